Source: an optimization exercise on an open RTL-to-GDS flow (aim: small area, a short achievable clock period and few clock cycles per item). Production flows keep margins and buffers that such runs may drop. At most, simulation tests tie the RTL to the original design; equivalence was not proved. Order is by start time. A run may have started before the one above it ended, and the first run may already hold edits. The series may have gaps, and a smaller design here may also do less where the tests do not look. No functional check of the RTL was part of runs 6 and 11. Power is estimated from default activity; no workload was simulated.

**design.v**
```verilog
`timescale 1ns / 1ps
module dijkstra_mod(
    input clk,
    input rst,
    input start,
    input [7:0] src,
    input [7:0] dest,
    output reg path_ready,
    output reg [95:0] path  
    );
    reg [5:0] dist_v [0:67] ;
    reg [67:0] visited ;
    reg [6:0] parent [0:67] ;
    reg [6:0] key ;
    reg [6:0] u ;
    reg [6:0] v ;
    reg [5:0] min ;
    reg [6:0] i ;
    reg [6:0] g ;
    reg [3:0] j ;
    reg [6:0] index_src ;
    reg [6:0] index_dest ;
    reg [7:0] dest_q ;
    reg busy ;
    reg done ;
    reg [6:0] temp_index ;
    reg [7:0] temp_node;  
    reg [5:0] w ;
    integer k ;
  always@ (posedge clk)
  begin
   if (rst)
   begin
      busy = 0 ;
      done = 0 ;
      path_ready = 0 ;
      i = 0 ; g = 0 ; v = 0 ; j = 1 ;
      key = 0 ;
      min = 60 ;
   end
   else
   begin
    if (start && !busy && !done)
    begin
      for (k = 0 ; k < 68 ; k = k + 1)
      begin
        dist_v[k] = 6'd60 ;
        parent[k] = 7'd60 ;
      end
      visited = 0 ;
      path_ready = 0 ;
      path = 0 ;
      FindIndex(src,index_src);
      FindIndex(dest,index_dest);
      dest_q = dest ;
      dist_v[index_src] = 0 ;
      parent[index_src]= 60 ;   
      i = 0 ; g = 0 ; v = 0 ; j = 1 ;
      key = 0 ;
      min = 60 ;
      busy = 1 ;
    end
    else if (busy)
    begin
   if (i <= 67 )
   begin
   if(!visited[i] && dist_v[i]<min)
           begin
            min = dist_v[i] ;
            key = i ;
           end
   i = i + 1 ;
   end
   if (i > 67)
    begin
      u = key ;
      visited[u] = 1 ;
      w = edge_w(u,v) ;
      if(!visited[v] && (dist_v[u]+w) <  dist_v[v] && w!=60)   
           begin
              parent[v] = u ;
              dist_v[v] = dist_v[u] + w ;
           end
       v = v + 1 ;
       if (v == 68)
         begin
          g = g + 1 ;
          v = 0 ;
           i = 0 ;
         key = 0 ;
         min = 60 ;
         end  
       if (g == 67)
         begin
          g = 0 ;
          busy = 0 ;
          done = 1 ;
          j = 1 ;
          temp_index = index_dest ;
          path[7:0] = dest_q ;
         end
    end
    end
    else if (done == 1)
    begin
       if (temp_index != index_src)
       begin
         temp_index = parent[temp_index] ;
         getNode(temp_index,temp_node);
         if (j < 12)
           path[8*j +: 8] = temp_node ;  
         j = j + 1 ;
       end
       else
         begin
         done = 0 ;
         path_ready = 1 ;
         end    
    end
   end
  end
    function [5:0] edge_w ;
     input [6:0] eu ;
     input [6:0] ev ;
     begin
      case ({eu,ev})
        {7'd0,7'd0} : edge_w = 6'd0 ;
        {7'd0,7'd4} : edge_w = 6'd1 ;
        {7'd1,7'd1} : edge_w = 6'd0 ;
        {7'd1,7'd5} : edge_w = 6'd1 ;
        {7'd2,7'd2} : edge_w = 6'd0 ;
        {7'd2,7'd6} : edge_w = 6'd1 ;
        {7'd3,7'd3} : edge_w = 6'd0 ;
        {7'd3,7'd4} : edge_w = 6'd5 ;
        {7'd3,7'd15} : edge_w = 6'd2 ;
        {7'd4,7'd0} : edge_w = 6'd1 ;
        {7'd4,7'd3} : edge_w = 6'd5 ;
        {7'd4,7'd4} : edge_w = 6'd0 ;
        {7'd4,7'd5} : edge_w = 6'd1 ;
        {7'd4,7'd11} : edge_w = 6'd1 ;
        {7'd5,7'd1} : edge_w = 6'd1 ;
        {7'd5,7'd4} : edge_w = 6'd1 ;
        {7'd5,7'd5} : edge_w = 6'd0 ;
        {7'd5,7'd6} : edge_w = 6'd1 ;
        {7'd5,7'd12} : edge_w = 6'd1 ;
        {7'd6,7'd2} : edge_w = 6'd1 ;
        {7'd6,7'd5} : edge_w = 6'd1 ;
        {7'd6,7'd6} : edge_w = 6'd0 ;
        {7'd6,7'd7} : edge_w = 6'd1 ;
        {7'd6,7'd13} : edge_w = 6'd1 ;
        {7'd7,7'd6} : edge_w = 6'd1 ;
        {7'd7,7'd7} : edge_w = 6'd0 ;
        {7'd7,7'd38} : edge_w = 6'd5 ;
        {7'd8,7'd8} : edge_w = 6'd0 ;
        {7'd8,7'd16} : edge_w = 6'd1 ;
        {7'd9,7'd9} : edge_w = 6'd0 ;
        {7'd9,7'd17} : edge_w = 6'd1 ;
        {7'd10,7'd10} : edge_w = 6'd0 ;
        {7'd10,7'd18} : edge_w = 6'd1 ;
        {7'd11,7'd4} : edge_w = 6'd1 ;
        {7'd11,7'd11} : edge_w = 6'd0 ;
        {7'd12,7'd5} : edge_w = 6'd1 ;
        {7'd12,7'd12} : edge_w = 6'd0 ;
        {7'd13,7'd6} : edge_w = 6'd1 ;
        {7'd13,7'd13} : edge_w = 6'd0 ;
        {7'd14,7'd14} : edge_w = 6'd0 ;
        {7'd14,7'd15} : edge_w = 6'd1 ;
        {7'd15,7'd3} : edge_w = 6'd2 ;
        {7'd15,7'd15} : edge_w = 6'd0 ;
        {7'd15,7'd16} : edge_w = 6'd1 ;
        {7'd15,7'd30} : edge_w = 6'd3 ;
        {7'd16,7'd8} : edge_w = 6'd1 ;
        {7'd16,7'd15} : edge_w = 6'd1 ;
        {7'd16,7'd16} : edge_w = 6'd0 ;
        {7'd16,7'd17} : edge_w = 6'd1 ;
        {7'd16,7'd20} : edge_w = 6'd1 ;
        {7'd17,7'd9} : edge_w = 6'd1 ;
        {7'd17,7'd16} : edge_w = 6'd1 ;
        {7'd17,7'd17} : edge_w = 6'd0 ;
        {7'd17,7'd18} : edge_w = 6'd1 ;
        {7'd17,7'd21} : edge_w = 6'd1 ;
        {7'd18,7'd10} : edge_w = 6'd1 ;
        {7'd18,7'd17} : edge_w = 6'd1 ;
        {7'd18,7'd18} : edge_w = 6'd0 ;
        {7'd18,7'd19} : edge_w = 6'd1 ;
        {7'd18,7'd22} : edge_w = 6'd1 ;
        {7'd19,7'd18} : edge_w = 6'd1 ;
        {7'd19,7'd19} : edge_w = 6'd0 ;
        {7'd19,7'd34} : edge_w = 6'd3 ;
        {7'd20,7'd16} : edge_w = 6'd1 ;
        {7'd20,7'd20} : edge_w = 6'd0 ;
        {7'd21,7'd17} : edge_w = 6'd1 ;
        {7'd21,7'd21} : edge_w = 6'd0 ;
        {7'd22,7'd18} : edge_w = 6'd1 ;
        {7'd22,7'd22} : edge_w = 6'd0 ;
        {7'd23,7'd23} : edge_w = 6'd0 ;
        {7'd23,7'd31} : edge_w = 6'd1 ;
        {7'd24,7'd24} : edge_w = 6'd0 ;
        {7'd24,7'd32} : edge_w = 6'd1 ;
        {7'd25,7'd25} : edge_w = 6'd0 ;
        {7'd25,7'd33} : edge_w = 6'd1 ;
        {7'd26,7'd26} : edge_w = 6'd0 ;
        {7'd26,7'd35} : edge_w = 6'd1 ;
        {7'd27,7'd27} : edge_w = 6'd0 ;
        {7'd27,7'd36} : edge_w = 6'd1 ;
        {7'd28,7'd28} : edge_w = 6'd0 ;
        {7'd28,7'd37} : edge_w = 6'd1 ;
        {7'd29,7'd29} : edge_w = 6'd0 ;
        {7'd29,7'd30} : edge_w = 6'd1 ;
        {7'd30,7'd15} : edge_w = 6'd3 ;
        {7'd30,7'd29} : edge_w = 6'd1 ;
        {7'd30,7'd30} : edge_w = 6'd0 ;
        {7'd30,7'd31} : edge_w = 6'd1 ;
        {7'd30,7'd49} : edge_w = 6'd3 ;
        {7'd31,7'd23} : edge_w = 6'd1 ;
        {7'd31,7'd30} : edge_w = 6'd1 ;
        {7'd31,7'd31} : edge_w = 6'd0 ;
        {7'd31,7'd32} : edge_w = 6'd1 ;
        {7'd31,7'd39} : edge_w = 6'd1 ;
        {7'd32,7'd24} : edge_w = 6'd1 ;
        {7'd32,7'd31} : edge_w = 6'd1 ;
        {7'd32,7'd32} : edge_w = 6'd0 ;
        {7'd32,7'd33} : edge_w = 6'd1 ;
        {7'd32,7'd40} : edge_w = 6'd1 ;
        {7'd33,7'd25} : edge_w = 6'd1 ;
        {7'd33,7'd32} : edge_w = 6'd1 ;
        {7'd33,7'd33} : edge_w = 6'd0 ;
        {7'd33,7'd34} : edge_w = 6'd1 ;
        {7'd33,7'd41} : edge_w = 6'd1 ;
        {7'd34,7'd19} : edge_w = 6'd3 ;
        {7'd34,7'd33} : edge_w = 6'd1 ;
        {7'd34,7'd34} : edge_w = 6'd0 ;
        {7'd34,7'd35} : edge_w = 6'd1 ;
        {7'd34,7'd53} : edge_w = 6'd3 ;
        {7'd35,7'd26} : edge_w = 6'd1 ;
        {7'd35,7'd34} : edge_w = 6'd1 ;
        {7'd35,7'd35} : edge_w = 6'd0 ;
        {7'd35,7'd36} : edge_w = 6'd1 ;
        {7'd35,7'd42} : edge_w = 6'd1 ;
        {7'd36,7'd27} : edge_w = 6'd1 ;
        {7'd36,7'd35} : edge_w = 6'd1 ;
        {7'd36,7'd36} : edge_w = 6'd0 ;
        {7'd36,7'd37} : edge_w = 6'd1 ;
        {7'd36,7'd43} : edge_w = 6'd1 ;
        {7'd37,7'd28} : edge_w = 6'd1 ;
        {7'd37,7'd36} : edge_w = 6'd1 ;
        {7'd37,7'd37} : edge_w = 6'd0 ;
        {7'd37,7'd38} : edge_w = 6'd1 ;
        {7'd37,7'd44} : edge_w = 6'd1 ;
        {7'd38,7'd7} : edge_w = 6'd5 ;
        {7'd38,7'd37} : edge_w = 6'd1 ;
        {7'd38,7'd38} : edge_w = 6'd0 ;
        {7'd38,7'd64} : edge_w = 6'd5 ;
        {7'd39,7'd31} : edge_w = 6'd1 ;
        {7'd39,7'd39} : edge_w = 6'd0 ;
        {7'd40,7'd32} : edge_w = 6'd1 ;
        {7'd40,7'd40} : edge_w = 6'd0 ;
        {7'd41,7'd33} : edge_w = 6'd1 ;
        {7'd41,7'd41} : edge_w = 6'd0 ;
        {7'd42,7'd35} : edge_w = 6'd1 ;
        {7'd42,7'd42} : edge_w = 6'd0 ;
        {7'd43,7'd36} : edge_w = 6'd1 ;
        {7'd43,7'd43} : edge_w = 6'd0 ;
        {7'd44,7'd37} : edge_w = 6'd1 ;
        {7'd44,7'd44} : edge_w = 6'd0 ;
        {7'd45,7'd45} : edge_w = 6'd0 ;
        {7'd45,7'd50} : edge_w = 6'd1 ;
        {7'd46,7'd46} : edge_w = 6'd0 ;
        {7'd46,7'd51} : edge_w = 6'd1 ;
        {7'd47,7'd47} : edge_w = 6'd0 ;
        {7'd47,7'd52} : edge_w = 6'd1 ;
        {7'd48,7'd48} : edge_w = 6'd0 ;
        {7'd48,7'd49} : edge_w = 6'd1 ;
        {7'd49,7'd31} : edge_w = 6'd3 ;
        {7'd49,7'd48} : edge_w = 6'd1 ;
        {7'd49,7'd49} : edge_w = 6'd0 ;
        {7'd49,7'd50} : edge_w = 6'd1 ;
        {7'd49,7'd60} : edge_w = 6'd2 ;
        {7'd50,7'd45} : edge_w = 6'd1 ;
        {7'd50,7'd49} : edge_w = 6'd1 ;
        {7'd50,7'd50} : edge_w = 6'd0 ;
        {7'd50,7'd51} : edge_w = 6'd1 ;
        {7'd50,7'd54} : edge_w = 6'd1 ;
        {7'd51,7'd46} : edge_w = 6'd1 ;
        {7'd51,7'd50} : edge_w = 6'd1 ;
        {7'd51,7'd51} : edge_w = 6'd0 ;
        {7'd51,7'd52} : edge_w = 6'd1 ;
        {7'd51,7'd55} : edge_w = 6'd1 ;
        {7'd52,7'd47} : edge_w = 6'd1 ;
        {7'd52,7'd51} : edge_w = 6'd1 ;
        {7'd52,7'd52} : edge_w = 6'd0 ;
        {7'd52,7'd53} : edge_w = 6'd1 ;
        {7'd52,7'd56} : edge_w = 6'd1 ;
        {7'd53,7'd35} : edge_w = 6'd3 ;
        {7'd53,7'd52} : edge_w = 6'd1 ;
        {7'd53,7'd53} : edge_w = 6'd0 ;
        {7'd54,7'd50} : edge_w = 6'd1 ;
        {7'd54,7'd54} : edge_w = 6'd0 ;
        {7'd55,7'd51} : edge_w = 6'd1 ;
        {7'd55,7'd55} : edge_w = 6'd0 ;
        {7'd56,7'd52} : edge_w = 6'd1 ;
        {7'd56,7'd56} : edge_w = 6'd0 ;
        {7'd57,7'd57} : edge_w = 6'd0 ;
        {7'd57,7'd61} : edge_w = 6'd1 ;
        {7'd58,7'd58} : edge_w = 6'd0 ;
        {7'd58,7'd62} : edge_w = 6'd1 ;
        {7'd59,7'd59} : edge_w = 6'd0 ;
        {7'd59,7'd63} : edge_w = 6'd1 ;
        {7'd60,7'd49} : edge_w = 6'd2 ;
        {7'd60,7'd60} : edge_w = 6'd0 ;
        {7'd60,7'd61} : edge_w = 6'd5 ;
        {7'd61,7'd57} : edge_w = 6'd1 ;
        {7'd61,7'd60} : edge_w = 6'd5 ;
        {7'd61,7'd61} : edge_w = 6'd0 ;
        {7'd61,7'd62} : edge_w = 6'd1 ;
        {7'd61,7'd65} : edge_w = 6'd1 ;
        {7'd62,7'd58} : edge_w = 6'd1 ;
        {7'd62,7'd61} : edge_w = 6'd1 ;
        {7'd62,7'd62} : edge_w = 6'd0 ;
        {7'd62,7'd63} : edge_w = 6'd1 ;
        {7'd62,7'd66} : edge_w = 6'd1 ;
        {7'd63,7'd59} : edge_w = 6'd1 ;
        {7'd63,7'd62} : edge_w = 6'd1 ;
        {7'd63,7'd63} : edge_w = 6'd0 ;
        {7'd63,7'd64} : edge_w = 6'd1 ;
        {7'd63,7'd67} : edge_w = 6'd1 ;
        {7'd64,7'd38} : edge_w = 6'd5 ;
        {7'd64,7'd63} : edge_w = 6'd1 ;
        {7'd64,7'd64} : edge_w = 6'd0 ;
        {7'd65,7'd61} : edge_w = 6'd1 ;
        {7'd65,7'd65} : edge_w = 6'd0 ;
        {7'd66,7'd62} : edge_w = 6'd1 ;
        {7'd66,7'd66} : edge_w = 6'd0 ;
        {7'd67,7'd63} : edge_w = 6'd1 ;
        {7'd67,7'd67} : edge_w = 6'd0 ;
        default : edge_w = 6'd60 ;
      endcase
     end
    endfunction
    task FindIndex ;
    input [7:0] value ;
    output [6:0] index ;
    begin
        index = 0 ;
        case(value[7:4])
                    4'd0 : begin
                              case(value[3:0])
                                 4'd6 : index = 0 ;  
                                 4'd7 : index = 1 ;  
                                 4'd8 : index = 2 ;  
                              endcase
                            end
                     4'd1 : begin
                              case(value[3:0])
                                 4'd1 : index = 3 ;  
                                 4'd6 : index = 4 ;  
                                 4'd7 : index = 5 ;  
                                 4'd8 : index = 6 ;  
                                 4'd9 : index = 7 ;  
                              endcase
                            end
                     4'd2 : begin
                              case(value[3:0])
                                 4'd2 : index = 8 ;  
                                 4'd3 : index = 9 ;  
                                 4'd4 : index = 10 ;  
                                 4'd6 : index = 11 ;  
                                 4'd7 : index = 12 ;  
                                 4'd8 : index = 13 ;  
                              endcase
                            end                
                     4'd3 : begin
                              case(value[3:0])
                                 4'd0 : index = 14 ;  
                                 4'd1 : index = 15 ;  
                                 4'd2 : index = 16 ;  
                                 4'd3 : index = 17 ;  
                                 4'd4 : index = 18 ;  
                                 4'd5 : index = 19 ;  
                              endcase
                            end
                     4'd4 : begin
                              case(value[3:0])
                                 4'd2 : index = 20 ;  
                                 4'd3 : index = 21 ;  
                                 4'd4 : index = 22 ;  
                              endcase
                            end    
                     4'd5 : begin
                              case(value[3:0])
                                 4'd2 : index = 23 ;  
                                 4'd3 : index = 24 ;  
                                 4'd4 : index = 25 ;  
                                 4'd6 : index = 26 ;  
                                 4'd7 : index = 27 ;  
                                 4'd8 : index = 28 ;  
                              endcase
                            end            
                     4'd6 : begin
                              case(value[3:0])
                                 4'd0 : index = 29 ;  
                                 4'd1 : index = 30 ;  
                                 4'd2 : index = 31 ;  
                                 4'd3 : index = 32 ;  
                                 4'd4 : index = 33 ;  
                                 4'd5 : index = 34 ;  
                                 4'd6 : index = 35 ;  
                                 4'd7 : index = 36 ;  
                                 4'd8 : index = 37 ;  
                                 4'd9 : index = 38 ;  
                              endcase
                            end
                      4'd7 : begin
                              case(value[3:0])
                                 4'd2 : index = 39 ;  
                                 4'd3 : index = 40 ;  
                                 4'd4 : index = 41 ;  
                                 4'd6 : index = 42 ;  
                                 4'd7 : index = 43 ;  
                                 4'd8 : index = 44 ;  
                              endcase
                            end
                      4'd8 : begin
                              case(value[3:0])
                                 4'd2 : index = 45 ;  
                                 4'd3 : index = 46 ;  
                                 4'd4 : index = 47 ;  
                              endcase
                            end
                      4'd9 : begin
                              case(value[3:0])
                                 4'd0 : index = 48 ;  
                                 4'd1 : index = 49 ;  
                                 4'd2 : index = 50 ;  
                                 4'd3 : index = 51 ;  
                                 4'd4 : index = 52 ;  
                                 4'd5 : index = 53 ;  
                              endcase
                            end
                      4'd10 : begin
                              case(value[3:0])
                                 4'd2 : index = 54 ;  
                                 4'd3 : index = 55 ;  
                                 4'd4 : index = 56 ;  
                                 4'd6 : index = 57 ;  
                                 4'd7 : index = 58 ;  
                                 4'd8 : index = 59 ;  
                              endcase
end
                      4'd11 : begin
                              case(value[3:0])
                                 4'd1 : index = 60 ;  
                                 4'd6 : index = 61 ;  
                                 4'd7 : index = 62 ;  
                                 4'd8 : index = 63 ;  
                                 4'd9 : index = 64 ;  
                              endcase
                            end
                      4'd12 : begin
                              case(value[3:0])
                                 4'd6 : index = 65 ;  
                                 4'd7 : index = 66 ;  
                                 4'd8 : index = 67 ;  
                              endcase
                            end  
endcase
    end
    endtask
    task getNode;
     input [6:0] n_index ;
     output [7:0] node ;
     begin
      node = 0 ;
      case(n_index)
        7'd0 : node = {4'd0,4'd6} ;  
        7'd1 : node = {4'd0,4'd7} ;  
        7'd2 : node = {4'd0,4'd8} ;  
        7'd3 : node = {4'd1,4'd1} ;  
        7'd4 : node = {4'd1,4'd6} ;  
        7'd5 : node = {4'd1,4'd7} ;  
        7'd6 : node = {4'd1,4'd8} ;  
        7'd7 : node = {4'd1,4'd9} ;  
        7'd8 : node = {4'd2,4'd2} ;  
        7'd9 : node = {4'd2,4'd3} ;  
        7'd10 : node = {4'd2,4'd4} ;  
        7'd11 : node = {4'd2,4'd6} ;  
        7'd12 : node = {4'd2,4'd7} ;  
        7'd13 : node = {4'd2,4'd8} ;  
        7'd14 : node = {4'd3,4'd0} ;  
        7'd15 : node = {4'd3,4'd1} ;  
        7'd16 : node = {4'd3,4'd2} ;  
        7'd17 : node = {4'd3,4'd3} ;  
        7'd18 : node = {4'd3,4'd4} ;  
        7'd19 : node = {4'd3,4'd5} ;  
        7'd20 : node = {4'd4,4'd2} ;  
        7'd21 : node = {4'd4,4'd3} ;  
        7'd22 : node = {4'd4,4'd4} ;  
        7'd23 : node = {4'd5,4'd2} ;  
        7'd24 : node = {4'd5,4'd3} ;  
        7'd25 : node = {4'd5,4'd4} ;  
        7'd26 : node = {4'd5,4'd6} ;  
        7'd27 : node = {4'd5,4'd7} ;  
        7'd28 : node = {4'd5,4'd8} ;  
        7'd29 : node = {4'd6,4'd0} ;  
        7'd30 : node = {4'd6,4'd1} ;  
        7'd31 : node = {4'd6,4'd2} ;  
        7'd32 : node = {4'd6,4'd3} ;  
        7'd33 : node = {4'd6,4'd4} ;  
        7'd34 : node = {4'd6,4'd5} ;  
        7'd35 : node = {4'd6,4'd6} ;  
        7'd36 : node = {4'd6,4'd7} ;  
        7'd37 : node = {4'd6,4'd8} ;  
        7'd38 : node = {4'd6,4'd9} ;  
        7'd39 : node = {4'd7,4'd2} ;  
        7'd40 : node = {4'd7,4'd3} ;  
        7'd41 : node = {4'd7,4'd4} ;  
        7'd42 : node = {4'd7,4'd6} ;  
        7'd43 : node = {4'd7,4'd7} ;  
        7'd44 : node = {4'd7,4'd8} ;  
        7'd45 : node = {4'd8,4'd2} ;  
        7'd46 : node = {4'd8,4'd3} ;  
        7'd47 : node = {4'd8,4'd4} ;  
        7'd48 : node = {4'd9,4'd0} ;  
        7'd49 : node = {4'd9,4'd1} ;  
        7'd50 : node = {4'd9,4'd2} ;  
        7'd51 : node = {4'd9,4'd3} ;  
        7'd52 : node = {4'd9,4'd4} ;  
        7'd53 : node = {4'd9,4'd5} ;  
        7'd54 : node = {4'd10,4'd2} ;  
        7'd55 : node = {4'd10,4'd3} ;  
        7'd56 : node = {4'd10,4'd4} ;  
        7'd57 : node = {4'd10,4'd6} ;  
        7'd58 : node = {4'd10,4'd7} ;  
        7'd59 : node = {4'd10,4'd8} ;  
        7'd60 : node = {4'd11,4'd1} ;  
        7'd61 : node = {4'd11,4'd6} ;  
        7'd62 : node = {4'd11,4'd7} ;  
        7'd63 : node = {4'd11,4'd8} ;  
        7'd64 : node = {4'd11,4'd9} ;  
        7'd65 : node = {4'd12,4'd6} ;  
        7'd66 : node = {4'd12,4'd7} ;  
        7'd67 : node = {4'd12,4'd8} ;  
      endcase
     end
    endtask
endmodule
```
**run.sh**
```bash
#!/bin/bash
# synth_recipe.tcl (not shown) runs the flow's synth.tcl, then flattens the netlist and writes it again
# the make line also repeats each setting of config.mk as NAME=value (left out here)
make -C /OpenROAD-flow-scripts/flow DESIGN_CONFIG=/design/flow/config.mk WORK_HOME=/design/flow/orfs CLKGATE_MAP_FILE= SYNTH_SCRIPT=/design/flow/synth_recipe.tcl finish
```
**config.mk**
```make
export PLATFORM = sky130hd
export DESIGN_NAME = dijkstra_mod
export DESIGN_NICKNAME = dijkstra_mod
export VERILOG_FILES = /design/flow/design.v
export SDC_FILE = /design/flow/constraint.sdc
export NUM_CORES = 4
export LEC_CHECK = 0
export CAP_MARGIN = 20
export CORE_MARGIN = 2
export CORE_UTILIZATION = 30
export SLEW_MARGIN = 20
export SYNTH_MEMORY_MAX_BITS = 65536
```
**constraint.sdc**
```tcl
create_clock -name core_clock -period 20.0 [get_ports {clk}]
set_input_delay 4.0000 -clock core_clock [delete_from_list [all_inputs] [get_ports {clk}]]
set_output_delay 4.0000 -clock core_clock [all_outputs]
set_load 0.01 [all_outputs]
```
==> results of run 1 <==
==> placed cells by master, fill, tap and decap left out, types with 22 or more instances in the layout <==
master and n:
o41ai_2 58, nand2b_1 40, nor2_1 415, clkbuf_16 133, a22o_1 147, nor4_1 66
a32o_1 30, ha_1 48, o22ai_1 24, nor2_4 58, nor2_2 66, and3_1 76
a211oi_1 83, edfxtp_1 1077, inv_1 98, nand2_1 584, diode_2 123, o21ai_0 183
and2_1 63, nor3_1 94, o21ai_1 30, nand4_1 133, a21oi_1 186, a221oi_1 157
nand3_1 194, a222oi_1 31, a31oi_1 51, a22oi_1 350, clkdlybuf4s50_1 115, a211o_1 25
mux2i_1 74, a32oi_1 102, buf_4 432, mux2_2 22, a2111oi_0 27, nor2b_1 52
clkbuf_1 31, clkinv_1 32, dfxtp_1 36
==> layout make-up <==
type                       count  area [um^2]
tap                         2656         3320
fill                       19800       127000
sequential                  1118        33200
clock buffer                 165         3460
timing repair buffer         555         4530
antenna                      123          308
multi-input combinational   3961        26800
inverter                     105          394
clock inverter                75          872
==> critical path: cells and delay by family, from the launching register on <==
family | cells | cell delay [ps]
multiplexers | 2 | 330
adder cells (fa/ha/maj) | 5 | 2690
XOR/XNOR | 1 | 360
buffers and inverters | 8 | 2810
AND/OR/NAND/NOR | 15 | 5440
flip-flops | 1 | 340
AO/OA/AOI/OAI | 12 | 3970
==> cell usage after synthesis (41+ instances only) <==
| cell | number |
|---|---|
| nor3_1 | 112 |
| and2_1 | 64 |
| edfxtp_1 | 1077 |
| nor2b_1 | 59 |
| a21oi_1 | 189 |
| nor2_1 | 538 |
| nand4_1 | 133 |
| buf_2 | 49 |
| o41ai_1 | 70 |
| nand3_1 | 194 |
| clkbuf_1 | 361 |
| mux2i_1 | 78 |
| a22oi_1 | 350 |
| nor4_1 | 70 |
| ha_1 | 48 |
| o21ai_0 | 188 |
| a22o_1 | 147 |
| nand2_1 | 588 |
| and3_1 | 79 |
| a221oi_1 | 160 |
| a31oi_1 | 52 |
| inv_1 | 98 |
| a211oi_1 | 85 |
| dfxtp_1 | 41 |
| nand2b_1 | 42 |
| a32oi_1 | 102 |
==> flip-flops by register name, summed over array words and instances (netlist names), 7 cells and up <==
signal	flops
dest_q	8
i	7
index_src	7
index_dest	7
v	7
temp_index	7
path	96
dist_v	408
key	7
parent	476
visited	68
g	7
==> cells by family after synthesis <==
kind of cell	after synthesis
adders and majority gates	49
AOI/OAI and AO/OA	1730
xor gates and xnor gates	30
and+or+nand+nor	2036
buffers and inverters	557
muxes	116
DFF	1118
==> through the flow <==
stage | instance area, um^2 | instances | power [mW] | hold WS (ps)
final | 72900 | 8758 | 6.69 | 501
after global routing | 72600 | 8655 | 6.73 | 520
after CTS | 72400 | 8630 | 6.57 | 501
after detailed placement | 68100 | 8390 | 4.14 | 467
after global placement | 68000 | 8387 | 4.15 | 468
after floorplan | 60500 | 5636 | 3.39 | 454
==> power by group through the flow <==
| stage | registers, mW | logic, mW | clock network [mW] |
|---|---|---|---|
| final | 3.25 | 0.971 | 2.47 |
| after global placement | 3.25 | 0.904 | 0 |
| after global routing | 3.20 | 0.969 | 2.56 |
| after detailed placement | 3.23 | 0.909 | 0 |
| after CTS | 3.19 | 0.912 | 2.47 |
| after floorplan | 2.96 | 0.433 | 0 |
==> per-layer routing <==
layer / wire length [um] / share of wire
met5: 1530 / 0.0028
met4: 67700 / 0.12
met3: 70400 / 0.13
met2: 219000 / 0.39
met1: 197000 / 0.35
==> worst max-delay path by stage <==
stage	startpoint	cells after the start	slack, ps	end
finish	i[0]	43	3400	parent[59][3]
global route	i[0]	44	3510	dist_v[48][0]
CTS	i[4]	44	4460	parent[59][4]
detailed placement	i[0]	45	4560	parent[59][3]
global placement	i[0]	42	3670	parent[59][0]
floorplan	i[1]	54	7710	dist_v[41][0]
==> summary.txt, run 1 <==
H-tree depth -> 4
Die area -> 205000 um^2
Setup Fix Bufs, Post-CTS -> 0
Post-synthesis xor/xnor area fraction -> 0.00457
Syn Nets -> 5704
Cell leakage power -> 24.5 nW
Vias in the first global route -> 57600
Worst VDD drop -> 0.0000910 V
Clock Skew -> 111 ps
HP Start -> path_ready
Drt first pass iters -> 8
Post-synthesis mux area share -> 0.0227
Worst hold path endpoint -> path_ready
1st-iter DRT viols -> 13100
Final setup vio count -> 0
WS Path Type -> flip-flop to flip-flop
Register area share after synthesis -> 0.548
Post-synth EDFFs -> 1077
Clk sinks -> 1118
Share of cells above drive strength 1 -> 0.167
Slew HR -> 0.0665
Worst reg2reg setup slack -> 3400 ps
Crit path DAT -> 17060 ps
Post-Syn Area -> 60500 um^2
DP Worst Slack -> 4560 ps
CTS buffer count -> 131
Total number of vias -> 65500
Number of I/O pins -> 116
Clock buffer depth -> 3
Min Tclk post-route -> 16600 ps
Synth top area cells -> edfxtp_1 (53%), a22oi_1 (4.3%), nand2_1 (3.6%), nor2_1 (3.3%), a221oi_1 (2.3%)
DP Wirelength -> 421000 um
Status -> complete, no violations
Hold/Removal Path Class -> flip-flop to flip-flop
P_sw -> 2.30 mW
Worst skew pair latency -> 890 ps
Total negative setup slack -> 0 ps
Max Cap Viol -> 0
Final hold viol count -> 0
Setup slack after layout -> 3400 ps
Largest family of logic cells by synthesized area -> compound AO/OA/AOI/OAI gates
Root Buffer -> clkbuf_16
Post-Synth Simple-Gate Area -> 0.162
First-pass GRT wire length -> 686000 um
Reg2Reg Depth -> 43
Initial antenna violation count -> 123
Routed len/inst -> 63.4 um
Final Max Slew Viols -> 0
CTS tree -> built
Startpoint types -> flip-flop
Top cell type's share of synthesized area -> 0.534
Power density cells -> 91.8 nW/um^2
Residual overflow from global routing -> 0
Slowest stage delay, CP -> 1070 ps
Mean post-synth cell area -> 10.7 um^2
Antenna Nets Post-Route -> 0
Switching part of the total power -> 0.343
CORE AREA -> 200000 um^2
Routing usage on met1 -> 0.599
Die H -> 453 um
RR Startpoint -> i[0]
F_max -> 60.3 MHz
Leading area contributor after synthesis -> edfxtp_1
Asr flop ratio synth -> 0
Fin crit share -> 0.830
Top_reg_cell synth -> edfxtp_1
Utilization after layout -> 0.364
Reg power frac -> 0.486
Routability cong. -> 1.21
Worst-Margin Slew -> 1400 ps
CP max stage cell -> ha_1
Clock network power share -> 0.369
Cell variety after synth -> 110
Final #Nets -> 5940
Met2 Resource Use GR -> 0.714
Logic pwr share -> 0.145
Crit path max fanout -> 46
Resize count post-CTS -> 0
DR DRC count -> 0
Worst path required time -> 20460 ps
Internal -> 4.39 mW
Initial Util -> 0.302
Gr usage total -> 0.528
Layout area overhead -> 20.4%
WHS Path Cells -> 2
Die W -> 453 um
Synth Instances -> 5636
Row count -> 164
Post-Synth Adder-Cell Area -> 0.0103
Via density -> 7.48
Largest net degree at the start of global routing -> 69
M3 GR Usage -> 0.243
Gr busiest metal -> met2
I/O Buffers -> 115
Register bit total from synthesis -> 1118
RSZ-0062 raised after global routing -> false
YS warnings -> 3
Hold_buf cts -> 0
Critical R2R Capture -> parent[59][3]
Worst setup EP type -> flip-flop
Synth Area in Compound Gates -> 0.215
Final wirelength -> 555000 um
Reg clk slew, reported paths -> 60 ps
Testbench counts, summed over its fixed seeds: cycles 579,402, queries 64.
==> inputs of run 2 (changes only) <==
==> design.v (replaced) <==
`timescale 1ns / 1ps
module dijkstra_mod(
    input clk,
    input rst,
    input start,
    input [7:0] src,
    input [7:0] dest,
    output reg path_ready,
    output reg [95:0] path
    );
  function [7:0] attach(input [7:0] c);
    begin
      attach = c;
      if (c[3:0] == 4'd0) attach[3:0] = 4'd1;
      else case (c[7:4])
        4'h0: attach[7:4] = 4'h1;
        4'h2: attach[7:4] = (c[3] | (c[2] & c[1])) ? 4'h1 : 4'h3;
        4'h4: attach[7:4] = 4'h3;
        4'h5: attach[7:4] = 4'h6;
        4'h7: attach[7:4] = 4'h6;
        4'h8: attach[7:4] = 4'h9;
        4'hA: attach[7:4] = (c[3] | (c[2] & c[1])) ? 4'hB : 4'h9;
        4'hC: attach[7:4] = 4'hB;
        default: ;
      endcase
    end
  endfunction
  function is_stub(input [7:0] c);
    is_stub = (c[3:0] == 4'd0) || !(c[7:4] == 4'h1 || c[7:4] == 4'h3 || c[7:4] == 4'h6 || c[7:4] == 4'h9 || c[7:4] == 4'hB);
  endfunction
  function [13:0] prm1(input [7:0] h);
    case (h)
      8'h11: prm1 = {4'd1, 4'd1, 4'd0, 1'b0, 1'b1};
      8'h16: prm1 = {4'd6, 4'd6, 4'd0, 1'b0, 1'b1};
      8'h17: prm1 = {4'd7, 4'd7, 4'd0, 1'b0, 1'b1};
      8'h18: prm1 = {4'd8, 4'd8, 4'd0, 1'b0, 1'b1};
      8'h19: prm1 = {4'd9, 4'd9, 4'd0, 1'b0, 1'b1};
      8'h31: prm1 = {4'd1, 4'd1, 4'd0, 1'b0, 1'b0};
      8'h32: prm1 = {4'd1, 4'd1, 4'd0, 1'b0, 1'b0};
      8'h33: prm1 = {4'd1, 4'd1, 4'd0, 1'b0, 1'b0};
      8'h34: prm1 = {4'd1, 4'd1, 4'd0, 1'b0, 1'b0};
      8'h35: prm1 = {4'd1, 4'd9, 4'd7, 1'b0, 1'b0};
      8'h61: prm1 = {4'd1, 4'd1, 4'd0, 1'b0, 1'b0};
      8'h62: prm1 = {4'd1, 4'd9, 4'd7, 1'b0, 1'b0};
      8'h63: prm1 = {4'd1, 4'd9, 4'd6, 1'b0, 1'b0};
      8'h64: prm1 = {4'd1, 4'd9, 4'd0, 1'b0, 1'b0};
      8'h65: prm1 = {4'd1, 4'd9, 4'd0, 1'b0, 1'b0};
      8'h66: prm1 = {4'd1, 4'd9, 4'd0, 1'b0, 1'b0};
      8'h67: prm1 = {4'd1, 4'd9, 4'd0, 1'b0, 1'b0};
      8'h68: prm1 = {4'd1, 4'd9, 4'd0, 1'b0, 1'b0};
      8'h69: prm1 = {4'd1, 4'd9, 4'd0, 1'b0, 1'b0};
      8'h91: prm1 = {4'd1, 4'd9, 4'd7, 1'b0, 1'b0};
      8'h92: prm1 = {4'd1, 4'd9, 4'd6, 1'b0, 1'b0};
      8'h93: prm1 = {4'd1, 4'd9, 4'd0, 1'b0, 1'b0};
      8'h94: prm1 = {4'd1, 4'd9, 4'd0, 1'b0, 1'b0};
      8'h95: prm1 = {4'd1, 4'd9, 4'd0, 1'b0, 1'b0};
      8'hB1: prm1 = {4'd1, 4'd9, 4'd7, 1'b0, 1'b0};
      8'hB6: prm1 = {4'd1, 4'd9, 4'd0, 1'b0, 1'b0};
      8'hB7: prm1 = {4'd1, 4'd9, 4'd0, 1'b0, 1'b0};
      8'hB8: prm1 = {4'd1, 4'd9, 4'd0, 1'b0, 1'b0};
      8'hB9: prm1 = {4'd1, 4'd9, 4'd0, 1'b0, 1'b0};
      default: prm1 = 14'bx;
    endcase
  endfunction
  function [13:0] prm3(input [7:0] h);
    case (h)
      8'h11: prm3 = {4'd1, 4'd1, 4'd0, 1'b0, 1'b0};
      8'h16: prm3 = {4'd1, 4'd1, 4'd0, 1'b0, 1'b0};
      8'h17: prm3 = {4'd1, 4'd1, 4'd0, 1'b0, 1'b0};
      8'h18: prm3 = {4'd1, 4'd1, 4'd0, 1'b0, 1'b0};
      8'h19: prm3 = {4'd1, 4'd5, 4'd3, 1'b0, 1'b0};
      8'h31: prm3 = {4'd1, 4'd1, 4'd0, 1'b0, 1'b1};
      8'h32: prm3 = {4'd2, 4'd2, 4'd0, 1'b0, 1'b1};
      8'h33: prm3 = {4'd3, 4'd3, 4'd0, 1'b0, 1'b1};
      8'h34: prm3 = {4'd4, 4'd4, 4'd0, 1'b0, 1'b1};
      8'h35: prm3 = {4'd5, 4'd5, 4'd0, 1'b0, 1'b1};
      8'h61: prm3 = {4'd1, 4'd1, 4'd0, 1'b1, 1'b0};
      8'h62: prm3 = {4'd1, 4'd5, 4'd3, 1'b1, 1'b0};
      8'h63: prm3 = {4'd1, 4'd5, 4'd2, 1'b1, 1'b0};
      8'h64: prm3 = {4'd1, 4'd5, 4'd0, 1'b1, 1'b0};
      8'h65: prm3 = {4'd1, 4'd5, 4'd0, 1'b1, 1'b0};
      8'h66: prm3 = {4'd1, 4'd5, 4'd0, 1'b1, 1'b0};
      8'h67: prm3 = {4'd1, 4'd5, 4'd0, 1'b1, 1'b0};
      8'h68: prm3 = {4'd1, 4'd5, 4'd0, 1'b1, 1'b0};
      8'h69: prm3 = {4'd1, 4'd5, 4'd0, 1'b1, 1'b0};
      8'h91: prm3 = {4'd1, 4'd5, 4'd3, 1'b1, 1'b0};
      8'h92: prm3 = {4'd1, 4'd5, 4'd3, 1'b1, 1'b0};
      8'h93: prm3 = {4'd1, 4'd5, 4'd2, 1'b1, 1'b0};
      8'h94: prm3 = {4'd1, 4'd5, 4'd0, 1'b1, 1'b0};
      8'h95: prm3 = {4'd1, 4'd5, 4'd0, 1'b1, 1'b0};
      8'hB1: prm3 = {4'd1, 4'd5, 4'd3, 1'b1, 1'b0};
      8'hB6: prm3 = {4'd1, 4'd5, 4'd3, 1'b1, 1'b0};
      8'hB7: prm3 = {4'd1, 4'd5, 4'd2, 1'b1, 1'b0};
      8'hB8: prm3 = {4'd1, 4'd5, 4'd0, 1'b1, 1'b0};
      8'hB9: prm3 = {4'd1, 4'd5, 4'd0, 1'b1, 1'b0};
      default: prm3 = 14'bx;
    endcase
  endfunction
  function [13:0] prm6(input [7:0] h);
    case (h)
      8'h11: prm6 = {4'd1, 4'd1, 4'd0, 1'b0, 1'b0};
      8'h16: prm6 = {4'd1, 4'd9, 4'd3, 1'b0, 1'b0};
      8'h17: prm6 = {4'd1, 4'd9, 4'd2, 1'b0, 1'b0};
      8'h18: prm6 = {4'd1, 4'd9, 4'd0, 1'b0, 1'b0};
      8'h19: prm6 = {4'd1, 4'd9, 4'd0, 1'b0, 1'b0};
      8'h31: prm6 = {4'd1, 4'd1, 4'd0, 1'b0, 1'b0};
      8'h32: prm6 = {4'd1, 4'd5, 4'd3, 1'b0, 1'b0};
      8'h33: prm6 = {4'd1, 4'd5, 4'd2, 1'b0, 1'b0};
      8'h34: prm6 = {4'd1, 4'd5, 4'd0, 1'b0, 1'b0};
      8'h35: prm6 = {4'd1, 4'd5, 4'd0, 1'b0, 1'b0};
      8'h61: prm6 = {4'd1, 4'd1, 4'd0, 1'b0, 1'b1};
      8'h62: prm6 = {4'd2, 4'd2, 4'd0, 1'b0, 1'b1};
      8'h63: prm6 = {4'd3, 4'd3, 4'd0, 1'b0, 1'b1};
      8'h64: prm6 = {4'd4, 4'd4, 4'd0, 1'b0, 1'b1};
      8'h65: prm6 = {4'd5, 4'd5, 4'd0, 1'b0, 1'b1};
      8'h66: prm6 = {4'd6, 4'd6, 4'd0, 1'b0, 1'b1};
      8'h67: prm6 = {4'd7, 4'd7, 4'd0, 1'b0, 1'b1};
      8'h68: prm6 = {4'd8, 4'd8, 4'd0, 1'b0, 1'b1};
      8'h69: prm6 = {4'd9, 4'd9, 4'd0, 1'b0, 1'b1};
      8'h91: prm6 = {4'd2, 4'd2, 4'd0, 1'b0, 1'b0};
      8'h92: prm6 = {4'd2, 4'd6, 4'd4, 1'b0, 1'b0};
      8'h93: prm6 = {4'd2, 4'd6, 4'd3, 1'b0, 1'b0};
      8'h94: prm6 = {4'd2, 4'd6, 4'd0, 1'b0, 1'b0};
      8'h95: prm6 = {4'd2, 4'd6, 4'd0, 1'b0, 1'b0};
      8'hB1: prm6 = {4'd2, 4'd2, 4'd0, 1'b0, 1'b0};
      8'hB6: prm6 = {4'd2, 4'd9, 4'd4, 1'b1, 1'b0};
      8'hB7: prm6 = {4'd2, 4'd9, 4'd3, 1'b1, 1'b0};
      8'hB8: prm6 = {4'd2, 4'd9, 4'd0, 1'b1, 1'b0};
      8'hB9: prm6 = {4'd9, 4'd9, 4'd0, 1'b1, 1'b0};
      default: prm6 = 14'bx;
    endcase
  endfunction
  function [13:0] prm9(input [7:0] h);
    case (h)
      8'h11: prm9 = {4'd1, 4'd1, 4'd0, 1'b0, 1'b0};
      8'h16: prm9 = {4'd1, 4'd5, 4'd3, 1'b0, 1'b0};
      8'h17: prm9 = {4'd1, 4'd5, 4'd2, 1'b0, 1'b0};
      8'h18: prm9 = {4'd1, 4'd5, 4'd0, 1'b0, 1'b0};
      8'h19: prm9 = {4'd1, 4'd5, 4'd0, 1'b0, 1'b0};
      8'h31: prm9 = {4'd1, 4'd1, 4'd0, 1'b0, 1'b0};
      8'h32: prm9 = {4'd1, 4'd5, 4'd3, 1'b0, 1'b0};
      8'h33: prm9 = {4'd1, 4'd5, 4'd2, 1'b0, 1'b0};
      8'h34: prm9 = {4'd1, 4'd5, 4'd0, 1'b0, 1'b0};
      8'h35: prm9 = {4'd1, 4'd5, 4'd0, 1'b0, 1'b0};
      8'h61: prm9 = {4'd1, 4'd1, 4'd0, 1'b0, 1'b0};
      8'h62: prm9 = {4'd1, 4'd5, 4'd3, 1'b0, 1'b0};
      8'h63: prm9 = {4'd1, 4'd5, 4'd2, 1'b0, 1'b0};
      8'h64: prm9 = {4'd1, 4'd5, 4'd0, 1'b0, 1'b0};
      8'h65: prm9 = {4'd1, 4'd5, 4'd0, 1'b0, 1'b0};
      8'h66: prm9 = {4'd1, 4'd5, 4'd0, 1'b0, 1'b0};
      8'h67: prm9 = {4'd1, 4'd5, 4'd0, 1'b0, 1'b0};
      8'h68: prm9 = {4'd1, 4'd5, 4'd0, 1'b0, 1'b0};
      8'h69: prm9 = {4'd1, 4'd5, 4'd0, 1'b0, 1'b0};
      8'h91: prm9 = {4'd1, 4'd1, 4'd0, 1'b0, 1'b1};
      8'h92: prm9 = {4'd2, 4'd2, 4'd0, 1'b0, 1'b1};
      8'h93: prm9 = {4'd3, 4'd3, 4'd0, 1'b0, 1'b1};
      8'h94: prm9 = {4'd4, 4'd4, 4'd0, 1'b0, 1'b1};
      8'h95: prm9 = {4'd5, 4'd5, 4'd0, 1'b0, 1'b1};
      8'hB1: prm9 = {4'd1, 4'd1, 4'd0, 1'b1, 1'b0};
      8'hB6: prm9 = {4'd1, 4'd1, 4'd0, 1'b1, 1'b0};
      8'hB7: prm9 = {4'd1, 4'd1, 4'd0, 1'b1, 1'b0};
      8'hB8: prm9 = {4'd1, 4'd1, 4'd0, 1'b1, 1'b0};
      8'hB9: prm9 = {4'd1, 4'd5, 4'd3, 1'b1, 1'b0};
      default: prm9 = 14'bx;
    endcase
  endfunction
  function [13:0] prmB(input [7:0] h);
    case (h)
      8'h11: prmB = {4'd1, 4'd1, 4'd0, 1'b0, 1'b0};
      8'h16: prmB = {4'd1, 4'd9, 4'd0, 1'b0, 1'b0};
      8'h17: prmB = {4'd1, 4'd9, 4'd0, 1'b0, 1'b0};
      8'h18: prmB = {4'd1, 4'd9, 4'd0, 1'b0, 1'b0};
      8'h19: prmB = {4'd1, 4'd9, 4'd0, 1'b0, 1'b0};
      8'h31: prmB = {4'd1, 4'd1, 4'd0, 1'b0, 1'b0};
      8'h32: prmB = {4'd1, 4'd9, 4'd7, 1'b0, 1'b0};
      8'h33: prmB = {4'd1, 4'd9, 4'd6, 1'b0, 1'b0};
      8'h34: prmB = {4'd1, 4'd9, 4'd0, 1'b0, 1'b0};
      8'h35: prmB = {4'd1, 4'd9, 4'd0, 1'b0, 1'b0};
      8'h61: prmB = {4'd1, 4'd1, 4'd0, 1'b0, 1'b0};
      8'h62: prmB = {4'd1, 4'd9, 4'd7, 1'b0, 1'b0};
      8'h63: prmB = {4'd1, 4'd9, 4'd6, 1'b0, 1'b0};
      8'h64: prmB = {4'd1, 4'd9, 4'd0, 1'b0, 1'b0};
      8'h65: prmB = {4'd1, 4'd9, 4'd0, 1'b0, 1'b0};
      8'h66: prmB = {4'd1, 4'd9, 4'd0, 1'b0, 1'b0};
      8'h67: prmB = {4'd1, 4'd9, 4'd0, 1'b0, 1'b0};
      8'h68: prmB = {4'd1, 4'd9, 4'd0, 1'b0, 1'b0};
      8'h69: prmB = {4'd1, 4'd9, 4'd0, 1'b0, 1'b0};
      8'h91: prmB = {4'd1, 4'd1, 4'd0, 1'b0, 1'b0};
      8'h92: prmB = {4'd1, 4'd1, 4'd0, 1'b0, 1'b0};
      8'h93: prmB = {4'd1, 4'd1, 4'd0, 1'b0, 1'b0};
      8'h94: prmB = {4'd1, 4'd9, 4'd8, 1'b0, 1'b0};
      8'h95: prmB = {4'd1, 4'd9, 4'd7, 1'b0, 1'b0};
      8'hB1: prmB = {4'd1, 4'd1, 4'd0, 1'b0, 1'b1};
      8'hB6: prmB = {4'd6, 4'd6, 4'd0, 1'b0, 1'b1};
      8'hB7: prmB = {4'd7, 4'd7, 4'd0, 1'b0, 1'b1};
      8'hB8: prmB = {4'd8, 4'd8, 4'd0, 1'b0, 1'b1};
      8'hB9: prmB = {4'd9, 4'd9, 4'd0, 1'b0, 1'b1};
      default: prmB = 14'bx;
    endcase
  endfunction
  function [7:0] xlink(input [7:0] c, input y);
    case (c)
      8'h11: xlink = 8'h31;
      8'h19: xlink = 8'h69;
      8'h31: xlink = y ? 8'h61 : 8'h11;
      8'h35: xlink = 8'h65;
      8'h61: xlink = 8'h31;
      8'h62: xlink = 8'h91;
      8'h65: xlink = 8'h35;
      8'h66: xlink = 8'h95;
      8'h69: xlink = y ? 8'hB9 : 8'h19;
      8'h91: xlink = y ? 8'hB1 : 8'h61;
      8'h95: xlink = 8'h65;
      8'hB1: xlink = 8'h91;
      8'hB9: xlink = 8'h69;
      default: xlink = 8'bx;
    endcase
  endfunction
  function [7:0] hubpred(input [7:0] c, input [13:0] p, input [7:0] s);
    reg [3:0] col, e1, e2, t;
    reg y, ins;
    begin
      col = c[3:0];
      {e1, e2, t, y, ins} = p;
      if (col == e1 || col == e2)
        hubpred = ins ? s : xlink(c, y);
      else if (col < e1 || (col < e2 && col > t))
        hubpred = {c[7:4], (col == 4'd1 && c[7] == c[5]) ? 4'd6 : col + 4'd1};
      else
        hubpred = {c[7:4], (col == 4'd6 && c[7] == c[5]) ? 4'd1 : col - 4'd1};
    end
  endfunction
  reg [7:0] s_q;
  reg [7:0] cur;
  reg busy;
  reg [2:0] win;
  wire [7:0] hs = attach(s_q);
  wire [13:0] p1 = prm1(hs);
  wire [13:0] p3 = prm3(hs);
  wire [13:0] p6 = prm6(hs);
  wire [13:0] p9 = prm9(hs);
  wire [13:0] pB = prmB(hs);
  wire [7:0] c [0:2];
  wire hit [0:2];
  assign c[0] = cur;
  genvar gi;
  generate for (gi = 0; gi < 2; gi = gi + 1) begin : unit
    wire [7:0] ci = c[gi];
    wire h = (gi == 0 ? !busy : hit[gi-1]) || ci == s_q;
    reg [13:0] pp;
    always @* begin
      case (ci[7:4])
        4'h1: pp = p1;
        4'h3: pp = p3;
        4'h6: pp = p6;
        4'h9: pp = p9;
        4'hB: pp = pB;
        default: pp = 14'bx;
      endcase
    end
    assign hit[gi] = h;
    assign c[gi+1] = h ? 8'd0 : is_stub(ci) ? attach(ci) : hubpred(ci, pp, s_q);
  end endgenerate
  wire fin = hit[1] || c[2] == s_q || win == 3'd5;
  integer j;
  always @(posedge clk) begin
    if (rst) begin
      busy <= 1'b0;
      path_ready <= 1'b0;
    end else if (!busy) begin
      if (start) begin
        busy <= 1'b1;
        path_ready <= 1'b0;
        s_q <= src;
        cur <= dest;
        win <= 3'd0;
        path[7:0] <= dest;
        path[1*8 +: 8] <= c[1];
        path[2*8 +: 8] <= c[2];
        path[3*8 +: 8] <= c[1];
        path[4*8 +: 8] <= c[2];
        path[5*8 +: 8] <= c[1];
        path[6*8 +: 8] <= c[2];
        path[7*8 +: 8] <= c[1];
        path[8*8 +: 8] <= c[2];
        path[9*8 +: 8] <= c[1];
        path[10*8 +: 8] <= c[2];
        path[11*8 +: 8] <= c[1];
      end
    end else begin
      cur <= c[2];
      win <= win + 3'd1;
      if (fin) begin
        busy <= 1'b0;
        path_ready <= 1'b1;
      end
      if (win == 3'd0) path[1*8 +: 8] <= c[1];
      if (win == 3'd0) path[2*8 +: 8] <= c[2];
      if (win == 3'd1) path[3*8 +: 8] <= c[1];
      if (win == 3'd1) path[4*8 +: 8] <= c[2];
      if (win == 3'd2) path[5*8 +: 8] <= c[1];
      if (win == 3'd2) path[6*8 +: 8] <= c[2];
      if (win == 3'd3) path[7*8 +: 8] <= c[1];
      if (win == 3'd3) path[8*8 +: 8] <= c[2];
      if (win == 3'd4) path[9*8 +: 8] <= c[1];
      if (win == 3'd4) path[10*8 +: 8] <= c[2];
      if (win == 3'd5) path[11*8 +: 8] <= c[1];
    end
  end
endmodule
==> summary.txt, run 2 <==
Status -> complete, no violations
Asr flop ratio synth -> 0
Clock buffer depth -> 2
Via density -> 6.01
CORE AREA -> 28000 um^2
YS warnings -> 1
Fillers -> 2777
First-pass GRT wire length -> 49100 um
DP Wirelength -> 23700 um
Clock Skew -> 15.9 ps
Hold/Removal Path Class -> flip-flop to flip-flop
Clk sinks -> 117
CTS buffer count -> 17
Largest register FFs -> 96
Initial antenna violation count -> 1
Gr usage total -> 0.208
Worst path required time -> 20310 ps
Post-Synth Simple-Gate Area -> 0.216
Final wirelength -> 32100 um
Final hold viol count -> 0
Fin crit share -> 0.574
H-tree depth -> 4
Slew HR -> 0.295
Number of I/O pins -> 116
Reg2Reg Depth -> 35
Routability cong. -> 0.970
Crit path max-delay family -> compound AO/OA/AOI/OAI gates
Final #Nets -> 1092
1st-iter DRT viols -> 1180
Post-Synth Adder-Cell Area -> 0.0569
Routed len/inst -> 22.5 um
Total negative setup slack -> 0 ps
Crit path DAT -> 11800 ps
Worst-Margin Slew -> 1060 ps
Dpl cells -> 1393
Hold_buf cts -> 0
Die H -> 173 um
WHS Path Cells -> 2
Total number of vias -> 8568
CTS tree -> built
I/O Buffers -> 115
Largest family of logic cells by synthesized area -> compound AO/OA/AOI/OAI gates
Min Tclk post-route -> 11490 ps
Fin cells -> 1425
Synth Area in Compound Gates -> 0.251
Power density cells -> 97.6 nW/um^2
Synth Instances -> 936
Commonest non-fill, non-tap cells in the layout -> edfxtp_1 (115), clkdlybuf4s50_1 (115), nand2_1 (83)
Row count -> 61
DR DRC count -> 0
Post-synthesis xor/xnor area fraction -> 0.0204
Setup Fix Bufs, Post-CTS -> 0
WS Path Type -> flip-flop to flip-flop
Worst hold path endpoint -> path_ready
Utilization after layout -> 0.384
Antenna Nets Post-Route -> 0
Startpoint types -> flip-flop
RSZ-0062 raised after global routing -> false
Worst reg2reg setup slack -> 8510 ps
Placed Area -> 10200 um^2
RR Startpoint -> s_q[5]
Post-synthesis mux area share -> 0.00539
Syn Nets -> 994
Layout area overhead -> 25.4%
Die area -> 30000 um^2
Final Max Slew Viols -> 0
Mean post-synth cell area -> 9.17 um^2
CP bufs+invs -> 3
Worst setup EP type -> flip-flop
Cell variety after synth -> 85
Reg clk slew, reported paths -> 60 ps
# diodes -> 0
Die W -> 173 um
Top cell type's share of synthesized area -> 0.402
Final hold slack -> 525 ps
Synth top area cells -> edfxtp_1 (40%), ha_1 (5.7%), nand2_1 (3.6%), a21oi_1 (3.6%), o21ai_0 (3.4%)
Cell leakage power -> 3.80 nW
Register bit total from synthesis -> 117
Finished Cell Area -> 10800 um^2
Worst VDD drop -> 0.0000571 V
Crit path max fanout -> 20
Post-synth EDFFs -> 115
Residual overflow from global routing -> 0
Share of cells above drive strength 1 -> 0.0745
Most frequent cell after synthesis -> edfxtp_1
Final setup vio count -> 0
F_max -> 87.1 MHz
Root Buffer -> clkbuf_16
HP Start -> path_ready
CP max stage cell -> edfxtp_1
Most common library cells after synthesis -> edfxtp_1 (115), nand2_1 (83), nor2_1 (76)
Drt first pass iters -> 7
Critical R2R Capture -> path_ready
Top_reg_cell synth -> edfxtp_1
Post-Syn Area -> 8580 um^2
Vias in the first global route -> 8120
Slowest stage delay, CP -> 880 ps
Register area share after synthesis -> 0.407
Max Cap Viol -> 0
Leading area contributor after synthesis -> edfxtp_1
Largest net degree at the start of global routing -> 36
Worst skew pair latency -> 410 ps
Resize count post-CTS -> 0
Initial Util -> 0.306
-- run 2: worst reg2reg max path, delay by kind of cell, from the launching register on --
kind                     cells  cell delay (ps)
adder cells (fa/ha/maj)      2              440
buffers and inverters        3             1170
XOR/XNOR                     1              130
flip-flops                   1              880
AND/OR/NAND/NOR             13             3400
AO/OA/AOI/OAI               16             5380
-- run 2: worst max-delay path by stage --
stage	startpoint	slack, ps	to	cells past startpoint
finish	s_q[5]	8510	path_ready	35
global route	s_q[5]	7940	path_ready	35
floorplan	s_q[4]	11310	busy	40
detailed placement	s_q[0]	8930	busy	36
CTS	s_q[0]	8900	path_ready	36
global placement	s_q[0]	8980	busy	36
-- run 2: layout make-up --
type,instances,area (um^2),share of cell area
multi-input cells,729,4740,0.440
repair buffers,142,1350,0.126
clock inverters,14,175,0.0163
inverters,27,101,0.00942
well taps,378,473,0.0439
clock buffers,18,429,0.0399
flip-flops and latches,117,3490,0.325
-- run 2: power breakdown --
| part | internal, mW | switching, mW | leakage, nW |
|---|---|---|---|
| clock | 0.197 | 0.113 | 0.299 |
| combinational | 0.150 | 0.254 | 2.38 |
| sequential | 0.314 | 0.0232 | 1.12 |
| total | 0.661 | 0.390 | 3.80 |
-- run 2: logic make-up (layout without fill, tap and decap cells) --
kind of cell / Yosys count / count (layout)
AO/OA/AOI/OAI: 312 / 312
XOR/XNOR: 20 / 20
adder cells (fa/ha/maj): 39 / 39
buffers and inverters: 90 / 201
flip-flops: 117 / 117
multiplexers: 4 / 4
AND/OR/NAND/NOR: 354 / 354
-- run 2: metrics by stage --
| step | setup slack (ps) | total power [mW] |
|---|---|---|
| 2_1_floorplan | 11310 | 0.584 |
| 3_5_place_dp | 8930 | 0.736 |
| 4_1_cts | 8900 | 1.05 |
| 6_report | 8510 | 1.05 |
| 3_3_place_gp | 8980 | 0.736 |
| 5_1_grt | 7940 | 1.10 |
-- run 2: layer usage --
layer  global-route usage  up-vias  wire length, um
met5                    0        -               13
met4               0.0759        2              837
met3               0.0345       77             2780
met2                0.330      555            14600
met1                0.286     4064            13900
li1                     -     3870                -
Testbench counts for the RTL of run 2, summed over its fixed seeds: cycles 278, queries 64.
==> inputs of run 3 (changes only) <==
==> design.v (replaced) <==
`timescale 1ns / 1ps
module dijkstra_mod(
    input clk,
    input rst,
    input start,
    input [7:0] src,
    input [7:0] dest,
    output reg path_ready,
    output reg [95:0] path
    );
  function [7:0] attach(input [7:0] c);
    begin
      attach = c;
      if (c[3:0] == 4'd0) attach[3:0] = 4'd1;
      else case (c[7:4])
        4'h0: attach[7:4] = 4'h1;
        4'h2: attach[7:4] = (c[3] | (c[2] & c[1])) ? 4'h1 : 4'h3;
        4'h4: attach[7:4] = 4'h3;
        4'h5: attach[7:4] = 4'h6;
        4'h7: attach[7:4] = 4'h6;
        4'h8: attach[7:4] = 4'h9;
        4'hA: attach[7:4] = (c[3] | (c[2] & c[1])) ? 4'hB : 4'h9;
        4'hC: attach[7:4] = 4'hB;
        default: ;
      endcase
    end
  endfunction
  function is_stub(input [7:0] c);
    is_stub = (c[3:0] == 4'd0) || !(c[7:4] == 4'h1 || c[7:4] == 4'h3 || c[7:4] == 4'h6 || c[7:4] == 4'h9 || c[7:4] == 4'hB);
  endfunction
  function [28:0] step(input [28:0] h, input [63:0] m);
    begin
      step[0] = h[1] & m[2] | h[5] & m[10];    
      step[1] = h[0] & m[0] | h[2] & m[4];    
      step[2] = h[1] & m[3] | h[3] & m[6];    
      step[3] = h[2] & m[5] | h[4] & m[8];    
      step[4] = h[3] & m[7] | h[18] & m[40];    
      step[5] = h[0] & m[1] | h[6] & m[13] | h[10] & m[21];    
      step[6] = h[5] & m[11] | h[7] & m[15];    
      step[7] = h[6] & m[14] | h[8] & m[17];    
      step[8] = h[7] & m[16] | h[9] & m[19];    
      step[9] = h[8] & m[18] | h[14] & m[30];    
      step[10] = h[5] & m[12] | h[11] & m[23] | h[19] & m[43];    
      step[11] = h[10] & m[22] | h[12] & m[26];    
      step[12] = h[11] & m[24] | h[13] & m[28];    
      step[13] = h[12] & m[27] | h[14] & m[31];    
      step[14] = h[9] & m[20] | h[13] & m[29] | h[15] & m[33] | h[23] & m[52];    
      step[15] = h[14] & m[32] | h[16] & m[36];    
      step[16] = h[15] & m[34] | h[17] & m[38];    
      step[17] = h[16] & m[37] | h[18] & m[41];    
      step[18] = h[4] & m[9] | h[17] & m[39] | h[28] & m[62];    
      step[19] = h[11] & m[25] | h[20] & m[46] | h[24] & m[54];    
      step[20] = h[19] & m[44] | h[21] & m[48];    
      step[21] = h[20] & m[47] | h[22] & m[50];    
      step[22] = h[21] & m[49] | h[23] & m[53];    
      step[23] = h[15] & m[35] | h[22] & m[51];    
      step[24] = h[19] & m[45] | h[25] & m[56];    
      step[25] = h[24] & m[55] | h[26] & m[58];    
      step[26] = h[25] & m[57] | h[27] & m[60];    
      step[27] = h[26] & m[59] | h[28] & m[63];    
      step[28] = h[18] & m[42] | h[27] & m[61];    
    end
  endfunction
  function [7:0] code(input [28:0] h);
    begin
      code[0] = h[0] | h[2] | h[4] | h[5] | h[7] | h[9] | h[10] | h[12] | h[14] | h[16] | h[18] | h[19] | h[21] | h[23] | h[24] | h[26] | h[28];
      code[1] = h[1] | h[2] | h[6] | h[7] | h[11] | h[12] | h[15] | h[16] | h[20] | h[21] | h[25] | h[26];
      code[2] = h[1] | h[2] | h[8] | h[9] | h[13] | h[14] | h[15] | h[16] | h[22] | h[23] | h[25] | h[26];
      code[3] = h[3] | h[4] | h[17] | h[18] | h[27] | h[28];
      code[4] = h[0] | h[1] | h[2] | h[3] | h[4] | h[5] | h[6] | h[7] | h[8] | h[9] | h[19] | h[20] | h[21] | h[22] | h[23] | h[24] | h[25] | h[26] | h[27] | h[28];
      code[5] = h[5] | h[6] | h[7] | h[8] | h[9] | h[10] | h[11] | h[12] | h[13] | h[14] | h[15] | h[16] | h[17] | h[18] | h[24] | h[25] | h[26] | h[27] | h[28];
      code[6] = h[10] | h[11] | h[12] | h[13] | h[14] | h[15] | h[16] | h[17] | h[18];
      code[7] = h[19] | h[20] | h[21] | h[22] | h[23] | h[24] | h[25] | h[26] | h[27] | h[28];
    end
  endfunction
  function [28:0] onehot(input [7:0] c);
    begin
      onehot[0] = c == 8'h11;
      onehot[1] = c == 8'h16;
      onehot[2] = c == 8'h17;
      onehot[3] = c == 8'h18;
      onehot[4] = c == 8'h19;
      onehot[5] = c == 8'h31;
      onehot[6] = c == 8'h32;
      onehot[7] = c == 8'h33;
      onehot[8] = c == 8'h34;
      onehot[9] = c == 8'h35;
      onehot[10] = c == 8'h61;
      onehot[11] = c == 8'h62;
      onehot[12] = c == 8'h63;
      onehot[13] = c == 8'h64;
      onehot[14] = c == 8'h65;
      onehot[15] = c == 8'h66;
      onehot[16] = c == 8'h67;
      onehot[17] = c == 8'h68;
      onehot[18] = c == 8'h69;
      onehot[19] = c == 8'h91;
      onehot[20] = c == 8'h92;
      onehot[21] = c == 8'h93;
      onehot[22] = c == 8'h94;
      onehot[23] = c == 8'h95;
      onehot[24] = c == 8'hB1;
      onehot[25] = c == 8'hB6;
      onehot[26] = c == 8'hB7;
      onehot[27] = c == 8'hB8;
      onehot[28] = c == 8'hB9;
    end
  endfunction
  function [63:0] preds(input [7:0] s);
    begin
      preds[0] = (s[1] & s[2] & ~s[6] & ~s[7]) | (s[3] & ~s[6] & ~s[7]) | (s[0] & s[3]);    
      preds[1] = (~s[2] & ~s[3] & s[5]) | (~s[3] & s[7]) | (~s[0] & s[7]) | (~s[1] & s[2]) | (s[1] & s[6]) | (~s[0] & s[6]);    
      preds[2] = (~s[0] & ~s[1] & s[2] & ~s[7]) | (~s[1] & s[2] & ~s[6] & ~s[7]) | (~s[2] & ~s[3]);    
      preds[3] = (s[1] & s[2] & s[6]) | (s[0] & s[1] & s[2]) | (s[0] & s[2] & ~s[4]) | (s[2] & s[7]) | (s[3]);    
      preds[4] = (~s[1] & s[2] & ~s[6] & ~s[7]) | (~s[0] & s[1] & ~s[6] & ~s[7]) | (~s[4] & ~s[5] & s[6] & ~s[7]) | (~s[1] & ~s[2] & ~s[3]) | (s[1] & ~s[2] & ~s[7]) | (~s[0] & s[1] & ~s[2]);    
      preds[5] = (s[2] & s[5] & s[6]) | (s[0] & s[1] & s[7]) | (s[2] & s[4] & s[6]) | (s[2] & s[7]) | (s[3]);    
      preds[6] = (~s[0] & ~s[2] & ~s[3] & ~s[7]) | (~s[3] & ~s[4] & ~s[5] & ~s[7]) | (~s[0] & ~s[3] & ~s[6] & ~s[7]) | (~s[1] & ~s[2] & ~s[3]) | (s[1] & ~s[6] & ~s[7]);    
      preds[7] = (s[0] & s[1] & s[5] & s[6]) | (s[2] & s[5] & s[6]) | (s[0] & s[4] & s[6]) | (s[0] & ~s[1] & s[2]) | (s[2] & s[4] & s[6]) | (s[3] & s[7]) | (s[3] & s[6]) | (s[2] & s[7]) | (s[0] & s[3]) | (s[1] & s[7]);    
      preds[8] = (~s[2] & ~s[4] & ~s[5] & ~s[7]) | (~s[0] & s[3] & ~s[6] & ~s[7]) | (~s[1] & ~s[2] & ~s[3] & ~s[7]) | (s[1] & ~s[6] & ~s[7]);    
      preds[9] = (s[1] & s[5] & s[6]) | (s[3] & s[6]) | (s[4] & s[6]) | (~s[1] & s[2]) | (s[7]);    
      preds[10] = (s[1] & s[2] & ~s[6] & ~s[7]) | (s[3] & ~s[6] & ~s[7]) | (~s[5] & ~s[6] & ~s[7]);    
      preds[11] = (~s[4] & ~s[5] & s[6] & ~s[7]) | (s[1] & s[2] & s[6] & ~s[7]) | (s[1] & ~s[2] & ~s[6] & ~s[7]) | (~s[1] & s[2] & ~s[6] & ~s[7]) | (s[3] & s[6] & ~s[7]) | (s[0] & ~s[1] & s[2]) | (s[0] & s[3] & s[7]);    
      preds[12] = (~s[0] & ~s[1] & ~s[3] & s[5] & s[6]) | (s[1] & ~s[2] & s[4] & s[6]) | (~s[2] & ~s[3] & s[5] & s[6]) | (~s[1] & s[2] & s[4] & s[6]) | (~s[2] & ~s[3] & s[7]) | (s[1] & s[7]) | (~s[0] & s[7]);    
      preds[13] = (~s[0] & ~s[1] & ~s[3] & s[5] & s[6]) | (~s[0] & ~s[1] & ~s[3] & s[4] & ~s[5]) | (~s[2] & ~s[3] & s[5] & s[6]) | (~s[2] & ~s[3] & s[4] & ~s[5]) | (s[1] & s[2] & ~s[6]) | (~s[3] & ~s[4] & s[7]) | (s[3] & ~s[6] & ~s[7]) | (~s[1] & ~s[2] & ~s[3]);    
      preds[14] = (s[0] & s[1] & ~s[2] & ~s[6] & ~s[7]) | (s[0] & ~s[4] & ~s[5] & s[6] & ~s[7]) | (s[1] & s[2] & s[6] & ~s[7]) | (~s[1] & s[2] & ~s[6] & ~s[7]) | (~s[1] & ~s[4] & ~s[5] & s[6]) | (s[0] & ~s[1] & s[2]) | (s[3] & s[6]) | (s[3] & s[7]);    
      preds[15] = (s[0] & ~s[2] & s[4] & s[6]) | (s[1] & s[2] & ~s[6] & ~s[7]) | (~s[1] & ~s[2] & ~s[6] & ~s[7]) | (~s[2] & ~s[3] & s[5] & s[6]) | (~s[0] & ~s[2] & ~s[3]) | (~s[0] & s[1] & s[7]) | (~s[2] & ~s[3] & s[7]);    
      preds[16] = (s[0] & s[2] & s[7]) | (s[2] & s[6] & ~s[7]) | (~s[1] & s[2]) | (s[3] & s[7]) | (s[3] & s[6]);    
      preds[17] = (~s[2] & ~s[4] & ~s[5] & ~s[7]) | (~s[0] & ~s[2] & ~s[6] & ~s[7]) | (s[1] & ~s[6] & ~s[7]) | (~s[0] & ~s[2] & ~s[3]) | (~s[1] & ~s[2] & ~s[3]);    
      preds[18] = (s[0] & s[1] & s[5] & s[6]) | (s[2] & s[5] & s[6]) | (s[0] & s[1] & s[7]) | (s[0] & s[4] & s[6]) | (s[0] & ~s[1] & s[2]) | (s[2] & s[4] & s[6]) | (s[3] & s[6]) | (s[3] & s[7]) | (s[2] & s[7]) | (s[0] & s[3]);    
      preds[19] = (~s[1] & ~s[2] & ~s[3] & ~s[7]) | (~s[3] & ~s[4] & ~s[5] & ~s[7]) | (~s[0] & ~s[3] & ~s[6] & ~s[7]) | (s[1] & ~s[6] & ~s[7]);    
      preds[20] = (s[2] & s[5] & s[6]) | (s[1] & s[5] & s[6]) | (s[4] & s[6]) | (s[7]) | (s[3]);    
      preds[21] = (~s[4] & ~s[5] & ~s[7]) | (~s[6] & ~s[7]);    
      preds[22] = (s[2] & s[5] & s[6]) | (s[1] & s[5] & s[6]) | (s[4] & s[6]) | (s[3] & s[6]) | (s[7]);    
      preds[23] = (~s[1] & ~s[2] & ~s[3] & ~s[7]) | (s[1] & ~s[6] & ~s[7]) | (~s[4] & ~s[5] & ~s[7]) | (~s[0] & ~s[6] & ~s[7]);    
      preds[24] = (s[0] & s[1] & s[5] & s[6]) | (s[0] & s[4] & s[6]) | (s[2] & s[5] & s[6]) | (s[0] & ~s[1] & s[2]) | (s[2] & s[4] & s[6]) | (s[3] & s[6] & ~s[7]) | (s[0] & s[3]);    
      preds[25] = (~s[2] & ~s[3] & s[7]) | (s[1] & s[7]) | (~s[0] & s[7]);    
      preds[26] = (~s[0] & ~s[3] & s[7]) | (~s[1] & ~s[2] & ~s[3]) | (s[1] & ~s[4] & ~s[5]) | (~s[0] & ~s[2] & ~s[3]) | (s[1] & ~s[6]);    
      preds[27] = (s[2] & s[6] & ~s[7]) | (~s[1] & s[2] & ~s[7]) | (s[0] & ~s[1] & s[2]) | (s[3]);    
      preds[28] = (~s[2] & ~s[3] & s[5] & s[6]) | (s[1] & ~s[2] & s[4] & ~s[5]) | (~s[0] & s[1] & ~s[4] & ~s[5]) | (~s[0] & s[1] & ~s[6]) | (~s[1] & ~s[2] & ~s[3]) | (s[1] & ~s[2] & s[7]);    
      preds[29] = (s[1] & s[2] & s[6] & ~s[7]) | (s[0] & s[1] & ~s[6] & ~s[7]) | (s[0] & ~s[4] & ~s[5] & s[6]) | (~s[1] & s[2] & ~s[6]) | (~s[1] & ~s[4] & ~s[5]) | (s[0] & s[2]) | (s[3]);    
      preds[30] = (~s[1] & ~s[3] & ~s[6] & ~s[7]) | (s[1] & ~s[2] & ~s[6] & ~s[7]) | (~s[4] & ~s[5] & s[6] & ~s[7]);    
      preds[31] = (~s[0] & ~s[1] & ~s[3] & s[5] & s[6]) | (~s[2] & ~s[3] & s[5] & s[6]) | (~s[0] & ~s[2] & ~s[3] & s[7]) | (~s[1] & ~s[2] & ~s[3] & s[7]) | (~s[2] & ~s[3] & s[4] & s[6]) | (~s[1] & ~s[3] & s[4] & s[6]);    
      preds[32] = (s[0] & s[1] & s[7]) | (s[1] & s[2]) | (s[2] & s[7]) | (s[3]);    
      preds[33] = (~s[2] & ~s[3] & ~s[7]) | (~s[1] & s[2] & ~s[7]) | (~s[1] & ~s[2] & ~s[3]);    
      preds[34] = (s[0] & s[1] & s[2]) | (s[1] & s[2] & ~s[6]) | (s[6] & s[7]) | (s[3]);    
      preds[35] = (~s[1] & s[2] & s[7]) | (s[1] & ~s[2] & s[7]);    
      preds[36] = (~s[0] & ~s[3] & s[6] & ~s[7]) | (~s[1] & ~s[3]) | (~s[2] & ~s[3]);    
      preds[37] = (s[1] & s[2] & ~s[6]) | (s[6] & s[7]) | (s[3]);    
      preds[38] = (~s[3] & s[6] & ~s[7]) | (~s[1] & ~s[3]) | (~s[2] & ~s[3]);    
      preds[39] = (s[1] & s[2] & ~s[6]) | (s[3] & ~s[6]) | (s[6] & s[7]) | (s[0] & s[3]);    
      preds[40] = (s[1] & s[2] & ~s[6] & ~s[7]) | (~s[5] & ~s[6] & ~s[7]) | (s[3] & ~s[6] & ~s[7]);    
      preds[41] = (~s[3] & s[6] & ~s[7]) | (~s[2] & ~s[3] & s[5]) | (~s[5] & ~s[6] & s[7]) | (~s[0] & s[6] & ~s[7]) | (~s[1] & s[2]);    
      preds[42] = (s[1] & s[2] & s[7]) | (s[3] & s[7]);    
      preds[43] = (~s[7]);    
      preds[44] = (s[1] & ~s[2] & s[7]) | (~s[1] & s[2] & s[7]);    
      preds[45] = (s[1] & s[2] & s[7]) | (s[4] & s[5] & s[7]) | (s[3] & s[7]);    
      preds[46] = (~s[0] & ~s[1] & s[2] & ~s[7]) | (s[1] & s[2] & ~s[6]) | (~s[2] & ~s[3] & ~s[7]) | (~s[1] & ~s[2] & s[7]) | (~s[4] & ~s[5] & s[6]) | (~s[0] & s[3] & ~s[6]);    
      preds[47] = (s[0] & s[1] & ~s[2] & s[7]) | (s[1] & s[2] & s[6] & ~s[7]) | (s[0] & ~s[1] & s[2]) | (~s[1] & s[2] & s[7]) | (s[3] & s[6] & ~s[7]) | (s[0] & s[3] & ~s[5]);    
      preds[48] = (~s[2] & ~s[3] & ~s[7]) | (s[1] & s[2] & ~s[6]) | (~s[1] & ~s[2] & s[7]) | (~s[0] & ~s[2] & s[7]) | (s[6] & s[7]);    
      preds[49] = (s[2] & s[6] & ~s[7]) | (~s[1] & s[2]) | (s[3] & ~s[7]);    
      preds[50] = (~s[0] & ~s[2] & s[7]) | (~s[1] & ~s[2] & ~s[3]) | (~s[0] & s[1] & ~s[2]) | (~s[0] & s[1] & ~s[6]) | (s[1] & s[7]);    
      preds[51] = (~s[1] & s[2] & ~s[7]) | (s[0] & s[1] & ~s[7]) | (s[2] & s[6] & ~s[7]) | (s[0] & ~s[1] & s[2]) | (s[0] & s[3]) | (s[3] & ~s[7]);    
      preds[52] = (~s[7]) | (s[3]);    
      preds[53] = (~s[2] & ~s[3] & s[7]) | (~s[0] & s[2] & s[7]) | (s[1] & s[7]);    
      preds[54] = (~s[3] & ~s[5] & ~s[6]) | (s[1] & ~s[2]) | (~s[3] & ~s[7]) | (~s[0] & ~s[7]) | (~s[1] & s[2]);    
      preds[55] = (s[1] & s[2] & s[7]) | (s[3] & s[7]) | (s[0] & s[3]);    
      preds[56] = (~s[5] & ~s[6] & s[7]) | (~s[0] & ~s[1] & ~s[3]) | (~s[2] & ~s[3]);    
      preds[57] = (s[1] & s[2] & ~s[7]) | (s[0] & s[2] & s[5]) | (s[0] & s[2] & ~s[4]) | (s[3]);    
      preds[58] = (~s[5] & ~s[6] & s[7]) | (~s[0] & ~s[3] & s[7]) | (~s[2] & ~s[3]);    
      preds[59] = (s[2] & ~s[7]) | (s[3]);    
      preds[60] = (~s[0] & ~s[2] & ~s[3]) | (~s[0] & s[2] & s[7]) | (~s[1] & ~s[2] & ~s[3]) | (s[1] & s[7]);    
      preds[61] = (s[0] & ~s[1] & s[2]) | (s[0] & s[1] & ~s[7]) | (s[3] & ~s[7]) | (s[2] & ~s[7]) | (s[0] & s[3]);    
      preds[62] = (s[1] & ~s[7]) | (~s[1] & s[2]) | (s[3] & ~s[7]) | (~s[5] & ~s[7]);    
      preds[63] = (~s[1] & ~s[2] & ~s[3] & s[5]) | (~s[2] & ~s[3] & s[7]) | (~s[0] & s[3] & s[7]) | (s[1] & s[7]);    
    end
  endfunction
  reg [7:0] s_q;       
  reg [7:0] cur;       
  reg busy;
  reg [1:0] win;     
  wire [63:0] m = preds(s_q);
  wire sstub = is_stub(s_q);
  wire [28:0] h [0:4];
  wire [7:0] c [1:4];
  wire [4:0] nz;
  wire first = busy && cur != s_q && is_stub(cur);
  assign h[0] = busy ? onehot(cur) : 29'd0;
  assign h[1] = step(h[0], m) | (first ? onehot(attach(cur)) : 29'd0);
  assign h[2] = step(h[1], m);
  assign h[3] = step(h[2], m);
  assign h[4] = step(h[3], m);
  assign nz[0] = |h[0];
  assign nz[1] = |h[1];
  assign nz[2] = |h[2];
  assign nz[3] = |h[3];
  assign nz[4] = |h[4];
  assign c[1] = code(h[1]) | ((sstub && nz[0] && !nz[1]) ? s_q : 8'd0);
  assign c[2] = code(h[2]) | ((sstub && nz[1] && !nz[2]) ? s_q : 8'd0);
  assign c[3] = code(h[3]) | ((sstub && nz[2] && !nz[3]) ? s_q : 8'd0);
  assign c[4] = code(h[4]) | ((sstub && nz[3] && !nz[4]) ? s_q : 8'd0);
  wire fin = !nz[4] || c[4] == s_q || win == 2'd2;
  always @(posedge clk) begin
    if (rst) begin
      busy <= 1'b0;
      path_ready <= 1'b0;
    end else if (!busy) begin
      if (start) begin
        busy <= 1'b1;
        path_ready <= 1'b0;
        s_q <= src;
        cur <= dest;
        win <= 2'd0;
        path[7:0] <= dest;
        path[1*8 +: 8] <= c[1];
        path[2*8 +: 8] <= c[2];
        path[3*8 +: 8] <= c[3];
        path[4*8 +: 8] <= c[4];
        path[5*8 +: 8] <= c[1];
        path[6*8 +: 8] <= c[2];
        path[7*8 +: 8] <= c[3];
        path[8*8 +: 8] <= c[4];
        path[9*8 +: 8] <= c[1];
        path[10*8 +: 8] <= c[2];
        path[11*8 +: 8] <= c[3];
      end
    end else begin
      cur <= c[4];
      win <= win + 2'd1;
      if (fin) begin
        busy <= 1'b0;
        path_ready <= 1'b1;
      end
      if (win == 2'd0) path[1*8 +: 8] <= c[1];
      if (win == 2'd0) path[2*8 +: 8] <= c[2];
      if (win == 2'd0) path[3*8 +: 8] <= c[3];
      if (win == 2'd0) path[4*8 +: 8] <= c[4];
      if (win == 2'd1) path[5*8 +: 8] <= c[1];
      if (win == 2'd1) path[6*8 +: 8] <= c[2];
      if (win == 2'd1) path[7*8 +: 8] <= c[3];
      if (win == 2'd1) path[8*8 +: 8] <= c[4];
      if (win == 2'd2) path[9*8 +: 8] <= c[1];
      if (win == 2'd2) path[10*8 +: 8] <= c[2];
      if (win == 2'd2) path[11*8 +: 8] <= c[3];
    end
  end
endmodule
==> summary.txt, run 3 <==
Row count -> 64
Mean post-synth cell area -> 8.83 um^2
Resize count post-CTS -> 0
CORE AREA -> 30700 um^2
Slowest stage delay, CP -> 1060 ps
Worst VDD drop -> 0.0000463 V
Post-Syn Area -> 9350 um^2
Status -> complete, no violations
DP Wirelength -> 37900 um
Asr flop ratio synth -> 0
Post-Synth Adder-Cell Area -> 0.00402
Clk sinks -> 116
Final Max Slew Viols -> 0
DP Worst Slack -> 13550 ps
Max Cap Viol -> 0
Number of I/O pins -> 116
Crit path max fanout -> 54
Crit path max-delay family -> compound AO/OA/AOI/OAI gates
Post-synth EDFFs -> 114
Largest register FFs -> 96
Root Buffer -> clkbuf_16
Top cell type's share of synthesized area -> 0.366
RSZ-0062 raised after global routing -> false
Worst path required time -> 20170 ps
Routability cong. -> 1.10
Die H -> 181 um
Reg clk slew, reported paths -> 70 ps
Worst skew pair latency -> 430 ps
Post-Synth Simple-Gate Area -> 0.258
Die W -> 181 um
Synth top area cells -> edfxtp_1 (37%), nand2_1 (4.1%), nor2_1 (2.8%), o21ai_0 (2.8%), a21oi_1 (2.7%)
Most frequent cell after synthesis -> edfxtp_1
Fin crit share -> 0.345
Worst-Margin Slew -> 1150 ps
Slew HR -> 0.231
Startpoint types -> flip-flop
Largest family of logic cells by synthesized area -> compound AO/OA/AOI/OAI gates
Most common cell after layout, fill and taps aside -> clkdlybuf4s50_1
CTS buffer count -> 17
Antenna Nets Post-Route -> 0
Power density cells -> 74.2 nW/um^2
Register bit total from synthesis -> 116
Clock Skew -> 21.1 ps
Setup Fix Bufs, Post-CTS -> 0
I/O Buffers -> 115
Synth Instances -> 1058
Post-synthesis xor/xnor area fraction -> 0.0159
Synth Area in Compound Gates -> 0.298
Register area share after synthesis -> 0.371
WS Path Type -> flip-flop to flip-flop
Fillers -> 3105
Setup slack after layout -> 13090 ps
F_max -> 145 MHz
Initial antenna violation count -> 2
Final hold viol count -> 0
Critical-path cell list -> buf_4, nor2b_1, o21ai_0, o2111ai_1, nand2_1, o221ai_1, a222oi_1, o22ai_1, a222oi_1, nand3_1, nor3_2, nand4_1, a21o_1, a21o_1
Cell variety after synth -> 97
Final wirelength -> 49100 um
CTS tree -> built
Post-synthesis mux area share -> 0.00455
Largest net degree at the start of global routing -> 63
YS warnings -> 1
Gr usage total -> 0.294
H-tree depth -> 4
Hold_buf cts -> 0
Initial Util -> 0.305
Syn Nets -> 1080
Commonest non-fill, non-tap cells in the layout -> clkdlybuf4s50_1 (115), edfxtp_1 (114), nand2_1 (102)
Drt first pass iters -> 6
Cell leakage power -> 4.24 nW
Die area -> 32600 um^2
Crit path DAT -> 7080 ps
CP bufs+invs -> 1
Clock buffer depth -> 2
1st-iter DRT viols -> 1782
CP max stage cell -> a222oi_1
Utilization after layout -> 0.373
First-pass GRT wire length -> 70800 um
Top_reg_cell synth -> edfxtp_1
Total number of vias -> 10500
Most common library cells after synthesis -> edfxtp_1 (114), nand2_1 (102), nor2_1 (70)
Final #Nets -> 1168
Layout area overhead -> 22.4%
Min Tclk post-route -> 6910 ps
Worst setup EP type -> flip-flop
Via density -> 6.73
Final setup vio count -> 0
Total negative setup slack -> 0 ps
Residual overflow from global routing -> 0
Hold/Removal Path Class -> flip-flop to flip-flop
Share of cells above drive strength 1 -> 0.0897
Vias in the first global route -> 9930
DR DRC count -> 0
Routed len/inst -> 31.6 um
Leading area contributor after synthesis -> edfxtp_1
[run 3: cell count changes after synthesis, moves of 11 or more]
cell      previous run  this run
a22oi_1             13        24
clkbuf_1            45        26
nand2_1             83       102
a21oi_1             62        51
ha_1                39         3
nor3_1              20        49
buf_2                8        29
o22ai_1              5        33
xnor2_1             18         7
and2_1               6        19
[run 3: cell families (layout without fill, tap and decap cells)]
| logic type | Yosys count | in the layout |
|---|---|---|
| simple gates | 441 | 441 |
| compound gates | 378 | 378 |
| flops | 116 | 116 |
| buf+inv | 99 | 200 |
| xor+xnor | 17 | 17 |
| mux | 4 | 4 |
| fa+ha+maj | 3 | 3 |
| other cells | 0 | 1 |
[run 3: where the power goes]
group          internal [mW]  total [mW]  switching (mW)
registers              0.305       0.323          0.0179
logic                 0.0813       0.222           0.141
clock network          0.185       0.304           0.120
total                  0.571       0.850           0.278
[run 3: final cells by class]
class / instances / area, um^2 / area share
diodes: 1 / 2.50 / 0.000219
clock buffers: 18 / 429 / 0.0375
clock inverters: 14 / 155 / 0.0136
inverters: 27 / 101 / 0.00886
multi-input cells: 843 / 5450 / 0.476
flip-flops and latches: 116 / 3460 / 0.303
well taps: 396 / 495 / 0.0433
repair buffers: 141 / 1350 / 0.118
[run 3: worst min-delay path: stages, from the launching register on]
cell,delay [ps]
dfxtp_1,340
nand3b_1,80
o31ai_1,70
a21o_1,80
[run 3: path summary, 6_finish.rpt]
| path | endpoint | cells past startpoint | startpoint | slack, ps |
|---|---|---|---|---|
| hold / removal | path_ready | 3 | path_ready | 590 |
| setup reg to reg | cur[5] | 14 | s_q[1] | 13090 |
| setup / recovery | cur[5] | 14 | s_q[1] | 13090 |
| hold reg to reg | path_ready | 3 | path_ready | 590 |
[run 3: routing by layer]
| layer | up-vias | wire length (um) | track usage |
|---|---|---|---|
| met4 | 2 | 3660 | 0.178 |
| li1 | 4379 | - | - |
| met2 | 827 | 21200 | 0.451 |
| met5 | - | 14 | 0 |
| met3 | 204 | 4910 | 0.0612 |
| met1 | 5067 | 19400 | 0.380 |
[run 3: stage by stage]
| step | cell area (um^2) | total power [mW] | hold slack [ps] | instances |
|---|---|---|---|---|
| after CTS | 11400 | 0.852 | 593 | 1555 |
| after detailed placement | 10900 | 0.543 | 561 | 1523 |
| final | 11400 | 0.850 | 591 | 1556 |
| after global placement | 10900 | 0.545 | 576 | 1523 |
| after global routing | 11400 | 0.881 | 637 | 1555 |
| after floorplan | 9350 | 0.443 | 553 | 1058 |
Testbench counts for the RTL of run 3, summed over its fixed seeds: cycles 188, queries 64.
==> inputs of run 4 (changes only) <==
==> flow/run.sh (new file) <==
#!/bin/bash
# Standard ORFS layout (standard.sh), with timing repair asked to reach a
# larger setup slack than the clock needs, so the layout runs faster.  The clock
# period, SDC and all other settings are the standard flow's.
set -euo pipefail
export SETUP_SLACK_MARGIN=15
bash standard.sh > standard_flow.log 2>&1
==> standard.sh (new file) <==
#!/bin/bash
# synth_recipe.tcl (not shown) runs the flow's synth.tcl, then flattens the netlist and writes it again
# the make line also repeats each setting of config.mk as NAME=value (left out here)
make -C /OpenROAD-flow-scripts/flow DESIGN_CONFIG=/design/flow/config.mk WORK_HOME=/design/flow/orfs CLKGATE_MAP_FILE= SYNTH_SCRIPT=/design/flow/synth_recipe.tcl "${@:-finish}"
removed: run.sh
==> summary.txt, run 4 <==
Utilization after layout -> 0.413
# diodes -> 0
Asr flop ratio synth -> 0
Row count -> 64
Antenna Nets Post-Route -> 0
H-tree depth -> 4
I/O Buffers -> 115
CTS tree -> built
First-pass GRT wire length -> 76400 um
Routability cong. -> 1.08
Register area share after synthesis -> 0.371
Reg2Reg Depth -> 16
Clock Skew -> 19.4 ps
CP startpoint -> s_q[3]
Final hold viol count -> 0
Worst VDD drop -> 0.0000455 V
Register bit total from synthesis -> 116
YS warnings -> 1
Top cell type's share of synthesized area -> 0.366
Drt first pass iters -> 7
Critical R2R Capture -> cur[5]
WS Path Type -> flip-flop to flip-flop
Final #Nets -> 1262
F_max -> 198 MHz
Top_reg_cell synth -> edfxtp_1
Slew HR -> 0.234
Clock buffer depth -> 2
CTS buffer count -> 17
Total negative setup slack -> 0 ps
DR DRC count -> 0
Cell variety after synth -> 97
Largest net degree at the start of global routing -> 63
Mean post-synth cell area -> 8.83 um^2
Initial Util -> 0.305
Syn Nets -> 1080
Startpoint types -> flip-flop
Synth Instances -> 1058
Worst-Margin Slew -> 1140 ps
Worst Setup EP -> cur[5]
Register area -> 3470 um^2
Root Buffer -> clkbuf_16
Number of I/O pins -> 116
1st-iter DRT viols -> 1901
Reg clk slew, reported paths -> 60 ps
DP Wirelength -> 38800 um
RSZ-0062 raised after global routing -> true
Max Cap Viol -> 0
Routed len/inst -> 33.3 um
Gr usage total -> 0.323
Fin crit share -> 0.252
Initial antenna violation count -> 1
Worst skew pair latency -> 430 ps
Final wirelength -> 55000 um
Worst path required time -> 20190 ps
Most common library cells after synthesis -> edfxtp_1 (114), nand2_1 (102), nor2_1 (70)
Most common cell after layout, fill and taps aside -> edfxtp_1
Hold/Removal Path Class -> flip-flop to flip-flop
Final Max Slew Viols -> 0
Via density -> 6.78
Min Tclk post-route -> 5040 ps
CORE AREA -> 30700 um^2
Largest register FFs -> 96
Multi-input logic area -> 6170 um^2
Post-synth EDFFs -> 114
Die area -> 32600 um^2
Synth top area cells -> edfxtp_1 (37%), nand2_1 (4.1%), nor2_1 (2.8%), o21ai_0 (2.8%), a21oi_1 (2.7%)
Total power -> 896 uW
Power density cells -> 70.8 nW/um^2
Commonest non-fill, non-tap cells in the layout -> edfxtp_1 (114), nand2_1 (99), buf_2 (97)
RR Startpoint -> s_q[3]
Cell leakage power -> 4.94 nW
Final hold slack -> 584 ps
Clk sinks -> 116
Worst setup EP type -> flip-flop
Vias in the first global route -> 10400
Final setup vio count -> 0
Leading area contributor after synthesis -> edfxtp_1
Crit path max fanout -> 20
Most frequent cell after synthesis -> edfxtp_1
Crit path DAT -> 5230 ps
Status -> complete, no violations
Share of cells above drive strength 1 -> 0.319
Die W -> 181 um
Residual overflow from global routing -> 0
Layout area overhead -> 35.5%
Total number of vias -> 11200
Worst reg2reg setup slack -> 14960 ps
Hold_buf cts -> 0
Fillers -> 3035
Die H -> 181 um
Post-Syn Area -> 9350 um^2
## run 4: cell types whose count changed in the layout (fill, tap and decap cells not counted), moves of 8 or more
cell,previous run,this run
a21oi_1,51,43
a21oi_2,1,9
a22oi_1,24,14
clkdlybuf4s50_1,115,17
buf_2,0,97
buf_12,0,13
a22oi_2,1,11
buf_4,26,95
## run 4: kinds of logic after synthesis
family                   Yosys count  share of synthesized area
AO/OA/AOI/OAI                    378                      0.298
XOR/XNOR                          17                     0.0159
adder cells (fa/ha/maj)            3                    0.00402
buffers and inverters             99                     0.0493
flip-flops                       116                      0.371
multiplexers                       4                    0.00455
AND/OR/NAND/NOR                  441                      0.258
## run 4: final cells by class
cell class,instances,share of cell area
well taps,396,0.0391
clock buffers,18,0.0339
repair buffers,232,0.142
flip-flops and latches,116,0.274
multi-input cells,846,0.487
clock inverters,13,0.0145
inverters,27,0.0103
## run 4: worst min path at each step
stage                 endpoint       start  cells after the start
global placement        win[0]      win[0]                      1
CTS                     win[0]      win[0]                      1
detailed placement      win[0]      win[0]                      1
floorplan               win[0]      win[0]                      1
finish                  win[0]      win[0]                      1
global route        path_ready  path_ready                      3
## run 4: worst max-delay path, cell delays in order, from the launching register on
cell	delay, ps
edfxtp_1	370
buf_6	190
buf_16	190
clkinvlp_4	110
buf_4	170
and3_1	340
o32ai_1	260
a21oi_1	290
o22ai_1	180
a211oi_4	400
o21a_1	250
a2bb2o_1	370
or4b_4	610
nor3_4	320
nand4_1	290
a21o_1	270
a21o_1	160
## run 4: report_power, final
group	internal (mW)	total (mW)	switching (mW)	leakage, nW
Clock	0.207	0.318	0.111	0.292
Sequential	0.305	0.314	0.00903	1.11
Combinational	0.0901	0.264	0.173	3.54
Total	0.603	0.896	0.294	4.94
## run 4: per-stage QoR
| step | setup slack, ps | std cells | cell area, um^2 |
|---|---|---|---|
| after global placement | 13660 | 1527 | 10900 |
| after detailed placement | 13660 | 1527 | 10900 |
| after floorplan | 14940 | 1058 | 9370 |
| final | 14960 | 1648 | 12700 |
| after global routing | 14940 | 1648 | 12700 |
| after CTS | 14990 | 1608 | 11900 |
## run 4: what timing repair did
action | 4_1_cts | 5_1_grt
endpoints found under the setup margin | 275 | 137
gates cloned | 3 | 3
hold endpoints to repair | 0 | 0
pin swaps | 16 | 30
buffers inserted | 47 | 37
gates resized for setup | 484 | 81
## run 4: metal layers
layer | vias to the layer above | GRT usage | wire length (um) | part of all wire
met5 | - | 0.00296 | 0 | 0
met4 | 0 | 0.187 | 4330 | 0.079
met3 | 250 | 0.0827 | 6210 | 0.11
met2 | 936 | 0.485 | 23000 | 0.42
met1 | 5396 | 0.421 | 21400 | 0.39
li1 | 4591 | - | - | -
==> inputs of run 5 (changes only) <==
==> flow/run.sh (replaced) <==
#!/bin/bash
# Standard ORFS layout (standard.sh), with timing repair asked to reach a
# larger setup slack than the clock needs, so the layout runs faster, and the
# smallest buffer cell for the port buffers.  The clock period, SDC and all
# other settings are the standard flow's.
set -euo pipefail
export SETUP_SLACK_MARGIN=15
export BUFFER_PORTS_ARGS="-buffer_cell sky130_fd_sc_hd__buf_1"
bash standard.sh > standard_flow.log 2>&1
--- a/config.mk
+++ b/config.mk
@@ -9,4 +9,5 @@
 export CORE_MARGIN = 2
 export CORE_UTILIZATION = 30
+export CTS_BUF_LIST = sky130_fd_sc_hd__clkbuf_8
 export SLEW_MARGIN = 20
 export SYNTH_MEMORY_MAX_BITS = 65536
==> summary.txt, run 5 <==
Status -> complete, no violations
Via density -> 6.80
DR DRC count -> 0
Final #Nets -> 1238
Total number of vias -> 11100
Worst Setup EP -> cur[7]
Final setup vio count -> 0
Largest net degree at the start of global routing -> 51
Worst setup EP type -> flip-flop
Routability cong. -> 1.05
Top cell type's share of synthesized area -> 0.366
Syn Nets -> 1080
Final hold slack -> 594 ps
First-pass GRT wire length -> 75300 um
Clock buffer depth -> 2
RSZ-0062 raised after global routing -> true
Crit path DAT -> 5360 ps
Critical R2R Capture -> cur[7]
Number of I/O pins -> 116
Startpoint types -> flip-flop
Worst VDD drop -> 0.0000505 V
Power density cells -> 65.4 nW/um^2
Most frequent cell after synthesis -> edfxtp_1
Row count -> 64
Fin crit share -> 0.257
DP Worst Slack -> 13430 ps
Met2 Resource Use GR -> 0.476
Clk sinks -> 116
Vias in the first global route -> 10500
Worst reg2reg setup slack -> 14850 ps
CTS buffer count -> 17
Die W -> 181 um
WS Path Type -> flip-flop to flip-flop
Gr usage total -> 0.315
Gr busiest metal -> met2
1st-iter DRT viols -> 1608
Placed Area -> 10100 um^2
Leading area contributor after synthesis -> edfxtp_1
Most common library cells after synthesis -> edfxtp_1 (114), nand2_1 (102), nor2_1 (70)
Setup slack after layout -> 14850 ps
Utilization after layout -> 0.390
Post-Syn Area -> 9350 um^2
RR Startpoint -> cur[0]
Clock Skew -> 20.2 ps
Finished Cell Area -> 12000 um^2
YS warnings -> 1
Reg2Reg Depth -> 16
Register area share after synthesis -> 0.371
Asr flop ratio synth -> 0
Initial antenna violation count -> 2
Worst-Margin Slew -> 1190 ps
Min Tclk post-route -> 5150 ps
Root Buffer -> clkbuf_8
Cell leakage power -> 4.56 nW
DP Wirelength -> 38200 um
Post-synth EDFFs -> 114
Reg clk slew, reported paths -> 80 ps
Antenna Nets Post-Route -> 0
Total negative setup slack -> 0 ps
# diodes -> 0
Mean post-synth cell area -> 8.83 um^2
Register bit total from synthesis -> 116
Slew HR -> 0.196
Worst path required time -> 20220 ps
Drt first pass iters -> 5
Synth top area cells -> edfxtp_1 (37%), nand2_1 (4.1%), nor2_1 (2.8%), o21ai_0 (2.8%), a21oi_1 (2.7%)
Layout area overhead -> 28.1%
Top_reg_cell synth -> edfxtp_1
Hold_buf cts -> 0
Cell variety after synth -> 97
Residual overflow from global routing -> 0
Max Cap Viol -> 0
F_max -> 194 MHz
Hold/Removal Path Class -> flip-flop to flip-flop
CTS tree -> built
H-tree depth -> 4
Routing usage on met1 -> 0.400
Dpl cells -> 1519
Largest register FFs -> 96
Final hold viol count -> 0
Most common cell after layout, fill and taps aside -> edfxtp_1
Initial Util -> 0.305
I/O Buffers -> 115
Commonest non-fill, non-tap cells in the layout -> edfxtp_1 (114), nand2_1 (101), buf_4 (79)
Total power -> 783 uW
Crit path max fanout -> 12
Final wirelength -> 52900 um
CORE AREA -> 30700 um^2
Die H -> 181 um
CP startpoint -> cur[0]
Routed len/inst -> 32.6 um
Die area -> 32600 um^2
Final Max Slew Viols -> 0
Worst skew pair latency -> 460 ps
Fin cells -> 1625
Share of cells above drive strength 1 -> 0.268
Synth Instances -> 1058
M3 GR Usage -> 0.0841
-- run 5: where the power goes --
group	switching [mW]	internal, mW	leakage (nW)	total [mW]
clock network	0.108	0.111	0.186	0.219
logic	0.168	0.0800	3.26	0.248
registers	0.0114	0.305	1.11	0.317
-- run 5: what timing repair did --
action                                  in CTS  in global routing
buffers inserted                            47                 25
gates cloned                                 1                  1
resized for setup                           97                114
pin swaps                                   16                  9
endpoints found under the setup margin     185                237
-- run 5: layout make-up --
class	instances	area, um^2
Clock inverter	15	156
Clock buffer	17	234
Timing Repair Buffer	211	1430
Multi-Input combinational cell	843	6070
Sequential cell	116	3460
Fill cell	3155	18700
Inverter	27	114
Tap cell	396	495
-- run 5: worst max-delay path: stages, from the launching register on --
cell and delay (ps):
edfxtp_1 420, buf_12 170, buf_4 190, nor4b_1 1020, nand3_1 470, a2bb2oi_1 240, o21ai_1 220, a21o_1 210
a222oi_1 110, buf_4 210, o22ai_1 430, a221oi_2 190, nand4_1 230, nor4_4 80, and4b_2 310, a21o_1 240
a21o_1 160
-- run 5: worst min-delay path by stage --
stage	slack, ps	end	start	cells past startpoint
after detailed placement	590	path_ready	path_ready	3
final	590	path_ready	path_ready	3
after CTS	610	win[0]	win[0]	1
after floorplan	550	win[0]	win[0]	1
after global placement	580	win[0]	win[0]	1
after global routing	650	win[0]	win[0]	1
-- run 5: cells by family after synthesis --
| family | after synthesis | share of synthesized area |
|---|---|---|
| compound gates | 378 | 0.298 |
| xor+xnor | 17 | 0.0159 |
| fa+ha+maj | 3 | 0.00402 |
| buf+inv | 99 | 0.0493 |
| flops | 116 | 0.371 |
| mux | 4 | 0.00455 |
| simple gates | 441 | 0.258 |
-- run 5: per-layer routing --
layer  routed length, um  vias up
met1               20200     5297
met4                4290        4
met3                6120      253
li1                    -     4526
met5                  29        -
met2               22300      977
==> inputs of run 6 (changes only) <==
--- a/design.v
+++ b/design.v
@@ -181,7 +181,7 @@
   wire [63:0] m = preds(s_q);
   wire sstub = is_stub(s_q);
-  wire [28:0] h [0:4];
-  wire [7:0] c [1:4];
-  wire [4:0] nz;
+  wire [28:0] h [0:5];
+  wire [7:0] c [1:5];
+  wire [5:0] nz;
   wire first = busy && cur != s_q && is_stub(cur);
   assign h[0] = busy ? onehot(cur) : 29'd0;
@@ -190,4 +190,5 @@
   assign h[3] = step(h[2], m);
   assign h[4] = step(h[3], m);
+  assign h[5] = step(h[4], m);
   assign nz[0] = |h[0];
   assign nz[1] = |h[1];
@@ -195,9 +196,11 @@
   assign nz[3] = |h[3];
   assign nz[4] = |h[4];
+  assign nz[5] = |h[5];
   assign c[1] = code(h[1]) | ((sstub && nz[0] && !nz[1]) ? s_q : 8'd0);
   assign c[2] = code(h[2]) | ((sstub && nz[1] && !nz[2]) ? s_q : 8'd0);
   assign c[3] = code(h[3]) | ((sstub && nz[2] && !nz[3]) ? s_q : 8'd0);
   assign c[4] = code(h[4]) | ((sstub && nz[3] && !nz[4]) ? s_q : 8'd0);
-  wire fin = !nz[4] || c[4] == s_q || win == 2'd2;
+  assign c[5] = code(h[5]) | ((sstub && nz[4] && !nz[5]) ? s_q : 8'd0);
+  wire fin = !nz[5] || c[5] == s_q || win == 2'd2;
   always @(posedge clk) begin
     if (rst) begin
@@ -216,14 +219,14 @@
         path[3*8 +: 8] <= c[3];
         path[4*8 +: 8] <= c[4];
-        path[5*8 +: 8] <= c[1];
-        path[6*8 +: 8] <= c[2];
-        path[7*8 +: 8] <= c[3];
-        path[8*8 +: 8] <= c[4];
-        path[9*8 +: 8] <= c[1];
-        path[10*8 +: 8] <= c[2];
-        path[11*8 +: 8] <= c[3];
+        path[5*8 +: 8] <= c[5];
+        path[6*8 +: 8] <= c[1];
+        path[7*8 +: 8] <= c[2];
+        path[8*8 +: 8] <= c[3];
+        path[9*8 +: 8] <= c[4];
+        path[10*8 +: 8] <= c[5];
+        path[11*8 +: 8] <= c[1];
       end
     end else begin
-      cur <= c[4];
+      cur <= c[5];
       win <= win + 2'd1;
       if (fin) begin
@@ -235,11 +238,11 @@
       if (win == 2'd0) path[3*8 +: 8] <= c[3];
       if (win == 2'd0) path[4*8 +: 8] <= c[4];
-      if (win == 2'd1) path[5*8 +: 8] <= c[1];
-      if (win == 2'd1) path[6*8 +: 8] <= c[2];
-      if (win == 2'd1) path[7*8 +: 8] <= c[3];
-      if (win == 2'd1) path[8*8 +: 8] <= c[4];
-      if (win == 2'd2) path[9*8 +: 8] <= c[1];
-      if (win == 2'd2) path[10*8 +: 8] <= c[2];
-      if (win == 2'd2) path[11*8 +: 8] <= c[3];
+      if (win == 2'd0) path[5*8 +: 8] <= c[5];
+      if (win == 2'd1) path[6*8 +: 8] <= c[1];
+      if (win == 2'd1) path[7*8 +: 8] <= c[2];
+      if (win == 2'd1) path[8*8 +: 8] <= c[3];
+      if (win == 2'd1) path[9*8 +: 8] <= c[4];
+      if (win == 2'd1) path[10*8 +: 8] <= c[5];
+      if (win == 2'd2) path[11*8 +: 8] <= c[1];
     end
   end
--- a/config.mk
+++ b/config.mk
@@ -9,5 +9,4 @@
 export CORE_MARGIN = 2
 export CORE_UTILIZATION = 30
-export CTS_BUF_LIST = sky130_fd_sc_hd__clkbuf_8
 export SLEW_MARGIN = 20
 export SYNTH_MEMORY_MAX_BITS = 65536
==> summary.txt, run 6 <==
Status -> complete, no violations
Critical-path cell list -> buf_4, bufbuf_16, nand2_2, a21oi_1, o311ai_2, o311a_1, nand2_4, a21oi_4, o221ai_2, buf_4, a221oi_4, or4b_4, or4_4, nor4_4, xnor2_1, nand4_1, a311oi_1
Worst setup EP type -> flip-flop
Switching part of the total power -> 0.490
H-tree depth -> 4
Final wirelength -> 75800 um
Reg power frac -> 0.233
Met2 routed WL -> 30900 um
Met3 wire length -> 9200 um
Worst path most repeated cell -> buf_4
Top_reg_cell synth -> edfxtp_1
Largest net degree at the start of global routing -> 49
Hold_buf cts -> 0
Largest register FFs -> 96
Layout area overhead -> 48.4%
Initial Util -> 0.305
Clock buffer depth -> 2
Internal -> 950 uW
Antenna Nets Post-Route -> 0
Syn Nets -> 1322
Reg clk slew, reported paths -> 60 ps
CTS buffer count -> 17
Min Tclk post-route -> 5200 ps
Residual overflow from global routing -> 0
Total number of vias -> 14400
Via density -> 6.92
Asr flop ratio synth -> 0
# diodes -> 0
Die H -> 194 um
Max layer used -> met5
Routability cong. -> 1.06
Crit path DAT -> 5540 ps
Routed len/inst -> 36.4 um
Slew HR -> 0.360
Commonest non-fill, non-tap cells in the layout -> buf_4 (211), nand2_1 (114), edfxtp_1 (114)
Total power -> 1.86 mW
First-pass GRT wire length -> 104000 um
Cell leakage power -> 6.11 nW
Slowest stage delay, CP -> 500 ps
Most common library cells after synthesis -> nand2_1 (130), nor2_1 (121), edfxtp_1 (114)
Crit path max-delay family -> compound AO/OA/AOI/OAI gates
Final #Nets -> 1630
Total negative setup slack -> 0 ps
RSZ-0062 raised after global routing -> true
Worst VDD drop -> 0.0000691 V
Power density cells -> 116 nW/um^2
M1 WL -> 28300 um
Final Max Slew Viols -> 0
Synth top area cells -> edfxtp_1 (32%), nand2_1 (4.5%), nor2_1 (4.2%), a21oi_1 (4.0%), nand3_1 (2.8%)
Share of cells above drive strength 1 -> 0.364
Most frequent cell after synthesis -> nand2_1
Worst reg2reg setup slack -> 14800 ps
CP max stage cell -> or4b_4
Register bit total from synthesis -> 116
Clk sinks -> 116
Gr usage total -> 0.387
Post-Syn Area -> 10800 um^2
DP Wirelength -> 54300 um
Clock network power share -> 0.154
Final hold viol count -> 0
Die W -> 194 um
CP bufs+invs -> 3
Number of I/O pins -> 116
Die area -> 37600 um^2
P_sw -> 914 uW
Mean post-synth cell area -> 8.31 um^2
CORE AREA -> 35500 um^2
DR DRC count -> 0
Clock Skew -> 16.8 ps
Most common cell after layout, fill and taps aside -> buf_4
Cell variety after synth -> 110
Crit path max fanout -> 14
Final setup vio count -> 0
Startpoint types -> flip-flop
F_max -> 192 MHz
Initial antenna violation count -> 3
Fin crit share -> 0.260
Fillers -> 3475
WS Path Type -> flip-flop to flip-flop
YS warnings -> 1
Root Buffer -> clkbuf_16
Register area share after synthesis -> 0.321
I/O Buffers -> 115
Drt first pass iters -> 7
Post-synth EDFFs -> 114
Vias in the first global route -> 13500
Row count -> 69
Worst skew pair latency -> 440 ps
Hold/Removal Path Class -> flip-flop to flip-flop
Logic pwr share -> 0.612
Max Cap Viol -> 0
Synth Instances -> 1300
Worst path required time -> 20340 ps
Top cell type's share of synthesized area -> 0.317
1st-iter DRT viols -> 2521
Worst-Margin Slew -> 947 ps
CTS tree -> built
Leading area contributor after synthesis -> edfxtp_1
-- run 6: cell count changes in the layout (fill, tap and decap cells not counted), moves of 17 or more --
cell and delta:
buf_1 +60, clkbuf_16 +19, clkbuf_8 -17, buf_4 +132, nor2_1 +42, clkbuf_2 -61
-- run 6: power groups by stage --
stage               Clock [mW]  Sequential (mW)  Combinational, mW
floorplan                    0            0.465              0.460
global placement             0            0.452              0.818
detailed placement           0            0.453              0.810
CTS                      0.293            0.436               1.01
global route             0.301            0.444               1.17
finish                   0.288            0.435               1.14
-- run 6: logic make-up (layout without fill, tap and decap cells) --
kind of cell               count (synthesis)  after routing  synth area share
xor gates and xnor gates                  17             17            0.0138
AOI/OAI and AO/OA                        493            495             0.339
and+or+nand+nor                          557            557             0.267
DFF                                      116            116             0.321
adders and majority gates                  3              3           0.00347
buffers and inverters                    111            430            0.0535
muxes                                      3              3           0.00289
-- run 6: what timing repair did --
item,in CTS,in global routing
pin swaps,72,63
resized for setup,282,109
cloned,6,5
buffers inserted,136,60
hold endpoints to repair,0,0
endpoints found under the setup margin,141,188
-- run 6: path summary, 6_finish.rpt --
| kind | startpoint | to | cells after the start |
|---|---|---|---|
| worst max-delay path | s_q[2] | path_ready | 17 |
| worst min-delay path | path_ready | path_ready | 2 |
| worst max register to register | s_q[2] | path_ready | 17 |
| worst min register to register | path_ready | path_ready | 2 |
-- run 6: final cells by class --
| type | instances | area [um^2] | share of cell area |
|---|---|---|---|
| Clock inverter | 15 | 133 | 0.00827 |
| Multi-Input combinational cell | 1075 | 8500 | 0.530 |
| Tap cell | 461 | 577 | 0.0360 |
| Clock buffer | 17 | 425 | 0.0265 |
| Timing Repair Buffer | 367 | 2800 | 0.175 |
| Inverter | 31 | 130 | 0.00812 |
| Sequential cell | 116 | 3460 | 0.216 |
-- run 6: worst register-to-register path, cell delays in order (launching register included) --
cell	delay [ps]
edfxtp_1	470
buf_4	200
bufbuf_16	320
nand2_2	150
a21oi_1	110
o311ai_2	360
o311a_1	360
nand2_4	130
a21oi_4	330
o221ai_2	150
buf_4	170
a221oi_4	400
or4b_4	500
or4_4	480
nor4_4	360
xnor2_1	170
nand4_1	160
a311oi_1	280
-- run 6: through the flow --
| step | util | hold WS, ps | setup slack (ps) | instances | area (um^2) |
|---|---|---|---|---|---|
| final | 0.452 | 572 | 14800 | 2082 | 16000 |
| after global routing | 0.452 | 577 | 14790 | 2082 | 16000 |
| after CTS | 0.421 | 569 | 14980 | 2017 | 14900 |
| after detailed placement | 0.331 | 556 | 13100 | 1843 | 11800 |
| after global placement | 0.331 | 573 | 12700 | 1841 | 11700 |
| after floorplan | - | 548 | 14920 | 1300 | 10800 |
-- run 6: metal layers --
metal	track usage	vias to the layer above
met5	0	-
met4	0.278	4
met3	0.126	441
met2	0.568	1300
met1	0.476	6881
li1	-	5782
==> inputs of run 7 (changes only) <==
==> design.v: back to that of run 3 <==
==> summary.txt, run 7 <==
Commonest non-fill, non-tap cells in the layout -> edfxtp_1 (114), buf_1 (112), nand2_1 (101)
Clk sinks -> 116
Leading area contributor after synthesis -> edfxtp_1
Final Max Slew Viols -> 0
Worst setup EP type -> primary output
Root Buffer -> clkbuf_16
Clock network power share -> 0.347
Met2 Resource Use GR -> 0.477
Register bit total from synthesis -> 116
Mean post-synth cell area -> 8.83 um^2
Synth Instances -> 1058
Final wirelength -> 53300 um
Top cell type's share of synthesized area -> 0.366
Worst reg2reg setup slack -> 15020 ps
DP Worst Slack -> 13430 ps
CP max stage cell -> edfxtp_1
Routed len/inst -> 32.8 um
Asr flop ratio synth -> 0
P_sw -> 299 uW
Worst VDD drop -> 0.0000504 V
Final #Nets -> 1240
Crit path DAT -> 1000 ps
CTS buffer count -> 17
CP bufs+invs -> 1
CTS tree -> built
Clock buffer depth -> 2
Top_reg_cell synth -> edfxtp_1
Total number of vias -> 11200
Routability cong. -> 1.05
YS warnings -> 1
Hold/Removal Path Class -> flip-flop to flip-flop
Post-Syn Area -> 9350 um^2
Gr busiest metal -> met2
H-tree depth -> 4
Startpoint types -> flip-flop
Initial Util -> 0.305
Die H -> 181 um
Largest net degree at the start of global routing -> 61
Fin crit share -> 0.250
Total negative setup slack -> 0 ps
CORE AREA -> 30700 um^2
Dpl cells -> 1519
Die W -> 181 um
Fin cells -> 1627
Cell leakage power -> 4.45 nW
WS Path Type -> flip-flop to primary output
Min Tclk post-route -> 5000 ps
Critical R2R Capture -> path[24]
Most common cell after layout, fill and taps aside -> edfxtp_1
Die area -> 32600 um^2
Gr usage total -> 0.314
Slew HR -> 0.304
Syn Nets -> 1080
Worst skew pair latency -> 420 ps
# diodes -> 0
RSZ-0062 raised after global routing -> true
F_max -> 200 MHz
Row count -> 64
Largest register FFs -> 96
Cell variety after synth -> 97
Setup slack after layout -> 15000 ps
DR DRC count -> 0
Reg2Reg Depth -> 15
Routing usage on met1 -> 0.394
Internal -> 568 uW
Drt first pass iters -> 8
Reg clk slew, reported paths -> 60 ps
Utilization after layout -> 0.396
Crit path max-delay family -> flip-flops
Worst-Margin Slew -> 1040 ps
Share of cells above drive strength 1 -> 0.225
Vias in the first global route -> 10500
Initial antenna violation count -> 1
WHS Path Cells -> 1
Switching part of the total power -> 0.345
Most common library cells after synthesis -> edfxtp_1 (114), nand2_1 (102), nor2_1 (70)
Crit path max fanout -> 1
Number of I/O pins -> 116
Clock Skew -> 16.9 ps
Power density cells -> 71.4 nW/um^2
HP Start -> win[0]
Max Cap Viol -> 0
Status -> complete, no violations
I/O Buffers -> 115
DP Wirelength -> 38200 um
Via density -> 6.88
Slowest stage delay, CP -> 430 ps
First-pass GRT wire length -> 75300 um
Residual overflow from global routing -> 0
Synth top area cells -> edfxtp_1 (37%), nand2_1 (4.1%), nor2_1 (2.8%), o21ai_0 (2.8%), a21oi_1 (2.7%)
Register area share after synthesis -> 0.371
Worst hold path endpoint -> win[0]
RR Startpoint -> cur[3]
Final setup vio count -> 0
Reg power frac -> 0.365
Worst path required time -> 16000 ps
Final hold viol count -> 0
Antenna Nets Post-Route -> 0
1st-iter DRT viols -> 1620
Layout area overhead -> 30.0%
Critical-path cell list -> buf_1
Logic pwr share -> 0.288
Final hold slack -> 602 ps
M3 GR Usage -> 0.0847
Most frequent cell after synthesis -> edfxtp_1
Post-synth EDFFs -> 114
==> run 7: metal layers <==
layer,vias up,wire length (um)
li1,4544,-
met1,5381,20200
met2,996,22400
met3,270,6270
met4,0,4400
met5,-,0
==> run 7: area by class of cell <==
| type | instances | area, um^2 |
|---|---|---|
| clock buffers | 17 | 425 |
| fillers | 3147 | 18500 |
| well taps | 396 | 495 |
| repair buffers | 210 | 1290 |
| multi-input cells | 846 | 6200 |
| flip-flops and latches | 116 | 3460 |
| clock inverters | 15 | 156 |
| inverters | 27 | 116 |
==> run 7: worst max-delay path by stage <==
stage	start	end	slack [ps]	cells past startpoint
final	path[38]	path[38]	15000	1
after CTS	rst	path[63]	14890	4
after global placement	s_q[7]	cur[7]	13280	15
after floorplan	rst	path[10]	14940	3
after global routing	cur[0]	path[24]	14940	15
after detailed placement	s_q[7]	cur[7]	13430	15
==> run 7: what timing repair did <==
item | in CTS | in global routing
setup endpoints to repair | 163 | 166
pin swaps | 16 | 17
buffers inserted | 45 | 28
cloned | 0 | 3
resized for setup | 89 | 71
hold buffers | 0 | 0
==> run 7: stage by stage <==
step	area, um^2	power [mW]
3_5_place_dp	10100	0.519
3_3_place_gp	10100	0.520
2_1_floorplan	9370	0.444
4_1_cts	11600	0.848
5_1_grt	12200	0.896
6_report	12200	0.867
==> run 7: power by group through the flow <==
stage                     sequential (mW)  clock (mW)  combinational, mW
after floorplan                     0.329           0              0.115
after global placement              0.330           0              0.190
after detailed placement            0.330           0              0.189
after CTS                           0.318       0.306              0.224
after global routing                0.319       0.317              0.260
final                               0.317       0.301              0.250
==> run 7: kinds of logic after synthesis <==
group,Yosys count,synth area share
adders and majority gates,3,0.00402
AOI/OAI and AO/OA,378,0.298
DFF,116,0.371
xor gates and xnor gates,17,0.0159
buffers and inverters,99,0.0493
muxes,4,0.00455
and+or+nand+nor,441,0.258
Testbench counts for the RTL of run 7, summed over its fixed seeds: cycles 188, queries 64.
==> inputs of run 8 (changes only) <==
--- a/config.mk
+++ b/config.mk
@@ -11,2 +11,3 @@
 export SLEW_MARGIN = 20
 export SYNTH_MEMORY_MAX_BITS = 65536
+export TNS_END_PERCENT = 10
==> summary.txt, run 8 <==
Row count -> 64
Startpoint types -> flip-flop
Largest net degree at the start of global routing -> 61
Utilization after layout -> 0.397
Vias in the first global route -> 10500
Initial Util -> 0.305
Reg clk slew, reported paths -> 60 ps
WS Path Type -> flip-flop to flip-flop
Cell leakage power -> 4.45 nW
Synth top area cells -> edfxtp_1 (37%), nand2_1 (4.1%), nor2_1 (2.8%), o21ai_0 (2.8%), a21oi_1 (2.7%)
CTS buffer count -> 17
Asr flop ratio synth -> 0
Commonest non-fill, non-tap cells in the layout -> buf_1 (115), edfxtp_1 (114), nand2_1 (101)
Slowest stage delay, CP -> 670 ps
Slew HR -> 0.271
CORE AREA -> 30700 um^2
Root Buffer -> clkbuf_16
Worst hold path endpoint -> win[0]
Most frequent cell after synthesis -> edfxtp_1
DP Wirelength -> 38200 um
Clock Skew -> 19.8 ps
Antenna Nets Post-Route -> 0
Initial antenna violation count -> 1
Synth Instances -> 1058
Register area share after synthesis -> 0.371
Top cell type's share of synthesized area -> 0.366
Mean post-synth cell area -> 8.83 um^2
Crit path DAT -> 5190 ps
Crit path max fanout -> 47
Routability cong. -> 1.05
Critical R2R Capture -> cur[0]
YS warnings -> 1
HP Start -> win[0]
# diodes -> 0
Worst path required time -> 20170 ps
Routed len/inst -> 32.7 um
Hold_buf cts -> 0
Status -> complete, no violations
Final hold viol count -> 0
Worst skew pair latency -> 430 ps
Most common cell after layout, fill and taps aside -> buf_1
Worst VDD drop -> 0.0000505 V
Worst reg2reg setup slack -> 14980 ps
Final setup vio count -> 0
Die W -> 181 um
Syn Nets -> 1080
Most common library cells after synthesis -> edfxtp_1 (114), nand2_1 (102), nor2_1 (70)
Power density cells -> 71.3 nW/um^2
Min Tclk post-route -> 5020 ps
RSZ-0062 raised after global routing -> true
Residual overflow from global routing -> 0
Post-synth EDFFs -> 114
Final #Nets -> 1241
CP max stage cell -> or4_1
RR Startpoint -> s_q[7]
Share of cells above drive strength 1 -> 0.226
Reg2Reg Depth -> 14
Drt first pass iters -> 8
Via density -> 6.88
Gr usage total -> 0.314
DR DRC count -> 0
CP bufs+invs -> 2
Layout area overhead -> 30.3%
Register bit total from synthesis -> 116
F_max -> 199 MHz
H-tree depth -> 4
Top_reg_cell synth -> edfxtp_1
Hold/Removal Path Class -> flip-flop to flip-flop
Post-Syn Area -> 9350 um^2
Total number of vias -> 11200
Clk sinks -> 116
WHS Path Cells -> 1
Final wirelength -> 53200 um
Worst-Margin Slew -> 1090 ps
Die H -> 181 um
Final Max Slew Viols -> 0
Critical-path cell list -> buf_8, nor2_4, buf_12, a221oi_2, o21ai_2, a32oi_1, o31ai_1, a22oi_2, o22ai_1, a221oi_2, nand4_1, or4_1, a21o_1, a21o_1
Cell variety after synth -> 97
Worst setup EP type -> flip-flop
Crit path max-delay family -> compound AO/OA/AOI/OAI gates
1st-iter DRT viols -> 1632
Total negative setup slack -> 0 ps
First-pass GRT wire length -> 75200 um
Clock buffer depth -> 2
Number of I/O pins -> 116
Die area -> 32600 um^2
Max Cap Viol -> 0
Total power -> 868 uW
Leading area contributor after synthesis -> edfxtp_1
Largest register FFs -> 96
CTS tree -> built
Fin crit share -> 0.251
I/O Buffers -> 115
## run 8: timing repair
action | CTS | global route
resized for setup | 88 | 70
setup endpoints to repair | 163 | 166
setup buffers | 45 | 29
gates cloned | 0 | 3
pin swaps | 16 | 18
endpoints found under the hold margin | 0 | 0
## run 8: metrics by stage
stage          cells  worst slack [ps]  area [um^2]  hold slack, ps
2_1_floorplan   1058             14940         9370             553
6_report        1628             14980        12200             598
5_1_grt         1628             14980        12200             646
3_3_place_gp    1519             13280        10100             580
4_1_cts         1596             14890        11500             607
3_5_place_dp    1519             13430        10100             591
## run 8: worst max-delay path by stage
stage           start        to  slack (ps)  depth (start not counted)
6_report       s_q[7]    cur[0]       14980                         14
5_1_grt        s_q[2]    cur[0]       14980                         15
4_1_cts           rst  path[63]       14890                          4
3_5_place_dp   s_q[7]    cur[7]       13430                         15
3_3_place_gp   s_q[7]    cur[7]       13280                         15
2_1_floorplan     rst  path[10]       14940                          3
## run 8: cells by family (layout without fill, tap and decap cells)
logic type                 Yosys count  after routing  synth area share
xor gates and xnor gates            17             17            0.0159
AOI/OAI and AO/OA                  378            381             0.298
DFF                                116            116             0.371
adders and majority gates            3              3           0.00402
buffers and inverters               99            270            0.0493
muxes                                4              4           0.00455
and+or+nand+nor                    441            441             0.258
## run 8: report_power, final
part | internal [mW] | leakage (nW) | switching, mW | total [mW]
registers | 0.305 | 1.11 | 0.0113 | 0.317
clock network | 0.184 | 0.274 | 0.117 | 0.301
logic | 0.0787 | 3.07 | 0.171 | 0.250
total | 0.568 | 4.45 | 0.300 | 0.868
## run 8: cell type report
| class | instances | area (um^2) |
|---|---|---|
| fill | 3148 | 18500 |
| timing repair buffer | 211 | 1310 |
| clock buffer | 17 | 425 |
| multi-input combinational | 846 | 6210 |
| inverter | 27 | 115 |
| sequential | 116 | 3460 |
| tap | 396 | 495 |
| clock inverter | 15 | 156 |
## run 8: per-layer routing
metal / part of all wire / wire length, um / GRT usage
met1: 0.38 / 20300 / 0.395
met2: 0.42 / 22400 / 0.476
met3: 0.11 / 6080 / 0.0841
met4: 0.082 / 4350 / 0.203
met5: 0.00019 / 10 / 0
==> inputs of run 9 (changes only) <==
--- a/flow/run.sh
+++ b/flow/run.sh
@@ -5,5 +5,5 @@
 # other settings are the standard flow's.
 set -euo pipefail
-export SETUP_SLACK_MARGIN=15
+export SETUP_SLACK_MARGIN=14.7
 export BUFFER_PORTS_ARGS="-buffer_cell sky130_fd_sc_hd__buf_1"
 bash standard.sh > standard_flow.log 2>&1
--- a/config.mk
+++ b/config.mk
@@ -11,3 +11,2 @@
 export SLEW_MARGIN = 20
 export SYNTH_MEMORY_MAX_BITS = 65536
-export TNS_END_PERCENT = 10
==> summary.txt, run 9 <==
Number of I/O pins -> 116
Leading area contributor after synthesis -> edfxtp_1
Root Buffer -> clkbuf_16
Status -> complete, no violations
HP Start -> win[0]
I/O Buffers -> 115
Final setup vio count -> 0
Critical R2R Capture -> cur[0]
WS Path Type -> flip-flop to flip-flop
Via density -> 6.72
Die area -> 32600 um^2
First-pass GRT wire length -> 67400 um
Final hold viol count -> 0
DP Wirelength -> 34400 um
Reg2Reg Depth -> 17
Syn Nets -> 1080
Post-synth EDFFs -> 114
Row count -> 64
Hold/Removal Path Class -> flip-flop to flip-flop
Register area share after synthesis -> 0.371
Utilization after layout -> 0.377
Clk sinks -> 116
Cell leakage power -> 4.27 nW
Register bit total from synthesis -> 116
Layout area overhead -> 23.7%
CTS tree -> built
DR DRC count -> 0
Mean post-synth cell area -> 8.83 um^2
Startpoint types -> flip-flop
Crit path DAT -> 5510 ps
Worst path required time -> 20180 ps
Slew HR -> 0.240
Worst VDD drop -> 0.0000503 V
Share of cells above drive strength 1 -> 0.163
Largest net degree at the start of global routing -> 63
Slowest stage delay, CP -> 760 ps
Most frequent cell after synthesis -> edfxtp_1
Commonest non-fill, non-tap cells in the layout -> buf_1 (115), edfxtp_1 (114), nand2_1 (101)
Routability cong. -> 1.10
WHS Path Cells -> 1
Final Max Slew Viols -> 0
Asr flop ratio synth -> 0
Top_reg_cell synth -> edfxtp_1
Synth Instances -> 1058
Gr usage total -> 0.278
1st-iter DRT viols -> 1569
Vias in the first global route -> 9925
H-tree depth -> 4
Post-Syn Area -> 9350 um^2
Routed len/inst -> 29.5 um
CTS buffer count -> 17
Worst skew pair latency -> 430 ps
Initial antenna violation count -> 0
Final hold slack -> 596 ps
Clock Skew -> 29.3 ps
Final #Nets -> 1216
CP max stage cell -> or4_1
Crit path max fanout -> 43
Power density cells -> 75.0 nW/um^2
Drt first pass iters -> 9
Synth top area cells -> edfxtp_1 (37%), nand2_1 (4.1%), nor2_1 (2.8%), o21ai_0 (2.8%), a21oi_1 (2.7%)
Top cell type's share of synthesized area -> 0.366
Die W -> 181 um
RR Startpoint -> s_q[0]
Cell variety after synth -> 97
Max Cap Viol -> 0
Final wirelength -> 47300 um
Most common library cells after synthesis -> edfxtp_1 (114), nand2_1 (102), nor2_1 (70)
Clock buffer depth -> 2
CORE AREA -> 30700 um^2
Fin crit share -> 0.267
F_max -> 187 MHz
Largest register FFs -> 96
RSZ-0062 raised after global routing -> false
Worst hold path endpoint -> win[0]
Total number of vias -> 10800
Initial Util -> 0.305
Reg clk slew, reported paths -> 60 ps
Die H -> 181 um
Worst reg2reg setup slack -> 14670 ps
Worst path most repeated cell -> buf_4
Most common cell after layout, fill and taps aside -> buf_1
CP startpoint -> s_q[0]
YS warnings -> 1
Min Tclk post-route -> 5330 ps
Critical-path cell list -> buf_6, nor2b_1, a21oi_1, a2111oi_4, buf_4, a2bb2oi_1, o32ai_1, buf_4, a222oi_1, buf_4, o22ai_1, a221oi_2, buf_4, nand4_1, or4_1, a21o_1, a21o_1
Worst setup EP type -> flip-flop
# diodes -> 0
Hold_buf cts -> 0
Antenna Nets Post-Route -> 0
Total negative setup slack -> 0 ps
Worst-Margin Slew -> 1130 ps
Residual overflow from global routing -> 0
## run 9: cell counts after synthesis
No cell type changed its count.
## run 9: layout make-up
cell class	count	area, um^2
well taps	396	495
fillers	3102	19100
clock inverters	9	154
multi-input cells	844	5810
repair buffers	188	1060
flip-flops and latches	116	3460
clock buffers	23	468
inverters	27	115
## run 9: timing repair
item	in CTS	in global routing
buffers inserted	21	31
cloned	0	1
setup endpoints to repair	162	162
pin swaps	4	9
resized for setup	40	47
## run 9: worst max-delay path: cells and delay by family, from the launching register on
| kind | cells | cell delay [ps] |
|---|---|---|
| and+or+nand+nor | 3 | 1360 |
| DFF | 1 | 340 |
| buffers and inverters | 5 | 1190 |
| AOI/OAI and AO/OA | 9 | 2150 |
## run 9: cells by family (layout without fill, tap and decap cells)
kind of cell / count (synthesis) / in the layout / synth area share
xor+xnor: 17 / 17 / 0.0159
mux: 4 / 4 / 0.00455
fa+ha+maj: 3 / 3 / 0.00402
compound gates: 378 / 379 / 0.298
buf+inv: 99 / 247 / 0.0493
simple gates: 441 / 441 / 0.258
flops: 116 / 116 / 0.371
## run 9: worst max path at each step
stage	endpoint	cells after the start
finish	cur[0]	17
global route	cur[7]	16
CTS	path[48]	4
detailed placement	cur[7]	13
global placement	cur[0]	12
floorplan	path[10]	3
## run 9: power breakdown
group / internal, mW / switching, mW / leakage (nW) / total [mW]
Combinational: 0.0710 / 0.155 / 2.86 / 0.226
Clock: 0.215 / 0.108 / 0.299 / 0.323
Sequential: 0.306 / 0.0117 / 1.11 / 0.317
## run 9: stage by stage
step | setup WS, ps | total power [mW] | instances | area [um^2]
floorplan | 14640 | 0.443 | 1058 | 9350
global placement | 13630 | 0.511 | 1518 | 10100
detailed placement | 13780 | 0.512 | 1518 | 10100
CTS | 14440 | 0.847 | 1571 | 11100
global route | 14630 | 0.896 | 1603 | 11600
finish | 14670 | 0.867 | 1603 | 11600
## run 9: routing by layer
metal / global-route usage / up-vias / part of all wire
met2: 0.411 / 958 / 0.41
met1: 0.354 / 5118 / 0.39
li1: - / 4482 / -
met4: 0.169 / 0 / 0.079
met5: 0 / - / 0
met3: 0.0837 / 222 / 0.12
==> inputs of run 10 (changes only) <==
--- a/flow/run.sh
+++ b/flow/run.sh
@@ -5,5 +5,5 @@
 # other settings are the standard flow's.
 set -euo pipefail
-export SETUP_SLACK_MARGIN=14.7
+export SETUP_SLACK_MARGIN=15.5
 export BUFFER_PORTS_ARGS="-buffer_cell sky130_fd_sc_hd__buf_1"
 bash standard.sh > standard_flow.log 2>&1
==> summary.txt, run 10 <==
Startpoint types -> flip-flop
WS Path Type -> flip-flop to primary output
Slew HR -> 0.353
Post-synthesis mux area share -> 0.00455
Most frequent cell after synthesis -> edfxtp_1
Most common cell after layout, fill and taps aside -> buf_4
Final setup vio count -> 0
First-pass GRT wire length -> 82700 um
Antenna Nets Post-Route -> 0
Internal -> 650 uW
CTS tree -> built
Worst path required time -> 16000 ps
Initial antenna violation count -> 2
Post-synthesis xor/xnor area fraction -> 0.0159
F_max -> 200 MHz
CP max stage cell -> edfxtp_1
Final hold viol count -> 0
Worst setup EP type -> primary output
Final wirelength -> 62600 um
Share of cells above drive strength 1 -> 0.477
Via density -> 7.03
Register bit total from synthesis -> 116
Worst VDD drop -> 0.0000508 V
Row count -> 64
Cell variety after synth -> 97
Final #Nets -> 1402
CORE AREA -> 30700 um^2
Top_reg_cell synth -> edfxtp_1
Max Cap Viol -> 0
Top cell type's share of synthesized area -> 0.366
Root Buffer -> clkbuf_16
Largest family of logic cells by synthesized area -> compound AO/OA/AOI/OAI gates
Hold_buf cts -> 0
Largest net degree at the start of global routing -> 63
Drt first pass iters -> 9
Slowest stage delay, CP -> 420 ps
Number of I/O pins -> 116
Reg power frac -> 0.323
Synth Instances -> 1058
Mean post-synth cell area -> 8.83 um^2
# diodes -> 0
Layout area overhead -> 64.0%
Commonest non-fill, non-tap cells in the layout -> buf_4 (183), edfxtp_1 (114), nand2_1 (84)
Critical-path cell list -> clkbuf_2
I/O Buffers -> 115
Clock Skew -> 19.1 ps
H-tree depth -> 4
Total negative setup slack -> 0 ps
Post-synth EDFFs -> 114
Initial Util -> 0.305
Post-Synth Adder-Cell Area -> 0.00402
DP Wirelength -> 39300 um
Crit path max fanout -> 1
Clock buffer depth -> 2
YS warnings -> 1
P_sw -> 329 uW
Post-Syn Area -> 9350 um^2
Clk sinks -> 116
Min Tclk post-route -> 5010 ps
DR DRC count -> 0
Register area share after synthesis -> 0.371
Worst skew pair latency -> 430 ps
Fin crit share -> 0.251
CP bufs+invs -> 1
Hold/Removal Path Class -> flip-flop to flip-flop
Power density cells -> 63.9 nW/um^2
Status -> complete, no violations
Fillers -> 2860
Most common library cells after synthesis -> edfxtp_1 (114), nand2_1 (102), nor2_1 (70)
Total number of vias -> 12600
Vias in the first global route -> 11100
Syn Nets -> 1080
Routability cong. -> 1.09
Die area -> 32600 um^2
Logic pwr share -> 0.341
Total power -> 979 uW
Routed len/inst -> 35.0 um
Reg clk slew, reported paths -> 60 ps
Final Max Slew Viols -> 0
Worst-Margin Slew -> 960 ps
Die H -> 181 um
Post-Synth Simple-Gate Area -> 0.258
Leading area contributor after synthesis -> edfxtp_1
Switching part of the total power -> 0.336
Gr usage total -> 0.351
Clock network power share -> 0.336
Synth top area cells -> edfxtp_1 (37%), nand2_1 (4.1%), nor2_1 (2.8%), o21ai_0 (2.8%), a21oi_1 (2.7%)
Die W -> 181 um
Crit path max-delay family -> flip-flops
RSZ-0062 raised after global routing -> true
Largest register FFs -> 96
Asr flop ratio synth -> 0
Residual overflow from global routing -> 0
Cell leakage power -> 6.10 nW
Crit path DAT -> 1010 ps
Synth Area in Compound Gates -> 0.298
CTS buffer count -> 17
1st-iter DRT viols -> 1883
run 10: path summary, 6_finish.rpt:
check | startpoint | end | slack, ps | depth (start not counted)
worst max-delay path | path[36] | path[36] | 14990 | 1
worst min-delay path | win[0] | win[0] | 590 | 1
worst max register to register | s_q[4] | path[32] | 15230 | 16
worst min register to register | win[0] | win[0] | 590 | 1
run 10: kinds of logic after synthesis:
family          count (synthesis)
compound gates                378
xor+xnor                       17
fa+ha+maj                       3
buf+inv                        99
flops                         116
mux                             4
simple gates                  441
run 10: cell type report:
type                    instances  area [um^2]  share of cell area
multi-input cells             851         7440               0.486
well taps                     396          495              0.0323
flip-flops and latches        116         3470               0.226
clock buffers                  19          433              0.0282
clock inverters                12          186              0.0122
inverters                      27          135             0.00882
repair buffers                367         3170               0.207
run 10: stage by stage:
| step | hold slack [ps] | instances | cell area, um^2 | worst slack, ps | util |
|---|---|---|---|---|---|
| after floorplan | 553 | 1058 | 9380 | 14940 | - |
| after global placement | 576 | 1519 | 10100 | 13100 | 0.330 |
| after detailed placement | 554 | 1521 | 10200 | 13580 | 0.331 |
| after CTS | 577 | 1675 | 13400 | 14980 | 0.435 |
| after global routing | 612 | 1788 | 15300 | 14970 | 0.500 |
| final | 589 | 1788 | 15300 | 14990 | 0.500 |
run 10: metal layers:
layer / routed length [um] / GRT usage / up-vias
li1: - / - / 4878
met1: 23000 / 0.453 / 6032
met2: 25000 / 0.506 / 1229
met3: 8410 / 0.113 / 431
met4: 6050 / 0.219 / 4
met5: 42 / 0 / -
run 10: repair_timing:
item | CTS | global route
resized for setup | 287 | 257
cloned | 16 | 10
buffers inserted | 107 | 102
endpoints found under the setup margin | 309 | 272
pin swaps | 59 | 88
run 10: power by group through the flow:
| stage | combinational (mW) | clock, mW | sequential [mW] |
|---|---|---|---|
| 3_3_place_gp | 0.196 | 0 | 0.326 |
| 3_5_place_dp | 0.194 | 0 | 0.326 |
| 6_report | 0.334 | 0.329 | 0.316 |
| 4_1_cts | 0.265 | 0.333 | 0.316 |
| 2_1_floorplan | 0.116 | 0 | 0.328 |
| 5_1_grt | 0.342 | 0.344 | 0.318 |
run 10: worst register-to-register path, stage by stage (launching register included):
cell,delay (ps)
edfxtp_1,340
buf_6,340
nor2_1,250
o21ai_1,530
nand2_1,390
a22oi_1,370
o32ai_4,200
a22oi_2,320
inv_1,170
o2bb2ai_1,230
o21ai_0,170
nand4_1,180
buf_4,200
nor4_4,280
and4b_2,370
a21o_1,200
buf_4,120
==> inputs of run 11 (changes only) <==
==> design.v (replaced) <==
`timescale 1ns / 1ps
module dijkstra_mod(
    input clk,
    input rst,
    input start,
    input [7:0] src,
    input [7:0] dest,
    output reg path_ready,
    output reg [95:0] path
    );
  function [7:0] attach(input [7:0] c);
    begin
      attach = c;
      if (c[3:0] == 4'd0) attach[3:0] = 4'd1;
      else case (c[7:4])
        4'h0: attach[7:4] = 4'h1;
        4'h2: attach[7:4] = (c[3] | (c[2] & c[1])) ? 4'h1 : 4'h3;
        4'h4: attach[7:4] = 4'h3;
        4'h5: attach[7:4] = 4'h6;
        4'h7: attach[7:4] = 4'h6;
        4'h8: attach[7:4] = 4'h9;
        4'hA: attach[7:4] = (c[3] | (c[2] & c[1])) ? 4'hB : 4'h9;
        4'hC: attach[7:4] = 4'hB;
        default: ;
      endcase
    end
  endfunction
  function is_stub(input [7:0] c);
    is_stub = (c[3:0] == 4'd0) || !(c[7:4] == 4'h1 || c[7:4] == 4'h3 || c[7:4] == 4'h6 || c[7:4] == 4'h9 || c[7:4] == 4'hB);
  endfunction
  function [28:0] step(input [28:0] h, input [63:0] m);
    begin
      step[0] = h[1] & m[2] | h[5] & m[10];    
      step[1] = h[0] & m[0] | h[2] & m[4];    
      step[2] = h[1] & m[3] | h[3] & m[6];    
      step[3] = h[2] & m[5] | h[4] & m[8];    
      step[4] = h[3] & m[7] | h[18] & m[40];    
      step[5] = h[0] & m[1] | h[6] & m[13] | h[10] & m[21];    
      step[6] = h[5] & m[11] | h[7] & m[15];    
      step[7] = h[6] & m[14] | h[8] & m[17];    
      step[8] = h[7] & m[16] | h[9] & m[19];    
      step[9] = h[8] & m[18] | h[14] & m[30];    
      step[10] = h[5] & m[12] | h[11] & m[23] | h[19] & m[43];    
      step[11] = h[10] & m[22] | h[12] & m[26];    
      step[12] = h[11] & m[24] | h[13] & m[28];    
      step[13] = h[12] & m[27] | h[14] & m[31];    
      step[14] = h[9] & m[20] | h[13] & m[29] | h[15] & m[33] | h[23] & m[52];    
      step[15] = h[14] & m[32] | h[16] & m[36];    
      step[16] = h[15] & m[34] | h[17] & m[38];    
      step[17] = h[16] & m[37] | h[18] & m[41];    
      step[18] = h[4] & m[9] | h[17] & m[39] | h[28] & m[62];    
      step[19] = h[11] & m[25] | h[20] & m[46] | h[24] & m[54];    
      step[20] = h[19] & m[44] | h[21] & m[48];    
      step[21] = h[20] & m[47] | h[22] & m[50];    
      step[22] = h[21] & m[49] | h[23] & m[53];    
      step[23] = h[15] & m[35] | h[22] & m[51];    
      step[24] = h[19] & m[45] | h[25] & m[56];    
      step[25] = h[24] & m[55] | h[26] & m[58];    
      step[26] = h[25] & m[57] | h[27] & m[60];    
      step[27] = h[26] & m[59] | h[28] & m[63];    
      step[28] = h[18] & m[42] | h[27] & m[61];    
    end
  endfunction
  function [7:0] code(input [28:0] h);
    begin
      code[0] = h[0] | h[2] | h[4] | h[5] | h[7] | h[9] | h[10] | h[12] | h[14] | h[16] | h[18] | h[19] | h[21] | h[23] | h[24] | h[26] | h[28];
      code[1] = h[1] | h[2] | h[6] | h[7] | h[11] | h[12] | h[15] | h[16] | h[20] | h[21] | h[25] | h[26];
      code[2] = h[1] | h[2] | h[8] | h[9] | h[13] | h[14] | h[15] | h[16] | h[22] | h[23] | h[25] | h[26];
      code[3] = h[3] | h[4] | h[17] | h[18] | h[27] | h[28];
      code[4] = h[0] | h[1] | h[2] | h[3] | h[4] | h[5] | h[6] | h[7] | h[8] | h[9] | h[19] | h[20] | h[21] | h[22] | h[23] | h[24] | h[25] | h[26] | h[27] | h[28];
      code[5] = h[5] | h[6] | h[7] | h[8] | h[9] | h[10] | h[11] | h[12] | h[13] | h[14] | h[15] | h[16] | h[17] | h[18] | h[24] | h[25] | h[26] | h[27] | h[28];
      code[6] = h[10] | h[11] | h[12] | h[13] | h[14] | h[15] | h[16] | h[17] | h[18];
      code[7] = h[19] | h[20] | h[21] | h[22] | h[23] | h[24] | h[25] | h[26] | h[27] | h[28];
    end
  endfunction
  function [28:0] onehot(input [7:0] c);
    begin
      onehot[0] = c == 8'h11;
      onehot[1] = c == 8'h16;
      onehot[2] = c == 8'h17;
      onehot[3] = c == 8'h18;
      onehot[4] = c == 8'h19;
      onehot[5] = c == 8'h31;
      onehot[6] = c == 8'h32;
      onehot[7] = c == 8'h33;
      onehot[8] = c == 8'h34;
      onehot[9] = c == 8'h35;
      onehot[10] = c == 8'h61;
      onehot[11] = c == 8'h62;
      onehot[12] = c == 8'h63;
      onehot[13] = c == 8'h64;
      onehot[14] = c == 8'h65;
      onehot[15] = c == 8'h66;
      onehot[16] = c == 8'h67;
      onehot[17] = c == 8'h68;
      onehot[18] = c == 8'h69;
      onehot[19] = c == 8'h91;
      onehot[20] = c == 8'h92;
      onehot[21] = c == 8'h93;
      onehot[22] = c == 8'h94;
      onehot[23] = c == 8'h95;
      onehot[24] = c == 8'hB1;
      onehot[25] = c == 8'hB6;
      onehot[26] = c == 8'hB7;
      onehot[27] = c == 8'hB8;
      onehot[28] = c == 8'hB9;
    end
  endfunction
  function [63:0] preds(input [7:0] s);
    begin
      preds[0] = (s[1] & s[2] & ~s[5]) | (s[0] & s[3]) | (s[3] & ~s[5]);    
      preds[1] = (~s[3] & s[5]) | (~s[5] & s[7]) | (~s[0] & s[5]);    
      preds[2] = (~s[0] & ~s[1] & ~s[3] & s[5]) | (s[5] & ~s[6] & ~s[7]) | (~s[2] & ~s[3]);    
      preds[3] = (s[1] & s[2] & ~s[4]) | (s[0] & s[2] & ~s[4]) | (s[0] & s[1] & s[2]) | (s[2] & s[7]) | (s[3]);    
      preds[4] = (s[4] & s[5] & ~s[7]) | (~s[1] & ~s[2] & ~s[3]) | (~s[2] & ~s[3] & ~s[7]) | (~s[0] & s[1] & ~s[5]);    
      preds[5] = (s[0] & s[1] & s[7]) | (s[2] & s[6]) | (s[2] & s[7]) | (s[3]);    
      preds[6] = (~s[0] & s[1] & ~s[2] & ~s[4]) | (~s[0] & ~s[3] & s[4] & ~s[7]) | (~s[1] & ~s[2] & ~s[3]) | (s[1] & s[4] & ~s[7]);    
      preds[7] = (s[0] & s[1] & s[6]) | (s[0] & ~s[1] & s[2]) | (s[3] & s[6]) | (s[2] & s[6]) | (s[2] & s[7]) | (s[0] & s[3]) | (s[3] & s[7]) | (s[1] & s[7]);    
      preds[8] = (~s[1] & ~s[2] & ~s[3] & ~s[7]) | (s[1] & ~s[6] & ~s[7]) | (~s[0] & ~s[5] & ~s[7]);    
      preds[9] = (s[1] & ~s[4]) | (s[2] & s[5]) | (s[3] & ~s[4]) | (s[7]);    
      preds[10] = (~s[5] & ~s[7]);    
      preds[11] = (~s[1] & s[2] & s[4] & s[5]) | (s[1] & ~s[2] & s[4] & s[5]) | (s[0] & s[3] & s[5]) | (s[1] & s[2] & ~s[4]) | (s[0] & ~s[1] & s[2]) | (s[3] & ~s[4]);    
      preds[12] = (~s[0] & ~s[1] & s[2] & ~s[4]) | (~s[2] & ~s[3] & ~s[4]) | (~s[2] & ~s[3] & s[7]) | (~s[0] & s[7]) | (s[1] & s[7]);    
      preds[13] = (~s[0] & ~s[1] & s[2] & ~s[4]) | (~s[1] & ~s[2] & ~s[3]) | (s[1] & ~s[2] & ~s[4]) | (s[1] & s[2] & s[4]) | (~s[2] & ~s[5]) | (~s[0] & ~s[5]);    
      preds[14] = (s[0] & s[1] & s[4] & s[5] & ~s[7]) | (~s[1] & s[2] & s[4] & s[5]) | (s[1] & s[2] & ~s[4]) | (s[0] & ~s[1] & s[2]) | (s[3] & s[5]);    
      preds[15] = (~s[2] & ~s[3] & ~s[4]) | (~s[0] & s[1] & s[4]) | (~s[1] & ~s[2] & ~s[3]) | (~s[2] & ~s[5]) | (s[1] & ~s[5]);    
      preds[16] = (s[0] & s[2] & s[5]) | (s[2] & s[6]) | (s[3] & s[5]) | (~s[1] & s[2]);    
      preds[17] = (~s[1] & ~s[2] & ~s[3]) | (s[1] & s[4] & ~s[7]) | (~s[0] & ~s[2] & ~s[3]) | (~s[0] & s[3] & ~s[5]);    
      preds[18] = (s[0] & s[1] & s[6]) | (s[0] & s[1] & s[7]) | (s[0] & s[2] & s[5]) | (s[3] & s[5]) | (s[2] & s[7]) | (s[2] & s[6]) | (s[0] & s[3]);    
      preds[19] = (~s[1] & ~s[2] & ~s[3] & ~s[7]) | (~s[0] & ~s[3] & s[4] & ~s[7]) | (s[1] & s[4] & ~s[7]);    
      preds[20] = (s[2] & s[6]) | (s[1] & s[6]) | (s[7]) | (s[3]);    
      preds[21] = (~s[6] & ~s[7]);    
      preds[22] = (s[2] & ~s[4]) | (s[3] & ~s[4]) | (s[1] & ~s[4]) | (s[7]);    
      preds[23] = (~s[1] & ~s[2] & ~s[3] & ~s[7]) | (~s[0] & s[4] & ~s[7]) | (s[1] & s[4] & ~s[7]);    
      preds[24] = (s[0] & ~s[1] & s[2]) | (s[0] & s[1] & ~s[4]) | (s[2] & ~s[4]) | (s[3] & ~s[4]) | (s[0] & s[3]);    
      preds[25] = (~s[2] & ~s[3] & s[7]) | (s[1] & s[7]) | (~s[0] & s[7]);    
      preds[26] = (~s[0] & ~s[3] & ~s[5]) | (~s[1] & ~s[2] & ~s[3]) | (~s[0] & s[1] & ~s[2]) | (s[1] & ~s[6]);    
      preds[27] = (s[2] & s[5] & ~s[7]) | (s[0] & ~s[1] & s[2]) | (s[3]);    
      preds[28] = (~s[2] & ~s[3] & ~s[5]) | (~s[0] & s[1] & s[4]) | (~s[2] & ~s[3] & ~s[4]) | (~s[1] & ~s[2] & ~s[3]);    
      preds[29] = (s[0] & s[1] & s[4] & s[5]) | (s[1] & s[2] & ~s[4]) | (~s[1] & s[2] & s[4]) | (s[0] & s[2]) | (s[3]);    
      preds[30] = (~s[1] & ~s[3] & s[4] & ~s[7]) | (s[4] & s[5] & ~s[7]);    
      preds[31] = (~s[1] & ~s[2] & ~s[3] & s[7]) | (~s[0] & ~s[2] & ~s[3] & s[7]) | (~s[0] & ~s[1] & ~s[3] & s[6]) | (~s[2] & ~s[3] & s[6]);    
      preds[32] = (s[0] & s[1] & s[7]) | (s[1] & s[2]) | (s[2] & s[7]) | (s[3]);    
      preds[33] = (~s[1] & ~s[3] & s[5]) | (~s[1] & ~s[2] & ~s[3]) | (s[1] & ~s[2] & s[5]);    
      preds[34] = (s[1] & s[2] & ~s[6]) | (s[0] & s[1] & s[2]) | (s[3]);    
      preds[35] = (s[1] & ~s[2] & ~s[5]) | (~s[1] & s[2] & ~s[5]);    
      preds[36] = (~s[0] & s[2] & s[6]) | (~s[2] & ~s[3]) | (~s[1] & s[2]);    
      preds[37] = (s[1] & s[2] & s[4]) | (s[3]);    
      preds[38] = (~s[3] & s[6]) | (~s[1] & ~s[3]) | (~s[2] & ~s[3]);    
      preds[39] = (s[1] & s[2] & s[4]) | (s[0] & s[3]) | (s[3] & s[4]);    
      preds[40] = (~s[5] & ~s[7]);    
      preds[41] = (~s[3] & s[5] & ~s[7]) | (~s[2] & ~s[3] & s[5]) | (~s[5] & s[7]) | (~s[0] & s[6]);    
      preds[42] = (s[1] & s[5] & s[7]) | (s[3] & s[7]);    
      preds[43] = (~s[7]);    
      preds[44] = (~s[1] & s[2] & s[7]) | (s[1] & ~s[5] & s[7]);    
      preds[45] = (s[5] & s[7]);    
      preds[46] = (~s[0] & ~s[1] & ~s[3] & ~s[7]) | (~s[2] & ~s[3] & ~s[7]) | (s[1] & s[2] & s[4]) | (~s[0] & s[3] & s[4]) | (~s[1] & ~s[2] & s[7]);    
      preds[47] = (s[0] & s[1] & ~s[2] & ~s[5]) | (~s[1] & s[2] & ~s[5]) | (s[1] & s[2] & s[6]) | (s[0] & ~s[1] & s[2]) | (s[0] & s[3] & ~s[5]) | (s[3] & s[6]);    
      preds[48] = (~s[2] & ~s[3] & ~s[7]) | (s[1] & s[2] & s[4]) | (~s[0] & s[1] & s[7]) | (~s[1] & ~s[2] & s[7]);    
      preds[49] = (~s[1] & s[2]) | (s[3] & ~s[7]) | (s[2] & ~s[4]);    
      preds[50] = (~s[0] & s[1] & ~s[6]) | (~s[1] & ~s[2] & ~s[3]) | (~s[0] & ~s[2] & ~s[3]) | (~s[0] & ~s[2] & s[7]) | (s[1] & s[7]);    
      preds[51] = (s[0] & ~s[1] & s[2]) | (s[2] & s[5] & ~s[7]) | (s[0] & s[1] & ~s[7]) | (s[3] & ~s[7]) | (s[0] & s[3]);    
      preds[52] = (~s[7]) | (s[3]);    
      preds[53] = (~s[2] & ~s[3] & s[7]) | (~s[0] & s[2] & s[7]) | (s[1] & s[7]);    
      preds[54] = (~s[3] & ~s[7]) | (~s[3] & ~s[5]) | (~s[0] & ~s[7]);    
      preds[55] = (s[1] & s[2] & s[7]) | (s[3] & s[7]) | (s[0] & s[3]);    
      preds[56] = (~s[0] & ~s[1] & ~s[3]) | (~s[5] & s[7]) | (~s[2] & ~s[3]);    
      preds[57] = (s[0] & s[2] & s[5]) | (s[1] & s[2] & ~s[7]) | (s[3]);    
      preds[58] = (~s[0] & s[1] & s[7]) | (~s[5] & s[7]) | (~s[2] & ~s[3]);    
      preds[59] = (s[2] & ~s[7]) | (s[3]);    
      preds[60] = (~s[0] & s[2] & s[7]) | (~s[0] & s[1] & ~s[2]) | (~s[1] & ~s[2] & ~s[3]) | (s[1] & s[7]);    
      preds[61] = (s[0] & s[1] & ~s[7]) | (s[0] & ~s[1] & s[2]) | (s[0] & s[3]) | (s[2] & ~s[7]) | (s[3] & ~s[7]);    
      preds[62] = (~s[1] & s[2]) | (s[1] & ~s[7]) | (~s[5] & ~s[7]) | (s[3] & ~s[7]);    
      preds[63] = (~s[1] & ~s[2] & ~s[3] & s[5]) | (~s[2] & ~s[5] & s[7]) | (~s[0] & s[5] & s[7]) | (s[1] & s[7]);    
    end
  endfunction
  reg [7:0] hs_q;      
  reg [1:0] sd_q;      
  reg same_q;          
  reg [7:0] cur;       
  reg busy;
  reg [1:0] win;     
  wire [63:0] m = preds(hs_q);
  wire sstub = sd_q != 2'd0;
  wire [7:0] s_q = sd_q == 2'd1 ? {hs_q[7:4], 4'd0} : sd_q == 2'd2 ? {hs_q[7:4] - 4'd1, hs_q[3:0]}
                 : sd_q == 2'd3 ? {hs_q[7:4] + 4'd1, hs_q[3:0]} : hs_q;
  wire [28:0] h [0:4];
  wire [7:0] c [1:4];
  wire [4:0] nz;
  wire first = busy && !same_q && is_stub(cur);
  assign h[0] = busy ? onehot(cur) : 29'd0;
  assign h[1] = step(h[0], m) | (first ? onehot(attach(cur)) : 29'd0);
  assign h[2] = step(h[1], m);
  assign h[3] = step(h[2], m);
  assign h[4] = step(h[3], m);
  assign nz[0] = |h[0];
  assign nz[1] = |h[1];
  assign nz[2] = |h[2];
  assign nz[3] = |h[3];
  assign nz[4] = |h[4];
  assign c[1] = code(h[1]) | ((sstub && nz[0] && !nz[1]) ? s_q : 8'd0);
  assign c[2] = code(h[2]) | ((sstub && nz[1] && !nz[2]) ? s_q : 8'd0);
  assign c[3] = code(h[3]) | ((sstub && nz[2] && !nz[3]) ? s_q : 8'd0);
  assign c[4] = code(h[4]) | ((sstub && nz[3] && !nz[4]) ? s_q : 8'd0);
  wire fin = !nz[4] || c[4] == hs_q && !sstub || win == 2'd2;
  always @(posedge clk) begin
    if (rst) begin
      busy <= 1'b0;
      path_ready <= 1'b0;
    end else if (!busy) begin
      if (start) begin
        busy <= 1'b1;
        path_ready <= 1'b0;
        hs_q <= attach(src);
        sd_q <= !is_stub(src) ? 2'd0 : src[3:0] == 4'd0 ? 2'd1 : attach(src) > src ? 2'd2 : 2'd3;
        same_q <= src == dest;
        cur <= dest;
        win <= 2'd0;
        path[7:0] <= dest;
        path[1*8 +: 8] <= c[1];
        path[2*8 +: 8] <= c[2];
        path[3*8 +: 8] <= c[3];
        path[4*8 +: 8] <= c[4];
        path[5*8 +: 8] <= c[1];
        path[6*8 +: 8] <= c[2];
        path[7*8 +: 8] <= c[3];
        path[8*8 +: 8] <= c[4];
        path[9*8 +: 8] <= c[1];
        path[10*8 +: 8] <= c[2];
        path[11*8 +: 8] <= c[3];
      end
    end else begin
      cur <= c[4];
      win <= win + 2'd1;
      if (fin) begin
        busy <= 1'b0;
        path_ready <= 1'b1;
      end
      if (win == 2'd0) path[1*8 +: 8] <= c[1];
      if (win == 2'd0) path[2*8 +: 8] <= c[2];
      if (win == 2'd0) path[3*8 +: 8] <= c[3];
      if (win == 2'd0) path[4*8 +: 8] <= c[4];
      if (win == 2'd1) path[5*8 +: 8] <= c[1];
      if (win == 2'd1) path[6*8 +: 8] <= c[2];
      if (win == 2'd1) path[7*8 +: 8] <= c[3];
      if (win == 2'd1) path[8*8 +: 8] <= c[4];
      if (win == 2'd2) path[9*8 +: 8] <= c[1];
      if (win == 2'd2) path[10*8 +: 8] <= c[2];
      if (win == 2'd2) path[11*8 +: 8] <= c[3];
    end
  end
endmodule
--- a/flow/run.sh
+++ b/flow/run.sh
@@ -5,5 +5,5 @@
 # other settings are the standard flow's.
 set -euo pipefail
-export SETUP_SLACK_MARGIN=15.5
+export SETUP_SLACK_MARGIN=15
 export BUFFER_PORTS_ARGS="-buffer_cell sky130_fd_sc_hd__buf_1"
 bash standard.sh > standard_flow.log 2>&1
==> summary.txt, run 11 <==
1st-iter DRT viols -> 2265
Largest net degree at the start of global routing -> 59
Worst skew pair latency -> 420 ps
YS warnings -> 1
Hold/Removal Path Class -> flip-flop to flip-flop
Root Buffer -> clkbuf_16
Most frequent cell after synthesis -> edfxtp_1
Vias in the first global route -> 11800
Final #Nets -> 1401
Asr flop ratio synth -> 0
Clk sinks -> 119
First-pass GRT wire length -> 83800 um
DP Wirelength -> 42800 um
Worst reg2reg setup slack -> 14900 ps
Final wirelength -> 59000 um
Routed len/inst -> 32.2 um
CTS buffer count -> 17
Utilization after layout -> 0.401
Power density cells -> 75.5 nW/um^2
Max Cap Viol -> 0
Top_reg_cell synth -> edfxtp_1
Initial antenna violation count -> 2
Routability cong. -> 1.09
Die area -> 35700 um^2
Number of I/O pins -> 116
Min Tclk post-route -> 5500 ps
Fin crit share -> 0.275
Final hold slack -> 547 ps
Die W -> 189 um
Initial Util -> 0.305
Mean post-synth cell area -> 8.57 um^2
Total number of vias -> 12600
Post-Synth Adder-Cell Area -> 0.0110
Layout area overhead -> 31.4%
Row count -> 67
Post-synth EDFFs -> 117
Worst VDD drop -> 0.0000556 V
Worst path required time -> 20170 ps
Largest register FFs -> 96
I/O Buffers -> 115
Clock buffer depth -> 2
Antenna Nets Post-Route -> 0
DR DRC count -> 0
Final setup vio count -> 0
Post-synthesis xor/xnor area fraction -> 0.0145
F_max -> 182 MHz
Residual overflow from global routing -> 0
Final hold viol count -> 0
Die H -> 189 um
Post-Syn Area -> 10300 um^2
Register area share after synthesis -> 0.347
H-tree depth -> 4
Reg clk slew, reported paths -> 60 ps
Most common cell after layout, fill and taps aside -> edfxtp_1
Top cell type's share of synthesized area -> 0.343
Share of cells above drive strength 1 -> 0.240
Synth Instances -> 1196
Status -> complete, no violations
Commonest non-fill, non-tap cells in the layout -> edfxtp_1 (117), buf_1 (111), buf_4 (108)
RSZ-0062 raised after global routing -> true
Crit path DAT -> 5660 ps
Hold_buf cts -> 0
Most common library cells after synthesis -> edfxtp_1 (117), nand2_1 (96), nor2_1 (90)
Startpoint types -> input port
Syn Nets -> 1224
Post-synthesis mux area share -> 0.00500
Drt first pass iters -> 8
Leading area contributor after synthesis -> edfxtp_1
Slew HR -> 0.318
Synth top area cells -> edfxtp_1 (34%), nand2_1 (3.5%), a21oi_1 (3.4%), nor2_1 (3.3%), a22oi_1 (2.9%)
Worst setup EP type -> flip-flop
Cell leakage power -> 4.92 nW
Gr usage total -> 0.322
Total negative setup slack -> 0 ps
Clock Skew -> 17.5 ps
WS Path Type -> input port to flip-flop
Synth Area in Compound Gates -> 0.305
Largest family of logic cells by synthesized area -> compound AO/OA/AOI/OAI gates
Register bit total from synthesis -> 119
Via density -> 6.88
Final Max Slew Viols -> 0
Worst-Margin Slew -> 1010 ps
Post-Synth Simple-Gate Area -> 0.268
Fillers -> 3365
Cell variety after synth -> 96
Crit path max fanout -> 4
CTS tree -> built
CORE AREA -> 33600 um^2
run 11: cells by family (layout without fill, tap and decap cells):
| kind of cell | after synthesis | count (layout) |
|---|---|---|
| simple gates | 504 | 504 |
| compound gates | 428 | 430 |
| flops | 119 | 119 |
| buf+inv | 114 | 302 |
| xor+xnor | 17 | 17 |
| fa+ha+maj | 9 | 9 |
| mux | 5 | 5 |
| other cells | 0 | 1 |
run 11: through the flow:
| stage | worst slack (ps) | cells | cell area (um^2) | power, mW |
|---|---|---|---|---|
| after floorplan | 14310 | 1196 | 10300 | 0.518 |
| after global routing | 14370 | 1834 | 13500 | 1.05 |
| final | 14500 | 1835 | 13500 | 1.02 |
| after detailed placement | 13730 | 1706 | 11200 | 0.629 |
| after CTS | 14440 | 1815 | 13100 | 0.986 |
| after global placement | 13650 | 1706 | 11200 | 0.631 |
run 11: where the power goes:
group / total [mW] / leakage, nW / switching, mW / internal, mW
sequential: 0.335 / 1.15 / 0.0157 / 0.319
clock: 0.313 / 0.276 / 0.123 / 0.190
combinational: 0.369 / 3.50 / 0.250 / 0.119
total: 1.02 / 4.92 / 0.389 / 0.629
run 11: area by class of cell:
type                       instances  area, um^2  share of cell area
multi-input combinational        965        7000               0.519
inverter                          30         128             0.00947
antenna                            1        2.50            0.000186
sequential                       119        3550               0.264
timing repair buffer             240        1650               0.122
tap                              448         561              0.0416
clock buffer                      21         460              0.0342
clock inverter                    11         126             0.00938
run 11: path summary, 6_finish.rpt:
| check | startpoint | to | cells after the start |
|---|---|---|---|
| max | src[2] | sd_q[0] | 11 |
| min reg2reg | path_ready | path_ready | 2 |
| min | path_ready | path_ready | 2 |
| max reg2reg | hs_q[3] | path_ready | 16 |
run 11: what timing repair did:
item,CTS,global route
gates resized for setup,136,62
endpoints found under the setup margin,99,110
buffers inserted,72,16
cloned,5,3
pin swaps,47,27
run 11: per-layer routing:
metal,vias to the layer above,track usage,routed length (um),part of all wire
met5,-,0,0,0
met4,0,0.211,4870,0.083
met3,333,0.0951,7460,0.13
met2,1109,0.469,24200,0.41
met1,6051,0.413,22500,0.38
li1,5138,-,-,-
run 11: worst max-delay path, stage by stage:
cell and delay, ps:
buf_8 110, nor4_4 310, buf_4 170, a21oi_1 40, o22a_1 200, ha_1 290, a21o_1 110, a21o_1 110
a21oi_2 50, a41oi_1 190, o21bai_1 90
==> inputs of run 12 (changes only) <==
==> design.v: back to that of run 3 <==
--- a/config.mk
+++ b/config.mk
@@ -9,4 +9,6 @@
 export CORE_MARGIN = 2
 export CORE_UTILIZATION = 30
+export CTS_CLUSTER_DIAMETER = 80
+export CTS_CLUSTER_SIZE = 40
 export SLEW_MARGIN = 20
 export SYNTH_MEMORY_MAX_BITS = 65536
==> summary.txt, run 12 <==
Worst path required time -> 16000 ps
Final Max Slew Viols -> 0
CP bufs+invs -> 1
Hold_buf cts -> 0
Die area -> 32600 um^2
Worst VDD drop -> 0.0000504 V
Largest register FFs -> 96
Post-Syn Area -> 9350 um^2
Mean post-synth cell area -> 8.83 um^2
Critical R2R Capture -> path[24]
Reg2Reg Depth -> 15
Root Buffer -> clkbuf_16
Clock Skew -> 16.9 ps
Top cell type's share of synthesized area -> 0.366
Status -> complete, no violations
WP depth -> 1
Routability cong. -> 1.05
RSZ-0062 raised after global routing -> true
Fin cells -> 1627
Reg clk slew, reported paths -> 60 ps
1st-iter DRT viols -> 1620
Crit path max-delay family -> flip-flops
Gr usage total -> 0.314
Asr flop ratio synth -> 0
Max Cap Viol -> 0
Most common library cells after synthesis -> edfxtp_1 (114), nand2_1 (102), nor2_1 (70)
DP Worst Slack -> 13430 ps
Final wirelength -> 53300 um
Utilization after layout -> 0.396
Antenna Nets Post-Route -> 0
Final hold viol count -> 0
Post-synth EDFFs -> 114
Cell variety after synth -> 97
Layout area overhead -> 30.0%
Clock buffer depth -> 2
WS Path Type -> flip-flop to primary output
Slew HR -> 0.304
Register bit total from synthesis -> 116
Worst-Margin Slew -> 1040 ps
Register area share after synthesis -> 0.371
Fin crit share -> 0.250
CP startpoint -> path[38]
Crit path DAT -> 1000 ps
DR DRC count -> 0
Final setup vio count -> 0
Die H -> 181 um
Number of I/O pins -> 116
Final #Nets -> 1240
F_max -> 200 MHz
Worst Setup EP -> path[38]
Worst skew pair latency -> 420 ps
CTS buffer count -> 17
Syn Nets -> 1080
Leading area contributor after synthesis -> edfxtp_1
Vias in the first global route -> 10500
Top_reg_cell synth -> edfxtp_1
Setup slack after layout -> 15000 ps
Power density cells -> 71.4 nW/um^2
Final hold slack -> 602 ps
Crit path max fanout -> 1
H-tree depth -> 4
CTS tree -> built
Dpl cells -> 1519
Drt first pass iters -> 8
CORE AREA -> 30700 um^2
Worst setup EP type -> primary output
# diodes -> 0
Routed len/inst -> 32.8 um
Row count -> 64
Critical-path cell list -> buf_1
Min Tclk post-route -> 5000 ps
CP max stage cell -> edfxtp_1
First-pass GRT wire length -> 75300 um
Worst reg2reg setup slack -> 15020 ps
RR Startpoint -> cur[3]
Synth top area cells -> edfxtp_1 (37%), nand2_1 (4.1%), nor2_1 (2.8%), o21ai_0 (2.8%), a21oi_1 (2.7%)
Share of cells above drive strength 1 -> 0.225
Total number of vias -> 11200
I/O Buffers -> 115
Synth Instances -> 1058
Largest net degree at the start of global routing -> 61
Via density -> 6.88
YS warnings -> 1
DP Wirelength -> 38200 um
Slowest stage delay, CP -> 430 ps
Fillers -> 3147
Initial antenna violation count -> 1
Clk sinks -> 116
Most common cell after layout, fill and taps aside -> edfxtp_1
Residual overflow from global routing -> 0
Startpoint types -> flip-flop
Most frequent cell after synthesis -> edfxtp_1
Die W -> 181 um
Total negative setup slack -> 0 ps
Commonest non-fill, non-tap cells in the layout -> edfxtp_1 (114), buf_1 (112), nand2_1 (101)
Hold/Removal Path Class -> flip-flop to flip-flop
Cell leakage power -> 4.45 nW
Initial Util -> 0.305
## run 12: cell types whose count changed in the layout (fill, tap and decap cells not counted), sizes merged, moves of 9 or more
cell,before,now
a211o,5,16
xor2,1,10
o21a,9,18
xnor2,16,7
a21oi,70,52
nand3,57,41
a22oi,40,25
a22o,14,5
o31ai,2,12
nor2,90,71
buf,235,206
a21o,25,16
## run 12: what timing repair did
item                       4_1_cts  5_1_grt
resized for setup               89       71
setup buffers                   45       28
gates cloned                     0        3
pin swaps                       16       17
setup endpoints to repair      163      166
## run 12: layer usage
metal	share of wire	wire (um)	up-vias	GRT usage
li1	-	-	4544	-
met1	0.38	20200	5381	0.394
met2	0.42	22400	996	0.477
met3	0.12	6270	270	0.0847
met4	0.082	4400	0	0.202
met5	0	0	-	0
## run 12: per-stage QoR
step                      area (um^2)  total power, mW
after floorplan                  9370            0.444
after global placement          10100            0.520
after detailed placement        10100            0.519
after CTS                       11600            0.848
after global routing            12200            0.896
final                           12200            0.867
## run 12: report_power, final
part	switching, mW	total, mW	internal (mW)
logic	0.171	0.250	0.0785
registers	0.0113	0.317	0.305
clock network	0.117	0.301	0.184
total	0.299	0.867	0.568
## run 12: how the worst min path moves through the flow
stage	start	cells past startpoint	to	slack, ps
final	win[0]	1	win[0]	600
after floorplan	win[0]	1	win[0]	550
after global routing	win[0]	1	win[0]	650
after CTS	win[0]	1	win[0]	610
after detailed placement	path_ready	3	path_ready	590
after global placement	win[0]	1	win[0]	580
## run 12: logic make-up after synthesis
group | count (synthesis) | share of synthesized area
muxes | 4 | 0.00455
buffers and inverters | 99 | 0.0493
xor gates and xnor gates | 17 | 0.0159
AOI/OAI and AO/OA | 378 | 0.298
adders and majority gates | 3 | 0.00402
DFF | 116 | 0.371
and+or+nand+nor | 441 | 0.258
## run 12: cell type report
cell class	instances	area, um^2	area share
tap	396	495	0.0408
sequential	116	3460	0.285
inverter	27	116	0.00957
clock inverter	15	156	0.0129
multi-input combinational	846	6200	0.510
clock buffer	17	425	0.0350
timing repair buffer	210	1290	0.106
Testbench counts for the RTL of run 12, summed over its fixed seeds: cycles 188, queries 64.
==> inputs of run 13 (changes only) <==
--- a/design.v
+++ b/design.v
@@ -201,4 +201,8 @@
   wire fin = !nz[4] || c[4] == s_q || win == 2'd2;
   always @(posedge clk) begin
+    cur <= busy ? c[4] : dest;
+    win <= busy ? win + 2'd1 : 2'd0;
+  end
+  always @(posedge clk) begin
     if (rst) begin
       busy <= 1'b0;
@@ -209,6 +213,4 @@
         path_ready <= 1'b0;
         s_q <= src;
-        cur <= dest;
-        win <= 2'd0;
         path[7:0] <= dest;
         path[1*8 +: 8] <= c[1];
@@ -225,6 +227,4 @@
       end
     end else begin
-      cur <= c[4];
-      win <= win + 2'd1;
       if (fin) begin
         busy <= 1'b0;
--- a/config.mk
+++ b/config.mk
@@ -9,6 +9,4 @@
 export CORE_MARGIN = 2
 export CORE_UTILIZATION = 30
-export CTS_CLUSTER_DIAMETER = 80
-export CTS_CLUSTER_SIZE = 40
 export SLEW_MARGIN = 20
 export SYNTH_MEMORY_MAX_BITS = 65536
==> summary.txt, run 13 <==
Utilization after layout -> 0.394
Synth Instances -> 1080
YS warnings -> 1
Power density cells -> 120 nW/um^2
Worst skew pair latency -> 430 ps
Cell leakage power -> 4.43 nW
Gr usage total -> 0.304
Largest register FFs -> 96
Routed len/inst -> 30.3 um
Syn Nets -> 1102
Row count -> 63
Min Tclk post-route -> 5020 ps
Drt first pass iters -> 8
Clock Skew -> 17.3 ps
Total power -> 1.41 mW
Asr flop ratio synth -> 0
Worst path required time -> 20320 ps
Switching part of the total power -> 0.459
# diodes -> 0
Setup slack after layout -> 14980 ps
Total negative setup slack -> 0 ps
Register area share after synthesis -> 0.368
DR DRC count -> 0
Synth top area cells -> edfxtp_1 (34%), nand2_1 (5.2%), nor2_1 (3.7%), a21oi_1 (3.6%), o21ai_0 (2.8%)
Total number of vias -> 11000
Vias in the first global route -> 9849
WHS Path Cells -> 1
I/O Buffers -> 115
Worst-Margin Slew -> 1080 ps
Most common library cells after synthesis -> nand2_1 (127), edfxtp_1 (104), nor2_1 (89)
P_sw -> 647 uW
Logic pwr share -> 0.472
Post-synthesis mux area share -> 0.00328
Final #Nets -> 1244
CORE AREA -> 29800 um^2
Synth Area in Compound Gates -> 0.305
Antenna Nets Post-Route -> 0
CTS tree -> built
Reg power frac -> 0.312
Internal -> 762 uW
Reg2Reg Depth -> 17
Slew HR -> 0.275
Top_reg_cell synth -> edfxtp_1
Cell variety after synth -> 88
Worst reg2reg setup slack -> 15100 ps
Commonest non-fill, non-tap cells in the layout -> nand2_1 (125), buf_1 (114), edfxtp_1 (104)
Die W -> 179 um
RSZ-0062 raised after global routing -> true
Clock network power share -> 0.216
Final setup vio count -> 0
Worst VDD drop -> 0.0000701 V
Critical R2R Capture -> cur[5]
Worst setup EP type -> flip-flop
Largest family of logic cells by synthesized area -> compound AO/OA/AOI/OAI gates
Post-Synth Adder-Cell Area -> 0.00411
Crit path DAT -> 5340 ps
Final hold slack -> 445 ps
Reg clk slew, reported paths -> 70 ps
Startpoint types -> input port
Final wirelength -> 49300 um
Number of I/O pins -> 116
Most frequent cell after synthesis -> nand2_1
Largest net degree at the start of global routing -> 63
Post-synthesis xor/xnor area fraction -> 0.0163
Fillers -> 3085
Routability cong. -> 1.12
CTS buffer count -> 17
H-tree depth -> 4
Mean post-synth cell area -> 8.46 um^2
Leading area contributor after synthesis -> edfxtp_1
Crit path max fanout -> 9
Post-Syn Area -> 9140 um^2
Worst hold path endpoint -> win[0]
Max Cap Viol -> 0
Clock buffer depth -> 2
Hold/Removal Path Class -> flip-flop to flip-flop
Root Buffer -> clkbuf_16
Die H -> 179 um
Most common cell after layout, fill and taps aside -> nand2_1
RR Startpoint -> cur[2]
1st-iter DRT viols -> 1767
Post-synth EDFFs -> 104
Residual overflow from global routing -> 0
Fin crit share -> 0.251
F_max -> 199 MHz
Share of cells above drive strength 1 -> 0.191
WS Path Type -> input port to flip-flop
Status -> complete, no violations
Final hold viol count -> 0
Top cell type's share of synthesized area -> 0.342
Clk sinks -> 116
Layout area overhead -> 28.5%
Via density -> 6.74
Post-Synth Simple-Gate Area -> 0.259
Register bit total from synthesis -> 116
Initial antenna violation count -> 0
Final Max Slew Viols -> 0
DP Worst Slack -> 13880 ps
Die area -> 31900 um^2
DP Wirelength -> 35800 um
HP Start -> win[0]
Initial Util -> 0.307
First-pass GRT wire length -> 69500 um
==> run 13: changes by cell type in the layout (fill, tap and decap cells not counted), moves of 7 or more <==
cell and change:
nand3_1 +8, a22oi_2 -8, nor2_1 +17, edfxtp_1 -10, nor3_1 -12, buf_4 -19
nand2_1 +24, inv_1 +7
==> run 13: final cells by class <==
type	instances	area (um^2)	share of cell area
multi-input cells	869	6060	0.515
inverters	28	105	0.00895
flip-flops and latches	116	3370	0.287
clock inverters	15	146	0.0125
well taps	390	488	0.0415
clock buffers	17	425	0.0362
repair buffers	190	1160	0.0985
==> run 13: cells by family after synthesis <==
group,Yosys count
buffers and inverters,97
and+or+nand+nor,454
xor gates and xnor gates,17
DFF,116
adders and majority gates,3
AOI/OAI and AO/OA,390
muxes,3
==> run 13: critical path: stages <==
cell and delay (ps):
buf_1 760, inv_1 140, nand3_1 130, o31ai_1 70, a41o_1 230
==> run 13: what timing repair did <==
action / CTS / global route
buffers inserted: 24 / 22
setup endpoints to repair: 188 / 147
gates resized for setup: 76 / 71
cloned: 2 / 1
hold buffers: 0 / 0
pin swaps: 13 / 21
==> run 13: through the flow <==
| stage | area, um^2 | instances |
|---|---|---|
| after global routing | 11700 | 1625 |
| after floorplan | 9190 | 1080 |
| after global placement | 10000 | 1542 |
| final | 11700 | 1625 |
| after CTS | 11200 | 1602 |
| after detailed placement | 10100 | 1544 |
==> run 13: per-layer routing <==
metal,GRT usage,share of wire,up-vias
met5,0,0,-
met4,0.136,0.058,0
met3,0.0833,0.12,190
met2,0.453,0.42,895
met1,0.409,0.40,5335
li1,-,-,4533
==> run 13: worst max path at each step <==
stage	depth (start not counted)	startpoint	end	slack, ps
after detailed placement	14	s_q[4]	busy	13880
final	5	rst	path_ready	14980
after CTS	2	rst	path[0]	14830
after global placement	14	s_q[4]	path[36]	13790
after global routing	5	rst	path_ready	14870
after floorplan	2	start	path[10]	14930
==> run 13: power groups by stage <==
stage	clock, mW	sequential (mW)	combinational [mW]
after floorplan	0	0.431	0.351
after global placement	0	0.441	0.564
after detailed placement	0	0.443	0.567
after CTS	0.308	0.439	0.606
after global routing	0.319	0.445	0.702
final	0.305	0.439	0.665
Testbench counts for the RTL of run 13, summed over its fixed seeds: cycles 188, queries 64.
==> inputs of run 14 (changes only) <==
--- a/config.mk
+++ b/config.mk
@@ -6,4 +6,5 @@
 export NUM_CORES = 4
 export LEC_CHECK = 0
+export ABC_CLOCK_PERIOD_IN_PS = 4000
 export CAP_MARGIN = 20
 export CORE_MARGIN = 2
==> summary.txt, run 14 <==
Final wirelength -> 49300 um
RR Startpoint -> cur[2]
Largest net degree at the start of global routing -> 63
Clock network power share -> 0.216
Crit path max fanout -> 9
Top cell type's share of synthesized area -> 0.342
Total number of vias -> 11000
Post-synth EDFFs -> 104
Met2 Resource Use GR -> 0.453
Antenna Nets Post-Route -> 0
Layout area overhead -> 28.5%
Root Buffer -> clkbuf_16
Synth top area cells -> edfxtp_1 (34%), nand2_1 (5.2%), nor2_1 (3.7%), a21oi_1 (3.6%), o21ai_0 (2.8%)
Initial Util -> 0.307
Routing usage on met1 -> 0.409
Switching part of the total power -> 0.459
RSZ-0062 raised after global routing -> true
Worst path required time -> 20320 ps
Worst setup EP type -> flip-flop
CP startpoint -> rst
# diodes -> 0
Cell leakage power -> 4.43 nW
Gr busiest metal -> met2
Logic pwr share -> 0.472
Final setup vio count -> 0
Post-Syn Area -> 9140 um^2
Syn Nets -> 1102
Placed Area -> 10100 um^2
P_sw -> 647 uW
Startpoint types -> input port
Asr flop ratio synth -> 0
Commonest non-fill, non-tap cells in the layout -> nand2_1 (125), buf_1 (114), edfxtp_1 (104)
Die W -> 179 um
Top_reg_cell synth -> edfxtp_1
CORE AREA -> 29800 um^2
Most common cell after layout, fill and taps aside -> nand2_1
1st-iter DRT viols -> 1767
Register area share after synthesis -> 0.368
Vias in the first global route -> 9849
HP Start -> win[0]
Most common library cells after synthesis -> nand2_1 (127), edfxtp_1 (104), nor2_1 (89)
M3 GR Usage -> 0.0833
First-pass GRT wire length -> 69500 um
Residual overflow from global routing -> 0
YS warnings -> 1
I/O Buffers -> 115
Clock Skew -> 17.3 ps
Internal -> 762 uW
Via density -> 6.74
Clk sinks -> 116
Slew HR -> 0.275
Die H -> 179 um
Final Max Slew Viols -> 0
Worst-Margin Slew -> 1080 ps
Routed len/inst -> 30.3 um
Crit path DAT -> 5340 ps
Gr usage total -> 0.304
Total negative setup slack -> 0 ps
Min Tclk post-route -> 5020 ps
Reg clk slew, reported paths -> 70 ps
Worst skew pair latency -> 430 ps
Hold/Removal Path Class -> flip-flop to flip-flop
Reg power frac -> 0.312
Fin crit share -> 0.251
Share of cells above drive strength 1 -> 0.191
Final #Nets -> 1244
Routability cong. -> 1.12
CTS tree -> built
H-tree depth -> 4
Status -> complete, no violations
Cell variety after synth -> 88
Finished Cell Area -> 11700 um^2
Largest register FFs -> 96
WS Path Type -> input port to flip-flop
Most frequent cell after synthesis -> nand2_1
Mean post-synth cell area -> 8.46 um^2
Worst VDD drop -> 0.0000701 V
Die area -> 31900 um^2
Leading area contributor after synthesis -> edfxtp_1
Clock buffer depth -> 2
Synth Instances -> 1080
Register bit total from synthesis -> 116
Initial antenna violation count -> 0
DP Wirelength -> 35800 um
F_max -> 199 MHz
Number of I/O pins -> 116
Row count -> 63
Hold_buf cts -> 0
DR DRC count -> 0
CTS buffer count -> 17
Max Cap Viol -> 0
Final hold viol count -> 0
Drt first pass iters -> 8
Power density cells -> 120 nW/um^2
## run 14: cell counts after synthesis
Identical to the previous run, type by type.
## run 14: area by class of cell
| cell class | instances | area (um^2) |
|---|---|---|
| clock buffer | 17 | 425 |
| clock inverter | 15 | 146 |
| fill | 3085 | 18000 |
| inverter | 28 | 105 |
| multi-input combinational | 869 | 6060 |
| sequential | 116 | 3370 |
| tap | 390 | 488 |
| timing repair buffer | 190 | 1160 |
## run 14: path summary, 6_finish.rpt
| kind | to | slack (ps) | cells after the start |
|---|---|---|---|
| setup / recovery | path_ready | 14980 | 5 |
| hold / removal | win[0] | 450 | 1 |
| setup reg to reg | cur[5] | 15100 | 17 |
| hold reg to reg | win[0] | 450 | 1 |
## run 14: critical path, cell delays in order
cell and delay [ps]:
buf_1 760, inv_1 140, nand3_1 130, o31ai_1 70
a41o_1 230
## run 14: power groups by stage
| stage | sequential [mW] | clock [mW] | combinational [mW] |
|---|---|---|---|
| floorplan | 0.431 | 0 | 0.351 |
| global placement | 0.441 | 0 | 0.564 |
| detailed placement | 0.443 | 0 | 0.567 |
| CTS | 0.439 | 0.308 | 0.606 |
| global route | 0.445 | 0.319 | 0.702 |
| finish | 0.439 | 0.305 | 0.665 |
## run 14: layer usage
| layer | part of all wire | vias to the layer above |
|---|---|---|
| met2 | 0.42 | 895 |
| li1 | - | 4533 |
| met5 | 0 | - |
| met1 | 0.40 | 5335 |
| met4 | 0.058 | 0 |
| met3 | 0.12 | 190 |
## run 14: logic make-up after synthesis
logic type / count (synthesis) / share of synthesized area
flip-flops: 116 / 0.368
multiplexers: 3 / 0.00329
AND/OR/NAND/NOR: 454 / 0.259
XOR/XNOR: 17 / 0.0163
AO/OA/AOI/OAI: 390 / 0.305
buffers and inverters: 97 / 0.0443
adder cells (fa/ha/maj): 3 / 0.00411
## run 14: timing repair
action | CTS | global route
pin swaps | 13 | 21
resized for setup | 76 | 71
buffers inserted | 24 | 22
gates cloned | 2 | 1
setup endpoints to repair | 188 | 147
hold endpoints to repair | 0 | 0
## run 14: metrics by stage
step / setup slack [ps] / hold slack, ps / instances / utilization / power [mW]
6_report: 14980 / 445 / 1625 / 0.394 / 1.41
3_3_place_gp: 13790 / 420 / 1542 / 0.336 / 1.01
2_1_floorplan: 14930 / 402 / 1080 / - / 0.782
4_1_cts: 14830 / 445 / 1602 / 0.376 / 1.35
5_1_grt: 14870 / 491 / 1625 / 0.394 / 1.47
3_5_place_dp: 13880 / 430 / 1544 / 0.338 / 1.01
==> inputs of run 15 (changes only) <==
--- a/config.mk
+++ b/config.mk
@@ -6,8 +6,7 @@
 export NUM_CORES = 4
 export LEC_CHECK = 0
-export ABC_CLOCK_PERIOD_IN_PS = 4000
 export CAP_MARGIN = 20
 export CORE_MARGIN = 2
-export CORE_UTILIZATION = 30
+export CORE_UTILIZATION = 40
 export SLEW_MARGIN = 20
 export SYNTH_MEMORY_MAX_BITS = 65536
==> summary.txt, run 15 <==
Final Max Slew Viols -> 0
Gr usage total -> 0.382
H-tree depth -> 4
Most common library cells after synthesis -> nand2_1 (127), edfxtp_1 (104), nor2_1 (89)
Final hold viol count -> 0
Initial Util -> 0.406
Final setup vio count -> 0
Top cell type's share of synthesized area -> 0.342
Fin cells -> 1536
Critical R2R Capture -> path[34]
Via density -> 7.14
Synth Instances -> 1080
Layout area overhead -> 30.0%
Worst reg2reg setup slack -> 15000 ps
First-pass GRT wire length -> 67400 um
Leading area contributor after synthesis -> edfxtp_1
Vias in the first global route -> 10000
Routability cong. -> 1.10
Power density cells -> 119 nW/um^2
Most frequent cell after synthesis -> nand2_1
Min Tclk post-route -> 5090 ps
Total number of vias -> 11000
Fillers -> 2117
RR Startpoint -> s_q[7]
Cell leakage power -> 4.53 nW
Clock Skew -> 17.4 ps
Commonest non-fill, non-tap cells in the layout -> nand2_1 (123), buf_1 (114), edfxtp_1 (104)
Most common cell after layout, fill and taps aside -> nand2_1
Crit path DAT -> 5130 ps
Die H -> 155 um
WHS Path Cells -> 1
I/O Buffers -> 115
WP depth -> 2
Hold/Removal Path Class -> flip-flop to flip-flop
Largest register FFs -> 96
HP Start -> win[0]
RSZ-0062 raised after global routing -> true
Register bit total from synthesis -> 116
Top_reg_cell synth -> edfxtp_1
Slowest stage delay, CP -> 810 ps
Crit path max-delay family -> simple AND/OR/NAND/NOR gates
Crit path max fanout -> 16
Share of cells above drive strength 1 -> 0.211
Worst path required time -> 20040 ps
Dpl cells -> 1438
F_max -> 196 MHz
Worst-Margin Slew -> 1050 ps
Initial antenna violation count -> 0
Clk sinks -> 116
Syn Nets -> 1102
Total negative setup slack -> 0 ps
Hold_buf cts -> 0
# diodes -> 0
YS warnings -> 1
Worst setup EP type -> flip-flop
Critical-path cell list -> buf_1, nor2_2
Cell variety after synth -> 88
DR DRC count -> 0
Row count -> 55
Routed len/inst -> 31.3 um
WS Path Type -> input port to flip-flop
Root Buffer -> clkbuf_16
Worst skew pair latency -> 430 ps
Max Cap Viol -> 0
Startpoint types -> input port
1st-iter DRT viols -> 1883
Worst VDD drop -> 0.0000962 V
Slew HR -> 0.287
Clock buffer depth -> 2
Antenna Nets Post-Route -> 0
CORE AREA -> 22500 um^2
Status -> complete, no violations
CP bufs+invs -> 1
Post-synth EDFFs -> 104
Final wirelength -> 48100 um
Die area -> 24100 um^2
Synth top area cells -> edfxtp_1 (34%), nand2_1 (5.2%), nor2_1 (3.7%), a21oi_1 (3.6%), o21ai_0 (2.8%)
CTS tree -> built
Die W -> 155 um
Post-Syn Area -> 9140 um^2
Register area share after synthesis -> 0.368
Number of I/O pins -> 116
Final #Nets -> 1260
CP max stage cell -> nor2_2
DP Wirelength -> 34500 um
Reg2Reg Depth -> 17
Drt first pass iters -> 7
Asr flop ratio synth -> 0
Mean post-synth cell area -> 8.46 um^2
Fin crit share -> 0.254
Worst hold path endpoint -> win[0]
Largest net degree at the start of global routing -> 78
Reg clk slew, reported paths -> 60 ps
CTS buffer count -> 17
Residual overflow from global routing -> 0
-- run 15: cell counts after synthesis --
No cell type changed its count.
-- run 15: cell type report --
| class | instances | area [um^2] | area share |
|---|---|---|---|
| inverters | 28 | 105 | 0.00885 |
| clock buffers | 17 | 425 | 0.0358 |
| flip-flops and latches | 116 | 3370 | 0.284 |
| clock inverters | 15 | 155 | 0.0131 |
| multi-input cells | 868 | 6190 | 0.521 |
| repair buffers | 207 | 1270 | 0.107 |
| well taps | 285 | 357 | 0.0300 |
-- run 15: cell families (layout without fill, tap and decap cells) --
logic type      count (synthesis)  count (layout)  synth area share
simple gates                  454             454             0.259
compound gates                390             391             0.305
flops                         116             116             0.368
buf+inv                        97             267            0.0443
xor+xnor                       17              17            0.0163
fa+ha+maj                       3               3           0.00411
mux                             3               3           0.00329
-- run 15: worst register-to-register path: stages (launching register included) --
cell and delay, ps:
edfxtp_1 550, clkbuf_16 240, xor2_1 170, nor4_4 500, buf_4 190, a211oi_2 130, a221o_2 510, buf_4 170
a22oi_2 190, o32ai_1 150, a2111oi_4 270, o221a_2 300, or3b_4 430, or3_4 390, nor4b_4 290, buf_4 180
nand2_1 80, nand2_1 110
-- run 15: worst max path at each step --
stage / startpoint / slack (ps) / end
after floorplan: start / 14930 / path[10]
after global placement: cur[1] / 13350 / busy
after detailed placement: cur[1] / 13470 / busy
after CTS: cur[1] / 14840 / busy
after global routing: start / 14810 / path[89]
final: rst / 14910 / path[5]
-- run 15: power breakdown --
group          switching, mW  internal [mW]
Combinational          0.446          0.216
Clock                  0.123          0.184
Sequential            0.0698          0.379
Total                  0.638          0.779
-- run 15: per-layer routing --
metal  global-route usage  vias up  wire length, um  share of wire
met1                0.503     5243            18200           0.38
met4                0.188        0             3180          0.066
met2                0.569      949            20300           0.42
met3                0.119      227             6430           0.13
li1                     -     4555                -              -
met5                    0        -                0              0
-- run 15: metrics by stage --
step	hold slack [ps]	utilization	power (mW)	instance area, um^2	setup slack, ps
after global placement	419	0.439	0.997	9890	13350
final	436	0.528	1.42	11900	14910
after floorplan	402	-	0.782	9190	14930
after detailed placement	422	0.441	1.00	9920	13470
after global routing	471	0.528	1.47	11900	14810
after CTS	437	0.485	1.34	10900	14840
-- run 15: timing repair --
| action | 4_1_cts | 5_1_grt |
|---|---|---|
| setup buffers | 16 | 46 |
| hold endpoints to repair | 0 | 0 |
| gates cloned | 1 | 3 |
| pin swaps | 9 | 32 |
| gates resized for setup | 58 | 112 |
| endpoints found under the setup margin | 186 | 93 |
==> inputs of run 16 (changes only) <==
--- a/flow/run.sh
+++ b/flow/run.sh
@@ -5,5 +5,5 @@
 # other settings are the standard flow's.
 set -euo pipefail
-export SETUP_SLACK_MARGIN=15
+export SETUP_SLACK_MARGIN=14.9
 export BUFFER_PORTS_ARGS="-buffer_cell sky130_fd_sc_hd__buf_1"
 bash standard.sh > standard_flow.log 2>&1
--- a/config.mk
+++ b/config.mk
@@ -8,5 +8,5 @@
 export CAP_MARGIN = 20
 export CORE_MARGIN = 2
-export CORE_UTILIZATION = 40
+export CORE_UTILIZATION = 30
 export SLEW_MARGIN = 20
 export SYNTH_MEMORY_MAX_BITS = 65536
==> summary.txt, run 16 <==
Clock buffer depth -> 2
CP max stage cell -> nor4bb_1
Post-Syn Area -> 9140 um^2
Total power -> 1.40 mW
Final hold viol count -> 0
Worst-Margin Slew -> 1290 ps
Fin crit share -> 0.260
Largest register FFs -> 96
Hold_buf cts -> 0
F_max -> 192 MHz
Total negative setup slack -> 0 ps
Critical-path cell list -> nor4bb_1, nand3_1, o32ai_1, a21oi_1, nor2_1, a21oi_4, o22ai_1, a221oi_2, buf_4, o221ai_2, nor3_4, xnor2_1, nand2_1, nor4_4, a311oi_1
Root Buffer -> clkbuf_16
Vias in the first global route -> 10100
Slew HR -> 0.133
Share of cells above drive strength 1 -> 0.178
Initial antenna violation count -> 1
Die W -> 179 um
Max Cap Viol -> 0
Via density -> 6.68
Syn Nets -> 1102
Internal -> 767 uW
Hold/Removal Path Class -> flip-flop to flip-flop
Final Max Slew Viols -> 0
Worst skew pair latency -> 440 ps
M3 GR Usage -> 0.0729
Leading area contributor after synthesis -> edfxtp_1
Top_reg_cell synth -> edfxtp_1
CTS buffer count -> 17
Post-synth EDFFs -> 104
Gr busiest metal -> met2
CTS tree -> built
Total number of vias -> 10800
Cell variety after synth -> 88
Commonest non-fill, non-tap cells in the layout -> nand2_1 (125), buf_1 (115), edfxtp_1 (104)
Synth top area cells -> edfxtp_1 (34%), nand2_1 (5.2%), nor2_1 (3.7%), a21oi_1 (3.6%), o21ai_0 (2.8%)
I/O Buffers -> 115
First-pass GRT wire length -> 69500 um
Synth Instances -> 1080
WS Path Type -> flip-flop to flip-flop
DR DRC count -> 0
Power density cells -> 121 nW/um^2
Worst VDD drop -> 0.0000738 V
Routing usage on met1 -> 0.401
Layout area overhead -> 26.7%
Row count -> 63
Clock Skew -> 31.7 ps
Fillers -> 3057
Mean post-synth cell area -> 8.46 um^2
Dpl cells -> 1547
Die area -> 31900 um^2
Switching part of the total power -> 0.452
Asr flop ratio synth -> 0
RSZ-0062 raised after global routing -> true
Antenna Nets Post-Route -> 0
Clk sinks -> 116
Crit path max fanout -> 19
Gr usage total -> 0.301
Register area share after synthesis -> 0.368
CORE AREA -> 29800 um^2
Crit path max-delay family -> simple AND/OR/NAND/NOR gates
Worst path required time -> 20280 ps
DP Wirelength -> 36000 um
Startpoint types -> flip-flop
Largest net degree at the start of global routing -> 78
Clock network power share -> 0.227
H-tree depth -> 4
# diodes -> 0
Top cell type's share of synthesized area -> 0.342
CP bufs+invs -> 1
Register bit total from synthesis -> 116
Logic pwr share -> 0.460
Worst setup EP type -> flip-flop
Reg power frac -> 0.313
Fin cells -> 1623
Status -> complete, no violations
Cell leakage power -> 4.38 nW
Routed len/inst -> 30.4 um
Routability cong. -> 1.07
Most frequent cell after synthesis -> nand2_1
P_sw -> 631 uW
1st-iter DRT viols -> 1444
Min Tclk post-route -> 5200 ps
Number of I/O pins -> 116
Most common library cells after synthesis -> nand2_1 (127), edfxtp_1 (104), nor2_1 (89)
Initial Util -> 0.307
Most common cell after layout, fill and taps aside -> nand2_1
Final setup vio count -> 0
Met2 Resource Use GR -> 0.456
Final wirelength -> 49300 um
Die H -> 179 um
Drt first pass iters -> 6
Final #Nets -> 1242
YS warnings -> 1
Slowest stage delay, CP -> 800 ps
Reg clk slew, reported paths -> 70 ps
Residual overflow from global routing -> 0
Crit path DAT -> 5480 ps
Final hold slack -> 448 ps
## run 16: per-layer routing
layer  vias up  share of wire  routed length (um)
li1       4500              -                   -
met1      5261           0.39               19400
met2       894           0.43               21000
met3       189           0.12                5810
met4         2          0.061                2990
met5         -        0.00026                  13
## run 16: cell families (layout without fill, tap and decap cells)
logic type,Yosys count,after routing,share of synthesized area
xor gates and xnor gates,17,17,0.0163
adders and majority gates,3,3,0.00411
and+or+nand+nor,454,454,0.259
AOI/OAI and AO/OA,390,391,0.305
buffers and inverters,97,249,0.0443
muxes,3,3,0.00329
DFF,116,116,0.368
## run 16: path summary, 6_finish.rpt
path	start	slack, ps	endpoint	cells after the start
min reg2reg	win[0]	450	win[0]	1
max reg2reg	cur[2]	14800	busy	15
min	win[0]	450	win[0]	1
max	cur[2]	14800	busy	15
## run 16: worst register-to-register path, delay by kind of cell (launching register included)
kind / cells / cell delay, ps
compound gates: 7 / 1520
simple gates: 6 / 2220
xor+xnor: 1 / 470
buf+inv: 1 / 180
flops: 1 / 660
## run 16: power groups by stage
stage	combinational (mW)	clock, mW	sequential, mW
CTS	0.592	0.322	0.438
global placement	0.556	0	0.441
detailed placement	0.561	0	0.442
global route	0.678	0.331	0.444
finish	0.643	0.317	0.438
floorplan	0.350	0	0.431
## run 16: final cells by class
type                            count  area [um^2]  area share
Timing Repair Buffer              189         1090      0.0941
Tap cell                          390          488      0.0421
Sequential cell                   116         3370       0.291
Clock inverter                     15          169      0.0146
Inverter                           28          105     0.00907
Multi-Input combinational cell    868         5940       0.513
Clock buffer                       17          425      0.0367
## run 16: what timing repair did
item,CTS,global route
endpoints found under the setup margin,115,132
buffers inserted,21,20
endpoints found under the hold margin,0,0
pin swaps,12,16
gates cloned,1,2
resized for setup,63,57
## run 16: metrics by stage
step                      area, um^2  utilization  setup slack, ps
after floorplan                 9190            -            14910
after global placement         10000        0.337            13280
after detailed placement       10100        0.338            13350
after CTS                      11100        0.373            14810
after global routing           11600        0.389            14760
final                          11600        0.389            14800
==> inputs of run 17 (changes only) <==
--- a/flow/run.sh
+++ b/flow/run.sh
@@ -5,5 +5,5 @@
 # other settings are the standard flow's.
 set -euo pipefail
-export SETUP_SLACK_MARGIN=14.9
+export SETUP_SLACK_MARGIN=15.1
 export BUFFER_PORTS_ARGS="-buffer_cell sky130_fd_sc_hd__buf_1"
 bash standard.sh > standard_flow.log 2>&1
==> summary.txt, run 17 <==
Total power -> 1.50 mW
Worst-Margin Slew -> 993 ps
Residual overflow from global routing -> 0
Mean post-synth cell area -> 8.46 um^2
Die W -> 179 um
Reg clk slew, reported paths -> 70 ps
Synth top area cells -> edfxtp_1 (34%), nand2_1 (5.2%), nor2_1 (3.7%), a21oi_1 (3.6%), o21ai_0 (2.8%)
Largest net degree at the start of global routing -> 63
Routed len/inst -> 31.4 um
CTS buffer count -> 17
Most frequent cell after synthesis -> nand2_1
Final setup vio count -> 0
Cell variety after synth -> 88
Synth Instances -> 1080
Max Cap Viol -> 0
Leading area contributor after synthesis -> edfxtp_1
Final hold viol count -> 0
Asr flop ratio synth -> 0
Power density cells -> 116 nW/um^2
YS warnings -> 1
Status -> complete, no violations
Total negative setup slack -> 0 ps
Initial antenna violation count -> 1
Commonest non-fill, non-tap cells in the layout -> nand2_1 (122), buf_4 (119), edfxtp_1 (104)
Largest register FFs -> 96
Critical-path cell list -> clkbuf_2
Antenna Nets Post-Route -> 0
Initial Util -> 0.307
WHS Path Cells -> 1
Share of cells above drive strength 1 -> 0.332
Register bit total from synthesis -> 116
Top cell type's share of synthesized area -> 0.342
Startpoint types -> flip-flop
Die H -> 179 um
Syn Nets -> 1102
Worst path required time -> 16000 ps
Finished Cell Area -> 12900 um^2
Crit path max fanout -> 1
Routability cong. -> 1.05
Post-synth EDFFs -> 104
Fin crit share -> 0.250
Row count -> 63
Number of I/O pins -> 116
Crit path DAT -> 990 ps
DR DRC count -> 0
CP max stage cell -> edfxtp_1
Hold/Removal Path Class -> flip-flop to flip-flop
Reg2Reg Depth -> 18
Cell leakage power -> 5.19 nW
Final Max Slew Viols -> 0
Slew HR -> 0.338
Most common cell after layout, fill and taps aside -> nand2_1
Top_reg_cell synth -> edfxtp_1
Clock Skew -> 13.0 ps
Worst VDD drop -> 0.0000837 V
Slowest stage delay, CP -> 410 ps
# diodes -> 0
WP depth -> 1
Root Buffer -> clkbuf_16
Crit path max-delay family -> flip-flops
H-tree depth -> 4
Die area -> 31900 um^2
CP bufs+invs -> 1
Worst setup EP type -> primary output
Min Tclk post-route -> 4990 ps
I/O Buffers -> 115
Layout area overhead -> 41.0%
DP Worst Slack -> 13280 ps
Fillers -> 2984
CORE AREA -> 29800 um^2
Drt first pass iters -> 7
Final wirelength -> 53300 um
Vias in the first global route -> 10200
1st-iter DRT viols -> 1749
Clock buffer depth -> 2
RSZ-0062 raised after global routing -> true
WS Path Type -> flip-flop to primary output
CTS tree -> built
Total number of vias -> 11500
First-pass GRT wire length -> 71700 um
Worst skew pair latency -> 430 ps
Register area share after synthesis -> 0.368
DP Wirelength -> 37100 um
Gr usage total -> 0.315
Placed Area -> 10100 um^2
Final #Nets -> 1318
Setup slack after layout -> 15010 ps
F_max -> 200 MHz
Via density -> 6.75
Most common library cells after synthesis -> nand2_1 (127), edfxtp_1 (104), nor2_1 (89)
Post-Syn Area -> 9140 um^2
Hold_buf cts -> 0
Clk sinks -> 116
[run 17: cell counts after synthesis]
Identical to the previous run, type by type.
[run 17: report_power, final]
part	total [mW]	switching, mW	internal (mW)
sequential	0.440	0.0614	0.379
combinational	0.735	0.477	0.258
clock	0.321	0.134	0.187
[run 17: final timing paths]
check	start	end	slack, ps
setup / recovery	path[33]	path[33]	15010
hold / removal	win[0]	win[0]	440
setup reg to reg	s_q[1]	path_ready	15080
hold reg to reg	win[0]	win[0]	440
[run 17: layer usage]
metal  vias to the layer above  GRT usage  part of all wire
li1                       4668          -                 -
met1                      5558      0.413              0.39
met2                       998      0.473              0.42
met3                       248     0.0833              0.12
met4                         2      0.165             0.069
met5                         -          0           0.00022
[run 17: cells by family after synthesis]
kind of cell,Yosys count,synth area share
XOR/XNOR,17,0.0163
AND/OR/NAND/NOR,454,0.259
multiplexers,3,0.00329
adder cells (fa/ha/maj),3,0.00411
flip-flops,116,0.368
AO/OA/AOI/OAI,390,0.305
buffers and inverters,97,0.0443
[run 17: metrics by stage]
step                      hold WS (ps)  utilization  instances
after floorplan                    402            -       1080
after global routing               470        0.433       1699
after global placement             422        0.338       1550
final                              443        0.433       1699
after CTS                          444        0.393       1631
after detailed placement           430        0.340       1552
[run 17: cell type report]
class                      instances  area, um^2  area share
inverter                          28         109     0.00844
tap                              390         488      0.0378
timing repair buffer             265        2070       0.160
multi-input combinational        868        6260       0.485
clock buffer                      17         425      0.0330
sequential                       116        3380       0.262
clock inverter                    15         170      0.0132
[run 17: repair_timing]
action,4_1_cts,5_1_grt
pin swaps,19,39
resized for setup,110,191
setup buffers,44,61
cloned,3,7
endpoints found under the setup margin,274,216
==> inputs of run 18 (changes only) <==
--- a/flow/run.sh
+++ b/flow/run.sh
@@ -5,5 +5,5 @@
 # other settings are the standard flow's.
 set -euo pipefail
-export SETUP_SLACK_MARGIN=15.1
+export SETUP_SLACK_MARGIN=15
 export BUFFER_PORTS_ARGS="-buffer_cell sky130_fd_sc_hd__buf_1"
 bash standard.sh > standard_flow.log 2>&1
--- a/config.mk
+++ b/config.mk
@@ -6,7 +6,7 @@
 export NUM_CORES = 4
 export LEC_CHECK = 0
-export CAP_MARGIN = 20
+export CAP_MARGIN = 0
 export CORE_MARGIN = 2
 export CORE_UTILIZATION = 30
-export SLEW_MARGIN = 20
+export SLEW_MARGIN = 0
 export SYNTH_MEMORY_MAX_BITS = 65536
==> summary.txt, run 18 <==
Status -> complete, no violations
Via density -> 6.74
First-pass GRT wire length -> 68000 um
Synth top area cells -> edfxtp_1 (34%), nand2_1 (5.2%), nor2_1 (3.7%), a21oi_1 (3.6%), o21ai_0 (2.8%)
Clk sinks -> 116
CTS tree -> built
CP max stage cell -> a2111oi_2
Worst path required time -> 20370 ps
Synth Instances -> 1080
Final hold viol count -> 0
Antenna Nets Post-Route -> 0
Met2 Resource Use GR -> 0.440
Final wirelength -> 49400 um
DR DRC count -> 0
Fillers -> 3065
Most frequent cell after synthesis -> nand2_1
Startpoint types -> flip-flop
Gr usage total -> 0.296
Critical-path cell list -> clkbuf_16, nor2_2, a22o_1, o21ai_2, a31oi_1, o21ai_1, a21oi_2, nor3_1, a2111oi_2, o221a_2, or3b_1, or3_1, nor4b_4, buf_4, a211o_1, a21o_1
Min Tclk post-route -> 4990 ps
F_max -> 200 MHz
Worst setup EP type -> flip-flop
Register bit total from synthesis -> 116
Top_reg_cell synth -> edfxtp_1
Dpl cells -> 1542
Vias in the first global route -> 9823
Worst VDD drop -> 0.0000694 V
Largest family of logic cells by synthesized area -> compound AO/OA/AOI/OAI gates
Die H -> 179 um
Worst skew pair latency -> 430 ps
Initial antenna violation count -> 0
Register area share after synthesis -> 0.368
Syn Nets -> 1102
Row count -> 63
CORE AREA -> 29800 um^2
Gr busiest metal -> met2
Commonest non-fill, non-tap cells in the layout -> nand2_1 (126), buf_1 (113), edfxtp_1 (104)
Cell variety after synth -> 88
Die W -> 179 um
RSZ-0062 raised after global routing -> true
Total number of vias -> 10900
Slew HR -> 0.277
Top cell type's share of synthesized area -> 0.342
Routing usage on met1 -> 0.398
Fin cells -> 1621
Layout area overhead -> 28.1%
Share of cells above drive strength 1 -> 0.184
Post-Syn Area -> 9140 um^2
Final #Nets -> 1240
Drt first pass iters -> 6
Post-synth EDFFs -> 104
Routed len/inst -> 30.5 um
CTS buffer count -> 17
Hold/Removal Path Class -> flip-flop to flip-flop
Worst-Margin Slew -> 1080 ps
Root Buffer -> clkbuf_16
Die area -> 31900 um^2
Residual overflow from global routing -> 0
Post-Synth Simple-Gate Area -> 0.259
Crit path DAT -> 5360 ps
Number of I/O pins -> 116
DP Wirelength -> 35300 um
Crit path max fanout -> 39
YS warnings -> 1
Asr flop ratio synth -> 0
Largest net degree at the start of global routing -> 78
Post-synthesis xor/xnor area fraction -> 0.0163
Leading area contributor after synthesis -> edfxtp_1
Largest register FFs -> 96
Most common cell after layout, fill and taps aside -> nand2_1
Clock buffer depth -> 2
Most common library cells after synthesis -> nand2_1 (127), edfxtp_1 (104), nor2_1 (89)
Synth Area in Compound Gates -> 0.305
Reg2Reg Depth -> 16
Initial Util -> 0.307
M3 GR Usage -> 0.0778
Post-synthesis mux area share -> 0.00328
I/O Buffers -> 115
Fin crit share -> 0.250
WHS Path Cells -> 1
Reg clk slew, reported paths -> 70 ps
Final Max Slew Viols -> 0
# diodes -> 0
WS Path Type -> flip-flop to flip-flop
H-tree depth -> 4
Mean post-synth cell area -> 8.46 um^2
Power density cells -> 121 nW/um^2
Final setup vio count -> 0
Max Cap Viol -> 0
1st-iter DRT viols -> 1575
Setup slack after layout -> 15010 ps
Total negative setup slack -> 0 ps
Routability cong. -> 1.12
Final hold slack -> 440 ps
Slowest stage delay, CP -> 480 ps
Cell leakage power -> 4.40 nW
DP Worst Slack -> 13870 ps
Clock Skew -> 26.2 ps
Post-Synth Adder-Cell Area -> 0.00411
run 18: cell counts after synthesis:
No cell type changed its count.
run 18: kinds of logic (layout without fill, tap and decap cells):
kind of cell,count (synthesis),in the layout
xor gates and xnor gates,17,17
and+or+nand+nor,454,454
adders and majority gates,3,3
muxes,3,3
AOI/OAI and AO/OA,390,393
DFF,116,116
buffers and inverters,97,245
run 18: power breakdown:
part / total (mW) / switching, mW / internal, mW / leakage [nW]
logic: 0.672 / 0.460 / 0.211 / 3.03
registers: 0.439 / 0.0614 / 0.378 / 1.10
clock network: 0.305 / 0.131 / 0.174 / 0.277
run 18: repair_timing:
action	4_1_cts	5_1_grt
pin swaps	9	18
gates resized for setup	66	78
hold buffers	0	0
buffers inserted	19	24
setup endpoints to repair	202	165
gates cloned	0	4
run 18: cell type report:
class / count / area, um^2 / share of cell area
clock inverters: 15 / 145 / 0.0124
repair buffers: 185 / 1140 / 0.0976
inverters: 28 / 105 / 0.00898
clock buffers: 17 / 425 / 0.0363
well taps: 390 / 488 / 0.0417
multi-input cells: 870 / 6030 / 0.515
flip-flops and latches: 116 / 3370 / 0.288
run 18: per-layer routing:
metal | part of all wire | vias up
li1 | - | 4516
met2 | 0.41 | 940
met1 | 0.39 | 5248
met4 | 0.065 | 0
met3 | 0.13 | 217
met5 | 0 | -
run 18: worst paths after layout:
check | startpoint | to | slack [ps]
min reg2reg | win[0] | win[0] | 440
min | win[0] | win[0] | 440
max | s_q[7] | cur[5] | 15010
max reg2reg | s_q[7] | cur[5] | 15010
run 18: through the flow:
step	cell area [um^2]	util	total power [mW]
5_1_grt	11700	0.393	1.47
3_5_place_dp	10000	0.336	1.00
3_3_place_gp	10000	0.336	1.01
4_1_cts	11000	0.370	1.34
2_1_floorplan	9190	-	0.782
6_report	11700	0.393	1.42
run 18: worst max-delay path: cells and delay by family (launching register included):
kind                   cells  cell delay [ps]
and+or+nand+nor            5             1620
buffers and inverters      2              440
DFF                        1              420
AOI/OAI and AO/OA          9             2430
==> inputs of run 19 (changes only) <==
--- a/config.mk
+++ b/config.mk
@@ -6,7 +6,8 @@
 export NUM_CORES = 4
 export LEC_CHECK = 0
-export CAP_MARGIN = 0
+export CAP_MARGIN = 20
 export CORE_MARGIN = 2
 export CORE_UTILIZATION = 30
-export SLEW_MARGIN = 0
+export PLACE_DENSITY = 0.75
+export SLEW_MARGIN = 20
 export SYNTH_MEMORY_MAX_BITS = 65536
==> summary.txt, run 19 <==
Synth Area in Compound Gates -> 0.305
Total number of vias -> 11000
Final hold slack -> 437 ps
1st-iter DRT viols -> 1746
Clock buffer depth -> 2
H-tree depth -> 4
Clock Skew -> 24.3 ps
Most frequent cell after synthesis -> nand2_1
Post-Synth Simple-Gate Area -> 0.259
Clk sinks -> 116
F_max -> 195 MHz
Top_reg_cell synth -> edfxtp_1
Hold_buf cts -> 0
Register bit total from synthesis -> 116
Fillers -> 3071
Post-synthesis mux area share -> 0.00328
Worst-Margin Slew -> 1190 ps
Worst VDD drop -> 0.0000765 V
Via density -> 6.78
Share of cells above drive strength 1 -> 0.181
Startpoint types -> input port
Antenna Nets Post-Route -> 0
Residual overflow from global routing -> 0
Min Tclk post-route -> 5140 ps
DR DRC count -> 0
RSZ-0062 raised after global routing -> true
Final wirelength -> 47200 um
CTS buffer count -> 17
Finished Cell Area -> 11600 um^2
Layout area overhead -> 26.9%
Post-Synth Adder-Cell Area -> 0.00411
CORE AREA -> 29800 um^2
Slew HR -> 0.197
Post-synthesis xor/xnor area fraction -> 0.0163
Crit path DAT -> 5160 ps
Fin crit share -> 0.257
Number of I/O pins -> 116
Row count -> 63
Cell variety after synth -> 88
Worst path required time -> 20020 ps
Crit path max fanout -> 24
Final setup vio count -> 0
Commonest non-fill, non-tap cells in the layout -> nand2_1 (125), buf_1 (113), edfxtp_1 (104)
First-pass GRT wire length -> 67000 um
M1 WL -> 17900 um
Mean post-synth cell area -> 8.46 um^2
Leading area contributor after synthesis -> edfxtp_1
Final #Nets -> 1246
YS warnings -> 1
Largest register FFs -> 96
Routed len/inst -> 29.0 um
Die H -> 179 um
Die area -> 31900 um^2
Cell leakage power -> 4.38 nW
Hold/Removal Path Class -> flip-flop to flip-flop
Met3 wire length -> 6370 um
WS Path Type -> input port to flip-flop
Syn Nets -> 1102
Worst setup EP type -> flip-flop
Reg clk slew, reported paths -> 60 ps
Max layer used -> met5
Final Max Slew Viols -> 0
DP Wirelength -> 34800 um
Root Buffer -> clkbuf_16
Synth top area cells -> edfxtp_1 (34%), nand2_1 (5.2%), nor2_1 (3.7%), a21oi_1 (3.6%), o21ai_0 (2.8%)
Post-synth EDFFs -> 104
Total negative setup slack -> 0 ps
Drt first pass iters -> 6
CTS tree -> built
Largest family of logic cells by synthesized area -> compound AO/OA/AOI/OAI gates
Register area share after synthesis -> 0.368
Met2 routed WL -> 19800 um
Post-Syn Area -> 9140 um^2
Routability cong. -> 1.09
Initial antenna violation count -> 2
Most common cell after layout, fill and taps aside -> nand2_1
Synth Instances -> 1080
Worst skew pair latency -> 420 ps
Largest net degree at the start of global routing -> 78
Die W -> 179 um
Most common library cells after synthesis -> nand2_1 (127), edfxtp_1 (104), nor2_1 (89)
Initial Util -> 0.307
Top cell type's share of synthesized area -> 0.342
Status -> complete, no violations
Placed Area -> 10000 um^2
Final hold viol count -> 0
Max Cap Viol -> 0
Asr flop ratio synth -> 0
Gr usage total -> 0.288
I/O Buffers -> 115
Vias in the first global route -> 9848
Power density cells -> 118 nW/um^2
-- run 19: cell families (layout without fill, tap and decap cells) --
logic type | count (synthesis) | count (layout)
XOR/XNOR | 17 | 17
adder cells (fa/ha/maj) | 3 | 3
buffers and inverters | 97 | 254
multiplexers | 3 | 3
AND/OR/NAND/NOR | 454 | 454
flip-flops | 116 | 116
AO/OA/AOI/OAI | 390 | 390
other | 0 | 2
-- run 19: power breakdown --
group	switching (mW)	internal (mW)	total (mW)	leakage, nW
Combinational	0.449	0.209	0.657	3.04
Clock	0.115	0.156	0.271	0.243
Sequential	0.0593	0.379	0.438	1.10
Total	0.623	0.744	1.37	4.38
-- run 19: repair_timing --
item / in CTS / in global routing
setup buffers: 28 / 21
gates cloned: 0 / 2
endpoints found under the setup margin: 203 / 134
pin swaps: 14 / 20
gates resized for setup: 66 / 62
-- run 19: worst paths after layout --
check                           startpoint       end  slack, ps  depth (start not counted)
worst max-delay path                 start  path[84]      14860                          3
worst min-delay path                win[0]    win[0]        440                          1
worst max register to register      cur[1]  path[27]      15020                         15
worst min register to register      win[0]    win[0]        440                          1
-- run 19: stage by stage --
stage                     std cells  setup WS [ps]  power, mW  utilization
after global routing           1627          14800       1.42        0.389
after global placement         1541          13780      0.990        0.336
after floorplan                1080          14930      0.782            -
after detailed placement       1542          13860       1.00        0.337
final                          1629          14860       1.37        0.389
after CTS                      1602          14710       1.31        0.371
-- run 19: per-layer routing --
layer  track usage  vias up
met4         0.143        2
li1              -     4526
met2         0.428     1016
met5        0.0176        -
met1         0.375     5272
met3        0.0880      233
-- run 19: area by class of cell --
class / count / area [um^2] / area share
clock buffer: 18 / 429 / 0.0370
antenna: 2 / 5.00 / 0.000431
tap: 390 / 488 / 0.0421
multi-input combinational: 867 / 5950 / 0.513
inverter: 28 / 109 / 0.00938
timing repair buffer: 194 / 1160 / 0.0998
sequential: 116 / 3370 / 0.291
clock inverter: 14 / 91.3 / 0.00787
-- run 19: critical path, stage by stage --
cell and delay, ps:
buf_1 250, nand2_8 110, a21oi_4 760

[re-timing with driven ports]
The results above use ideal ports. As a check the final layouts listed here were re-extracted and re-timed, cells and wires unchanged. Step 1, drivers: a clkbuf_16 drives clk and a buf_2 each remaining input, both assumed. Step 2 adds t to the input delays and takes it off the output delays; t is the mean of the earliest and latest rising clock arrival at the registers after step 1. Input paths then give back, and output paths get back, about the clock's delay inside the block. Slacks: ideal / step 1 / step 2; pairs: ideal / step 1.
| run | t (ns) | setup WS [ns] | worst data-port slew with drivers (ns) |
|---|---|---|---|
| run 1 | 0.935 | 3.404 / 3.404 / 3.404 | 0.14 |
| run 2 | 0.445 | 8.512 / 8.512 / 8.512 | 0.05 |
| run 3 | 0.470 | 13.091 / 13.091 / 13.091 | 0.04 |
| run 4 | 0.473 | 14.956 / 14.956 / 14.544 | 0.05 |
| run 5 | 0.499 | 14.851 / 14.851 / 14.447 | 0.03 |
| run 6 | 0.490 | 14.801 / 14.801 / 14.699 | 0.03 |
| run 7 | 0.467 | 15.000 / 14.950 / 14.650 | 0.03 |
| run 8 | 0.464 | 14.982 / 14.952 / 14.617 | 0.03 |
| run 9 | 0.466 | 14.667 / 14.667 / 14.375 | 0.04 |
| run 10 | 0.476 | 14.988 / 14.935 / 14.811 | 0.06 |
| run 11 | 0.467 | 14.502 / 14.507 / 14.040 | 0.06 |
| run 12 | 0.467 | 15.000 / 14.950 / 14.650 | 0.03 |
| run 13 | 0.473 | 14.977 / 14.968 / 14.522 | 0.04 |
| run 14 | 0.473 | 14.977 / 14.968 / 14.522 | 0.04 |
| run 15 | 0.465 | 14.911 / 14.933 / 14.468 | 0.04 |
| run 16 | 0.474 | 14.797 / 14.797 / 14.368 | 0.04 |
| run 17 | 0.479 | 15.007 / 14.956 / 14.726 | 0.06 |
| run 18 | 0.471 | 15.006 / 14.968 / 14.811 | 0.05 |
| run 19 | 0.456 | 14.862 / 14.873 / 14.417 | 0.05 |
After both steps every run listed still meets setup and hold. The setup slack of run 11, which loses most, moves by +0.005 ns with the drivers and by -0.462 ns with both steps.
